Source: an optimization exercise on an open RTL-to-GDS flow (aim: small area, a short achievable clock period and few clock cycles per item). Production flows keep margins and buffers that such runs may drop. The RTL was checked by simulation tests, not by an equivalence proof against the original design. Runs are listed by start time; runs that overlapped did not see each other's results, and the first one shown may already differ from the original design. The series may have gaps, and a smaller design here may also do less where the tests do not look.

==> design/flow/design.v <==
module ALU (input logic [31:0] A, B,
				input logic	[1:0] ALUK,
			   output logic [31:0] out);
always_comb begin
	case (ALUK)
		2'b00: out = A+B;
		2'b01: out = A & B;
		2'b10: out = ~A;
		2'b11: out = A-B;
	endcase
end
endmodule
module int_mult( input clk,
			 input reset,
			 input execute,
			 input [15:0] val1,
			 input [15:0] val2,
			 output logic [31:0] out,
			 output logic ready); 
logic sign, active, add;
logic [15:0] A, B, S;
logic [4:0] cycle;
assign ready = active;
always_ff @ (posedge clk) begin
	if (reset) begin
		sign <= 0;
		active <= 0;
		add <= 0;
		cycle <= 0;
		out <= 32'b0;
		S <= 16'b0;
	end
	else begin
		if (execute) begin
			cycle <= 5'b0;
			sign <= val1[15] ^ val2[15];
			A <= 16'b0;
			if (val1[15] == 1'b0) B[15:0] <= val1;
			else B[15:0] <= ~val1+16'b1;
			if (val2[15] == 1'b0) S <= val2;
			else S <= ~val2+1'b1;
			active <= 1'b1;
			add <= 1'b0;
		end	
		else if (active) begin
			if (add == 1'b0) begin
				if (B[0] == 1'b1) A <= A+S;
				add <= 1'b1;
			end
			else begin
				B <= {A[0], B[15:1]};
				A <= {1'b0, A[15:1]};
				if (cycle == 5'b11111) active <= 0;
				add <= 1'b0;
			end
			cycle <= cycle+5'b00001;
		end
		else begin
			if (sign == 1'b0) out <= {A, B};
			else out <= ~{A, B}+32'b1;
		end
	end	
end
endmodule
module int_div (
    input clk,
    input reset,
    input execute,
    input [31:0] dividend,
    input [31:0] divisor,
    output logic [31:0] quotient,
    output logic [31:0] remainder,
    output logic ready
    );
    logic sign, sign_rem, active, rem_add;
    logic [4:0] cycle;
    logic [31:0] divisor_temp;
    logic [63:0] result;
    logic setup;
    logic status;  
    assign ready = active;
    always_ff @ (posedge clk) begin
        if (reset) begin
            active <= 1'b0;
            sign <= 1'b0;
            cycle <= 5'b0;
            divisor_temp <= 32'b0;
            result <= 64'b0;
            status <= 1'b0;
            setup <= 1'b0;
        end
        else begin
            if (execute) begin
                sign <= dividend[31] ^ divisor[31];
					 sign_rem <= dividend[31];
                if (dividend[31] == 1'b0) 
                    result <= {32'b0, dividend[30:0]};
                else
                    result <= {32'b0, ~dividend[30:0]} + 64'b1;
                if (divisor[31] == 1'b0) divisor_temp <= divisor;
                else divisor_temp <= ~divisor + 32'b1;
                setup <= 1'b1;
            end
            else if (setup) begin
                result <= {result[62:0], 1'b0};
                cycle <= 5'b11111;
                setup <= 1'b0;
                status <= 1'b0;
                rem_add <= 1'b0;
					 active <= 1'b1;
            end
            else if (active) begin
                if (status == 1'b0) begin
                    if (rem_add == 1'b0) begin
                        result[63:32] <= result[63:32] - divisor_temp;
							end
                    else begin
                        result[63:32] <= result[63:32] + divisor_temp;
							end
                    status <= 1'b1;
                end
                else if (status == 1'b1) begin
                    if (result[63] == 1'b1) begin
                        result <= {result[62:0], 1'b0};
                        rem_add <= 1'b1;
                    end
                    else begin
                        result <= {result[62:0], 1'b1};
                        rem_add <= 1'b0;
                    end
                    if (cycle == 5'b0) active <= 1'b0;
                    status <= 1'b0;
                    cycle <= cycle - 1'b1;
                end               
            end
            else begin
                if (sign) quotient <= ~result[31:0] + 32'b1;
                else quotient <= result[31:0];
                if (sign_rem) begin
					     if (result[63] == 1'b0) begin
							   if (result[63:33] == 31'b0) remainder <= 32'b0;
								else remainder <= {1'b0, result[63:33]} - divisor_temp;
						  end
					     else remainder <= {1'b1, result[63:33]};
					 end
                else begin
					     if (result[63] == 1'b1) remainder <= {1'b1, result[63:33]} + divisor_temp;
                    else remainder <= {1'b0, result[63:33]};
				    end
            end
        end         
    end
endmodule
module denormalize_24 (input [24:0] A,  input [7:0] shift, output logic [24:0] out); 
  assign out = A >> shift;
endmodule
module float_add_sub( input clk,
			 input reset,
			 input select,
			 input execute,
			 input [31:0] A,
			 input [31:0] B,
			 output logic [31:0] out,
			 output logic ready); 
	 logic [24:0] shift_out_A, shift_out_B;
	 logic A_sign, B_sign, out_sign, greater, active;  
	 logic [24:0] A_frac, B_frac, result;  
	 logic [22:0] frac_diff;
	 logic [7:0] A_exp, B_exp, exp_diff, out_exp;
	 logic [3:0] status;
	 logic debug;
    denormalize_24 shift_A (.A(A_frac), .shift(exp_diff), .out(shift_out_A));
    denormalize_24 shift_B (.A(B_frac), .shift(exp_diff), .out(shift_out_B));
	 assign ready = active;
	 always_ff @ (posedge clk) begin
	     if (reset) begin
			   A_sign <= 1'b0;
				B_sign <= 1'b0;
				out_sign <= 1'b0;
				A_frac <= 25'b0;
				B_frac <= 25'b0;
				A_exp <= 8'b0;
				B_exp <= 8'b0;
				greater <= 1'b0;
				exp_diff <= 8'b0;
		      status <= 3'b000;
				result <= 25'b0;
				out_exp <= 8'b0;
				frac_diff <= 23'b0;
				active <= 1'b0;
		  end
		  else begin
			  if (execute) begin
					A_sign <= A[31];
					if (select == 1'b0) B_sign <= B[31];
					else B_sign <= ~B[31];
					A_frac <= {1'b0, 1'b1, A[22:0]};
					B_frac <= {1'b0, 1'b1, B[22:0]};
					A_exp <= A[30:23] - 8'b01111111;
					B_exp <= B[30:23] - 8'b01111111;
					greater <= 1'b0;
					exp_diff <= 8'b0;
					status <= 3'b000;
					result <= 24'b0;
					out_exp <= 8'b0;
					frac_diff <= 23'b0;
					active <= 1'b1;
					debug <= 1'b0;
			  end
			  else if (active) begin
				  if (status == 3'b000) begin
						exp_diff <= A_exp - B_exp;
						status <= 3'b001;
				  end
				  else if (status == 3'b001) begin
						if (exp_diff[7] == 1'b1) begin  
							 exp_diff <= ~exp_diff + 8'b1;
							 greater <= 1'b1;
						end
						else greater <= 1'b0;
						status <= 3'b010;
				  end
				  else if (status == 3'b010) begin  
						if (greater == 1'b0) out_exp <= A_exp;
						else out_exp <= B_exp; 
						status <= 3'b011;
				  end
				  else if (status == 3'b011) begin  
				  		if (greater == 1'b0) begin  
						    frac_diff <= A_frac[22:0] - shift_out_B[22:0];
							 B_frac <= shift_out_B;
						end
						else begin
						    frac_diff <= shift_out_A[22:0] - B_frac[22:0];
							 A_frac <= shift_out_A;
						end
						status <= 3'b100;
				  end
				  else if (status == 3'b100) begin  
						if (A_sign == 1'b0 && B_sign == 1'b0) begin
							 result <= A_frac + B_frac;
							 out_sign <= 1'b0;
						end
						else if (A_sign == 1'b0 && B_sign == 1'b1) begin
							 if (frac_diff[22] == 1'b1) begin
								  result <= B_frac - A_frac;
								  out_sign <= 1'b1;
							 end
							 else begin
								  result <= A_frac - B_frac;
								  out_sign <= 1'b0;
							 end
						end
						else if (A_sign == 1'b1 && B_sign == 1'b0) begin
							 if (frac_diff[22] == 1'b1) begin
								  result <= B_frac - A_frac;
								  out_sign <= 1'b0;
							 end
							 else begin
								  result <= A_frac - B_frac;
								  out_sign <= 1'b1;
							 end
						end
						else begin
							 out_sign <= 1'b1;
							 result <= A_frac + B_frac;
						end
						status <= 3'b101;
				  end
				  else if (status == 3'b101) begin  
				      if (result == 25'b0 && exp_diff == 8'b0) begin  
						    out_sign <= 1'b0;
							 out_exp <= 8'b0;
							 result <= 25'b0;
						end
						else if (result[24] == 1'b1) begin
							 out_exp <= out_exp + 8'b1 + 8'b01111111;
							 result <= {1'b0, result[24:1]};
						end
						else begin
							 result <= result;
							 out_exp <= out_exp + 8'b01111111;
						end
						active <= 1'b0;
				  end
			  end
			  else begin  
				   debug <= 1'b1;
					out <= {out_sign, out_exp, result[22:0]};
			  end
		  end
    end
endmodule
module denormalize_23 (input [22:0] A,  input [7:0] shift, output logic [22:0] out); 
  assign out = A >> shift;
endmodule
module float_cmp( input clk,
			 input reset,
			 input execute,
			 input [31:0] A,
			 input [31:0] B,
			 output logic [1:0] out,
			 output logic ready); 
	 logic [22:0] shift_out_A, shift_out_B;
	 logic A_sign, B_sign, greater, active;  
	 logic [22:0] A_frac, B_frac, frac_diff;
	 logic [7:0] A_exp, B_exp, exp_diff;
	 logic [3:0] status;
    denormalize_23 shift_A (.A(A_frac), .shift(exp_diff), .out(shift_out_A));
    denormalize_23 shift_B (.A(B_frac), .shift(exp_diff), .out(shift_out_B));
	 assign ready = active;
	 always_ff @ (posedge clk) begin
	     if (reset) begin
			   A_sign <= 1'b0;
				B_sign <= 1'b0;
				A_frac <= 23'b0;
				B_frac <= 23'b0;
				A_exp <= 8'b0;
				B_exp <= 8'b0;
				greater <= 1'b0;
				exp_diff <= 8'b0;
		      status <= 3'b000;
				frac_diff <= 23'b0;
				active <= 1'b0;
		  end
		  else begin
			  if (execute) begin
					A_sign <= A[31];
					B_sign <= B[31];
					A_frac <= A[22:0];
					B_frac <= B[22:0];
					A_exp <= A[30:23] - 8'b01111111;
					B_exp <= B[30:23] - 8'b01111111;
					greater <= 1'b0;
					exp_diff <= 8'b0;
					status <= 3'b000;
					frac_diff <= 23'b0;
					active <= 1'b1;
			  end
			  else if (active) begin
			     if (status == 3'b000) begin
						exp_diff <= A_exp - B_exp;
						status <= 3'b001;
				  end
				  else if (status == 3'b001) begin
						if (exp_diff[7] == 1'b1) begin  
							 exp_diff <= ~exp_diff + 8'b1;
							 greater <= 1'b1;
						end
						else greater <= 1'b0;
						status <= 3'b010;
				  end
				  else if (status == 3'b010) begin  
						status <= 3'b011;
				  end
				  else if (status == 3'b011) begin  
				      if (greater == 1'b1)
						    frac_diff <= A_frac - shift_out_B;
						else
						    frac_diff <= shift_out_A - B_frac;
						active <= 1'b0;
				  end
			end
         else begin  
				 if (A_sign == 1'b0 && B_sign == 1'b0) begin  
                 if (frac_diff == 23'b0) out <= 2'b00;
					  else if (frac_diff[22] == 1'b1) out <= 2'b11;
					  else out <= 2'b01;
				 end
				 else if (A_sign == 1'b0 && B_sign == 1'b1) out <= 2'b01;  
				 else if (A_sign == 1'b1 && B_sign == 1'b0) out <= 2'b11;  
				 else begin  
                 if (frac_diff == 23'b0) out <= 2'b00;
					  else if (frac_diff[22] == 1'b1) out <= 2'b01;
					  else out <= 2'b11;
			    end
		   end
      end
    end
endmodule
module left_shift (input [54:0] A,  input [7:0] shift, output logic [54:0] out); 
  assign out = A << shift;
endmodule
module float_round( input clk,
			 input reset,
			 input execute,
			 input [31:0] in,
			 output logic [31:0] out,
			 output logic ready);
    logic [54:0] result, shift_out;
	 logic [7:0] exp_diff;
	 logic sign, active, exception;
	 assign ready = active;
	 left_shift shift_55(.A(result), .shift(exp_diff), .out(shift_out));
    always_ff @ (posedge clk) begin
	     if (reset) begin
			   sign <= 1'b0;
				exp_diff <= 8'b0;
				active <= 1'b0;
				exception <= 1'b0;
				result <= 54'b0;
		  end
		  else begin
		      if (execute) begin
				    sign <= in[31];
					 exp_diff <= in[30:23] - 8'b01111111;
					 result <= {31'b0, 1'b1, in[22:0]};
				    active <= 1'b1;
					 exception <= 1'b0;
				end
				else if (active) begin
					 if (exp_diff[7] == 1'b0 && exp_diff > 8'b00011110) begin  
						  if (sign ==1'b0) out <= 32'b01111111111111111111111111111111;
						  else out <= 32'b10000000000000000000000000000000;
						  exception <= 1'b1;
					 end
					 else if (exp_diff == 8'b11111111) begin  
						  if (sign == 1'b0) out <= 32'b00000000000000000000000000000001;
						  else out <= 32'b11111111111111111111111111111111;
						  exception <= 1'b1;
					 end
					 else if (exp_diff[7] == 1'b1) begin  
						  out <= 32'b00000000000000000000000000000000;
						  exception <= 1'b1;
					 end
					 else begin
					     exception <= 1'b0;
					 end
					 active <= 1'b0;
				end
				else begin
				    if (exception == 1'b1) out <= out;
					 else begin
					     if (result[22] == 1'b0) begin  
						      if (sign == 1'b0) out <= shift_out[54:23];
								else out <= ~shift_out[54:23] + 32'b1;
						  end
						  else begin
						      if (sign == 1'b0) out <= shift_out[54:23] + 32'b1;
								else out <= ~shift_out[54:23];
						  end
					 end
				end
		  end
    end
endmodule
module mips_arith (input  logic        clk,
                   input  logic        reset,
                   input  logic        start,
                   input  logic [3:0]  op,
                   input  logic [31:0] a,
                   input  logic [31:0] b,
                   output logic        ready,
                   output logic        done,
                   output logic [31:0] result,
                   output logic [31:0] result2);
localparam logic [1:0] S_IDLE = 2'd0, S_WAIT = 2'd1, S_FIN = 2'd2;
logic [1:0]  state;
logic [3:0]  op_q;
logic        seen_busy;
logic [31:0] alu_out, alu_q;
logic [31:0] mult_out, quo_out, rem_out, fadd_out, fround_out;
logic [1:0]  fcmp_out;
logic        mult_busy, div_busy, fadd_busy, fcmp_busy, fround_busy;
logic        accept, is_alu, busy;
assign ready  = (state != S_WAIT);
assign done   = (state == S_FIN);
assign accept = start & ready;
assign is_alu = (op < 4'd4) | (op > 4'd9);
ALU ALU(.A(a), .B(b), .ALUK(op[1:0]), .out(alu_out));
int_mult multiply(.clk(clk), .reset(reset), .execute(accept & (op == 4'd4)),
                  .val1(a[15:0]), .val2(b[15:0]), .out(mult_out), .ready(mult_busy));
int_div division(.clk(clk), .reset(reset), .execute(accept & (op == 4'd5)),
                 .dividend(a), .divisor(b), .quotient(quo_out), .remainder(rem_out),
                 .ready(div_busy));
float_add_sub fadd(.clk(clk), .reset(reset), .select(op == 4'd7),
                   .execute(accept & ((op == 4'd6) | (op == 4'd7))),
                   .A(a), .B(b), .out(fadd_out), .ready(fadd_busy));
float_cmp fcmp(.clk(clk), .reset(reset), .execute(accept & (op == 4'd8)),
               .A(a), .B(b), .out(fcmp_out), .ready(fcmp_busy));
float_round fround(.clk(clk), .reset(reset), .execute(accept & (op == 4'd9)),
                   .in(a), .out(fround_out), .ready(fround_busy));
always_comb begin
	case (op_q)
		4'd4:       busy = mult_busy;
		4'd5:       busy = div_busy;
		4'd6, 4'd7: busy = fadd_busy;
		4'd8:       busy = fcmp_busy;
		4'd9:       busy = fround_busy;
		default:    busy = 1'b0;
	endcase
end
always_comb begin
	result2 = 32'b0;
	case (op_q)
		4'd4:       result = mult_out;
		4'd5: begin
			result  = quo_out;
			result2 = rem_out;
		end
		4'd6, 4'd7: result = fadd_out;
		4'd8:       result = {30'b0, fcmp_out};
		4'd9:       result = fround_out;
		default:    result = alu_q;
	endcase
end
always_ff @ (posedge clk) begin
	if (reset) begin
		state     <= S_IDLE;
		op_q      <= 4'd0;
		seen_busy <= 1'b0;
		alu_q     <= 32'b0;
	end
	else begin
		case (state)
			S_WAIT: begin
				if (busy) seen_busy <= 1'b1;
				else if (seen_busy) state <= S_FIN;
			end
			default: begin
				if (start) begin
					op_q      <= op;
					seen_busy <= 1'b0;
					alu_q     <= alu_out;
					state     <= is_alu ? S_FIN : S_WAIT;
				end
				else state <= S_IDLE;
			end
		endcase
	end
end
endmodule
==> design/flow/run.sh <==
#!/bin/bash
# synth_recipe.tcl (not shown) runs the flow's synth.tcl, then flattens the netlist and writes it again
# the make line also repeats each setting of config.mk as NAME=value (left out here)
make -C /OpenROAD-flow-scripts/flow DESIGN_CONFIG=/design/flow/config.mk WORK_HOME=/design/flow/orfs CLKGATE_MAP_FILE= SYNTH_SCRIPT=/design/flow/synth_recipe.tcl finish
==> design/flow/config.mk <==
export PLATFORM = sky130hd
export DESIGN_NAME = mips_arith
export DESIGN_NICKNAME = mips_arith
export VERILOG_FILES = /design/flow/design.v
export SDC_FILE = /design/flow/constraint.sdc
export NUM_CORES = 4
export LEC_CHECK = 0
export CAP_MARGIN = 20
export CORE_MARGIN = 2
export CORE_UTILIZATION = 40
export SLEW_MARGIN = 20
==> design/flow/constraint.sdc <==
create_clock -name core_clock -period 10.0 [get_ports {clk}]
set_input_delay 2.0000 -clock core_clock [delete_from_list [all_inputs] [get_ports {clk}]]
set_output_delay 2.0000 -clock core_clock [all_outputs]
set_load 0.01 [all_outputs]
==> results of run 1 <==
[logic make-up (layout without fill, tap and decap cells)]
| group | count (synthesis) | count (layout) |
|---|---|---|
| xor gates and xnor gates | 431 | 431 |
| AOI/OAI and AO/OA | 2131 | 2131 |
| DFF | 614 | 614 |
| other | 0 | 6 |
| and+or+nand+nor | 2322 | 2322 |
| buffers and inverters | 780 | 668 |
| muxes | 191 | 191 |
| adders and majority gates | 359 | 359 |
[layout make-up]
cell class	instances	area, um^2
Clock buffer	98	2090
Inverter	263	987.2
Sequential cell	614	13940
Antenna cell	6	15.01
Fill cell	13150	72090
Tap cell	1742	2180
Clock inverter	40	446.7
Multi-Input combinational cell	5434	35560
Timing Repair Buffer	267	2341
[worst paths after layout]
| check | startpoint | endpoint | slack (ns) | cells after the start |
|---|---|---|---|---|
| worst max-delay path | b[3] | alu_q[31] | 2.64 | 21 |
| worst min-delay path | fadd.out_sign | fadd.out[31] | 0.45 | 0 |
| worst max register to register | fcmp.exp_diff[0] | fcmp.frac_diff[22] | 3.58 | 21 |
| worst min register to register | fadd.out_sign | fadd.out[31] | 0.45 | 0 |
[flip-flops by register name, summed over array words and instances (netlist names), 25 cells and up]
name                   count
division.quotient         32
alu_q                     32
fadd.B_frac               25
fadd.A_frac               25
division.result           64
fround.out                32
fadd.out                  32
division.divisor_temp     32
division.remainder        32
fadd.result               25
multiply.out              32
[layout by cell type (no fill, tap or decap), drive strengths merged, types with 134 or more instances in the layout]
master and n:
nor2 721, nand3 164, dfxtp 450, xnor2 304, edfxtp 164, clkdlybuf4s50 134
inv 262, o21ai 506, a21oi 492, a211oi 192, nand2 714, nor3 171
ha 347
[metrics by stage]
step | hold WS (ns) | std cells | setup WS [ns] | area (um^2)
finish | 0.4472 | 8464 | 2.642 | 57560
detailed placement | 0.4325 | 8319 | 2.029 | 55010
floorplan | 0.4019 | 6828 | 3.448 | 52380
global placement | 0.4327 | 8319 | 2.051 | 55000
global route | 0.4652 | 8460 | 2.362 | 57550
CTS | 0.4475 | 8457 | 2.752 | 57540
[routing by layer]
metal / vias up / global-route usage / part of all wire
li1: 24490 / - / -
met3: 388 / 0.05772 / 0.086
met2: 2267 / 0.4683 / 0.44
met5: - / 0 / 0.00019
met4: 6 / 0.1390 / 0.050
met1: 24950 / 0.4056 / 0.43
==> results.ini, run 1 <==
[run_status]
status=no timing/DRC/antenna violations

[synth]
netlist_area_um2=52380
synth_cell_types=107
synth_top_family_by_area=compound AO/OA/AOI/OAI gates
synth_top_area_share=0.1720
synth_nets=7258
synth-simple-area-share=0.2057
syn-mean-instance-area_um2=7.671
synthAdderAreaFrac=0.08748
ys_seq_area_frac=0.2660
async_flop_share=0
yosysWarnings=7
post-synth-top-area-cell=dfxtp_1
synth_compound_area_frac=0.2636
synth_area_leaders=dfxtp_1, edfxtp_1, ha_1
synth_xor_xnor_area_share=0.07207
synthTopCellsByCount=nor2_1, nand2_1, a21oi_1, o21ai_0, dfxtp_1
ys_seq_elements=614
yosys.cell_count.top_type=nor2_1
synth-edff-count=164
synth_top_flop_cell=dfxtp_1
synthCells=6828
muxShareOfSynthArea=0.04785

[grt]
grt_pass1_wl_um=312400
grt_usage=0.3024
grt_max_degree=88
grt_pass1_vias=47750
antenna_found_initial=13
grt_overflow=0

[cts]
cts.path.max_buffers=3
cts_setup_buffers=0
cts_tree=built
ctsRootBufferMaster=clkbuf_16
clock_insertion_delay_worst_skew_ns=0.71
htreeDepth=3
cts.repair.resized=0
hold_buffers=0
cts_num_sinks=614
numCtsBuffers=76
clk_pin_slew_ns=0.06

[floorplanning]
rows=132
core_um2=129600
die_x_um=365.9
start_util=0.4040
dieHeight_um=365.9
design.portCount=137
die_area_um2=133900

[placed_design]
place_congestion=0.9674
dp_hpwl_um=156900
portBuffers=136

[sta]
finalClockSkew_ns=0.05578
period_needed_ns=7.358
setup-tns-final_ns=0
hold_viol_final=0
fmax_ghz=0.1359
slew_violations=0
rsz0062_at_grt=false
fin_crit_sh=0.7358
relSlewSlack=0.3027
setup_viol=0
tightestPinTransition_ns=1.042

[setup_path]
critPathArrivalTime_ns=7.97
critPathKind=in -> reg
crit_buf_inv=1
cp-start-kind=primary input
cpMaxStageDelayCell=clkdlybuf4s50_1
worstPathCellList=clkdlybuf4s50_1 -> nor2_1 -> nand2_1 -> or4_1 -> or4_1 -> or3_1 -> or3_1 -> nor2b_1 -> xnor2_1 -> ha_1 -> a21o_1 -> a21o_1 -> a21oi_1 -> o21a_1 -> o21ai_0 -> nand3_1 -> o211ai_1 -> nand3_1 -> o41ai_1 -> xnor2_1 -> a311oi_1
crit_family=simple AND/OR/NAND/NOR gates
worst_setup_path_end_kind=flop
cp_data_required_time_ns=10.61
critPathMaxStageDelay_ns=0.84
cp_max_fo=8

[worst_hold_path]
hold_path.class=reg -> reg

[detailed_routing]
routed_wl_um=211300
avgRoutedWirePerCell_um=24.96
ant_nets=0
drcViolationCount=0
firstDrtPassIters=6
vias_per_cell=6.156
vias=52100
drtIter0Drc=6030

[layout]
area_growth_pct=9.907
fin_util=0.4440
drive_gt1_frac=0.06447
nets=7086

[run]
cap_violations=0

Testbench counts, summed over its fixed seeds: cycles 103,886, ops 8,000.
Power of run 1 is not shown: the default activity estimate is doubtful for this run.
==> run 2: changes to the inputs <==
==> design/flow/design.v (replaced) <==
module int_mult (input  logic [15:0] a,
                 input  logic [15:0] b,
                 output logic [31:0] s,
                 output logic [31:0] c);
wire [16:0] ax = {a[15], a};
wire [16:0] a2 = {a, 1'b0};
wire [16:0] bx = {b, 1'b0};
wire neg0 = bx[2];
wire one0 = bx[1] ^ bx[0];
wire two0 = (bx[2] & ~bx[1] & ~bx[0]) | (~bx[2] & bx[1] & bx[0]);
wire [16:0] w0 = (({17{one0}} & ax) | ({17{two0}} & a2)) ^ {17{neg0}};
wire neg1 = bx[4];
wire one1 = bx[3] ^ bx[2];
wire two1 = (bx[4] & ~bx[3] & ~bx[2]) | (~bx[4] & bx[3] & bx[2]);
wire [16:0] w1 = (({17{one1}} & ax) | ({17{two1}} & a2)) ^ {17{neg1}};
wire neg2 = bx[6];
wire one2 = bx[5] ^ bx[4];
wire two2 = (bx[6] & ~bx[5] & ~bx[4]) | (~bx[6] & bx[5] & bx[4]);
wire [16:0] w2 = (({17{one2}} & ax) | ({17{two2}} & a2)) ^ {17{neg2}};
wire neg3 = bx[8];
wire one3 = bx[7] ^ bx[6];
wire two3 = (bx[8] & ~bx[7] & ~bx[6]) | (~bx[8] & bx[7] & bx[6]);
wire [16:0] w3 = (({17{one3}} & ax) | ({17{two3}} & a2)) ^ {17{neg3}};
wire neg4 = bx[10];
wire one4 = bx[9] ^ bx[8];
wire two4 = (bx[10] & ~bx[9] & ~bx[8]) | (~bx[10] & bx[9] & bx[8]);
wire [16:0] w4 = (({17{one4}} & ax) | ({17{two4}} & a2)) ^ {17{neg4}};
wire neg5 = bx[12];
wire one5 = bx[11] ^ bx[10];
wire two5 = (bx[12] & ~bx[11] & ~bx[10]) | (~bx[12] & bx[11] & bx[10]);
wire [16:0] w5 = (({17{one5}} & ax) | ({17{two5}} & a2)) ^ {17{neg5}};
wire neg6 = bx[14];
wire one6 = bx[13] ^ bx[12];
wire two6 = (bx[14] & ~bx[13] & ~bx[12]) | (~bx[14] & bx[13] & bx[12]);
wire [16:0] w6 = (({17{one6}} & ax) | ({17{two6}} & a2)) ^ {17{neg6}};
wire neg7 = bx[16];
wire one7 = bx[15] ^ bx[14];
wire two7 = (bx[16] & ~bx[15] & ~bx[14]) | (~bx[16] & bx[15] & bx[14]);
wire [16:0] w7 = (({17{one7}} & ax) | ({17{two7}} & a2)) ^ {17{neg7}};
wire s1 = w0[10] ^ w1[8];
wire k2 = w0[10] & w1[8];
wire s3 = w0[11] ^ w1[9];
wire k4 = w0[11] & w1[9];
wire s5 = w0[12] ^ w1[10] ^ w2[8];
wire k6 = (w0[12] & w1[10]) | (w0[12] & w2[8]) | (w1[10] & w2[8]);
wire s7 = w3[6] ^ w4[4];
wire k8 = w3[6] & w4[4];
wire s9 = w0[13] ^ w1[11] ^ w2[9];
wire k10 = (w0[13] & w1[11]) | (w0[13] & w2[9]) | (w1[11] & w2[9]);
wire s11 = w3[7] ^ w4[5];
wire k12 = w3[7] & w4[5];
wire s13 = w0[14] ^ w1[12] ^ w2[10];
wire k14 = (w0[14] & w1[12]) | (w0[14] & w2[10]) | (w1[12] & w2[10]);
wire s15 = w3[8] ^ w4[6] ^ w5[4];
wire k16 = (w3[8] & w4[6]) | (w3[8] & w5[4]) | (w4[6] & w5[4]);
wire s17 = w6[2] ^ w7[0];
wire k18 = w6[2] & w7[0];
wire s19 = w0[15] ^ w1[13] ^ w2[11];
wire k20 = (w0[15] & w1[13]) | (w0[15] & w2[11]) | (w1[13] & w2[11]);
wire s21 = w3[9] ^ w4[7] ^ w5[5];
wire k22 = (w3[9] & w4[7]) | (w3[9] & w5[5]) | (w4[7] & w5[5]);
wire s23 = w6[3] ^ w7[1];
wire k24 = w6[3] & w7[1];
wire s25 = ~w0[16] ^ w1[14] ^ w2[12];
wire k26 = (~w0[16] & w1[14]) | (~w0[16] & w2[12]) | (w1[14] & w2[12]);
wire s27 = w3[10] ^ w4[8] ^ w5[6];
wire k28 = (w3[10] & w4[8]) | (w3[10] & w5[6]) | (w4[8] & w5[6]);
wire s29 = w6[4] ^ w7[2] ^ 1'b1;
wire k30 = (w6[4] & w7[2]) | (w6[4] & 1'b1) | (w7[2] & 1'b1);
wire s31 = w1[15] ^ w2[13] ^ w3[11];
wire k32 = (w1[15] & w2[13]) | (w1[15] & w3[11]) | (w2[13] & w3[11]);
wire s33 = w4[9] ^ w5[7] ^ w6[5];
wire k34 = (w4[9] & w5[7]) | (w4[9] & w6[5]) | (w5[7] & w6[5]);
wire s35 = w7[3] ^ 1'b1;
wire k36 = w7[3] & 1'b1;
wire s37 = ~w1[16] ^ w2[14] ^ w3[12];
wire k38 = (~w1[16] & w2[14]) | (~w1[16] & w3[12]) | (w2[14] & w3[12]);
wire s39 = w4[10] ^ w5[8] ^ w6[6];
wire k40 = (w4[10] & w5[8]) | (w4[10] & w6[6]) | (w5[8] & w6[6]);
wire s41 = w2[15] ^ w3[13] ^ w4[11];
wire k42 = (w2[15] & w3[13]) | (w2[15] & w4[11]) | (w3[13] & w4[11]);
wire s43 = w5[9] ^ w6[7];
wire k44 = w5[9] & w6[7];
wire s45 = ~w2[16] ^ w3[14] ^ w4[12];
wire k46 = (~w2[16] & w3[14]) | (~w2[16] & w4[12]) | (w3[14] & w4[12]);
wire s47 = w3[15] ^ w4[13];
wire k48 = w3[15] & w4[13];
wire s49 = w0[6] ^ w1[4];
wire k50 = w0[6] & w1[4];
wire s51 = w0[7] ^ w1[5];
wire k52 = w0[7] & w1[5];
wire s53 = w0[8] ^ w1[6] ^ w2[4];
wire k54 = (w0[8] & w1[6]) | (w0[8] & w2[4]) | (w1[6] & w2[4]);
wire s55 = w3[2] ^ w4[0];
wire k56 = w3[2] & w4[0];
wire s57 = w0[9] ^ w1[7] ^ w2[5];
wire k58 = (w0[9] & w1[7]) | (w0[9] & w2[5]) | (w1[7] & w2[5]);
wire s59 = w3[3] ^ w4[1];
wire k60 = w3[3] & w4[1];
wire s61 = s1 ^ w2[6] ^ w3[4];
wire k62 = (s1 & w2[6]) | (s1 & w3[4]) | (w2[6] & w3[4]);
wire s63 = w4[2] ^ w5[0] ^ neg5;
wire k64 = (w4[2] & w5[0]) | (w4[2] & neg5) | (w5[0] & neg5);
wire s65 = k2 ^ s3 ^ w2[7];
wire k66 = (k2 & s3) | (k2 & w2[7]) | (s3 & w2[7]);
wire s67 = w3[5] ^ w4[3] ^ w5[1];
wire k68 = (w3[5] & w4[3]) | (w3[5] & w5[1]) | (w4[3] & w5[1]);
wire s69 = k4 ^ s5 ^ s7;
wire k70 = (k4 & s5) | (k4 & s7) | (s5 & s7);
wire s71 = w5[2] ^ w6[0] ^ neg6;
wire k72 = (w5[2] & w6[0]) | (w5[2] & neg6) | (w6[0] & neg6);
wire s73 = k6 ^ k8 ^ s9;
wire k74 = (k6 & k8) | (k6 & s9) | (k8 & s9);
wire s75 = s11 ^ w5[3] ^ w6[1];
wire k76 = (s11 & w5[3]) | (s11 & w6[1]) | (w5[3] & w6[1]);
wire s77 = k10 ^ k12 ^ s13;
wire k78 = (k10 & k12) | (k10 & s13) | (k12 & s13);
wire s79 = s15 ^ s17 ^ neg7;
wire k80 = (s15 & s17) | (s15 & neg7) | (s17 & neg7);
wire s81 = k14 ^ k16 ^ k18;
wire k82 = (k14 & k16) | (k14 & k18) | (k16 & k18);
wire s83 = s19 ^ s21 ^ s23;
wire k84 = (s19 & s21) | (s19 & s23) | (s21 & s23);
wire s85 = k20 ^ k22 ^ k24;
wire k86 = (k20 & k22) | (k20 & k24) | (k22 & k24);
wire s87 = s25 ^ s27 ^ s29;
wire k88 = (s25 & s27) | (s25 & s29) | (s27 & s29);
wire s89 = k26 ^ k28 ^ k30;
wire k90 = (k26 & k28) | (k26 & k30) | (k28 & k30);
wire s91 = s31 ^ s33 ^ s35;
wire k92 = (s31 & s33) | (s31 & s35) | (s33 & s35);
wire s93 = k32 ^ k34 ^ k36;
wire k94 = (k32 & k34) | (k32 & k36) | (k34 & k36);
wire s95 = s37 ^ s39 ^ w7[4];
wire k96 = (s37 & s39) | (s37 & w7[4]) | (s39 & w7[4]);
wire s97 = k38 ^ k40 ^ s41;
wire k98 = (k38 & k40) | (k38 & s41) | (k40 & s41);
wire s99 = s43 ^ w7[5] ^ 1'b1;
wire k100 = (s43 & w7[5]) | (s43 & 1'b1) | (w7[5] & 1'b1);
wire s101 = k42 ^ k44 ^ s45;
wire k102 = (k42 & k44) | (k42 & s45) | (k44 & s45);
wire s103 = w5[10] ^ w6[8] ^ w7[6];
wire k104 = (w5[10] & w6[8]) | (w5[10] & w7[6]) | (w6[8] & w7[6]);
wire s105 = k46 ^ s47 ^ w5[11];
wire k106 = (k46 & s47) | (k46 & w5[11]) | (s47 & w5[11]);
wire s107 = w6[9] ^ w7[7] ^ 1'b1;
wire k108 = (w6[9] & w7[7]) | (w6[9] & 1'b1) | (w7[7] & 1'b1);
wire s109 = k48 ^ ~w3[16] ^ w4[14];
wire k110 = (k48 & ~w3[16]) | (k48 & w4[14]) | (~w3[16] & w4[14]);
wire s111 = w5[12] ^ w6[10] ^ w7[8];
wire k112 = (w5[12] & w6[10]) | (w5[12] & w7[8]) | (w6[10] & w7[8]);
wire s113 = w4[15] ^ w5[13] ^ w6[11];
wire k114 = (w4[15] & w5[13]) | (w4[15] & w6[11]) | (w5[13] & w6[11]);
wire s115 = w7[9] ^ 1'b1;
wire k116 = w7[9] & 1'b1;
wire s117 = ~w4[16] ^ w5[14] ^ w6[12];
wire k118 = (~w4[16] & w5[14]) | (~w4[16] & w6[12]) | (w5[14] & w6[12]);
wire s119 = w5[15] ^ w6[13];
wire k120 = w5[15] & w6[13];
wire s121 = w0[4] ^ w1[2];
wire k122 = w0[4] & w1[2];
wire s123 = w0[5] ^ w1[3];
wire k124 = w0[5] & w1[3];
wire s125 = s49 ^ w2[2] ^ w3[0];
wire k126 = (s49 & w2[2]) | (s49 & w3[0]) | (w2[2] & w3[0]);
wire s127 = k50 ^ s51 ^ w2[3];
wire k128 = (k50 & s51) | (k50 & w2[3]) | (s51 & w2[3]);
wire s129 = k52 ^ s53 ^ s55;
wire k130 = (k52 & s53) | (k52 & s55) | (s53 & s55);
wire s131 = k54 ^ k56 ^ s57;
wire k132 = (k54 & k56) | (k54 & s57) | (k56 & s57);
wire s133 = k58 ^ k60 ^ s61;
wire k134 = (k58 & k60) | (k58 & s61) | (k60 & s61);
wire s135 = k62 ^ k64 ^ s65;
wire k136 = (k62 & k64) | (k62 & s65) | (k64 & s65);
wire s137 = k66 ^ k68 ^ s69;
wire k138 = (k66 & k68) | (k66 & s69) | (k68 & s69);
wire s139 = k70 ^ k72 ^ s73;
wire k140 = (k70 & k72) | (k70 & s73) | (k72 & s73);
wire s141 = k74 ^ k76 ^ s77;
wire k142 = (k74 & k76) | (k74 & s77) | (k76 & s77);
wire s143 = k78 ^ k80 ^ s81;
wire k144 = (k78 & k80) | (k78 & s81) | (k80 & s81);
wire s145 = k82 ^ k84 ^ s85;
wire k146 = (k82 & k84) | (k82 & s85) | (k84 & s85);
wire s147 = k86 ^ k88 ^ s89;
wire k148 = (k86 & k88) | (k86 & s89) | (k88 & s89);
wire s149 = k90 ^ k92 ^ s93;
wire k150 = (k90 & k92) | (k90 & s93) | (k92 & s93);
wire s151 = k94 ^ k96 ^ s97;
wire k152 = (k94 & k96) | (k94 & s97) | (k96 & s97);
wire s153 = k98 ^ k100 ^ s101;
wire k154 = (k98 & k100) | (k98 & s101) | (k100 & s101);
wire s155 = k102 ^ k104 ^ s105;
wire k156 = (k102 & k104) | (k102 & s105) | (k104 & s105);
wire s157 = k106 ^ k108 ^ s109;
wire k158 = (k106 & k108) | (k106 & s109) | (k108 & s109);
wire s159 = k110 ^ k112 ^ s113;
wire k160 = (k110 & k112) | (k110 & s113) | (k112 & s113);
wire s161 = k114 ^ k116 ^ s117;
wire k162 = (k114 & k116) | (k114 & s117) | (k116 & s117);
wire s163 = k118 ^ s119 ^ w7[11];
wire k164 = (k118 & s119) | (k118 & w7[11]) | (s119 & w7[11]);
wire s165 = k120 ^ ~w5[16] ^ w6[14];
wire k166 = (k120 & ~w5[16]) | (k120 & w6[14]) | (~w5[16] & w6[14]);
wire s167 = w6[15] ^ w7[13];
wire k168 = w6[15] & w7[13];
wire s169 = w0[2] ^ w1[0];
wire k170 = w0[2] & w1[0];
wire s171 = w0[3] ^ w1[1];
wire k172 = w0[3] & w1[1];
wire s173 = s121 ^ w2[0] ^ neg2;
wire k174 = (s121 & w2[0]) | (s121 & neg2) | (w2[0] & neg2);
wire s175 = k122 ^ s123 ^ w2[1];
wire k176 = (k122 & s123) | (k122 & w2[1]) | (s123 & w2[1]);
wire s177 = k124 ^ s125 ^ neg3;
wire k178 = (k124 & s125) | (k124 & neg3) | (s125 & neg3);
wire s179 = k126 ^ s127 ^ w3[1];
wire k180 = (k126 & s127) | (k126 & w3[1]) | (s127 & w3[1]);
wire s181 = k128 ^ s129 ^ neg4;
wire k182 = (k128 & s129) | (k128 & neg4) | (s129 & neg4);
wire s183 = k130 ^ s131 ^ s59;
wire k184 = (k130 & s131) | (k130 & s59) | (s131 & s59);
wire s185 = k132 ^ s133 ^ s63;
wire k186 = (k132 & s133) | (k132 & s63) | (s133 & s63);
wire s187 = k134 ^ s135 ^ s67;
wire k188 = (k134 & s135) | (k134 & s67) | (s135 & s67);
wire s189 = k136 ^ s137 ^ s71;
wire k190 = (k136 & s137) | (k136 & s71) | (s137 & s71);
wire s191 = k138 ^ s139 ^ s75;
wire k192 = (k138 & s139) | (k138 & s75) | (s139 & s75);
wire s193 = k140 ^ s141 ^ s79;
wire k194 = (k140 & s141) | (k140 & s79) | (s141 & s79);
wire s195 = k142 ^ s143 ^ s83;
wire k196 = (k142 & s143) | (k142 & s83) | (s143 & s83);
wire s197 = k144 ^ s145 ^ s87;
wire k198 = (k144 & s145) | (k144 & s87) | (s145 & s87);
wire s199 = k146 ^ s147 ^ s91;
wire k200 = (k146 & s147) | (k146 & s91) | (s147 & s91);
wire s201 = k148 ^ s149 ^ s95;
wire k202 = (k148 & s149) | (k148 & s95) | (s149 & s95);
wire s203 = k150 ^ s151 ^ s99;
wire k204 = (k150 & s151) | (k150 & s99) | (s151 & s99);
wire s205 = k152 ^ s153 ^ s103;
wire k206 = (k152 & s153) | (k152 & s103) | (s153 & s103);
wire s207 = k154 ^ s155 ^ s107;
wire k208 = (k154 & s155) | (k154 & s107) | (s155 & s107);
wire s209 = k156 ^ s157 ^ s111;
wire k210 = (k156 & s157) | (k156 & s111) | (s157 & s111);
wire s211 = k158 ^ s159 ^ s115;
wire k212 = (k158 & s159) | (k158 & s115) | (s159 & s115);
wire s213 = k160 ^ s161 ^ w7[10];
wire k214 = (k160 & s161) | (k160 & w7[10]) | (s161 & w7[10]);
wire s215 = k162 ^ s163 ^ 1'b1;
wire k216 = (k162 & s163) | (k162 & 1'b1) | (s163 & 1'b1);
wire s217 = k164 ^ s165 ^ w7[12];
wire k218 = (k164 & s165) | (k164 & w7[12]) | (s165 & w7[12]);
wire s219 = k166 ^ s167 ^ 1'b1;
wire k220 = (k166 & s167) | (k166 & 1'b1) | (s167 & 1'b1);
wire s221 = k168 ^ ~w6[16] ^ w7[14];
wire k222 = (k168 & ~w6[16]) | (k168 & w7[14]) | (~w6[16] & w7[14]);
wire s223 = w7[15] ^ 1'b1;
wire k224 = w7[15] & 1'b1;
assign s = {1'b1, k224, k222, k220, k218, k216, k214, k212, k210, k208, k206, k204, k202, k200, k198, k196, k194, k192, k190, k188, k186, k184, k182, k180, k178, k176, k174, k172, k170, s169, w0[1], w0[0]};
assign c = {1'b0, ~w7[16], s223, s221, s219, s217, s215, s213, s211, s209, s207, s205, s203, s201, s199, s197, s195, s193, s191, s189, s187, s185, s183, s181, s179, s177, s175, s173, s171, neg1, 1'b0, neg0};
endmodule
module mips_arith (input  logic        clk,
                   input  logic        reset,
                   input  logic        start,
                   input  logic [3:0]  op,
                   input  logic [31:0] a,
                   input  logic [31:0] b,
                   output logic        ready,
                   output logic        done,
                   output logic [31:0] result,
                   output logic [31:0] result2);
localparam logic [2:0] K_INC = 3'd0, K_MUL = 3'd1, K_FADD = 3'd2, K_FCMP = 3'd3, K_DIV = 3'd4;
localparam logic [1:0] D_NONE = 2'd0, D_LOAD = 2'd1, D_STEP = 2'd2, D_FIN = 2'd3;
logic        rdy, v1;
logic [3:0]  op1;
logic [31:0] a1, b1;
assign ready = rdy;
logic        v2;
logic [2:0]  k2;
logic [1:0]  dph;
logic [31:0] m_a, m_b;
logic [7:0]  m_c;
logic        f0, f1, f2;
logic        is_div1;
logic [2:0]  k1;
assign is_div1 = (op1 == 4'd5);
always_comb begin
	case (op1)
		4'd4:       k1 = K_MUL;
		4'd5:       k1 = K_DIV;
		4'd6, 4'd7: k1 = K_FADD;
		4'd8:       k1 = K_FCMP;
		default:    k1 = K_INC;    
	endcase
end
logic [31:0] alu;
always_comb begin
	case (op1[1:0])
		2'b00: alu = a1 + b1;
		2'b01: alu = a1 & b1;
		2'b10: alu = ~a1;
		2'b11: alu = a1 - b1;
	endcase
end
logic [7:0]  re;
logic [54:0] rwide;
logic [31:0] rint, rj;
logic        rcin, r_norm, r_sat, r_m1;
assign re     = a1[30:23];
assign rwide  = {31'b0, 1'b1, a1[22:0]} << (re[4:0] + 5'd1);
assign rint   = rwide[54:23];
assign r_norm = (re >= 8'd127) && (re <= 8'd157);
assign r_sat  = (re >= 8'd158) && (re <= 8'd254);
assign r_m1   = (re == 8'd126);
always_comb begin
	if (r_norm)     rj = rint ^ {32{a1[31]}};
	else if (r_sat) rj = a1[31] ? 32'h80000000 : 32'h7fffffff;
	else if (r_m1)  rj = a1[31] ? 32'hffffffff : 32'h00000001;
	else            rj = 32'h0;
end
assign rcin = r_norm & (a1[22] ^ a1[31]);
logic [7:0]  ea, eb, dab, dba, ad;
logic        greater, isadd, sh_a;
logic [23:0] sh_in, sh_out, unsh, fx, fy;
assign ea      = a1[30:23];
assign eb      = b1[30:23];
assign dab     = ea - eb;
assign dba     = eb - ea;
assign greater = dab[7];
assign ad      = greater ? dba : dab;
assign isadd   = (op1[3:1] == 3'b011);
assign sh_a    = isadd ? greater : ~greater;
assign sh_in   = {isadd, sh_a ? a1[22:0] : b1[22:0]};
assign unsh    = {isadd, sh_a ? b1[22:0] : a1[22:0]};
assign sh_out  = sh_in >> ad;
assign fx      = sh_a ? sh_out : unsh;
assign fy      = sh_a ? unsh : sh_out;
logic [31:0] ms, mc;
int_mult multiply(.a(a1[15:0]), .b(b1[15:0]), .s(ms), .c(mc));
logic [31:0] dn, dd;
logic [5:0]  lzn, lzd;
logic [6:0]  sdiff;
logic [4:0]  dsh;
logic        dz;
assign dn = a1[31] ? -a1 : a1;
assign dd = b1[31] ? -b1 : b1;
always_comb begin
	lzn = 6'd32;
	for (int i = 0; i < 32; i++) if (dn[i]) lzn = 6'(31 - i);
	lzd = 6'd32;
	for (int i = 0; i < 32; i++) if (dd[i]) lzd = 6'(31 - i);
end
assign dz    = (dd == 32'b0);
assign sdiff = {1'b0, lzd} - {1'b0, lzn};
assign dsh   = (dz | sdiff[6]) ? 5'd0 : sdiff[4:0];
logic [32:0] dt;
logic        dq, dlast;
assign dt    = {1'b0, m_a} - {1'b0, m_b};
assign dq    = ~dt[32];
assign dlast = (m_c[4:0] == 5'd0);
logic [31:0] qf, quo, ds, dsd, rem;
assign qf  = f2 ? {31'h7fffffff, ~m_a[31]} : result;
assign quo = f0 ? -qf : qf;
assign ds  = {m_a[30], m_a[30:0]};
assign dsd = f1 ? ds - m_b : ds + m_b;
always_comb begin
	if (f1) rem = m_a[30] ? ds : ((m_a[30:0] == 31'b0) ? 32'b0 : dsd);
	else    rem = m_a[30] ? dsd : ds;
end
logic [24:0] fxx, fyy, fsum, fdxy, fdyx, fres;
logic        fd22, feff, fsign, fzero, fxy_eq;
logic [31:0] fadd_out;
logic [1:0]  fcmp_out;
assign fxx    = {1'b0, m_a[23:0]};
assign fyy    = {1'b0, m_b[23:0]};
assign fsum   = fxx + fyy;
assign fdxy   = fxx - fyy;
assign fdyx   = fyy - fxx;
assign fd22   = fdxy[22];
assign fxy_eq = (m_a[23:0] == m_b[23:0]);
assign feff   = f0 ^ f1;
assign fres   = feff ? (fd22 ? fdyx : fdxy) : fsum;
assign fsign  = feff ? (f0 ^ fd22) : f0;
assign fzero  = feff ? fxy_eq : ((m_a[23:0] == 24'b0) && (m_b[23:0] == 24'b0));
always_comb begin
	if (fzero && f2)  fadd_out = 32'b0;
	else if (fres[24]) fadd_out = {fsign, m_c + 8'd1, fres[23:1]};
	else               fadd_out = {fsign, m_c, fres[22:0]};
end
always_comb begin
	case ({f0, f1})
		2'b00:   fcmp_out = fxy_eq ? 2'b00 : (fd22 ? 2'b11 : 2'b01);
		2'b01:   fcmp_out = 2'b01;
		2'b10:   fcmp_out = 2'b11;
		default: fcmp_out = fxy_eq ? 2'b00 : (fd22 ? 2'b01 : 2'b11);
	endcase
end
logic [31:0] res_n;
always_comb begin
	case (k2)
		K_MUL:   res_n = m_a + m_b;
		K_FADD:  res_n = fadd_out;
		K_FCMP:  res_n = {30'b0, fcmp_out};
		K_DIV: begin
			case (dph)
				D_LOAD:  res_n = 32'b0;
				D_STEP:  res_n = {result[30:0], dq};
				default: res_n = quo;
			endcase
		end
		default: res_n = m_a + {31'b0, f0};
	endcase
end
logic mid_free;
assign mid_free = (dph == D_NONE) || (dph == D_FIN);
always_ff @(posedge clk) begin
	op1 <= op;
	a1  <= a;
	b1  <= b;
	result  <= res_n;
	result2 <= rem;
	if (reset) begin
		rdy  <= 1'b1;
		v1   <= 1'b0;
		v2   <= 1'b0;
		dph  <= D_NONE;
		done <= 1'b0;
	end
	else begin
		v1   <= start & rdy;
		done <= v2 & ((k2 != K_DIV) | (dph == D_FIN));
		rdy  <= ~(start & rdy & (op == 4'd5)) & ~(v1 & is_div1) &
		        ~((dph == D_LOAD) & (m_c[4:0] != 5'd0)) &
		        ~((dph == D_STEP) & (m_c[4:0] > 5'd1));
		if (mid_free) begin
			v2  <= v1;
			dph <= (v1 & is_div1) ? D_LOAD : D_NONE;
		end
		else if (dph == D_LOAD) dph <= D_STEP;
		else if (dlast)         dph <= D_FIN;
	end
	if (mid_free) begin
		k2 <= k1;
		case (k1)
			K_MUL: begin
				m_a <= ms;
				m_b <= mc;
			end
			K_FADD, K_FCMP: begin
				m_a <= {8'b0, fx};
				m_b <= {8'b0, fy};
				m_c <= greater ? eb : ea;
				f0  <= a1[31];
				f1  <= b1[31] ^ (isadd & op1[0]);
				f2  <= (ea == eb);
			end
			K_DIV: begin
				m_a <= dn;
				m_b <= dd;
				m_c <= {3'b0, dsh};
				f0  <= a1[31] ^ b1[31];
				f1  <= a1[31];
				f2  <= dz;
			end
			default: begin
				m_a <= (op1 == 4'd9) ? rj : alu;
				f0  <= (op1 == 4'd9) & rcin;
			end
		endcase
	end
	else if (dph == D_LOAD) begin
		m_b <= m_b << m_c[4:0];
	end
	else begin
		if (dq | dlast) m_a <= dt[31:0];
		if (!dlast) m_b <= m_b >> 1;
		m_c <= m_c - 8'd1;
	end
end
endmodule
==> run 2 against run 1 <==
Effect of this change: still clean; wire length down 20%; clock-buffer cell count down 61; non-clock buffer count down 16; global-route usage up 5.9 points; sequential share of layout area down 11 points; worst setup slack better by 1.2 ns; critical endpoint is now m_a[29].
==> results.ini, run 2 <==
[sta]
rsz0062_at_grt=false  ; unchanged
setup_viol=0  ; unchanged
slew_violations=0  ; unchanged
hold_viol_final=0  ; unchanged
tightestPinTransition_ns=1.140  ; was 1.042 ns
period_needed_ns=6.161  ; was 7.358 ns
fin_crit_sh=0.6161  ; was 0.7358
setup-tns-final_ns=0  ; unchanged
fmax_ghz=0.1623  ; was 0.1359 GHz
finalClockSkew_ns=0.02017  ; was 0.05578 ns
relSlewSlack=0.2319  ; was 0.3027

[setup_path]
cpMaxStageDelayCell=o41ai_1  ; was clkdlybuf4s50_1
cp_data_required_time_ns=10.49  ; was 10.61 ns
cp-start-kind=flop  ; was primary input
cp_max_fo=22  ; was 8
critPathKind=reg -> reg  ; was in -> reg
worstPathCellList=buf_4 -> inv_1 -> ha_1 -> and4b_1 -> and3_1 -> and2_0 -> nor2_1 -> xnor2_1 -> ha_1 -> nand2_1 -> nor3b_1 -> o31a_1 -> o31a_1 -> o21ai_0 -> a21oi_1 -> o41ai_1 -> nand3_1 -> a221oi_1 -> o32a_1  ; was clkdlybuf4s50_1 -> nor2_1 -> nand2_1 -> or4_1 -> or4_1 -> or3_1 -> or3_1 -> nor2b_1 -> xnor2_1 -> ha_1 -> a21o_1 -> a21o_1 -> a21oi_1 -> o21a_1 -> o21ai_0 -> nand3_1 -> o211ai_1 -> nand3_1 -> o41ai_1 -> xnor2_1 -> a311oi_1
worst_setup_path_end_kind=flop  ; unchanged
critPathMaxStageDelay_ns=0.87  ; was 0.84 ns
critPathArrivalTime_ns=6.65  ; was 7.97 ns

[detailed_routing]
routed_wl_um=168200  ; was 211,300 um
firstDrtPassIters=7  ; was 6
avgRoutedWirePerCell_um=29.22  ; was 24.96 um
ant_nets=0  ; unchanged
drcViolationCount=0  ; unchanged
vias_per_cell=6.614  ; was 6.156
drtIter0Drc=4933  ; was 6,030
vias=38080  ; was 52.10k

[cts]
clk_pin_slew_ns=0.06  ; about the same
numCtsBuffers=28  ; was 76
cts.repair.resized=0  ; unchanged
cts_setup_buffers=0  ; unchanged
ctsRootBufferMaster=clkbuf_16  ; unchanged
cts_num_sinks=216  ; was 614
cts.path.max_buffers=3  ; unchanged
htreeDepth=1  ; was 3
hold_buffers=0  ; unchanged
clock_insertion_delay_worst_skew_ns=0.63  ; was 0.71 ns
cts_tree=built  ; unchanged

[grt]
grt_pass1_wl_um=246000  ; was 312,400 um
grt_overflow=0  ; unchanged
grt_usage=0.3618  ; was 0.3024
grt_max_degree=67  ; was 88
grt_pass1_vias=36060  ; was 47.75k
antenna_found_initial=6  ; was 13

[placed_design]
dp_hpwl_um=129000  ; was 156,900 um
place_congestion=1.087  ; was 0.9674
portBuffers=136  ; unchanged

[synth]
yosysWarnings=1  ; was 7
ys_seq_area_frac=0.1445  ; was 0.2660
synth_top_area_share=0.09138  ; was 0.1720
synthTopCellsByCount=nand2_1, nor2_1, xnor2_1, a21oi_1, o21ai_0  ; was nor2_1, nand2_1, a21oi_1, o21ai_0, dfxtp_1
post-synth-top-area-cell=ha_1  ; was dfxtp_1
synth-edff-count=78  ; was 164
synthCells=4666  ; was 6,828
yosys.cell_count.top_type=nand2_1  ; was nor2_1
async_flop_share=0  ; unchanged
synth_area_leaders=ha_1, xnor2_1, dfxtp_1  ; was dfxtp_1, edfxtp_1, ha_1
synth_nets=5087  ; was 7,258
netlist_area_um2=35330  ; was 52,380 um^2
synth_cell_types=105  ; was 107
synth_top_flop_cell=dfxtp_1  ; unchanged
ys_seq_elements=216  ; was 614
syn-mean-instance-area_um2=7.571  ; was 7.671 um^2

[run_status]
status=no timing/DRC/antenna violations  ; unchanged

[floorplanning]
design.portCount=137  ; unchanged
die_x_um=301.2  ; was 365.9 um
rows=108  ; was 132
core_um2=87160  ; was 129,600 um^2
dieHeight_um=301.2  ; was 365.9 um
start_util=0.4053  ; was 0.4040
die_area_um2=90710  ; was 133,900 um^2

[worst_hold_path]
hold_path.class=reg -> reg  ; unchanged

[layout]
layout_commonest_cell=nand2_1  ; was nor2_1
drive_gt1_frac=0.06868  ; was 0.06447
nets=5001  ; was 7,086
area_growth_pct=9.304  ; was 9.907%
final_cell_mix=nand2_1, nor2_1, xnor2_1  ; was nor2_1, nand2_1, o21ai_0, a21oi_1, dfxtp_1

[run]
cap_violations=0  ; unchanged

run 2: cell count changes in the layout (fill, tap and decap cells not counted), sizes merged, moves of 134 or more:
| cell | before | now |
|---|---|---|
| a211oi | 192 | 58 |
| a21oi | 492 | 328 |
| dfxtp | 450 | 138 |
| nand2 | 714 | 395 |
| nor2 | 721 | 388 |
| o21ai | 506 | 326 |
run 2: metrics by stage:
stage                       util  setup WS (ns)  instance area [um^2]  std cells  hold slack (ns)
after floorplan                -          4.946                 35330       4666           0.4517
after global placement    0.4320          3.949                 37650       5705           0.4460
after detailed placement  0.4321          3.970                 37660       5705           0.4404
after CTS                 0.4429          3.948                 38600       5756           0.4571
after global routing      0.4430          3.348                 38610       5757           0.5054
final                     0.4430          3.839                 38610       5757           0.4564
run 2: cell families (layout without fill, tap and decap cells):
kind of cell	count (synthesis)	count (layout)	share of synthesized area
other	0	1	0
and+or+nand+nor	1345	1345	0.1800
xor gates and xnor gates	449	449	0.1115
muxes	182	182	0.07020
AOI/OAI and AO/OA	1508	1508	0.2830
adders and majority gates	350	350	0.1435
buffers and inverters	616	551	0.06722
DFF	216	216	0.1445
run 2: path summary, 6_finish.rpt:
kind,startpoint,end,slack [ns],depth (start not counted)
setup / recovery,b1[3],m_a[29],3.84,19
hold / removal,rdy,v1,0.46,2
setup reg to reg,b1[3],m_a[29],3.84,19
hold reg to reg,rdy,v1,0.46,2
run 2: worst max-delay path: cells and delay by family, from the launching register on:
| family | cells | cell delay, ns |
|---|---|---|
| AND/OR/NAND/NOR | 7 | 1.73 |
| buffers and inverters | 2 | 0.77 |
| flip-flops | 1 | 0.30 |
| AO/OA/AOI/OAI | 7 | 2.39 |
| XOR/XNOR | 1 | 0.15 |
| adder cells (fa/ha/maj) | 2 | 0.67 |
run 2: cell type report:
cell class | count | area [um^2]
Tap cell | 1155 | 1445
Multi-Input combinational cell | 3834 | 27960
Clock buffer | 37 | 785.8
Sequential cell | 216 | 5109
Inverter | 249 | 934.6
Clock inverter | 14 | 150.1
Fill cell | 9016 | 48550
Timing Repair Buffer | 251 | 2225
Antenna cell | 1 | 2.502
run 2: per-layer routing:
layer / track usage / part of all wire / up-vias
li1: - / - / 16870
met1: 0.4477 / 0.38 / 18190
met2: 0.5609 / 0.43 / 2402
met3: 0.07197 / 0.097 / 618
met4: 0.2591 / 0.092 / 4
met5: 0.003704 / 0.00038 / -
Testbench counts for the RTL of run 2, summed over its fixed seeds: cycles 13,808, ops 8,000.
Power of run 2 is not shown: the default activity estimate is doubtful for this run.
==> run 3: changes to the inputs <==
--- a/design/flow/design.v
+++ b/design/flow/design.v
@@ -344,23 +344,29 @@
 int_mult multiply(.a(a1[15:0]), .b(b1[15:0]), .s(ms), .c(mc));
 logic [31:0] dn, dd;
-logic [5:0]  lzn, lzd;
-logic [6:0]  sdiff;
-logic [4:0]  dsh;
-logic        dz;
 assign dn = a1[31] ? -a1 : a1;
 assign dd = b1[31] ? -b1 : b1;
+logic [5:0]  lzn, lzd;
+logic [6:0]  sdiff;
+logic        dz, dsingle;
 always_comb begin
 	lzn = 6'd32;
-	for (int i = 0; i < 32; i++) if (dn[i]) lzn = 6'(31 - i);
+	for (int i = 0; i < 32; i++) if (m_a[i]) lzn = 6'(31 - i);
 	lzd = 6'd32;
-	for (int i = 0; i < 32; i++) if (dd[i]) lzd = 6'(31 - i);
+	for (int i = 0; i < 32; i++) if (m_b[i]) lzd = 6'(31 - i);
 end
-assign dz    = (dd == 32'b0);
-assign sdiff = {1'b0, lzd} - {1'b0, lzn};
-assign dsh   = (dz | sdiff[6]) ? 5'd0 : sdiff[4:0];
-logic [32:0] dt;
-logic        dq, dlast;
-assign dt    = {1'b0, m_a} - {1'b0, m_b};
-assign dq    = ~dt[32];
+logic [31:0] dsmear;
+assign dz      = (m_b == 32'b0);
+assign sdiff   = {1'b0, lzd} - {1'b0, lzn};
+assign dsmear  = m_b | (m_b >> 1) | (m_b >> 2) | (m_b >> 3) | (m_b >> 4) | (m_b >> 5) |
+                 (m_b >> 6) | (m_b >> 7) | (m_b >> 8) | (m_b >> 9) | (m_b >> 10) | (m_b >> 11) |
+                 (m_b >> 12) | (m_b >> 13) | (m_b >> 14) | (m_b >> 15) | (m_b >> 16) | (m_b >> 17) |
+                 (m_b >> 18) | (m_b >> 19) | (m_b >> 20) | (m_b >> 21) | (m_b >> 22) | (m_b >> 23) |
+                 (m_b >> 24) | (m_b >> 25) | (m_b >> 26) | (m_b >> 27) | (m_b >> 28) | (m_b >> 29) |
+                 (m_b >> 30) | (m_b >> 31);
+assign dsingle = dz | ((m_a & ~dsmear) == 32'b0);
+logic        dsub, dq, dlast;
+logic [31:0] dsum;
+assign dsub = ~((dph == D_FIN) & ~f1);
+assign {dq, dsum} = {1'b0, m_a} + {1'b0, m_b ^ {32{dsub}}} + {32'b0, dsub};
 assign dlast = (m_c[4:0] == 5'd0);
 logic [31:0] qf, quo, ds, dsd, rem;
@@ -368,5 +374,5 @@
 assign quo = f0 ? -qf : qf;
 assign ds  = {m_a[30], m_a[30:0]};
-assign dsd = f1 ? ds - m_b : ds + m_b;
+assign dsd = {dsum[31] ^ m_a[31] ^ m_a[30], dsum[30:0]};
 always_comb begin
 	if (f1) rem = m_a[30] ? ds : ((m_a[30:0] == 31'b0) ? 32'b0 : dsd);
@@ -379,5 +385,5 @@
 assign fxx    = {1'b0, m_a[23:0]};
 assign fyy    = {1'b0, m_b[23:0]};
-assign fsum   = fxx + fyy;
+assign fsum   = ssum[24:0];
 assign fdxy   = fxx - fyy;
 assign fdyx   = fyy - fxx;
@@ -401,18 +407,20 @@
 	endcase
 end
+logic [31:0] ssum;
+assign ssum = m_a + m_b + {31'b0, (k2 == K_INC) & f0};
 logic [31:0] res_n;
 always_comb begin
 	case (k2)
-		K_MUL:   res_n = m_a + m_b;
+		K_MUL:   res_n = ssum;
 		K_FADD:  res_n = fadd_out;
 		K_FCMP:  res_n = {30'b0, fcmp_out};
 		K_DIV: begin
 			case (dph)
-				D_LOAD:  res_n = 32'b0;
+				D_LOAD:  res_n = {31'b0, dsingle & dq};
 				D_STEP:  res_n = {result[30:0], dq};
 				default: res_n = quo;
 			endcase
 		end
-		default: res_n = m_a + {31'b0, f0};
+		default: res_n = ssum;
 	endcase
 end
@@ -436,5 +444,5 @@
 		done <= v2 & ((k2 != K_DIV) | (dph == D_FIN));
 		rdy  <= ~(start & rdy & (op == 4'd5)) & ~(v1 & is_div1) &
-		        ~((dph == D_LOAD) & (m_c[4:0] != 5'd0)) &
+		        ~((dph == D_LOAD) & ~dsingle) &
 		        ~((dph == D_STEP) & (m_c[4:0] > 5'd1));
 		if (mid_free) begin
@@ -442,5 +450,5 @@
 			dph <= (v1 & is_div1) ? D_LOAD : D_NONE;
 		end
-		else if (dph == D_LOAD) dph <= D_STEP;
+		else if (dph == D_LOAD) dph <= dsingle ? D_FIN : D_STEP;
 		else if (dlast)         dph <= D_FIN;
 	end
@@ -463,11 +471,10 @@
 				m_a <= dn;
 				m_b <= dd;
-				m_c <= {3'b0, dsh};
 				f0  <= a1[31] ^ b1[31];
 				f1  <= a1[31];
-				f2  <= dz;
 			end
 			default: begin
 				m_a <= (op1 == 4'd9) ? rj : alu;
+				m_b <= 32'b0;
 				f0  <= (op1 == 4'd9) & rcin;
 			end
@@ -475,8 +482,13 @@
 	end
 	else if (dph == D_LOAD) begin
-		m_b <= m_b << m_c[4:0];
+		f2 <= dz;
+		if (dsingle) m_a <= dsum;
+		else begin
+			m_b <= m_b << sdiff[4:0];
+			m_c <= {3'b0, sdiff[4:0]};
+		end
 	end
 	else begin
-		if (dq | dlast) m_a <= dt[31:0];
+		if (dq | dlast) m_a <= dsum;
 		if (!dlast) m_b <= m_b >> 1;
 		m_c <= m_c - 8'd1;
--- a/design/flow/config.mk
+++ b/design/flow/config.mk
@@ -8,4 +8,5 @@
 export CAP_MARGIN = 20
 export CORE_MARGIN = 2
-export CORE_UTILIZATION = 40
+export CORE_UTILIZATION = 60
+export SETUP_SLACK_MARGIN = 5
 export SLEW_MARGIN = 20
==> run 3 against run 2 <==
Effect of this change: wire length down 17%; global-route usage grew 11 points; critical path depth grew 1; register-to-register slack better by 1.1 ns; synthesized cell count down 6.3%; clock-buffer cell count is 4 lower; via count fell by 4.4%; hold slack worse by 0.0089 ns; non-clock buffer count up 59; die area shrank 37%; final area down 3.1%; worst setup slack better by 1.1 ns; critical endpoint is now m_b[14].
==> results.ini, run 3 <==
[detailed_routing]
routed_wl_um=140300  ; was 168,200 um
drcViolationCount=0  ; unchanged
ant_nets=0  ; unchanged
vias_per_cell=7.125  ; was 6.614
vias=36420  ; was 38.08k
drtIter0Drc=5373  ; was 4,933
firstDrtPassIters=7  ; unchanged
avgRoutedWirePerCell_um=27.46  ; was 29.22 um

[cts]
numCtsBuffers=27  ; was 28
htreeDepth=1  ; unchanged
clock_insertion_delay_worst_skew_ns=0.62  ; was 0.63 ns
clk_pin_slew_ns=0.06  ; about the same
cts_num_sinks=216  ; unchanged
cts_tree=built  ; unchanged
ctsRootBufferMaster=clkbuf_16  ; unchanged
cts.path.max_buffers=3  ; unchanged

[run_status]
status=no timing/DRC/antenna violations  ; unchanged

[setup_path]
crit_buf_inv=3  ; was 2
cpMaxStageDelayCell=fa_2  ; was o41ai_1
cp-start-kind=flop  ; unchanged
critPathKind=reg -> reg  ; unchanged
cp_data_required_time_ns=10.33  ; was 10.49 ns
r2r-start=m_b[2]  ; was b1[3]
cp_max_fo=6  ; was 22
worstPathCellList=buf_4 -> o311ai_1 -> a211oi_1 -> o311ai_1 -> a311oi_1 -> nor3_1 -> nor3_1 -> nor3_1 -> o31ai_1 -> a21boi_1 -> fa_2 -> buf_12 -> buf_4 -> mux4_2 -> mux2i_1 -> mux2i_1 -> a31oi_2 -> a21oi_1 -> a21oi_1 -> o21ai_0  ; was buf_4 -> inv_1 -> ha_1 -> and4b_1 -> and3_1 -> and2_0 -> nor2_1 -> xnor2_1 -> ha_1 -> nand2_1 -> nor3b_1 -> o31a_1 -> o31a_1 -> o21ai_0 -> a21oi_1 -> o41ai_1 -> nand3_1 -> a221oi_1 -> o32a_1
worst_setup_path_end_kind=flop  ; unchanged
crit_family=compound AO/OA/AOI/OAI gates  ; unchanged
critPathArrivalTime_ns=5.36  ; was 6.65 ns
critPathMaxStageDelay_ns=0.53  ; was 0.87 ns
worstSetupStartpoint=m_b[2]  ; was b1[3]
crit_path_frequent_cell=nor3_1

[worst_hold_path]
hold_path.startpoint=rdy  ; unchanged
hold_path.class=reg -> reg  ; unchanged

[placed_design]
dp.cells=4973  ; was 5,705
portBuffers=136  ; unchanged
place_congestion=1.086  ; was 1.087
dp_hpwl_um=103100  ; was 129,000 um

[sta]
tightestPinTransition_ns=1.290  ; was 1.140 ns
finalClockSkew_ns=0.02962  ; was 0.02017 ns
hold_ws_ns=0.4475  ; was 0.4564 ns
relSlewSlack=0.1312  ; was 0.2319
setup-tns-final_ns=0  ; unchanged
setup_viol=0  ; unchanged
fin_crit_sh=0.5031  ; was 0.6161
period_needed_ns=5.031  ; was 6.161 ns
slew_violations=0  ; unchanged
rsz0062_at_grt=true  ; was false
fmax_ghz=0.1988  ; was 0.1623 GHz
hold_viol_final=0  ; unchanged

[layout]
area_growth_pct=12.13  ; was 9.304%
nets=4727  ; was 5,001
drive_gt1_frac=0.1087  ; was 0.06868
final_cells=5111  ; was 5,757
final_cell_mix=nand2_1, nor2_1, xnor2_1  ; unchanged
layout_commonest_cell=nand2_1  ; unchanged

[floorplanning]
rows=86  ; was 108
core_um2=54990  ; was 87,160 um^2
start_util=0.6068  ; was 0.4053
design.portCount=137  ; unchanged
die_area_um2=57510  ; was 90,710 um^2
die_x_um=239.8  ; was 301.2 um
dieHeight_um=239.8  ; was 301.2 um

[synth]
synth-edff-count=78  ; unchanged
synthTopCellsByCount=nand2_1, nor2_1, xnor2_1, o21ai_0, a21oi_1  ; was nand2_1, nor2_1, xnor2_1, a21oi_1, o21ai_0
synth_top_area_share=0.08872  ; was 0.09138
netlist_area_um2=33370  ; was 35,330 um^2
synth_cell_types=113  ; was 105
synthCells=4371  ; was 4,666
ys_seq_elements=216  ; unchanged
yosys.cell_count.top_type=nand2_1  ; unchanged
post-synth-top-area-cell=xnor2_1  ; was ha_1
synth_area_leaders=xnor2_1, ha_1, dfxtp_1  ; was ha_1, xnor2_1, dfxtp_1
synth_nets=4757  ; was 5,087
ys_seq_area_frac=0.1530  ; was 0.1445
synth_top_flop_cell=dfxtp_1  ; unchanged
async_flop_share=0  ; unchanged
yosysWarnings=1  ; unchanged
syn-mean-instance-area_um2=7.633  ; was 7.571 um^2

[grt]
grt_pass1_wl_um=208600  ; was 246,000 um
grt_pass1_vias=33560  ; was 36.06k
grt_overflow=0  ; unchanged
grt_usage=0.4765  ; was 0.3618
grt_max_degree=62  ; was 67
antenna_found_initial=3  ; was 6

[run]
cap_violations=0  ; unchanged

run 3: routing by layer:
metal	track usage	up-vias	share of wire
met2	0.7426	2877	0.44
met1	0.5554	16900	0.34
met4	0.3714	6	0.10
met5	0.01039	-	0.00063
met3	0.1279	772	0.12
li1	-	15860	-
run 3: cell type report:
type | instances | area [um^2]
clock buffer | 33 | 750.7
sequential | 216 | 5112
timing repair buffer | 310 | 2843
antenna | 1 | 2.502
fill | 4685 | 17570
clock inverter | 17 | 163.9
inverter | 233 | 919.6
multi-input combinational | 3553 | 26680
tap | 748 | 935.9
run 3: what timing repair did:
| item | in CTS | in global routing |
|---|---|---|
| hold buffers | 0 | 0 |
| endpoints found under the setup margin | 130 | 119 |
| buffers inserted | 31 | 51 |
| gates cloned | 1 | 3 |
| pin swaps | 8 | 23 |
| gates resized for setup | 80 | 107 |
| hold endpoints to repair | 0 | 0 |
run 3: cell families after synthesis:
group,share of synthesized area
AO/OA/AOI/OAI,0.2832
AND/OR/NAND/NOR,0.1686
buffers and inverters,0.07065
XOR/XNOR,0.1110
adder cells (fa/ha/maj),0.1388
flip-flops,0.1530
multiplexers,0.07481
run 3: metrics by stage:
| stage | setup WS [ns] | utilization | area (um^2) |
|---|---|---|---|
| floorplan | 5.026 | - | 33370 |
| global placement | 3.643 | 0.6358 | 34960 |
| detailed placement | 3.540 | 0.6359 | 34970 |
| CTS | 4.994 | 0.6629 | 36450 |
| global route | 4.785 | 0.6804 | 37410 |
| finish | 4.969 | 0.6804 | 37410 |
run 3: worst reg2reg max path: cells and delay by family, from the launching register on:
| kind | cells | cell delay (ns) |
|---|---|---|
| AO/OA/AOI/OAI | 10 | 2.00 |
| adder cells (fa/ha/maj) | 1 | 0.53 |
| buffers and inverters | 3 | 0.52 |
| flip-flops | 1 | 0.45 |
| multiplexers | 3 | 0.77 |
| AND/OR/NAND/NOR | 3 | 0.50 |
run 3: worst paths after layout:
path                            endpoint  depth (start not counted)  slack (ns)
worst max register to register   m_b[14]                         20        4.97
worst max-delay path             m_b[14]                         20        4.97
worst min register to register        v1                          2        0.45
worst min-delay path                  v1                          2        0.45
Testbench counts for the RTL of run 3, summed over its fixed seeds: cycles 13,808, ops 8,000.
Power of run 3 is not shown: the default activity estimate is doubtful for this run.
==> run 4: changes to the inputs <==
--- a/design/flow/config.mk
+++ b/design/flow/config.mk
@@ -9,4 +9,3 @@
 export CORE_MARGIN = 2
 export CORE_UTILIZATION = 60
-export SETUP_SLACK_MARGIN = 5
 export SLEW_MARGIN = 20
==> run 4 against run 3 <==
Effect of this change: first-iteration DRC count down 3.5%; via count shrank 2.1%; die area unchanged; register-to-register slack got worse by 1.9 ns; sequential share of layout area up 0.54 points; final area down 3.9%; still clean; clock skew decreased by 0.0028 ns.
==> results.ini, run 4 <==
[detailed_routing]
vias_per_cell=7.098  ; was 7.125
routed_wl_um=137600  ; was 140,300 um
avgRoutedWirePerCell_um=27.40  ; was 27.46 um
drtIter0Drc=5187  ; was 5,373
vias=35660  ; was 36.42k
ant_nets=0  ; unchanged
drcViolationCount=0  ; unchanged
firstDrtPassIters=7  ; unchanged

[setup_path]
cp_max_fo=40  ; was 6
critPathArrivalTime_ns=7.47  ; was 5.36 ns
r2r-start=f0  ; was m_b[2]
worst_setup_path_end_kind=flop  ; unchanged
worstSetupStartpoint=f0  ; was m_b[2]
critPathKind=reg -> reg  ; unchanged
cp-start-kind=flop  ; unchanged
cp_data_required_time_ns=10.50  ; was 10.33 ns

[run_status]
status=no timing/DRC/antenna violations  ; unchanged

[placed_design]
dp_hpwl_um=103100  ; unchanged
dp.cells=4973  ; unchanged
portBuffers=136  ; unchanged
place_congestion=1.086  ; unchanged

[grt]
grt_pass1_vias=33110  ; was 33.56k
grt_pass1_wl_um=206500  ; was 208,600 um
grt_usage=0.4725  ; was 0.4765
antenna_found_initial=2  ; was 3
grt_max_degree=62  ; unchanged
grt_overflow=0  ; unchanged

[synth]
synthCells=4371  ; unchanged
post-synth-top-area-cell=xnor2_1  ; unchanged
yosysWarnings=1  ; unchanged
ys_seq_elements=216  ; unchanged
synth_top_family_by_area=compound AO/OA/AOI/OAI gates  ; unchanged
synth_top_area_share=0.08872  ; unchanged
synthTopCellsByCount=nand2_1, nor2_1, xnor2_1, o21ai_0, a21oi_1  ; unchanged
synthAdderAreaFrac=0.1388  ; unchanged
synth_xor_xnor_area_share=0.1110  ; unchanged
synth-edff-count=78  ; unchanged
async_flop_share=0  ; unchanged
synth_area_leaders=xnor2_1, ha_1, dfxtp_1  ; unchanged
synth_nets=4757  ; unchanged
yosys.cell_count.top_type=nand2_1  ; unchanged
netlist_area_um2=33370  ; unchanged
synth-simple-area-share=0.1686  ; unchanged
muxShareOfSynthArea=0.07481  ; unchanged
synth_top_flop_cell=dfxtp_1  ; unchanged
synth_compound_area_frac=0.2832  ; unchanged
syn-mean-instance-area_um2=7.633  ; unchanged
ys_seq_area_frac=0.1530  ; unchanged
synth_cell_types=113  ; unchanged

[run]
cap_violations=0  ; unchanged

[layout]
n_fill_cell=4919  ; was 4,685
n_antenna_cell=0  ; was 1
drive_gt1_frac=0.06642  ; was 0.1087
final_cells=5024  ; was 5,111
nets=4641  ; was 4,727
layout_commonest_cell=nand2_1  ; unchanged
area_growth_pct=7.740  ; was 12.13%
final_cell_mix=nand2_1, nor2_1, xnor2_1  ; unchanged

[cts]
cts_num_sinks=216  ; unchanged
cts.path.max_buffers=3  ; unchanged
hold_buffers=0  ; unchanged
cts_tree=built  ; unchanged
cts_setup_buffers=0  ; was 31
htreeDepth=1  ; unchanged
cts.repair.resized=0  ; was 80
clk_pin_slew_ns=0.07  ; was 0.06 ns
ctsRootBufferMaster=clkbuf_16  ; unchanged
numCtsBuffers=27  ; unchanged
clock_insertion_delay_worst_skew_ns=0.62  ; about the same

[sta]
relSlewSlack=0.1487  ; was 0.1312
setup_viol=0  ; unchanged
period_needed_ns=6.965  ; was 5.031 ns
fin_crit_sh=0.6965  ; was 0.5031
tightestPinTransition_ns=1.264  ; was 1.290 ns
hold_viol_final=0  ; unchanged
rsz0062_at_grt=false  ; was true
fmax_ghz=0.1436  ; was 0.1988 GHz
slew_violations=0  ; unchanged
setup-tns-final_ns=0  ; unchanged
finalClockSkew_ns=0.02685  ; was 0.02962 ns

[worst_hold_path]
hold_path.startpoint=rdy  ; unchanged
hold_path.class=reg -> reg  ; unchanged

[floorplanning]
core_um2=54990  ; unchanged
rows=86  ; unchanged
start_util=0.6068  ; unchanged
dieHeight_um=239.8  ; unchanged
die_area_um2=57510  ; unchanged
design.portCount=137  ; unchanged
die_x_um=239.8  ; unchanged

-- run 4: cell counts after synthesis --
Identical to the previous run, type by type.
-- run 4: worst paths after layout --
kind	slack, ns	to	depth (start not counted)
max	3.03	result[20]	18
min	0.45	v1	2
max reg2reg	3.03	result[20]	18
min reg2reg	0.45	v1	2
-- run 4: logic make-up (layout without fill, tap and decap cells) --
kind of cell,count (synthesis),in the layout
XOR/XNOR,421,421
flip-flops,216,216
AO/OA/AOI/OAI,1412,1412
buffers and inverters,602,507
multiplexers,191,191
adder cells (fa/ha/maj),315,315
AND/OR/NAND/NOR,1214,1214
-- run 4: metal layers --
layer  share of wire  vias to the layer above  track usage
met5        0.000087                        -            0
li1                -                    15680            -
met3            0.12                      687       0.1237
met1            0.35                    16700       0.5544
met2            0.44                     2602       0.7399
met4           0.098                        2       0.3587
-- run 4: final cells by class --
cell class / instances / area [um^2] / share of cell area
multi-input combinational: 3553 / 26090 / 0.7258
sequential: 216 / 5106 / 0.1420
timing repair buffer: 224 / 2026 / 0.05635
tap: 748 / 935.9 / 0.02603
inverter: 233 / 874.6 / 0.02433
clock buffer: 33 / 750.7 / 0.02088
clock inverter: 17 / 163.9 / 0.004560
-- run 4: through the flow --
step | worst slack, ns | hold slack [ns] | utilization | instance area (um^2)
2_1_floorplan | 5.026 | 0.4517 | - | 33370
3_3_place_gp | 3.643 | 0.4403 | 0.6358 | 34960
3_5_place_dp | 3.540 | 0.4405 | 0.6359 | 34970
4_1_cts | 3.489 | 0.4449 | 0.6526 | 35880
5_1_grt | 2.885 | 0.4627 | 0.6538 | 35950
6_report | 3.035 | 0.4450 | 0.6538 | 35950
-- run 4: worst max-delay path: stages (launching register included) --
cell	delay [ns]
edfxtp_1	0.33
buf_4	0.36
clkinv_1	0.65
nor4_1	1.08
fa_1	0.36
inv_1	0.06
fa_1	0.43
nor2_1	0.16
o311a_1	0.19
o221ai_1	0.29
o41a_1	0.46
o21ai_1	0.48
a21boi_0	0.21
xnor2_1	0.20
o221ai_2	0.51
buf_4	0.35
nand2b_1	0.26
o2111a_1	0.21
a21bo_2	0.21
Power of run 4 is not shown: the default activity estimate is doubtful for this run.
==> run 5: changes to the inputs <==
--- a/design/flow/design.v
+++ b/design/flow/design.v
@@ -286,5 +286,6 @@
 logic [31:0] m_a, m_b;
 logic [7:0]  m_c;
-logic        f0, f1, f2;
+logic        f0, f1, f2, f3, m_ci;
+logic [1:0]  d3h;
 logic        is_div1;
 logic [2:0]  k1;
@@ -299,11 +300,11 @@
 	endcase
 end
-logic [31:0] alu;
+logic [31:0] alu, alu_as;
+assign alu_as = a1 + (b1 ^ {32{op1[1]}}) + {31'b0, op1[1]};
 always_comb begin
 	case (op1[1:0])
-		2'b00: alu = a1 + b1;
-		2'b01: alu = a1 & b1;
-		2'b10: alu = ~a1;
-		2'b11: alu = a1 - b1;
+		2'b01:   alu = a1 & b1;
+		2'b10:   alu = ~a1;
+		default: alu = alu_as;
 	endcase
 end
@@ -341,28 +342,31 @@
 assign fx      = sh_a ? sh_out : unsh;
 assign fy      = sh_a ? unsh : sh_out;
+logic fsub1;
+assign fsub1   = ~isadd | (a1[31] ^ b1[31] ^ op1[0]);
 logic [31:0] ms, mc;
 int_mult multiply(.a(a1[15:0]), .b(b1[15:0]), .s(ms), .c(mc));
-logic [31:0] dn, dd;
-assign dn = a1[31] ? -a1 : a1;
-assign dd = b1[31] ? -b1 : b1;
+logic [31:0] dn, dd, dsmear;
 logic [5:0]  lzn, lzd;
 logic [6:0]  sdiff;
 logic        dz, dsingle;
+assign dn = a1[31] ? -a1 : a1;
+assign dd = b1[31] ? -b1 : b1;
 always_comb begin
 	lzn = 6'd32;
-	for (int i = 0; i < 32; i++) if (m_a[i]) lzn = 6'(31 - i);
+	for (int i = 0; i < 32; i++) if (dn[i]) lzn = 6'(31 - i);
 	lzd = 6'd32;
-	for (int i = 0; i < 32; i++) if (m_b[i]) lzd = 6'(31 - i);
+	for (int i = 0; i < 32; i++) if (dd[i]) lzd = 6'(31 - i);
 end
-logic [31:0] dsmear;
-assign dz      = (m_b == 32'b0);
+assign dz      = (dd == 32'b0);
 assign sdiff   = {1'b0, lzd} - {1'b0, lzn};
-assign dsmear  = m_b | (m_b >> 1) | (m_b >> 2) | (m_b >> 3) | (m_b >> 4) | (m_b >> 5) |
-                 (m_b >> 6) | (m_b >> 7) | (m_b >> 8) | (m_b >> 9) | (m_b >> 10) | (m_b >> 11) |
-                 (m_b >> 12) | (m_b >> 13) | (m_b >> 14) | (m_b >> 15) | (m_b >> 16) | (m_b >> 17) |
-                 (m_b >> 18) | (m_b >> 19) | (m_b >> 20) | (m_b >> 21) | (m_b >> 22) | (m_b >> 23) |
-                 (m_b >> 24) | (m_b >> 25) | (m_b >> 26) | (m_b >> 27) | (m_b >> 28) | (m_b >> 29) |
-                 (m_b >> 30) | (m_b >> 31);
-assign dsingle = dz | ((m_a & ~dsmear) == 32'b0);
+assign dsmear  = dd | (dd >> 1) | (dd >> 2) | (dd >> 3) | (dd >> 4) | (dd >> 5) |
+                 (dd >> 6) | (dd >> 7) | (dd >> 8) | (dd >> 9) | (dd >> 10) | (dd >> 11) |
+                 (dd >> 12) | (dd >> 13) | (dd >> 14) | (dd >> 15) | (dd >> 16) | (dd >> 17) |
+                 (dd >> 18) | (dd >> 19) | (dd >> 20) | (dd >> 21) | (dd >> 22) | (dd >> 23) |
+                 (dd >> 24) | (dd >> 25) | (dd >> 26) | (dd >> 27) | (dd >> 28) | (dd >> 29) |
+                 (dd >> 30) | (dd >> 31);
+assign dsingle = dz | ((dn & ~dsmear) == 32'b0);
+logic [31:0] ssum;
+assign ssum = m_a + m_b + {31'b0, m_ci};
 logic        dsub, dq, dlast;
 logic [31:0] dsum;
@@ -370,4 +374,13 @@
 assign {dq, dsum} = {1'b0, m_a} + {1'b0, m_b ^ {32{dsub}}} + {32'b0, dsub};
 assign dlast = (m_c[4:0] == 5'd0);
+logic [33:0] dtb, dtc, dl3_load;
+logic [31:0] dl_load;
+logic        dq1, dq0;
+assign dtb      = {2'b0, m_a} - {1'b0, m_b, 1'b0};
+assign dtc      = {2'b0, m_a} - {d3h, result2};
+assign dq1      = ~dtb[33];
+assign dq0      = dq1 ? ~dtc[33] : dq;
+assign dl_load  = m_b << {m_c[4:1], 1'b0};
+assign dl3_load = {2'b0, dl_load} + {1'b0, dl_load, 1'b0};
 logic [31:0] qf, quo, ds, dsd, rem;
 assign qf  = f2 ? {31'h7fffffff, ~m_a[31]} : result;
@@ -379,17 +392,13 @@
 	else    rem = m_a[30] ? dsd : ds;
 end
-logic [24:0] fxx, fyy, fsum, fdxy, fdyx, fres;
+logic [24:0] fdyx, fres;
 logic        fd22, feff, fsign, fzero, fxy_eq;
 logic [31:0] fadd_out;
 logic [1:0]  fcmp_out;
-assign fxx    = {1'b0, m_a[23:0]};
-assign fyy    = {1'b0, m_b[23:0]};
-assign fsum   = ssum[24:0];
-assign fdxy   = fxx - fyy;
-assign fdyx   = fyy - fxx;
-assign fd22   = fdxy[22];
-assign fxy_eq = (m_a[23:0] == m_b[23:0]);
+assign fdyx   = ~(m_a[24:0] + m_b[24:0]);
+assign fd22   = ssum[22];
+assign fxy_eq = &(m_a[23:0] ^ m_b[23:0]);
 assign feff   = f0 ^ f1;
-assign fres   = feff ? (fd22 ? fdyx : fdxy) : fsum;
+assign fres   = (feff & fd22) ? fdyx : ssum[24:0];
 assign fsign  = feff ? (f0 ^ fd22) : f0;
 assign fzero  = feff ? fxy_eq : ((m_a[23:0] == 24'b0) && (m_b[23:0] == 24'b0));
@@ -407,6 +416,4 @@
 	endcase
 end
-logic [31:0] ssum;
-assign ssum = m_a + m_b + {31'b0, (k2 == K_INC) & f0};
 logic [31:0] res_n;
 always_comb begin
@@ -417,6 +424,6 @@
 		K_DIV: begin
 			case (dph)
-				D_LOAD:  res_n = {31'b0, dsingle & dq};
-				D_STEP:  res_n = {result[30:0], dq};
+				D_LOAD:  res_n = {31'b0, f3 & dq};
+				D_STEP:  res_n = {result[29:0], dq1, dq0};
 				default: res_n = quo;
 			endcase
@@ -432,5 +439,7 @@
 	b1  <= b;
 	result  <= res_n;
-	result2 <= rem;
+	if ((k2 == K_DIV) & (dph == D_LOAD)) {d3h, result2} <= dl3_load;
+	else if ((k2 == K_DIV) & (dph == D_STEP)) {d3h, result2} <= {2'b0, d3h, result2[31:2]};
+	else result2 <= rem;
 	if (reset) begin
 		rdy  <= 1'b1;
@@ -443,13 +452,13 @@
 		v1   <= start & rdy;
 		done <= v2 & ((k2 != K_DIV) | (dph == D_FIN));
-		rdy  <= ~(start & rdy & (op == 4'd5)) & ~(v1 & is_div1) &
-		        ~((dph == D_LOAD) & ~dsingle) &
-		        ~((dph == D_STEP) & (m_c[4:0] > 5'd1));
+		rdy  <= ~(start & rdy & (op == 4'd5)) & ~(v1 & is_div1 & ~dsingle) &
+		        ~((dph == D_LOAD) & ~f3 & (m_c[4:1] != 4'd0)) &
+		        ~((dph == D_STEP) & (m_c[4:1] != 4'd0));
 		if (mid_free) begin
 			v2  <= v1;
 			dph <= (v1 & is_div1) ? D_LOAD : D_NONE;
 		end
-		else if (dph == D_LOAD) dph <= dsingle ? D_FIN : D_STEP;
-		else if (dlast)         dph <= D_FIN;
+		else if (dph == D_LOAD) dph <= f3 ? D_FIN : D_STEP;
+		else if (dlast) dph <= D_FIN;
 	end
 	if (mid_free) begin
@@ -459,8 +468,10 @@
 				m_a <= ms;
 				m_b <= mc;
+				m_ci <= 1'b0;
 			end
 			K_FADD, K_FCMP: begin
 				m_a <= {8'b0, fx};
-				m_b <= {8'b0, fy};
+				m_b <= {8'b0, fy} ^ {32{fsub1}};
+				m_ci <= fsub1;
 				m_c <= greater ? eb : ea;
 				f0  <= a1[31];
@@ -471,25 +482,29 @@
 				m_a <= dn;
 				m_b <= dd;
+				m_c <= {3'b0, sdiff[4:0]};
 				f0  <= a1[31] ^ b1[31];
 				f1  <= a1[31];
+				f2  <= dz;
+				f3  <= dsingle;
 			end
 			default: begin
 				m_a <= (op1 == 4'd9) ? rj : alu;
 				m_b <= 32'b0;
-				f0  <= (op1 == 4'd9) & rcin;
+				m_ci <= (op1 == 4'd9) & rcin;
 			end
 		endcase
 	end
 	else if (dph == D_LOAD) begin
-		f2 <= dz;
-		if (dsingle) m_a <= dsum;
+		if (f3) m_a <= dsum;
 		else begin
-			m_b <= m_b << sdiff[4:0];
-			m_c <= {3'b0, sdiff[4:0]};
+			m_b <= dl_load;
+			m_c <= {4'b0, m_c[4:1]};
 		end
 	end
+	else if (dlast) m_a <= dq1 ? dtc[31:0] : dsum;
 	else begin
-		if (dq | dlast) m_a <= dsum;
-		if (!dlast) m_b <= m_b >> 1;
+		if (dq1) m_a <= dq0 ? dtc[31:0] : dtb[31:0];
+		else if (dq0) m_a <= dsum;
+		m_b <= m_b >> 2;
 		m_c <= m_c - 8'd1;
 	end
--- a/design/flow/config.mk
+++ b/design/flow/config.mk
@@ -6,6 +6,8 @@
 export NUM_CORES = 4
 export LEC_CHECK = 0
+export ABC_AREA = 1
 export CAP_MARGIN = 20
 export CORE_MARGIN = 2
-export CORE_UTILIZATION = 60
+export CORE_UTILIZATION = 50
+export SETUP_SLACK_MARGIN = 5
 export SLEW_MARGIN = 20
==> run 5 against run 4 <==
Effect of this change: sequential cell count is 4 higher; clock-buffer cell count is 4 higher; wire length is 40% higher; synthesized cell count is 37% higher; sequential share of layout area is 1.7 points lower; area after synthesis is 12% higher; non-clock buffer count is 97 higher; critical endpoint is now m_a[19].
==> results.ini, run 5 <==
[run_status]
status=no timing/DRC/antenna violations  ; unchanged

[layout]
nets=6467  ; was 4,641
fin_util=0.5661  ; was 0.6538
final_cell_mix=nand2_1, inv_1, o21ai_0  ; was nand2_1, nor2_1, xnor2_1
drive_gt1_frac=0.07347  ; was 0.06642
area_growth_pct=12.15  ; was 7.740%
layout_commonest_cell=nand2_1  ; unchanged

[synth]
synth_top_area_share=0.1370  ; was 0.08872
synth_nets=6423  ; was 4,757
ys_seq_elements=220  ; was 216
synth_area_leaders=nand2_1, ha_1, xor2_1  ; was xnor2_1, ha_1, dfxtp_1
synthTopCellsByCount=nand2_1, inv_1, o21ai_0, a21oi_1, nor2_1  ; was nand2_1, nor2_1, xnor2_1, o21ai_0, a21oi_1
ys_seq_area_frac=0.1393  ; was 0.1530
yosys.cell_count.top_type=nand2_1  ; unchanged
async_flop_share=0  ; unchanged
synthCells=5991  ; was 4,371
post-synth-top-area-cell=nand2_1  ; was xnor2_1
synth_top_flop_cell=dfxtp_1  ; unchanged
yosysWarnings=1  ; unchanged
netlist_area_um2=37520  ; was 33,370 um^2
syn-mean-instance-area_um2=6.262  ; was 7.633 um^2
synth_cell_types=76  ; was 113
synth-edff-count=82  ; was 78

[cts]
cts_num_sinks=220  ; was 216
clock_insertion_delay_worst_skew_ns=0.64  ; was 0.62 ns
htreeDepth=1  ; unchanged
ctsRootBufferMaster=clkbuf_16  ; unchanged
cts_tree=built  ; unchanged
clk_pin_slew_ns=0.07  ; about the same
numCtsBuffers=29  ; was 27
cts.path.max_buffers=3  ; unchanged

[floorplanning]
dieHeight_um=277.9  ; was 239.8 um
design.portCount=137  ; unchanged
start_util=0.5048  ; was 0.6068
rows=100  ; was 86
die_x_um=277.9  ; was 239.8 um
die_area_um2=77240  ; was 57,510 um^2
core_um2=74320  ; was 54,990 um^2

[setup_path]
reg2reg_depth=15  ; was 18
worstSetupStartpoint=b1[6]  ; was f0
crit_path_frequent_cell=fa_1
cp_data_required_time_ns=10.35  ; was 10.50 ns
worstReg2RegEnd=m_a[19]  ; was result[20]
cp_max_fo=7  ; was 40
worstPathCellList=inv_1 -> ha_2 -> clkinvlp_4 -> buf_4 -> o22ai_1 -> xor2_1 -> fa_1 -> fa_1 -> inv_1 -> fa_1 -> fa_1 -> nand2_1 -> nand3_1 -> nand2_1 -> o211ai_1  ; was buf_4 -> clkinv_1 -> nor4_1 -> fa_1 -> inv_1 -> fa_1 -> nor2_1 -> o311a_1 -> o221ai_1 -> o41a_1 -> o21ai_1 -> a21boi_0 -> xnor2_1 -> o221ai_2 -> buf_4 -> nand2b_1 -> o2111a_1 -> a21bo_2
critPathArrivalTime_ns=5.38  ; was 7.47 ns
crit_path_end=m_a[19]  ; was result[20]
worst_setup_path_end_kind=flop  ; unchanged
critPathMaxStageDelay_ns=0.56  ; was 1.08 ns
cp-start-kind=flop  ; unchanged
r2r-start=b1[6]  ; was f0
critPathKind=reg -> reg  ; unchanged
reg2reg_slack_ns=4.97  ; was 3.03 ns
cpMaxStageDelayCell=dfxtp_2  ; was nor4_1

[grt]
grt_pass1_vias=41060  ; was 33.11k
grt_pass1_wl_um=274900  ; was 206,500 um
antenna_found_initial=7  ; was 2
grt_usage=0.4753  ; was 0.4725
grt_max_degree=72  ; was 62
grt_overflow=0  ; unchanged

[detailed_routing]
vias_per_cell=6.496  ; was 7.098
firstDrtPassIters=10  ; was 7
vias=45670  ; was 35.66k
drcViolationCount=0  ; unchanged
ant_nets=0  ; unchanged
drtIter0Drc=6798  ; was 5,187
avgRoutedWirePerCell_um=27.35  ; was 27.40 um
routed_wl_um=192300  ; was 137,600 um

[sta]
finalClockSkew_ns=0.03457  ; was 0.02685 ns
hold_ws_ns=0.4803  ; was 0.4450 ns
setup-tns-final_ns=0  ; unchanged
slew_violations=0  ; unchanged
hold_viol_final=0  ; unchanged
relSlewSlack=0.2033  ; was 0.1487
period_needed_ns=5.032  ; was 6.965 ns
fin_crit_sh=0.5032  ; was 0.6965
tightestPinTransition_ns=1.176  ; was 1.264 ns
setup_viol=0  ; unchanged
fmax_ghz=0.1987  ; was 0.1436 GHz
rsz0062_at_grt=true  ; was false

[placed_design]
portBuffers=136  ; unchanged
dp_hpwl_um=147900  ; was 103,100 um
place_congestion=1.138  ; was 1.086

[worst_hold_path]
hold_path.class=reg -> reg  ; unchanged

[run]
cap_violations=0  ; unchanged

run 5: area by class of cell:
| class | instances | area [um^2] |
|---|---|---|
| Fill cell | 7506 | 32250 |
| Multi-Input combinational cell | 4743 | 28860 |
| Sequential cell | 220 | 5248 |
| Timing Repair Buffer | 321 | 2925 |
| Inverter | 718 | 2796 |
| Tap cell | 969 | 1212 |
| Clock buffer | 37 | 804.5 |
| Clock inverter | 16 | 201.4 |
| Timing Repair inverter | 2 | 12.51 |
| Antenna cell | 4 | 10.01 |
run 5: worst max-delay path, delay by kind of cell, from the launching register on:
kind | cells | cell delay (ns)
compound gates | 2 | 0.32
xor+xnor | 1 | 0.12
fa+ha+maj | 5 | 2.37
buf+inv | 4 | 0.72
flops | 1 | 0.56
simple gates | 3 | 0.65
run 5: worst min path at each step:
stage          to  cells past startpoint  start
2_1_floorplan  v2                      2     v1
3_3_place_gp   v2                      2     v1
3_5_place_dp   v2                      2     v1
4_1_cts        v2                      2     v1
5_1_grt        v2                      2     v1
6_report       v2                      2     v1
run 5: per-layer routing:
metal  vias to the layer above  wire [um]  global-route usage
met4                         8      17700              0.3453
met1                     21000      70820              0.6009
li1                      20380          -                   -
met2                      3471      78770              0.7018
met5                         -         38                   0
met3                       816      24960              0.1184
run 5: what timing repair did:
item,CTS,global route
setup buffers,24,56
endpoints found under the setup margin,135,104
pin swaps,0,23
gates cloned,0,4
hold endpoints to repair,0,0
resized for setup,65,131
hold buffers,0,0
run 5: cells by family (layout without fill, tap and decap cells):
| logic type | count (synthesis) | in the layout | share of synthesized area |
|---|---|---|---|
| compound gates | 1567 | 1567 | 0.2427 |
| buf+inv | 1030 | 1094 | 0.1060 |
| fa+ha+maj | 361 | 361 | 0.1392 |
| xor+xnor | 444 | 444 | 0.1049 |
| other cells | 0 | 4 | 0 |
| simple gates | 2347 | 2349 | 0.2620 |
| flops | 220 | 220 | 0.1393 |
| mux | 22 | 22 | 0.005970 |
run 5: metrics by stage:
step,cell area [um^2],worst slack (ns),cells
after detailed placement,39660,3.824,6888
final,42070,4.968,7030
after CTS,41110,4.967,6965
after global routing,42060,4.801,7026
after floorplan,37520,5.271,5991
after global placement,39660,3.819,6888
Testbench counts for the RTL of run 5, summed over its fixed seeds: cycles 11,227, ops 8,000.
Power of run 5 is not shown: the default activity estimate is doubtful for this run.
==> run 6: changes to the inputs <==
==> design/flow/flow/run.sh (new file) <==
#!/bin/bash
set -euo pipefail
bash standard.sh SETUP_SLACK_MARGIN=6 finish > standard.log 2>&1
==> design/flow/standard.sh (new file) <==
#!/bin/bash
# synth_recipe.tcl (not shown) runs the flow's synth.tcl, then flattens the netlist and writes it again
# the make line also repeats each setting of config.mk as NAME=value (left out here)
make -C /OpenROAD-flow-scripts/flow DESIGN_CONFIG=/design/flow/config.mk WORK_HOME=/design/flow/orfs CLKGATE_MAP_FILE= SYNTH_SCRIPT=/design/flow/synth_recipe.tcl "${@:-finish}"
--- a/design/flow/config.mk
+++ b/design/flow/config.mk
@@ -10,4 +10,3 @@
 export CORE_MARGIN = 2
 export CORE_UTILIZATION = 50
-export SETUP_SLACK_MARGIN = 5
 export SLEW_MARGIN = 20
removed: design/flow/run.sh
==> run 6 against run 5 <==
Effect of this change: area after synthesis stayed put; wire length grew 11%; critical path depth grew 3; clock skew is 0.013 ns lower; clock-buffer cell count unchanged; highest routed layer unchanged.
==> results.ini, run 6 <==
[run_status]
status=no timing/DRC/antenna violations  ; unchanged

[setup_path]
critPathMaxStageDelay_ns=0.55  ; was 0.56 ns
worst_setup_path_end_kind=flop  ; unchanged
cp_data_required_time_ns=10.36  ; was 10.35 ns
cpMaxStageDelayCell=fa_2  ; was dfxtp_2
crit_buf_inv=6  ; was 4
critPathArrivalTime_ns=4.99  ; was 5.38 ns
critPathKind=reg -> reg  ; unchanged
crit_family=adder cells  ; unchanged
worstSetupStartpoint=b1[2]  ; was b1[6]
cp_max_fo=5  ; was 7
r2r-start=b1[2]  ; was b1[6]
cp-start-kind=flop  ; unchanged
worstPathCellList=buf_8 -> clkinvlp_4 -> buf_4 -> buf_4 -> o21ai_1 -> nand2_2 -> buf_4 -> o22ai_2 -> xor2_2 -> fa_2 -> fa_1 -> inv_1 -> fa_2 -> fa_2 -> a22oi_1 -> o21ai_2 -> nand2_1 -> o211ai_1  ; was inv_1 -> ha_2 -> clkinvlp_4 -> buf_4 -> o22ai_1 -> xor2_1 -> fa_1 -> fa_1 -> inv_1 -> fa_1 -> fa_1 -> nand2_1 -> nand3_1 -> nand2_1 -> o211ai_1

[synth]
synth-edff-count=82  ; unchanged
synth_top_family_by_area=simple AND/OR/NAND/NOR gates  ; unchanged
ys_seq_area_frac=0.1393  ; unchanged
synth_nets=6423  ; unchanged
synth_compound_area_frac=0.2427  ; unchanged
synth_xor_xnor_area_share=0.1049  ; unchanged
async_flop_share=0  ; unchanged
muxShareOfSynthArea=0.005970  ; unchanged
synthCells=5991  ; unchanged
yosysWarnings=1  ; unchanged
synth_cell_types=76  ; unchanged
yosys.cell_count.top_type=nand2_1  ; unchanged
synth_top_area_share=0.1370  ; unchanged
synth_top_flop_cell=dfxtp_1  ; unchanged
ys_seq_elements=220  ; unchanged
post-synth-top-area-cell=nand2_1  ; unchanged
netlist_area_um2=37520  ; unchanged
synth_area_leaders=nand2_1, ha_1, xor2_1  ; unchanged
synthTopCellsByCount=nand2_1, inv_1, o21ai_0, a21oi_1, nor2_1  ; unchanged
synth-simple-area-share=0.2620  ; unchanged
syn-mean-instance-area_um2=6.262  ; unchanged
synthAdderAreaFrac=0.1392  ; unchanged

[layout]
final_cells=7396  ; was 7,030
n_fill_cell=6555  ; was 7,506
register_area_um2=5331  ; was 5248 um^2
area_growth_pct=29.65  ; was 12.15%
final_cell_mix=nand2_1, inv_1, o21ai_0  ; unchanged
drive_gt1_frac=0.1982  ; was 0.07347
fin_util=0.6544  ; was 0.5661
layout_commonest_cell=nand2_1  ; unchanged
nets=6826  ; was 6,467
multi_input_area_um2=31430  ; was 28,860 um^2

[cts]
cts_tree=built  ; unchanged
numCtsBuffers=30  ; was 29
ctsRootBufferMaster=clkbuf_16  ; unchanged
cts.path.max_buffers=3  ; unchanged
cts_num_sinks=220  ; unchanged
hold_buffers=0  ; unchanged
clk_pin_slew_ns=0.07  ; about the same
htreeDepth=1  ; unchanged
clock_insertion_delay_worst_skew_ns=0.64  ; about the same

[floorplanning]
die_area_um2=77240  ; unchanged
design.portCount=137  ; unchanged
start_util=0.5048  ; unchanged
die_x_um=277.9  ; unchanged
dieHeight_um=277.9  ; unchanged
rows=100  ; unchanged
core_um2=74320  ; unchanged

[grt]
grt_max_degree=66  ; was 72
grt_usage=0.5127  ; was 0.4753
grt_pass1_wl_um=293600  ; was 274,900 um
grt_pass1_vias=43480  ; was 41.06k
grt_overflow=0  ; unchanged
antenna_found_initial=12  ; was 7

[worst_hold_path]
hold_path.class=reg -> reg  ; unchanged
hold_path.startpoint=v1  ; unchanged

[sta]
relSlewSlack=0.2731  ; was 0.2033
fin_crit_sh=0.4622  ; was 0.5032
setup-tns-final_ns=0  ; unchanged
fmax_ghz=0.2164  ; was 0.1987 GHz
slew_violations=0  ; unchanged
rsz0062_at_grt=true  ; unchanged
finalClockSkew_ns=0.02134  ; was 0.03457 ns
tightestPinTransition_ns=1.063  ; was 1.176 ns
setup_viol=0  ; unchanged
period_needed_ns=4.622  ; was 5.032 ns
hold_viol_final=0  ; unchanged

[placed_design]
dp.cells=6880  ; was 6,888
place_congestion=1.134  ; was 1.138
dp_hpwl_um=149600  ; was 147,900 um
portBuffers=136  ; unchanged

[detailed_routing]
routed_wl_um=213900  ; was 192,300 um
drcViolationCount=0  ; unchanged
vias_per_cell=6.644  ; was 6.496
vias=49140  ; was 45.67k
avgRoutedWirePerCell_um=28.92  ; was 27.35 um
firstDrtPassIters=11  ; was 10
ant_nets=0  ; unchanged
drtIter0Drc=8091  ; was 6,798

[run]
cap_violations=0  ; unchanged

## run 6: cell counts after synthesis
Identical to the previous run, type by type.
## run 6: final cells by class
cell class	count	area share
multi-input cells	4755	0.6461
repair buffers	659	0.1327
flip-flops and latches	220	0.1096
inverters	718	0.06279
well taps	969	0.02493
clock buffers	37	0.01749
clock inverters	19	0.004142
repair inverters	10	0.001775
diodes	9	0.0004630
## run 6: worst reg2reg max path: stages (launching register included)
cell        delay, ns
dfxtp_2          0.33
buf_8            0.14
clkinvlp_4       0.14
buf_4            0.15
buf_4            0.13
o21ai_1          0.14
nand2_2          0.16
buf_4            0.18
o22ai_2          0.13
xor2_2           0.23
fa_2             0.50
fa_1             0.51
inv_1            0.06
fa_2             0.55
fa_2             0.47
a22oi_1          0.22
o21ai_2          0.13
nand2_1          0.09
o211ai_1         0.10
## run 6: per-stage QoR
stage               area [um^2]  setup slack (ns)  hold slack [ns]
floorplan                 37880             6.004           0.4303
global placement          39770             4.073           0.4508
detailed placement        39770             3.804           0.4632
CTS                       45570             5.608           0.4660
global route              48620             5.156           0.5091
finish                    48640             5.378           0.4805
## run 6: kinds of logic (layout without fill, tap and decap cells)
logic type,after synthesis,count (layout)
AO/OA/AOI/OAI,1567,1567
XOR/XNOR,444,444
adder cells (fa/ha/maj),361,361
buffers and inverters,1030,1443
flip-flops,220,220
multiplexers,22,22
other,0,9
AND/OR/NAND/NOR,2347,2361
## run 6: timing repair
action	CTS	global route
pin swaps	100	175
endpoints found under the setup margin	173	143
gates cloned	31	13
resized for setup	592	382
buffers inserted	234	172
## run 6: worst paths after layout
path / slack, ns / depth (start not counted) / end
setup reg to reg: 5.38 / 18 / m_b[14]
hold / removal: 0.48 / 2 / v2
hold reg to reg: 0.48 / 2 / v2
setup / recovery: 5.38 / 18 / m_b[14]
## run 6: routing by layer
layer	up-vias	track usage	routed length [um]
li1	21150	-	-
met2	4306	0.7496	84890
met5	-	0.005629	54
met1	22340	0.6191	73520
met4	8	0.4144	24410
met3	1337	0.1587	31030
Power of run 6 is not shown: the default activity estimate is doubtful for this run.
==> run 7: changes to the inputs <==
--- a/design/flow/design.v
+++ b/design/flow/design.v
@@ -1,40 +1,53 @@
+module booth_enc (input  logic [15:0] b,
+                  output logic [7:0]  neg,
+                  output logic [7:0]  one,
+                  output logic [7:0]  two);
+wire [16:0] bx = {b, 1'b0};
+genvar j;
+for (j = 0; j < 8; j++) begin : g
+	assign neg[j] = bx[2*j+2];
+	assign one[j] = bx[2*j+1] ^ bx[2*j];
+	assign two[j] = (bx[2*j+2] & ~bx[2*j+1] & ~bx[2*j]) | (~bx[2*j+2] & bx[2*j+1] & bx[2*j]);
+end
+endmodule
 module int_mult (input  logic [15:0] a,
-                 input  logic [15:0] b,
+                 input  logic [7:0]  neg,
+                 input  logic [7:0]  one,
+                 input  logic [7:0]  two,
                  output logic [31:0] s,
                  output logic [31:0] c);
 wire [16:0] ax = {a[15], a};
 wire [16:0] a2 = {a, 1'b0};
-wire [16:0] bx = {b, 1'b0};
-wire neg0 = bx[2];
-wire one0 = bx[1] ^ bx[0];
-wire two0 = (bx[2] & ~bx[1] & ~bx[0]) | (~bx[2] & bx[1] & bx[0]);
+wire neg0 = neg[0];
+wire one0 = one[0];
+wire two0 = two[0];
 wire [16:0] w0 = (({17{one0}} & ax) | ({17{two0}} & a2)) ^ {17{neg0}};
-wire neg1 = bx[4];
-wire one1 = bx[3] ^ bx[2];
-wire two1 = (bx[4] & ~bx[3] & ~bx[2]) | (~bx[4] & bx[3] & bx[2]);
+wire neg1 = neg[1];
+wire one1 = one[1];
+wire two1 = two[1];
 wire [16:0] w1 = (({17{one1}} & ax) | ({17{two1}} & a2)) ^ {17{neg1}};
-wire neg2 = bx[6];
-wire one2 = bx[5] ^ bx[4];
-wire two2 = (bx[6] & ~bx[5] & ~bx[4]) | (~bx[6] & bx[5] & bx[4]);
+wire neg2 = neg[2];
+wire one2 = one[2];
+wire two2 = two[2];
 wire [16:0] w2 = (({17{one2}} & ax) | ({17{two2}} & a2)) ^ {17{neg2}};
-wire neg3 = bx[8];
-wire one3 = bx[7] ^ bx[6];
-wire two3 = (bx[8] & ~bx[7] & ~bx[6]) | (~bx[8] & bx[7] & bx[6]);
+wire neg3 = neg[3];
+wire one3 = one[3];
+wire two3 = two[3];
 wire [16:0] w3 = (({17{one3}} & ax) | ({17{two3}} & a2)) ^ {17{neg3}};
-wire neg4 = bx[10];
-wire one4 = bx[9] ^ bx[8];
-wire two4 = (bx[10] & ~bx[9] & ~bx[8]) | (~bx[10] & bx[9] & bx[8]);
+wire neg4 = neg[4];
+wire one4 = one[4];
+wire two4 = two[4];
 wire [16:0] w4 = (({17{one4}} & ax) | ({17{two4}} & a2)) ^ {17{neg4}};
-wire neg5 = bx[12];
-wire one5 = bx[11] ^ bx[10];
-wire two5 = (bx[12] & ~bx[11] & ~bx[10]) | (~bx[12] & bx[11] & bx[10]);
+wire neg5 = neg[5];
+wire one5 = one[5];
+wire two5 = two[5];
 wire [16:0] w5 = (({17{one5}} & ax) | ({17{two5}} & a2)) ^ {17{neg5}};
-wire neg6 = bx[14];
-wire one6 = bx[13] ^ bx[12];
-wire two6 = (bx[14] & ~bx[13] & ~bx[12]) | (~bx[14] & bx[13] & bx[12]);
+wire neg6 = neg[6];
+wire one6 = one[6];
+wire two6 = two[6];
 wire [16:0] w6 = (({17{one6}} & ax) | ({17{two6}} & a2)) ^ {17{neg6}};
-wire neg7 = bx[16];
-wire one7 = bx[15] ^ bx[14];
-wire two7 = (bx[16] & ~bx[15] & ~bx[14]) | (~bx[16] & bx[15] & bx[14]);
+wire neg7 = neg[7];
+wire one7 = one[7];
+wire two7 = two[7];
 wire [16:0] w7 = (({17{one7}} & ax) | ({17{two7}} & a2)) ^ {17{neg7}};
 wire s1 = w0[10] ^ w1[8];
@@ -281,4 +294,27 @@
 logic [31:0] a1, b1;
 assign ready = rdy;
+logic [7:0]  bone_n, btwo_n, bone1, btwo1;
+booth_enc benc(.b(b[15:0]), .neg(), .one(bone_n), .two(btwo_n));
+logic [7:0]  dab_n, dba_n, ad_n, ad1;
+logic        gt_n, gt1, eq1;
+assign dab_n = a[30:23] - b[30:23];
+assign dba_n = b[30:23] - a[30:23];
+assign gt_n  = dab_n[7];
+assign ad_n  = gt_n ? dba_n : dab_n;
+logic [31:0] na, nb;
+logic [5:0]  lza, lzb;
+logic [5:0]  lza1, lzb1;
+logic        pa, pb, pa1, pb1, dz_n, dz1;
+assign na = a ^ {32{a[31]}};
+assign nb = b ^ {32{b[31]}};
+always_comb begin
+	lza = 6'd32;
+	for (int i = 0; i < 32; i++) if (na[i]) lza = 6'(31 - i);
+	lzb = 6'd32;
+	for (int i = 0; i < 32; i++) if (nb[i]) lzb = 6'(31 - i);
+end
+assign pa        = a[31] & ((na[31:1] & ~na[30:0]) == 31'b0);
+assign pb        = b[31] & ((nb[31:1] & ~nb[30:0]) == 31'b0);
+assign dz_n      = (b == 32'b0);
 logic        v2;
 logic [2:0]  k2;
@@ -309,11 +345,28 @@
 	endcase
 end
+logic [7:0]  ea, eb, ad, sh_amt;
+logic        greater, isadd, isround, sh_a;
+logic [30:0] sh_in, sh_out;
+logic [23:0] unsh, fx, fy;
+assign ea      = a1[30:23];
+assign eb      = b1[30:23];
+assign greater = gt1;
+assign ad      = ad1;
+assign isadd   = (op1[3:1] == 3'b011);
+assign isround = (op1 == 4'd9);
+assign sh_a    = isadd ? greater : ~greater;
+assign sh_in   = {isadd | isround, (sh_a | isround) ? a1[22:0] : b1[22:0], 7'b0};
+assign sh_amt  = isround ? {3'b0, 5'd29 - a1[27:23]} : ad;
+assign sh_out  = sh_in >> sh_amt;
+assign unsh    = {isadd, sh_a ? b1[22:0] : a1[22:0]};
+assign fx      = sh_a ? sh_out[30:7] : unsh;
+assign fy      = sh_a ? unsh : sh_out[30:7];
+logic fsub1;
+assign fsub1   = ~isadd | (a1[31] ^ b1[31] ^ op1[0]);
 logic [7:0]  re;
-logic [54:0] rwide;
 logic [31:0] rint, rj;
 logic        rcin, r_norm, r_sat, r_m1;
 assign re     = a1[30:23];
-assign rwide  = {31'b0, 1'b1, a1[22:0]} << (re[4:0] + 5'd1);
-assign rint   = rwide[54:23];
+assign rint   = {1'b0, sh_out};
 assign r_norm = (re >= 8'd127) && (re <= 8'd157);
 assign r_sat  = (re >= 8'd158) && (re <= 8'd254);
@@ -326,45 +379,14 @@
 end
 assign rcin = r_norm & (a1[22] ^ a1[31]);
-logic [7:0]  ea, eb, dab, dba, ad;
-logic        greater, isadd, sh_a;
-logic [23:0] sh_in, sh_out, unsh, fx, fy;
-assign ea      = a1[30:23];
-assign eb      = b1[30:23];
-assign dab     = ea - eb;
-assign dba     = eb - ea;
-assign greater = dab[7];
-assign ad      = greater ? dba : dab;
-assign isadd   = (op1[3:1] == 3'b011);
-assign sh_a    = isadd ? greater : ~greater;
-assign sh_in   = {isadd, sh_a ? a1[22:0] : b1[22:0]};
-assign unsh    = {isadd, sh_a ? b1[22:0] : a1[22:0]};
-assign sh_out  = sh_in >> ad;
-assign fx      = sh_a ? sh_out : unsh;
-assign fy      = sh_a ? unsh : sh_out;
-logic fsub1;
-assign fsub1   = ~isadd | (a1[31] ^ b1[31] ^ op1[0]);
 logic [31:0] ms, mc;
-int_mult multiply(.a(a1[15:0]), .b(b1[15:0]), .s(ms), .c(mc));
-logic [31:0] dn, dd, dsmear;
-logic [5:0]  lzn, lzd;
+int_mult multiply(.a(a1[15:0]), .neg({b1[15], b1[13], b1[11], b1[9], b1[7], b1[5], b1[3], b1[1]}),
+                  .one(bone1), .two(btwo1), .s(ms), .c(mc));
+logic [31:0] dn, dd;
 logic [6:0]  sdiff;
-logic        dz, dsingle;
+logic        dsingle;
 assign dn = a1[31] ? -a1 : a1;
 assign dd = b1[31] ? -b1 : b1;
-always_comb begin
-	lzn = 6'd32;
-	for (int i = 0; i < 32; i++) if (dn[i]) lzn = 6'(31 - i);
-	lzd = 6'd32;
-	for (int i = 0; i < 32; i++) if (dd[i]) lzd = 6'(31 - i);
-end
-assign dz      = (dd == 32'b0);
-assign sdiff   = {1'b0, lzd} - {1'b0, lzn};
-assign dsmear  = dd | (dd >> 1) | (dd >> 2) | (dd >> 3) | (dd >> 4) | (dd >> 5) |
-                 (dd >> 6) | (dd >> 7) | (dd >> 8) | (dd >> 9) | (dd >> 10) | (dd >> 11) |
-                 (dd >> 12) | (dd >> 13) | (dd >> 14) | (dd >> 15) | (dd >> 16) | (dd >> 17) |
-                 (dd >> 18) | (dd >> 19) | (dd >> 20) | (dd >> 21) | (dd >> 22) | (dd >> 23) |
-                 (dd >> 24) | (dd >> 25) | (dd >> 26) | (dd >> 27) | (dd >> 28) | (dd >> 29) |
-                 (dd >> 30) | (dd >> 31);
-assign dsingle = dz | ((dn & ~dsmear) == 32'b0);
+assign sdiff   = {1'b0, lzb1} - {6'b0, pb1} - {1'b0, lza1} + {6'b0, pa1};
+assign dsingle = dz1 | sdiff[6] | (sdiff == 7'd0);
 logic [31:0] ssum;
 assign ssum = m_a + m_b + {31'b0, m_ci};
@@ -438,4 +460,14 @@
 	a1  <= a;
 	b1  <= b;
+	bone1    <= bone_n;
+	btwo1    <= btwo_n;
+	ad1      <= ad_n;
+	gt1      <= gt_n;
+	eq1      <= (dab_n == 8'd0);
+	lza1     <= lza;
+	lzb1     <= lzb;
+	pa1      <= pa;
+	pb1      <= pb;
+	dz1      <= dz_n;
 	result  <= res_n;
 	if ((k2 == K_DIV) & (dph == D_LOAD)) {d3h, result2} <= dl3_load;
@@ -477,5 +509,5 @@
 				f0  <= a1[31];
 				f1  <= b1[31] ^ (isadd & op1[0]);
-				f2  <= (ea == eb);
+				f2  <= eq1;
 			end
 			K_DIV: begin
@@ -485,5 +517,5 @@
 				f0  <= a1[31] ^ b1[31];
 				f1  <= a1[31];
-				f2  <= dz;
+				f2  <= dz1;
 				f3  <= dsingle;
 			end
==> design/flow/run.sh (new file) <==
#!/bin/bash
# synth_recipe.tcl (not shown) runs the flow's synth.tcl, then flattens the netlist and writes it again
# the make line also repeats each setting of config.mk as NAME=value (left out here)
make -C /OpenROAD-flow-scripts/flow DESIGN_CONFIG=/design/flow/config.mk WORK_HOME=/design/flow/orfs CLKGATE_MAP_FILE= SYNTH_SCRIPT=/design/flow/synth_recipe.tcl finish
--- a/design/flow/config.mk
+++ b/design/flow/config.mk
@@ -9,4 +9,5 @@
 export CAP_MARGIN = 20
 export CORE_MARGIN = 2
-export CORE_UTILIZATION = 50
+export CORE_UTILIZATION = 40
+export SETUP_SLACK_MARGIN = 5
 export SLEW_MARGIN = 20
removed: design/flow/flow/run.sh
removed: design/flow/standard.sh
==> run 7 against run 6 <==
Effect of this change: still clean on timing, DRC and antenna; sequential share of layout area grew 3.4 points; utilization decreased by 21 points; cell count shrank 2.0%; via count decreased by 11%; sequential cell count rose by 40; hold slack gained 0.023 ns; register-to-register slack worse by 0.34 ns; critical endpoint is now m_a[19]; largest cell class unchanged.
==> results.ini, run 7 <==
[sta]
slew_violations=0  ; unchanged
tightestPinTransition_ns=1.186  ; was 1.063 ns
fmax_ghz=0.2017  ; was 0.2164 GHz
finalWorstSetupSlack_ns=5.041  ; was 5.378 ns
setup_viol=0  ; unchanged
hold_viol_final=0  ; unchanged
relSlewSlack=0.2091  ; was 0.2731
finalClockSkew_ns=0.03629  ; was 0.02134 ns
fin_crit_sh=0.4959  ; was 0.4622
period_needed_ns=4.959  ; was 4.622 ns
setup-tns-final_ns=0  ; unchanged
rsz0062_at_grt=false  ; was true

[grt]
antenna_found_initial=6  ; was 12
grt_pass1_vias=40820  ; was 43.48k
grt_overflow=0  ; unchanged
grt_max_degree=68  ; was 66
grt_pass1_wl_um=279300  ; was 293,600 um
grt_usage=0.3850  ; was 0.5127

[floorplanning]
design.portCount=137  ; unchanged
die_area_um2=97980  ; was 77,240 um^2
rows=113  ; was 100
dieHeight_um=313.0  ; was 277.9 um
core_um2=94870  ; was 74,320 um^2
start_util=0.4026  ; was 0.5048
die_x_um=313.0  ; was 277.9 um

[synth]
ys_seq_area_frac=0.1577  ; was 0.1393
synth_nets=6420  ; was 6,423
synth_cell_types=80  ; was 76
synth-edff-count=82  ; unchanged
async_flop_share=0  ; unchanged
yosysWarnings=1  ; unchanged
ys_seq_elements=260  ; was 220
synth_top_flop_cell=dfxtp_1  ; unchanged
post-synth-top-area-cell=nand2_1  ; unchanged
synthTopCellsByCount=nand2_1, inv_1, o21ai_0, a21oi_1, nor2_1  ; unchanged
syn-mean-instance-area_um2=6.373  ; was 6.262 um^2
synthCells=5994  ; was 5,991
synth_area_leaders=nand2_1, dfxtp_1, ha_1  ; was nand2_1, ha_1, xor2_1
yosys.cell_count.top_type=nand2_1  ; unchanged
synth_top_area_share=0.1292  ; was 0.1370
netlist_area_um2=38200  ; was 37,520 um^2

[placed_design]
dp_hpwl_um=153300  ; was 149,600 um
place_congestion=1.074  ; was 1.134
dp_slack_ns=3.372  ; was 3.804 ns
portBuffers=136  ; unchanged

[layout]
nets=6382  ; was 6,826
final_cell_mix=nand2_1, inv_1, o21ai_0  ; unchanged
drive_gt1_frac=0.05200  ; was 0.1982
layout_commonest_cell=nand2_1  ; unchanged
area_growth_pct=10.13  ; was 29.65%

[cts]
hold_buffers=0  ; unchanged
clock_insertion_delay_worst_skew_ns=0.62  ; was 0.64 ns
htreeDepth=2  ; was 1
clk_pin_slew_ns=0.06  ; was 0.07 ns
ctsRootBufferMaster=clkbuf_16  ; unchanged
numCtsBuffers=36  ; was 30
cts_num_sinks=260  ; was 220
cts_tree=built  ; unchanged
cts.path.max_buffers=3  ; unchanged

[detailed_routing]
drcViolationCount=0  ; unchanged
routed_wl_um=195200  ; was 213,900 um
ant_nets=0  ; unchanged
drtIter0Drc=4777  ; was 8,091
firstDrtPassIters=6  ; was 11
vias=43590  ; was 49.14k
vias_per_cell=6.015  ; was 6.644
avgRoutedWirePerCell_um=26.93  ; was 28.92 um

[setup_path]
worst_setup_path_end_kind=flop  ; unchanged
reg2reg_depth=12  ; was 18
critPathArrivalTime_ns=5.31  ; was 4.99 ns
cp_data_required_time_ns=10.35  ; was 10.36 ns
critPathKind=reg -> reg  ; unchanged
cp-start-kind=flop  ; unchanged
cp_max_fo=11  ; was 5

[worst_hold_path]
hold_path_depth=2  ; unchanged
hold_path.class=reg -> reg  ; unchanged

[run_status]
status=no timing/DRC/antenna violations  ; unchanged

[run]
cap_violations=0  ; unchanged

[run 7: cell types whose count changed in the layout (fill, tap and decap cells not counted), sizes merged, moves of 34 or more]
cell / before / now
xor2: 367 / 317
nand3: 340 / 300
xnor2: 77 / 128
nand4: 95 / 45
nand2: 1395 / 1326
buf: 504 / 85
dfxtp: 138 / 178
nor2: 415 / 466
nor3: 59 / 93
o21ai: 588 / 622
o211ai: 73 / 120
[run 7: repair_timing]
item                       4_1_cts  5_1_grt
gates resized for setup         32       52
buffers inserted                 2       12
setup endpoints to repair       91       88
pin swaps                        1        5
cloned                           2        2
[run 7: per-stage QoR]
| step | hold WS [ns] | cells | area [um^2] | utilization |
|---|---|---|---|---|
| final | 0.5034 | 7247 | 42070 | 0.4434 |
| after detailed placement | 0.4743 | 7165 | 40520 | 0.4271 |
| after floorplan | 0.4469 | 5994 | 38200 | - |
| after global placement | 0.4711 | 7165 | 40520 | 0.4271 |
| after global routing | 0.5154 | 7247 | 42070 | 0.4434 |
| after CTS | 0.5021 | 7232 | 41780 | 0.4404 |
[run 7: area by class of cell]
type	count	area, um^2
fill	10280	52800
multi-input combinational	4745	28640
sequential	260	6028
inverter	691	2648
timing repair buffer	220	2007
tap	1265	1583
clock buffer	53	1049
clock inverter	10	96.34
timing repair inverter	2	12.51
antenna	1	2.502
[run 7: per-layer routing]
layer / track usage / share of wire / vias up
li1: - / - / 20210
met1: 0.4649 / 0.38 / 20530
met2: 0.6180 / 0.45 / 2229
met3: 0.07265 / 0.085 / 617
met4: 0.2697 / 0.082 / 8
met5: 0 / 0.00029 / -
[run 7: path summary, 6_finish.rpt]
| kind | startpoint | to | slack, ns |
|---|---|---|---|
| worst max-delay path | a1[9] | m_a[19] | 5.04 |
| worst min register to register | v1 | v2 | 0.50 |
| worst min-delay path | v1 | v2 | 0.50 |
| worst max register to register | a1[9] | m_a[19] | 5.04 |
[run 7: cells by family after synthesis]
| kind of cell | synth area share |
|---|---|
| adders and majority gates | 0.1351 |
| xor gates and xnor gates | 0.1022 |
| buffers and inverters | 0.1005 |
| DFF | 0.1577 |
| AOI/OAI and AO/OA | 0.2465 |
| muxes | 0.003243 |
| and+or+nand+nor | 0.2546 |
[run 7: worst max-delay path, cell delays in order, from the launching register on]
cell	delay, ns
dfxtp_1	0.72
clkinvlp_4	0.51
o22ai_1	0.30
xor2_1	0.13
fa_1	0.49
fa_1	0.51
inv_1	0.05
fa_1	0.46
fa_1	0.57
a2111oi_2	0.48
nor2_1	0.13
nand2_1	0.23
o21ai_1	0.11
Testbench counts for the RTL of run 7, summed over its fixed seeds: cycles 11,227, ops 8,000.
Power of run 7 is not shown: the default activity estimate is doubtful for this run.
==> run 8: changes to the inputs <==
--- a/design/flow/design.v
+++ b/design/flow/design.v
@@ -1,53 +1,40 @@
-module booth_enc (input  logic [15:0] b,
-                  output logic [7:0]  neg,
-                  output logic [7:0]  one,
-                  output logic [7:0]  two);
-wire [16:0] bx = {b, 1'b0};
-genvar j;
-for (j = 0; j < 8; j++) begin : g
-	assign neg[j] = bx[2*j+2];
-	assign one[j] = bx[2*j+1] ^ bx[2*j];
-	assign two[j] = (bx[2*j+2] & ~bx[2*j+1] & ~bx[2*j]) | (~bx[2*j+2] & bx[2*j+1] & bx[2*j]);
-end
-endmodule
 module int_mult (input  logic [15:0] a,
-                 input  logic [7:0]  neg,
-                 input  logic [7:0]  one,
-                 input  logic [7:0]  two,
+                 input  logic [15:0] b,
                  output logic [31:0] s,
                  output logic [31:0] c);
 wire [16:0] ax = {a[15], a};
 wire [16:0] a2 = {a, 1'b0};
-wire neg0 = neg[0];
-wire one0 = one[0];
-wire two0 = two[0];
+wire [16:0] bx = {b, 1'b0};
+wire neg0 = bx[2];
+wire one0 = bx[1] ^ bx[0];
+wire two0 = (bx[2] & ~bx[1] & ~bx[0]) | (~bx[2] & bx[1] & bx[0]);
 wire [16:0] w0 = (({17{one0}} & ax) | ({17{two0}} & a2)) ^ {17{neg0}};
-wire neg1 = neg[1];
-wire one1 = one[1];
-wire two1 = two[1];
+wire neg1 = bx[4];
+wire one1 = bx[3] ^ bx[2];
+wire two1 = (bx[4] & ~bx[3] & ~bx[2]) | (~bx[4] & bx[3] & bx[2]);
 wire [16:0] w1 = (({17{one1}} & ax) | ({17{two1}} & a2)) ^ {17{neg1}};
-wire neg2 = neg[2];
-wire one2 = one[2];
-wire two2 = two[2];
+wire neg2 = bx[6];
+wire one2 = bx[5] ^ bx[4];
+wire two2 = (bx[6] & ~bx[5] & ~bx[4]) | (~bx[6] & bx[5] & bx[4]);
 wire [16:0] w2 = (({17{one2}} & ax) | ({17{two2}} & a2)) ^ {17{neg2}};
-wire neg3 = neg[3];
-wire one3 = one[3];
-wire two3 = two[3];
+wire neg3 = bx[8];
+wire one3 = bx[7] ^ bx[6];
+wire two3 = (bx[8] & ~bx[7] & ~bx[6]) | (~bx[8] & bx[7] & bx[6]);
 wire [16:0] w3 = (({17{one3}} & ax) | ({17{two3}} & a2)) ^ {17{neg3}};
-wire neg4 = neg[4];
-wire one4 = one[4];
-wire two4 = two[4];
+wire neg4 = bx[10];
+wire one4 = bx[9] ^ bx[8];
+wire two4 = (bx[10] & ~bx[9] & ~bx[8]) | (~bx[10] & bx[9] & bx[8]);
 wire [16:0] w4 = (({17{one4}} & ax) | ({17{two4}} & a2)) ^ {17{neg4}};
-wire neg5 = neg[5];
-wire one5 = one[5];
-wire two5 = two[5];
+wire neg5 = bx[12];
+wire one5 = bx[11] ^ bx[10];
+wire two5 = (bx[12] & ~bx[11] & ~bx[10]) | (~bx[12] & bx[11] & bx[10]);
 wire [16:0] w5 = (({17{one5}} & ax) | ({17{two5}} & a2)) ^ {17{neg5}};
-wire neg6 = neg[6];
-wire one6 = one[6];
-wire two6 = two[6];
+wire neg6 = bx[14];
+wire one6 = bx[13] ^ bx[12];
+wire two6 = (bx[14] & ~bx[13] & ~bx[12]) | (~bx[14] & bx[13] & bx[12]);
 wire [16:0] w6 = (({17{one6}} & ax) | ({17{two6}} & a2)) ^ {17{neg6}};
-wire neg7 = neg[7];
-wire one7 = one[7];
-wire two7 = two[7];
+wire neg7 = bx[16];
+wire one7 = bx[15] ^ bx[14];
+wire two7 = (bx[16] & ~bx[15] & ~bx[14]) | (~bx[16] & bx[15] & bx[14]);
 wire [16:0] w7 = (({17{one7}} & ax) | ({17{two7}} & a2)) ^ {17{neg7}};
 wire s1 = w0[10] ^ w1[8];
@@ -294,27 +281,4 @@
 logic [31:0] a1, b1;
 assign ready = rdy;
-logic [7:0]  bone_n, btwo_n, bone1, btwo1;
-booth_enc benc(.b(b[15:0]), .neg(), .one(bone_n), .two(btwo_n));
-logic [7:0]  dab_n, dba_n, ad_n, ad1;
-logic        gt_n, gt1, eq1;
-assign dab_n = a[30:23] - b[30:23];
-assign dba_n = b[30:23] - a[30:23];
-assign gt_n  = dab_n[7];
-assign ad_n  = gt_n ? dba_n : dab_n;
-logic [31:0] na, nb;
-logic [5:0]  lza, lzb;
-logic [5:0]  lza1, lzb1;
-logic        pa, pb, pa1, pb1, dz_n, dz1;
-assign na = a ^ {32{a[31]}};
-assign nb = b ^ {32{b[31]}};
-always_comb begin
-	lza = 6'd32;
-	for (int i = 0; i < 32; i++) if (na[i]) lza = 6'(31 - i);
-	lzb = 6'd32;
-	for (int i = 0; i < 32; i++) if (nb[i]) lzb = 6'(31 - i);
-end
-assign pa        = a[31] & ((na[31:1] & ~na[30:0]) == 31'b0);
-assign pb        = b[31] & ((nb[31:1] & ~nb[30:0]) == 31'b0);
-assign dz_n      = (b == 32'b0);
 logic        v2;
 logic [2:0]  k2;
@@ -345,5 +309,5 @@
 	endcase
 end
-logic [7:0]  ea, eb, ad, sh_amt;
+logic [7:0]  ea, eb, dab, dba, ad, sh_amt;
 logic        greater, isadd, isround, sh_a;
 logic [30:0] sh_in, sh_out;
@@ -351,6 +315,8 @@
 assign ea      = a1[30:23];
 assign eb      = b1[30:23];
-assign greater = gt1;
-assign ad      = ad1;
+assign dab     = ea - eb;
+assign dba     = eb - ea;
+assign greater = dab[7];
+assign ad      = greater ? dba : dab;
 assign isadd   = (op1[3:1] == 3'b011);
 assign isround = (op1 == 4'd9);
@@ -380,13 +346,26 @@
 assign rcin = r_norm & (a1[22] ^ a1[31]);
 logic [31:0] ms, mc;
-int_mult multiply(.a(a1[15:0]), .neg({b1[15], b1[13], b1[11], b1[9], b1[7], b1[5], b1[3], b1[1]}),
-                  .one(bone1), .two(btwo1), .s(ms), .c(mc));
-logic [31:0] dn, dd;
+int_mult multiply(.a(a1[15:0]), .b(b1[15:0]), .s(ms), .c(mc));
+logic [31:0] dn, dd, dsmear;
+logic [5:0]  lzn, lzd;
 logic [6:0]  sdiff;
-logic        dsingle;
+logic        dz, dsingle;
 assign dn = a1[31] ? -a1 : a1;
 assign dd = b1[31] ? -b1 : b1;
-assign sdiff   = {1'b0, lzb1} - {6'b0, pb1} - {1'b0, lza1} + {6'b0, pa1};
-assign dsingle = dz1 | sdiff[6] | (sdiff == 7'd0);
+always_comb begin
+	lzn = 6'd32;
+	for (int i = 0; i < 32; i++) if (dn[i]) lzn = 6'(31 - i);
+	lzd = 6'd32;
+	for (int i = 0; i < 32; i++) if (dd[i]) lzd = 6'(31 - i);
+end
+assign dz      = (dd == 32'b0);
+assign sdiff   = {1'b0, lzd} - {1'b0, lzn};
+assign dsmear  = dd | (dd >> 1) | (dd >> 2) | (dd >> 3) | (dd >> 4) | (dd >> 5) |
+                 (dd >> 6) | (dd >> 7) | (dd >> 8) | (dd >> 9) | (dd >> 10) | (dd >> 11) |
+                 (dd >> 12) | (dd >> 13) | (dd >> 14) | (dd >> 15) | (dd >> 16) | (dd >> 17) |
+                 (dd >> 18) | (dd >> 19) | (dd >> 20) | (dd >> 21) | (dd >> 22) | (dd >> 23) |
+                 (dd >> 24) | (dd >> 25) | (dd >> 26) | (dd >> 27) | (dd >> 28) | (dd >> 29) |
+                 (dd >> 30) | (dd >> 31);
+assign dsingle = dz | ((dn & ~dsmear) == 32'b0);
 logic [31:0] ssum;
 assign ssum = m_a + m_b + {31'b0, m_ci};
@@ -460,14 +439,4 @@
 	a1  <= a;
 	b1  <= b;
-	bone1    <= bone_n;
-	btwo1    <= btwo_n;
-	ad1      <= ad_n;
-	gt1      <= gt_n;
-	eq1      <= (dab_n == 8'd0);
-	lza1     <= lza;
-	lzb1     <= lzb;
-	pa1      <= pa;
-	pb1      <= pb;
-	dz1      <= dz_n;
 	result  <= res_n;
 	if ((k2 == K_DIV) & (dph == D_LOAD)) {d3h, result2} <= dl3_load;
@@ -509,5 +478,5 @@
 				f0  <= a1[31];
 				f1  <= b1[31] ^ (isadd & op1[0]);
-				f2  <= eq1;
+				f2  <= (ea == eb);
 			end
 			K_DIV: begin
@@ -517,5 +486,5 @@
 				f0  <= a1[31] ^ b1[31];
 				f1  <= a1[31];
-				f2  <= dz1;
+				f2  <= dz;
 				f3  <= dsingle;
 			end
==> run 8 against run 7 <==
Effect of this change: still clean on timing, DRC and antenna; clock skew is 0.010 ns lower; wire length is 1.7% lower; critical path depth grew 4; area after synthesis shrank 4.3%; largest cell class unchanged; highest routed layer unchanged.
==> results.ini, run 8 <==
[run_status]
status=no timing/DRC/antenna violations  ; unchanged

[synth]
synth_area_leaders=nand2_1, ha_1, xor2_1  ; was nand2_1, dfxtp_1, ha_1
synthTopCellsByCount=nand2_1, inv_1, a21oi_1, o21ai_0, nand3_1  ; was nand2_1, inv_1, o21ai_0, a21oi_1, nor2_1
synth_compound_area_frac=0.2383  ; was 0.2465
netlist_area_um2=36570  ; was 38,200 um^2
synth-edff-count=82  ; unchanged
yosys.cell_count.top_type=nand2_1  ; unchanged
async_flop_share=0  ; unchanged
synth-simple-area-share=0.2712  ; was 0.2546
synth_nets=6257  ; was 6,420
yosysWarnings=1  ; unchanged
synth_xor_xnor_area_share=0.1008  ; was 0.1022
synth_cell_types=71  ; was 80
syn-mean-instance-area_um2=6.277  ; was 6.373 um^2
synth_top_flop_cell=dfxtp_1  ; unchanged
synth_top_family_by_area=simple AND/OR/NAND/NOR gates  ; unchanged
ys_seq_area_frac=0.1429  ; was 0.1577
synthCells=5826  ; was 5,994
post-synth-top-area-cell=nand2_1  ; unchanged
muxShareOfSynthArea=0.0008211  ; was 0.003243
synthAdderAreaFrac=0.1425  ; was 0.1351
ys_seq_elements=220  ; was 260
synth_top_area_share=0.1372  ; was 0.1292

[setup_path]
critPathMaxStageDelay_ns=0.51  ; was 0.72 ns
crit_buf_inv=4  ; was 2
critPathKind=reg -> reg  ; unchanged
worst_setup_path_end_kind=flop  ; unchanged
cp.depth=16  ; was 12
crit_family=adder cells  ; unchanged
cp-start-kind=flop  ; unchanged
reg2reg_depth=16  ; was 12
cp_data_required_time_ns=10.39  ; was 10.35 ns
crit_path_frequent_cell=fa_1  ; unchanged
cpMaxStageDelayCell=fa_1  ; was dfxtp_1
worstSetupStartpoint=b1[3]  ; was a1[9]
cp_max_fo=16  ; was 11
critPathArrivalTime_ns=5.35  ; was 5.31 ns
r2r-start=b1[3]  ; was a1[9]
worstPathCellList=buf_12 -> buf_4 -> buf_4 -> o21ai_0 -> nand2_2 -> o22ai_1 -> xor2_1 -> fa_1 -> fa_1 -> inv_1 -> fa_1 -> fa_1 -> nand2_1 -> o21ai_0 -> o21ai_1 -> nand2_1  ; was clkinvlp_4 -> o22ai_1 -> xor2_1 -> fa_1 -> fa_1 -> inv_1 -> fa_1 -> fa_1 -> a2111oi_2 -> nor2_1 -> nand2_1 -> o21ai_1

[sta]
relSlewSlack=0.2684  ; was 0.2091
setup-tns-final_ns=0  ; unchanged
tightestPinTransition_ns=1.080  ; was 1.186 ns
slew_violations=0  ; unchanged
rsz0062_at_grt=true  ; was false
hold_viol_final=0  ; unchanged
hold_ws_ns=0.4790  ; was 0.5034 ns
finalClockSkew_ns=0.02584  ; was 0.03629 ns
fin_crit_sh=0.4962  ; was 0.4959
period_needed_ns=4.962  ; was 4.959 ns
fmax_ghz=0.2015  ; was 0.2017 GHz
setup_viol=0  ; unchanged
finalWorstSetupSlack_ns=5.038  ; was 5.041 ns

[placed_design]
dp_hpwl_um=148000  ; was 153,300 um
dp.cells=6920  ; was 7,165
place_congestion=1.085  ; was 1.074
dp_slack_ns=4.150  ; was 3.372 ns
portBuffers=136  ; unchanged

[cts]
cts.path.max_buffers=3  ; unchanged
clk_pin_slew_ns=0.07  ; was 0.06 ns
clock_insertion_delay_worst_skew_ns=0.66  ; was 0.62 ns
cts_num_sinks=220  ; was 260
numCtsBuffers=31  ; was 36
ctsRootBufferMaster=clkbuf_16  ; unchanged
cts_tree=built  ; unchanged
hold_buffers=0  ; unchanged
htreeDepth=1  ; was 2

[worst_hold_path]
hold_path_depth=2  ; unchanged
hold_path.class=reg -> reg  ; unchanged
hold_path.startpoint=v1  ; unchanged

[layout]
drive_gt1_frac=0.08509  ; was 0.05200
final_cells=7101  ; was 7,247
layout_commonest_cell=nand2_1  ; unchanged
nets=6330  ; was 6,382
area_growth_pct=13.73  ; was 10.13%
final_cell_mix=nand2_1, inv_1, a21oi_1  ; was nand2_1, inv_1, o21ai_0

[floorplanning]
dieHeight_um=306.4  ; was 313.0 um
rows=110  ; was 113
start_util=0.4051  ; was 0.4026
design.portCount=137  ; unchanged
die_area_um2=93860  ; was 97,980 um^2
die_x_um=306.4  ; was 313.0 um
core_um2=90290  ; was 94,870 um^2

[grt]
grt_usage=0.3911  ; was 0.3850
grt_max_degree=65  ; was 68
grt_pass1_wl_um=273100  ; was 279,300 um
antenna_found_initial=3  ; was 6
grt_pass1_vias=40190  ; was 40.82k
grt_overflow=0  ; unchanged

[detailed_routing]
routed_wl_um=191900  ; was 195,200 um
firstDrtPassIters=8  ; was 6
vias=43430  ; was 43.59k
avgRoutedWirePerCell_um=27.02  ; was 26.93 um
ant_nets=0  ; unchanged
vias_per_cell=6.117  ; was 6.015
drtIter0Drc=6173  ; was 4,777
drcViolationCount=0  ; unchanged

[run]
cap_violations=0  ; unchanged

==> run 8: cell families after synthesis <==
kind of cell,after synthesis
buf+inv,975
flops,220
simple gates,2347
xor+xnor,419
mux,3
compound gates,1502
fa+ha+maj,360
==> run 8: timing repair <==
action,in CTS,in global routing
setup endpoints to repair,121,126
pin swaps,4,23
setup buffers,27,80
resized for setup,87,160
cloned,7,8
==> run 8: worst reg2reg max path, stage by stage, from the launching register on <==
cell and delay [ns]:
dfxtp_1 0.33, buf_12 0.14, buf_4 0.19, buf_4 0.20, o21ai_0 0.22, nand2_2 0.28
o22ai_1 0.25, xor2_1 0.22, fa_1 0.47, fa_1 0.51, inv_1 0.05, fa_1 0.48
fa_1 0.47, nand2_1 0.12, o21ai_0 0.37, o21ai_1 0.35, nand2_1 0.07
==> run 8: metrics by stage <==
| step | util | cell area (um^2) |
|---|---|---|
| 2_1_floorplan | - | 36570 |
| 3_3_place_gp | 0.4299 | 38810 |
| 3_5_place_dp | 0.4299 | 38810 |
| 4_1_cts | 0.4471 | 40370 |
| 5_1_grt | 0.4606 | 41590 |
| 6_report | 0.4607 | 41590 |
==> run 8: worst paths after layout <==
check | end | slack, ns
worst max-delay path | m_b[12] | 5.04
worst max register to register | m_b[12] | 5.04
worst min-delay path | v2 | 0.48
worst min register to register | v2 | 0.48
==> run 8: per-layer routing <==
layer / up-vias / global-route usage / wire, um
met3: 535 / 0.06539 / 19720
met2: 2598 / 0.6060 / 82040
met4: 6 / 0.2356 / 14600
met1: 20410 / 0.5090 / 75470
met5: - / 0 / 51
li1: 19890 / - / -
==> run 8: layout make-up <==
cell class,count,area [um^2]
clock inverters,21,182.7
clock buffers,36,825.8
inverters,681,2694
repair inverters,9,56.30
flip-flops and latches,220,5276
diodes,2,5.005
multi-input cells,4634,28070
fillers,9688,48690
well taps,1176,1471
repair buffers,322,3009
Testbench counts for the RTL of run 8, summed over its fixed seeds: cycles 11,227, ops 8,000.
Power of run 8 is not shown: the default activity estimate is doubtful for this run.
==> run 9: changes to the inputs <==
--- a/design/flow/design.v
+++ b/design/flow/design.v
@@ -1,40 +1,53 @@
+module booth_enc (input  logic [15:0] b,
+                  output logic [7:0]  neg,
+                  output logic [7:0]  one,
+                  output logic [7:0]  two);
+wire [16:0] bx = {b, 1'b0};
+genvar j;
+for (j = 0; j < 8; j++) begin : g
+	assign neg[j] = bx[2*j+2];
+	assign one[j] = bx[2*j+1] ^ bx[2*j];
+	assign two[j] = (bx[2*j+2] & ~bx[2*j+1] & ~bx[2*j]) | (~bx[2*j+2] & bx[2*j+1] & bx[2*j]);
+end
+endmodule
 module int_mult (input  logic [15:0] a,
-                 input  logic [15:0] b,
+                 input  logic [7:0]  neg,
+                 input  logic [7:0]  one,
+                 input  logic [7:0]  two,
                  output logic [31:0] s,
                  output logic [31:0] c);
 wire [16:0] ax = {a[15], a};
 wire [16:0] a2 = {a, 1'b0};
-wire [16:0] bx = {b, 1'b0};
-wire neg0 = bx[2];
-wire one0 = bx[1] ^ bx[0];
-wire two0 = (bx[2] & ~bx[1] & ~bx[0]) | (~bx[2] & bx[1] & bx[0]);
+wire neg0 = neg[0];
+wire one0 = one[0];
+wire two0 = two[0];
 wire [16:0] w0 = (({17{one0}} & ax) | ({17{two0}} & a2)) ^ {17{neg0}};
-wire neg1 = bx[4];
-wire one1 = bx[3] ^ bx[2];
-wire two1 = (bx[4] & ~bx[3] & ~bx[2]) | (~bx[4] & bx[3] & bx[2]);
+wire neg1 = neg[1];
+wire one1 = one[1];
+wire two1 = two[1];
 wire [16:0] w1 = (({17{one1}} & ax) | ({17{two1}} & a2)) ^ {17{neg1}};
-wire neg2 = bx[6];
-wire one2 = bx[5] ^ bx[4];
-wire two2 = (bx[6] & ~bx[5] & ~bx[4]) | (~bx[6] & bx[5] & bx[4]);
+wire neg2 = neg[2];
+wire one2 = one[2];
+wire two2 = two[2];
 wire [16:0] w2 = (({17{one2}} & ax) | ({17{two2}} & a2)) ^ {17{neg2}};
-wire neg3 = bx[8];
-wire one3 = bx[7] ^ bx[6];
-wire two3 = (bx[8] & ~bx[7] & ~bx[6]) | (~bx[8] & bx[7] & bx[6]);
+wire neg3 = neg[3];
+wire one3 = one[3];
+wire two3 = two[3];
 wire [16:0] w3 = (({17{one3}} & ax) | ({17{two3}} & a2)) ^ {17{neg3}};
-wire neg4 = bx[10];
-wire one4 = bx[9] ^ bx[8];
-wire two4 = (bx[10] & ~bx[9] & ~bx[8]) | (~bx[10] & bx[9] & bx[8]);
+wire neg4 = neg[4];
+wire one4 = one[4];
+wire two4 = two[4];
 wire [16:0] w4 = (({17{one4}} & ax) | ({17{two4}} & a2)) ^ {17{neg4}};
-wire neg5 = bx[12];
-wire one5 = bx[11] ^ bx[10];
-wire two5 = (bx[12] & ~bx[11] & ~bx[10]) | (~bx[12] & bx[11] & bx[10]);
+wire neg5 = neg[5];
+wire one5 = one[5];
+wire two5 = two[5];
 wire [16:0] w5 = (({17{one5}} & ax) | ({17{two5}} & a2)) ^ {17{neg5}};
-wire neg6 = bx[14];
-wire one6 = bx[13] ^ bx[12];
-wire two6 = (bx[14] & ~bx[13] & ~bx[12]) | (~bx[14] & bx[13] & bx[12]);
+wire neg6 = neg[6];
+wire one6 = one[6];
+wire two6 = two[6];
 wire [16:0] w6 = (({17{one6}} & ax) | ({17{two6}} & a2)) ^ {17{neg6}};
-wire neg7 = bx[16];
-wire one7 = bx[15] ^ bx[14];
-wire two7 = (bx[16] & ~bx[15] & ~bx[14]) | (~bx[16] & bx[15] & bx[14]);
+wire neg7 = neg[7];
+wire one7 = one[7];
+wire two7 = two[7];
 wire [16:0] w7 = (({17{one7}} & ax) | ({17{two7}} & a2)) ^ {17{neg7}};
 wire s1 = w0[10] ^ w1[8];
@@ -281,4 +294,27 @@
 logic [31:0] a1, b1;
 assign ready = rdy;
+logic [7:0]  bone_n, btwo_n, bone1, btwo1;
+booth_enc benc(.b(b[15:0]), .neg(), .one(bone_n), .two(btwo_n));
+logic [7:0]  dab_n, dba_n, ad_n, ad1;
+logic        gt_n, gt1, eq1;
+assign dab_n = a[30:23] - b[30:23];
+assign dba_n = b[30:23] - a[30:23];
+assign gt_n  = dab_n[7];
+assign ad_n  = gt_n ? dba_n : dab_n;
+logic [31:0] na, nb;
+logic [5:0]  lza, lzb;
+logic [5:0]  lza1, lzb1;
+logic        pa, pb, pa1, pb1, dz_n, dz1;
+assign na = a ^ {32{a[31]}};
+assign nb = b ^ {32{b[31]}};
+always_comb begin
+	lza = 6'd32;
+	for (int i = 0; i < 32; i++) if (na[i]) lza = 6'(31 - i);
+	lzb = 6'd32;
+	for (int i = 0; i < 32; i++) if (nb[i]) lzb = 6'(31 - i);
+end
+assign pa        = a[31] & ((na[31:1] & ~na[30:0]) == 31'b0);
+assign pb        = b[31] & ((nb[31:1] & ~nb[30:0]) == 31'b0);
+assign dz_n      = (b == 32'b0);
 logic        v2;
 logic [2:0]  k2;
@@ -286,6 +322,6 @@
 logic [31:0] m_a, m_b;
 logic [7:0]  m_c;
-logic        f0, f1, f2, f3, m_ci;
-logic [1:0]  d3h;
+logic        f0, f1, f2, f3, m_ci;    
+logic [33:0] m_d;
 logic        is_div1;
 logic [2:0]  k1;
@@ -309,5 +345,5 @@
 	endcase
 end
-logic [7:0]  ea, eb, dab, dba, ad, sh_amt;
+logic [7:0]  ea, eb, ad, sh_amt;
 logic        greater, isadd, isround, sh_a;
 logic [30:0] sh_in, sh_out;
@@ -315,8 +351,6 @@
 assign ea      = a1[30:23];
 assign eb      = b1[30:23];
-assign dab     = ea - eb;
-assign dba     = eb - ea;
-assign greater = dab[7];
-assign ad      = greater ? dba : dab;
+assign greater = gt1;
+assign ad      = ad1;
 assign isadd   = (op1[3:1] == 3'b011);
 assign isround = (op1 == 4'd9);
@@ -346,26 +380,16 @@
 assign rcin = r_norm & (a1[22] ^ a1[31]);
 logic [31:0] ms, mc;
-int_mult multiply(.a(a1[15:0]), .b(b1[15:0]), .s(ms), .c(mc));
-logic [31:0] dn, dd, dsmear;
-logic [5:0]  lzn, lzd;
+int_mult multiply(.a(a1[15:0]), .neg({b1[15], b1[13], b1[11], b1[9], b1[7], b1[5], b1[3], b1[1]}),
+                  .one(bone1), .two(btwo1), .s(ms), .c(mc));
+logic [31:0] dn, dd, dl_s1;
+logic [33:0] dl3_s1;
 logic [6:0]  sdiff;
-logic        dz, dsingle;
+logic        dsingle;
 assign dn = a1[31] ? -a1 : a1;
 assign dd = b1[31] ? -b1 : b1;
-always_comb begin
-	lzn = 6'd32;
-	for (int i = 0; i < 32; i++) if (dn[i]) lzn = 6'(31 - i);
-	lzd = 6'd32;
-	for (int i = 0; i < 32; i++) if (dd[i]) lzd = 6'(31 - i);
-end
-assign dz      = (dd == 32'b0);
-assign sdiff   = {1'b0, lzd} - {1'b0, lzn};
-assign dsmear  = dd | (dd >> 1) | (dd >> 2) | (dd >> 3) | (dd >> 4) | (dd >> 5) |
-                 (dd >> 6) | (dd >> 7) | (dd >> 8) | (dd >> 9) | (dd >> 10) | (dd >> 11) |
-                 (dd >> 12) | (dd >> 13) | (dd >> 14) | (dd >> 15) | (dd >> 16) | (dd >> 17) |
-                 (dd >> 18) | (dd >> 19) | (dd >> 20) | (dd >> 21) | (dd >> 22) | (dd >> 23) |
-                 (dd >> 24) | (dd >> 25) | (dd >> 26) | (dd >> 27) | (dd >> 28) | (dd >> 29) |
-                 (dd >> 30) | (dd >> 31);
-assign dsingle = dz | ((dn & ~dsmear) == 32'b0);
+assign sdiff   = {1'b0, lzb1} - {6'b0, pb1} - {1'b0, lza1} + {6'b0, pa1};
+assign dsingle = dz1 | sdiff[6] | (sdiff == 7'd0);
+assign dl_s1   = dsingle ? dd : dd << {sdiff[4:1], 1'b0};
+assign dl3_s1  = {2'b0, dl_s1} + {1'b0, dl_s1, 1'b0};
 logic [31:0] ssum;
 assign ssum = m_a + m_b + {31'b0, m_ci};
@@ -375,13 +399,10 @@
 assign {dq, dsum} = {1'b0, m_a} + {1'b0, m_b ^ {32{dsub}}} + {32'b0, dsub};
 assign dlast = (m_c[4:0] == 5'd0);
-logic [33:0] dtb, dtc, dl3_load;
-logic [31:0] dl_load;
+logic [33:0] dtb, dtc;
 logic        dq1, dq0;
 assign dtb      = {2'b0, m_a} - {1'b0, m_b, 1'b0};
-assign dtc      = {2'b0, m_a} - {d3h, result2};
+assign dtc      = {2'b0, m_a} - m_d;
 assign dq1      = ~dtb[33];
 assign dq0      = dq1 ? ~dtc[33] : dq;
-assign dl_load  = m_b << {m_c[4:1], 1'b0};
-assign dl3_load = {2'b0, dl_load} + {1'b0, dl_load, 1'b0};
 logic [31:0] qf, quo, ds, dsd, rem;
 assign qf  = f2 ? {31'h7fffffff, ~m_a[31]} : result;
@@ -425,6 +446,5 @@
 		K_DIV: begin
 			case (dph)
-				D_LOAD:  res_n = {31'b0, f3 & dq};
-				D_STEP:  res_n = {result[29:0], dq1, dq0};
+				D_STEP:  res_n = f3 ? {30'b0, dq1, dq0} : {result[29:0], dq1, dq0};
 				default: res_n = quo;
 			endcase
@@ -439,8 +459,16 @@
 	a1  <= a;
 	b1  <= b;
+	bone1    <= bone_n;
+	btwo1    <= btwo_n;
+	ad1      <= ad_n;
+	gt1      <= gt_n;
+	eq1      <= (dab_n == 8'd0);
+	lza1     <= lza;
+	lzb1     <= lzb;
+	pa1      <= pa;
+	pb1      <= pb;
+	dz1      <= dz_n;
 	result  <= res_n;
-	if ((k2 == K_DIV) & (dph == D_LOAD)) {d3h, result2} <= dl3_load;
-	else if ((k2 == K_DIV) & (dph == D_STEP)) {d3h, result2} <= {2'b0, d3h, result2[31:2]};
-	else result2 <= rem;
+	result2 <= rem;
 	if (reset) begin
 		rdy  <= 1'b1;
@@ -453,14 +481,14 @@
 		v1   <= start & rdy;
 		done <= v2 & ((k2 != K_DIV) | (dph == D_FIN));
-		rdy  <= ~(start & rdy & (op == 4'd5)) & ~(v1 & is_div1 & ~dsingle) &
-		        ~((dph == D_LOAD) & ~f3 & (m_c[4:1] != 4'd0)) &
+		rdy  <= ~(start & rdy & (op == 4'd5)) &
+		        ~(v1 & is_div1 & ~dsingle & (sdiff[4:1] != 4'd0)) &
 		        ~((dph == D_STEP) & (m_c[4:1] != 4'd0));
 		if (mid_free) begin
 			v2  <= v1;
-			dph <= (v1 & is_div1) ? D_LOAD : D_NONE;
+			dph <= (v1 & is_div1) ? D_STEP : D_NONE;
 		end
-		else if (dph == D_LOAD) dph <= f3 ? D_FIN : D_STEP;
 		else if (dlast) dph <= D_FIN;
 	end
+	m_d <= mid_free ? dl3_s1 : m_d >> 2;
 	if (mid_free) begin
 		k2 <= k1;
@@ -478,14 +506,14 @@
 				f0  <= a1[31];
 				f1  <= b1[31] ^ (isadd & op1[0]);
-				f2  <= (ea == eb);
+				f2  <= eq1;
 			end
 			K_DIV: begin
 				m_a <= dn;
-				m_b <= dd;
-				m_c <= {3'b0, sdiff[4:0]};
+				m_b <= dl_s1;
+				m_c <= dsingle ? 8'd0 : {4'b0, sdiff[4:1]};
 				f0  <= a1[31] ^ b1[31];
 				f1  <= a1[31];
-				f2  <= dz;
-				f3  <= dsingle;
+				f2  <= dz1;
+				f3  <= 1'b1;
 			end
 			default: begin
@@ -496,18 +524,14 @@
 		endcase
 	end
-	else if (dph == D_LOAD) begin
-		if (f3) m_a <= dsum;
+	else begin
+		f3 <= 1'b0;
+		if (dlast) m_a <= dq1 ? dtc[31:0] : dsum;
 		else begin
-			m_b <= dl_load;
-			m_c <= {4'b0, m_c[4:1]};
+			if (dq1) m_a <= dq0 ? dtc[31:0] : dtb[31:0];
+			else if (dq0) m_a <= dsum;
+			m_b <= m_b >> 2;
+			m_c <= m_c - 8'd1;
 		end
 	end
-	else if (dlast) m_a <= dq1 ? dtc[31:0] : dsum;
-	else begin
-		if (dq1) m_a <= dq0 ? dtc[31:0] : dtb[31:0];
-		else if (dq0) m_a <= dsum;
-		m_b <= m_b >> 2;
-		m_c <= m_c - 8'd1;
-	end
 end
 endmodule
==> run 9 against run 8 <==
Effect of this change: critical endpoint is now m_d[30]; non-clock buffer count is 46 lower; area after synthesis is 6.4% higher; final area is 6.0% higher; clock skew is 0.016 ns higher; fmax is 11% lower; hold slack worse by 0.026 ns.
==> results.ini, run 9 <==
[synth]
yosysWarnings=1  ; unchanged
syn-mean-instance-area_um2=6.503  ; was 6.277 um^2
synth_top_area_share=0.1270  ; was 0.1372
synth_area_leaders=nand2_1, dfxtp_1, ha_1  ; was nand2_1, ha_1, xor2_1
synth_nets=6411  ; was 6,257
synthCells=5986  ; was 5,826
async_flop_share=0  ; unchanged
synth_top_flop_cell=dfxtp_1  ; unchanged
yosys.cell_count.top_type=nand2_1  ; unchanged
ys_seq_elements=292  ; was 220
synth_cell_types=91  ; was 71
ys_seq_area_frac=0.1705  ; was 0.1429
synthTopCellsByCount=nand2_1, inv_1, a21oi_1, o21ai_0, nor2_1  ; was nand2_1, inv_1, a21oi_1, o21ai_0, nand3_1
synth-edff-count=79  ; was 82
netlist_area_um2=38930  ; was 36,570 um^2
post-synth-top-area-cell=nand2_1  ; unchanged

[sta]
period_needed_ns=5.600  ; was 4.962 ns
setup_viol=0  ; unchanged
finalClockSkew_ns=0.04137  ; was 0.02584 ns
rsz0062_at_grt=true  ; unchanged
tightestPinTransition_ns=1.215  ; was 1.080 ns
hold_viol_final=0  ; unchanged
fmax_ghz=0.1786  ; was 0.2015 GHz
setup-tns-final_ns=0  ; unchanged
slew_violations=0  ; unchanged
relSlewSlack=0.1817  ; was 0.2684
fin_crit_sh=0.5600  ; was 0.4962

[worst_hold_path]
hold_path.class=reg -> reg  ; unchanged
hold_path.startpoint=rdy  ; was v1
hold_path_depth=2  ; unchanged
whs_endpoint=v1  ; was v2

[layout]
largest_reg_flops=34
n_fill_cell=10250  ; was 9,688
nets=6430  ; was 6,330
regMostFlops=m_d
area_growth_pct=13.24  ; was 13.73%
layout_commonest_cell=nand2_1  ; unchanged
fin_area_um2=44080  ; was 41,590 um^2
drive_gt1_frac=0.08553  ; was 0.08509
final_cell_mix=nand2_1, inv_1, a21oi_1  ; unchanged
final_cells=7310  ; was 7,101

[setup_path]
critPathArrivalTime_ns=6.07  ; was 5.35 ns
crit_path_frequent_cell=nand2_2  ; was fa_1
cp-start-kind=flop  ; unchanged
cp_max_fo=7  ; was 16
worst_setup_path_end_kind=flop  ; unchanged
reg2reg_depth=37  ; was 16
reg2reg_slack_ns=4.40  ; was 5.04 ns
r2r-start=lza1[0]  ; was b1[3]
critPathMaxStageDelay_ns=0.64  ; was 0.51 ns
critPathKind=reg -> reg  ; unchanged
worstReg2RegEnd=m_d[30]  ; was m_b[12]
cp_data_required_time_ns=10.47  ; was 10.39 ns
cpMaxStageDelayCell=fa_2  ; was fa_1

[floorplanning]
rows=114  ; was 110
die_x_um=316.0  ; was 306.4 um
die_area_um2=99830  ; was 93,860 um^2
core_um2=96570  ; was 90,290 um^2
start_util=0.4031  ; was 0.4051
dieHeight_um=316.0  ; was 306.4 um
design.portCount=137  ; unchanged

[cts]
cts_num_sinks=292  ; was 220
htreeDepth=2  ; was 1
ctsRootBufferMaster=clkbuf_16  ; unchanged
clock_insertion_delay_worst_skew_ns=0.61  ; was 0.66 ns
cts.path.max_buffers=3  ; unchanged
clk_pin_slew_ns=0.06  ; was 0.07 ns
hold_buffers=0  ; unchanged
cts_tree=built  ; unchanged
numCtsBuffers=36  ; was 31

[detailed_routing]
routed_wl_um=188200  ; was 191,900 um
drcViolationCount=0  ; unchanged
firstDrtPassIters=6  ; was 8
vias=42970  ; was 43.43k
avgRoutedWirePerCell_um=25.74  ; was 27.02 um
vias_per_cell=5.878  ; was 6.117
drtIter0Drc=4613  ; was 6,173
ant_nets=0  ; unchanged

[grt]
grt_pass1_wl_um=267000  ; was 273,100 um
grt_max_degree=70  ; was 65
grt_usage=0.3634  ; was 0.3911
antenna_found_initial=8  ; was 3
grt_pass1_vias=39560  ; was 40.19k
grt_overflow=0  ; unchanged

[placed_design]
dp_hpwl_um=149900  ; was 148,000 um
place_area_um2=41320  ; was 38,810 um^2
portBuffers=136  ; unchanged
place_congestion=1.087  ; was 1.085
dp.cells=7165  ; was 6,920

[run_status]
status=no timing/DRC/antenna violations  ; unchanged

[run]
cap_violations=0  ; unchanged

run 9: cell count changes in the layout (fill, tap and decap cells not counted), moves of 25 or more:
cell and change:
o21ai_0 -28, o21ai_2 +33, xnor2_1 +57, o21ai_1 +84, a22oi_1 -36, clkinvlp_4 -26, buf_4 -36, nor3_1 +31
nor2_1 +56, nand3_1 -126, dfxtp_1 +96, o221ai_1 -25
run 9: logic make-up (layout without fill, tap and decap cells):
| logic type | Yosys count | after routing | share of synthesized area |
|---|---|---|---|
| AO/OA/AOI/OAI | 1570 | 1571 | 0.2328 |
| XOR/XNOR | 492 | 492 | 0.1112 |
| adder cells (fa/ha/maj) | 354 | 354 | 0.1323 |
| buffers and inverters | 971 | 1016 | 0.09884 |
| flip-flops | 292 | 292 | 0.1705 |
| multiplexers | 7 | 7 | 0.001929 |
| other | 0 | 1 | 0 |
| AND/OR/NAND/NOR | 2300 | 2301 | 0.2525 |
run 9: routing by layer:
layer | vias to the layer above | wire length [um] | GRT usage
met2 | 2037 | 84380 | 0.5864
met5 | - | 60 | 0
met3 | 492 | 14230 | 0.04801
met1 | 20220 | 74670 | 0.4561
met4 | 8 | 14830 | 0.2351
li1 | 20210 | - | -
run 9: cell type report:
class	instances	area, um^2	share of cell area
Antenna cell	1	2.502	0.00005677
Timing Repair Buffer	276	2574	0.05839
Tap cell	1276	1597	0.03622
Inverter	668	2601	0.05901
Clock buffer	47	1035	0.02347
Multi-Input combinational cell	4725	29310	0.6649
Sequential cell	292	6639	0.1506
Timing Repair inverter	6	45.04	0.001022
Clock inverter	19	277.8	0.006301
run 9: worst max path at each step:
| stage | to | startpoint | cells after the start | slack (ns) |
|---|---|---|---|---|
| after detailed placement | m_d[29] | lza1[0] | 31 | 2.48 |
| after global placement | m_d[31] | lza1[0] | 32 | 2.62 |
| after floorplan | m_d[31] | lza1[0] | 29 | 4.85 |
| final | m_d[30] | lza1[0] | 37 | 4.40 |
| after CTS | m_d[31] | lza1[0] | 32 | 4.49 |
| after global routing | m_d[30] | lza1[0] | 37 | 4.19 |
run 9: worst max-delay path: cells and delay by family, from the launching register on:
family                     cells  cell delay (ns)
AOI/OAI and AO/OA              6             0.82
adders and majority gates      5             2.00
buffers and inverters          6             0.56
DFF                            1             0.32
and+or+nand+nor               20             1.75
run 9: repair_timing:
item,4_1_cts,5_1_grt
gates cloned,6,4
setup endpoints to repair,137,114
setup buffers,48,20
pin swaps,34,20
resized for setup,112,75
run 9: through the flow:
step,utilization,worst slack (ns),hold WS (ns)
4_1_cts,0.4512,4.492,0.4604
3_3_place_gp,0.4276,2.624,0.4488
6_report,0.4565,4.400,0.4535
3_5_place_dp,0.4279,2.485,0.4520
2_1_floorplan,-,4.852,0.4283
5_1_grt,0.4565,4.185,0.4875
Testbench counts for the RTL of run 9, summed over its fixed seeds: cycles 10,794, ops 8,000.
Power of run 9 is not shown: the default activity estimate is doubtful for this run.
==> run 10: changes to the inputs <==
--- a/design/flow/design.v
+++ b/design/flow/design.v
@@ -1,2 +1,36 @@
+module bk_add #(parameter int W = 32)
+               (input  logic [W-1:0] x,
+                input  logic [W-1:0] y,
+                input  logic         ci,
+                output logic [W-1:0] s,
+                output logic         co);
+localparam int L = (W <= 2) ? 1 : (W <= 4) ? 2 : (W <= 8) ? 3 : (W <= 16) ? 4 : (W <= 32) ? 5 : 6;
+logic [W-1:0] p, g, pp, gg;
+always_comb begin
+	p  = x ^ y;
+	g  = x & y;
+	pp = p;
+	gg = g;
+	gg[0] = g[0] | (p[0] & ci);
+	for (int lv = 0; lv < L; lv++) begin
+		for (int i = 0; i < W; i++) begin
+			if ((i % (2 << lv)) == (2 << lv) - 1) begin
+				gg[i] = gg[i] | (pp[i] & gg[i - (1 << lv)]);
+				pp[i] = pp[i] & pp[i - (1 << lv)];
+			end
+		end
+	end
+	for (int lv = L - 2; lv >= 0; lv--) begin
+		for (int i = 0; i < W; i++) begin
+			if ((i >= 3 * (1 << lv) - 1) && (((i - (3 * (1 << lv) - 1)) % (2 << lv)) == 0)) begin
+				gg[i] = gg[i] | (pp[i] & gg[i - (1 << lv)]);
+				pp[i] = pp[i] & pp[i - (1 << lv)];
+			end
+		end
+	end
+	s  = p ^ {gg[W-2:0], ci};
+	co = gg[W-1];
+end
+endmodule
 module booth_enc (input  logic [15:0] b,
                   output logic [7:0]  neg,
@@ -322,6 +356,6 @@
 logic [31:0] m_a, m_b;
 logic [7:0]  m_c;
-logic        f0, f1, f2, f3, m_ci;    
-logic [33:0] m_d;
+logic        f0, f1, f2, f3, m_ci;
+logic [1:0]  d3h;
 logic        is_div1;
 logic [2:0]  k1;
@@ -337,5 +371,5 @@
 end
 logic [31:0] alu, alu_as;
-assign alu_as = a1 + (b1 ^ {32{op1[1]}}) + {31'b0, op1[1]};
+bk_add #(32) alu_add(.x(a1), .y(b1 ^ {32{op1[1]}}), .ci(op1[1]), .s(alu_as), .co());
 always_comb begin
 	case (op1[1:0])
@@ -382,16 +416,13 @@
 int_mult multiply(.a(a1[15:0]), .neg({b1[15], b1[13], b1[11], b1[9], b1[7], b1[5], b1[3], b1[1]}),
                   .one(bone1), .two(btwo1), .s(ms), .c(mc));
-logic [31:0] dn, dd, dl_s1;
-logic [33:0] dl3_s1;
+logic [31:0] dn, dd;
 logic [6:0]  sdiff;
 logic        dsingle;
-assign dn = a1[31] ? -a1 : a1;
-assign dd = b1[31] ? -b1 : b1;
+bk_add #(32) dn_add(.x(a1 ^ {32{a1[31]}}), .y(32'b0), .ci(a1[31]), .s(dn), .co());
+bk_add #(32) dd_add(.x(b1 ^ {32{b1[31]}}), .y(32'b0), .ci(b1[31]), .s(dd), .co());
 assign sdiff   = {1'b0, lzb1} - {6'b0, pb1} - {1'b0, lza1} + {6'b0, pa1};
 assign dsingle = dz1 | sdiff[6] | (sdiff == 7'd0);
-assign dl_s1   = dsingle ? dd : dd << {sdiff[4:1], 1'b0};
-assign dl3_s1  = {2'b0, dl_s1} + {1'b0, dl_s1, 1'b0};
 logic [31:0] ssum;
-assign ssum = m_a + m_b + {31'b0, m_ci};
+bk_add #(32) s_add(.x(m_a), .y(m_b), .ci(m_ci), .s(ssum), .co());
 logic        dsub, dq, dlast;
 logic [31:0] dsum;
@@ -399,13 +430,16 @@
 assign {dq, dsum} = {1'b0, m_a} + {1'b0, m_b ^ {32{dsub}}} + {32'b0, dsub};
 assign dlast = (m_c[4:0] == 5'd0);
-logic [33:0] dtb, dtc;
+logic [33:0] dtb, dtc, dl3_load;
+logic [31:0] dl_load;
 logic        dq1, dq0;
 assign dtb      = {2'b0, m_a} - {1'b0, m_b, 1'b0};
-assign dtc      = {2'b0, m_a} - m_d;
+assign dtc      = {2'b0, m_a} - {d3h, result2};
 assign dq1      = ~dtb[33];
 assign dq0      = dq1 ? ~dtc[33] : dq;
+assign dl_load  = m_b << {m_c[4:1], 1'b0};
+bk_add #(34) d3_add(.x({2'b0, dl_load}), .y({1'b0, dl_load, 1'b0}), .ci(1'b0), .s(dl3_load), .co());
 logic [31:0] qf, quo, ds, dsd, rem;
 assign qf  = f2 ? {31'h7fffffff, ~m_a[31]} : result;
-assign quo = f0 ? -qf : qf;
+bk_add #(32) q_add(.x(qf ^ {32{f0}}), .y(32'b0), .ci(f0), .s(quo), .co());
 assign ds  = {m_a[30], m_a[30:0]};
 assign dsd = {dsum[31] ^ m_a[31] ^ m_a[30], dsum[30:0]};
@@ -418,5 +452,7 @@
 logic [31:0] fadd_out;
 logic [1:0]  fcmp_out;
-assign fdyx   = ~(m_a[24:0] + m_b[24:0]);
+logic [24:0] fxy;
+bk_add #(25) f_add(.x(m_a[24:0]), .y(m_b[24:0]), .ci(1'b0), .s(fxy), .co());
+assign fdyx   = ~fxy;
 assign fd22   = ssum[22];
 assign fxy_eq = &(m_a[23:0] ^ m_b[23:0]);
@@ -446,5 +482,6 @@
 		K_DIV: begin
 			case (dph)
-				D_STEP:  res_n = f3 ? {30'b0, dq1, dq0} : {result[29:0], dq1, dq0};
+				D_LOAD:  res_n = {31'b0, f3 & dq};
+				D_STEP:  res_n = {result[29:0], dq1, dq0};
 				default: res_n = quo;
 			endcase
@@ -470,5 +507,7 @@
 	dz1      <= dz_n;
 	result  <= res_n;
-	result2 <= rem;
+	if ((k2 == K_DIV) & (dph == D_LOAD)) {d3h, result2} <= dl3_load;
+	else if ((k2 == K_DIV) & (dph == D_STEP)) {d3h, result2} <= {2'b0, d3h, result2[31:2]};
+	else result2 <= rem;
 	if (reset) begin
 		rdy  <= 1'b1;
@@ -481,14 +520,14 @@
 		v1   <= start & rdy;
 		done <= v2 & ((k2 != K_DIV) | (dph == D_FIN));
-		rdy  <= ~(start & rdy & (op == 4'd5)) &
-		        ~(v1 & is_div1 & ~dsingle & (sdiff[4:1] != 4'd0)) &
+		rdy  <= ~(start & rdy & (op == 4'd5)) & ~(v1 & is_div1 & ~dsingle) &
+		        ~((dph == D_LOAD) & ~f3 & (m_c[4:1] != 4'd0)) &
 		        ~((dph == D_STEP) & (m_c[4:1] != 4'd0));
 		if (mid_free) begin
 			v2  <= v1;
-			dph <= (v1 & is_div1) ? D_STEP : D_NONE;
+			dph <= (v1 & is_div1) ? D_LOAD : D_NONE;
 		end
+		else if (dph == D_LOAD) dph <= f3 ? D_FIN : D_STEP;
 		else if (dlast) dph <= D_FIN;
 	end
-	m_d <= mid_free ? dl3_s1 : m_d >> 2;
 	if (mid_free) begin
 		k2 <= k1;
@@ -510,10 +549,10 @@
 			K_DIV: begin
 				m_a <= dn;
-				m_b <= dl_s1;
-				m_c <= dsingle ? 8'd0 : {4'b0, sdiff[4:1]};
+				m_b <= dd;
+				m_c <= {3'b0, sdiff[4:0]};
 				f0  <= a1[31] ^ b1[31];
 				f1  <= a1[31];
 				f2  <= dz1;
-				f3  <= 1'b1;
+				f3  <= dsingle;
 			end
 			default: begin
@@ -524,14 +563,18 @@
 		endcase
 	end
-	else begin
-		f3 <= 1'b0;
-		if (dlast) m_a <= dq1 ? dtc[31:0] : dsum;
+	else if (dph == D_LOAD) begin
+		if (f3) m_a <= dsum;
 		else begin
-			if (dq1) m_a <= dq0 ? dtc[31:0] : dtb[31:0];
-			else if (dq0) m_a <= dsum;
-			m_b <= m_b >> 2;
-			m_c <= m_c - 8'd1;
+			m_b <= dl_load;
+			m_c <= {4'b0, m_c[4:1]};
 		end
 	end
+	else if (dlast) m_a <= dq1 ? dtc[31:0] : dsum;
+	else begin
+		if (dq1) m_a <= dq0 ? dtc[31:0] : dtb[31:0];
+		else if (dq0) m_a <= dsum;
+		m_b <= m_b >> 2;
+		m_c <= m_c - 8'd1;
+	end
 end
 endmodule
==> run 10 against run 9 <==
Effect of this change: still clean on timing, DRC and antenna; register-to-register slack improved by 0.68 ns; clock skew decreased by 0.015 ns; wire length decreased by 5.7%; final area decreased by 5.4%; first-iteration DRC count decreased by 10%; cell count decreased by 7.5%; critical endpoint is now m_b[17]; largest cell class unchanged.
==> results.ini, run 10 <==
[run_status]
status=no timing/DRC/antenna violations  ; unchanged

[synth]
ys_seq_area_frac=0.1621  ; was 0.1705
synth_top_flop_cell=dfxtp_1  ; unchanged
synth_cell_types=71  ; was 91
ys_seq_elements=260  ; was 292
synth_compound_area_frac=0.2125  ; was 0.2328
yosys.cell_count.top_type=nand2_1  ; unchanged
synthCells=5449  ; was 5,986
netlist_area_um2=37180  ; was 38,930 um^2
synth-edff-count=82  ; was 79
synth_top_family_by_area=simple AND/OR/NAND/NOR gates  ; unchanged
syn-mean-instance-area_um2=6.824  ; was 6.503 um^2
yosysWarnings=4  ; was 1
synth_top_area_share=0.1201  ; was 0.1270
muxShareOfSynthArea=0.003533  ; was 0.001929
async_flop_share=0  ; unchanged
synthAdderAreaFrac=0.1826  ; was 0.1323
synth_xor_xnor_area_share=0.1260  ; was 0.1112
synth_area_leaders=nand2_1, ha_1, dfxtp_1  ; was nand2_1, dfxtp_1, ha_1
synth-simple-area-share=0.2185  ; was 0.2525
synth_nets=5972  ; was 6,411
post-synth-top-area-cell=nand2_1  ; unchanged
synthTopCellsByCount=nand2_1, inv_1, o21ai_0, xor2_1, nor2_1  ; was nand2_1, inv_1, a21oi_1, o21ai_0, nor2_1

[cts]
numCtsBuffers=38  ; was 36
clock_insertion_delay_worst_skew_ns=0.60  ; was 0.61 ns
cts_num_sinks=260  ; was 292
clk_pin_slew_ns=0.06  ; about the same
ctsRootBufferMaster=clkbuf_16  ; unchanged
cts.path.max_buffers=3  ; unchanged
htreeDepth=2  ; unchanged
cts_tree=built  ; unchanged

[detailed_routing]
firstDrtPassIters=6  ; unchanged
vias=40080  ; was 42.97k
ant_nets=0  ; unchanged
avgRoutedWirePerCell_um=26.26  ; was 25.74 um
vias_per_cell=5.930  ; was 5.878
routed_wl_um=177500  ; was 188,200 um
drcViolationCount=0  ; unchanged
drtIter0Drc=4152  ; was 4,613

[floorplanning]
die_area_um2=95410  ; was 99,830 um^2
die_x_um=308.9  ; was 316.0 um
dieHeight_um=308.9  ; was 316.0 um
rows=111  ; was 114
start_util=0.4044  ; was 0.4031
core_um2=91940  ; was 96,570 um^2
design.portCount=137  ; unchanged

[sta]
finalWorstSetupSlack_ns=5.081  ; was 4.400 ns
setup_viol=0  ; unchanged
slew_violations=0  ; unchanged
hold_viol_final=0  ; unchanged
setup-tns-final_ns=0  ; unchanged
fin_crit_sh=0.4919  ; was 0.5600
finalClockSkew_ns=0.02674  ; was 0.04137 ns
period_needed_ns=4.919  ; was 5.600 ns
fmax_ghz=0.2033  ; was 0.1786 GHz
relSlewSlack=0.1787  ; was 0.1817
rsz0062_at_grt=true  ; unchanged
tightestPinTransition_ns=1.232  ; was 1.215 ns

[setup_path]
critPathKind=reg -> reg  ; unchanged
worst_setup_path_end_kind=flop  ; unchanged
reg2reg_depth=12  ; was 37
critPathArrivalTime_ns=5.23  ; was 6.07 ns
cp_max_fo=18  ; was 7
cp-start-kind=flop  ; unchanged
cp_data_required_time_ns=10.31  ; was 10.47 ns

[placed_design]
place_congestion=1.021  ; was 1.087
dp_slack_ns=3.620  ; was 2.485 ns
portBuffers=136  ; unchanged
dp_hpwl_um=139800  ; was 149,900 um

[layout]
drive_gt1_frac=0.06258  ; was 0.08553
nets=6008  ; was 6,430
area_growth_pct=12.18  ; was 13.24%
final_cell_mix=nand2_1, inv_1, o21ai_0  ; was nand2_1, inv_1, a21oi_1
layout_commonest_cell=nand2_1  ; unchanged

[worst_hold_path]
hold_path_depth=2  ; unchanged
hold_path.class=reg -> reg  ; unchanged

[grt]
grt_overflow=0  ; unchanged
grt_pass1_wl_um=255100  ; was 267,000 um
grt_usage=0.3623  ; was 0.3634
antenna_found_initial=6  ; was 8
grt_pass1_vias=38250  ; was 39.56k
grt_max_degree=68  ; was 70

[run]
cap_violations=0  ; unchanged

==> run 10: changes by cell type after synthesis, moves of 55 or more <==
cell     delta
a21oi_1   -182
o21ai_1   -107
nand3_1    -84
nor2_1     -85
xnor2_1    +57
fa_1       +55
nand2_1   -127
==> run 10: worst max-delay path, cell delays in order (launching register included) <==
cell,delay [ns]
dfxtp_1,0.68
clkinvlp_4,0.59
o22ai_1,0.31
xor2_1,0.13
fa_1,0.46
fa_1,0.51
inv_1,0.05
fa_1,0.53
inv_1,0.06
fa_1,0.55
nor2_1,0.14
o31ai_1,0.50
nand3_1,0.14
==> run 10: through the flow <==
| step | cell area [um^2] | utilization | hold slack [ns] | cells |
|---|---|---|---|---|
| final | 41710 | 0.4537 | 0.4807 | 6759 |
| after CTS | 41160 | 0.4477 | 0.4744 | 6719 |
| after detailed placement | 39630 | 0.4310 | 0.4496 | 6632 |
| after global placement | 39600 | 0.4307 | 0.4509 | 6631 |
| after global routing | 41700 | 0.4536 | 0.5091 | 6756 |
| after floorplan | 37180 | - | 0.4451 | 5449 |
==> run 10: kinds of logic after synthesis <==
group / after synthesis
flops: 260
mux: 13
xor+xnor: 535
simple gates: 1942
compound gates: 1335
buf+inv: 912
fa+ha+maj: 452
==> run 10: cell type report <==
type / count / area, um^2
Fill cell: 9761 / 50230
Multi-Input combinational cell: 4278 / 27930
Sequential cell: 260 / 6030
Inverter: 644 / 2502
Timing Repair Buffer: 258 / 2401
Tap cell: 1243 / 1555
Clock buffer: 42 / 1028
Clock inverter: 26 / 229.0
Timing Repair inverter: 5 / 32.53
Antenna cell: 3 / 7.507
==> run 10: final timing paths <==
kind	start	endpoint	slack [ns]
worst min register to register	rdy	v1	0.48
worst min-delay path	rdy	v1	0.48
worst max register to register	a1[7]	m_b[17]	5.08
worst max-delay path	a1[7]	m_b[17]	5.08
==> run 10: what timing repair did <==
action                     in CTS  in global routing
gates resized for setup        48                 64
pin swaps                       0                  6
gates cloned                    3                  5
buffers inserted               16                 32
setup endpoints to repair     128                 90
hold buffers                    0                  0
==> run 10: metal layers <==
layer | GRT usage | wire (um)
met2 | 0.5922 | 80710
met5 | 0 | 39
met4 | 0.2242 | 13200
met1 | 0.4424 | 68140
met3 | 0.06474 | 15430
Testbench counts for the RTL of run 10, summed over its fixed seeds: cycles 11,227, ops 8,000.
Power of run 10 is not shown: the default activity estimate is doubtful for this run.
==> run 11: changes to the inputs <==
--- a/design/flow/design.v
+++ b/design/flow/design.v
@@ -339,5 +339,5 @@
 logic [5:0]  lza, lzb;
 logic [5:0]  lza1, lzb1;
-logic        pa, pb, pa1, pb1, dz_n, dz1;
+logic        pa, pb, dz_n, dz1;
 assign na = a ^ {32{a[31]}};
 assign nb = b ^ {32{b[31]}};
@@ -356,6 +356,6 @@
 logic [31:0] m_a, m_b;
 logic [7:0]  m_c;
-logic        f0, f1, f2, f3, m_ci;
-logic [1:0]  d3h;
+logic        f0, f1, f2, f3, m_ci;    
+logic [33:0] m_d;
 logic        is_div1;
 logic [2:0]  k1;
@@ -416,11 +416,14 @@
 int_mult multiply(.a(a1[15:0]), .neg({b1[15], b1[13], b1[11], b1[9], b1[7], b1[5], b1[3], b1[1]}),
                   .one(bone1), .two(btwo1), .s(ms), .c(mc));
-logic [31:0] dn, dd;
+logic [31:0] dn, dd, dl_s1;
+logic [33:0] dl3_s1;
 logic [6:0]  sdiff;
 logic        dsingle;
-bk_add #(32) dn_add(.x(a1 ^ {32{a1[31]}}), .y(32'b0), .ci(a1[31]), .s(dn), .co());
-bk_add #(32) dd_add(.x(b1 ^ {32{b1[31]}}), .y(32'b0), .ci(b1[31]), .s(dd), .co());
-assign sdiff   = {1'b0, lzb1} - {6'b0, pb1} - {1'b0, lza1} + {6'b0, pa1};
+assign dn = a1[31] ? -a1 : a1;
+assign dd = b1[31] ? -b1 : b1;
+assign sdiff   = {1'b0, lzb1} - {1'b0, lza1};
 assign dsingle = dz1 | sdiff[6] | (sdiff == 7'd0);
+assign dl_s1   = dsingle ? dd : dd << {sdiff[4:1], 1'b0};
+assign dl3_s1  = {2'b0, dl_s1} + {1'b0, dl_s1, 1'b0};
 logic [31:0] ssum;
 bk_add #(32) s_add(.x(m_a), .y(m_b), .ci(m_ci), .s(ssum), .co());
@@ -430,13 +433,10 @@
 assign {dq, dsum} = {1'b0, m_a} + {1'b0, m_b ^ {32{dsub}}} + {32'b0, dsub};
 assign dlast = (m_c[4:0] == 5'd0);
-logic [33:0] dtb, dtc, dl3_load;
-logic [31:0] dl_load;
+logic [33:0] dtb, dtc;
 logic        dq1, dq0;
 assign dtb      = {2'b0, m_a} - {1'b0, m_b, 1'b0};
-assign dtc      = {2'b0, m_a} - {d3h, result2};
+assign dtc      = {2'b0, m_a} - m_d;
 assign dq1      = ~dtb[33];
 assign dq0      = dq1 ? ~dtc[33] : dq;
-assign dl_load  = m_b << {m_c[4:1], 1'b0};
-bk_add #(34) d3_add(.x({2'b0, dl_load}), .y({1'b0, dl_load, 1'b0}), .ci(1'b0), .s(dl3_load), .co());
 logic [31:0] qf, quo, ds, dsd, rem;
 assign qf  = f2 ? {31'h7fffffff, ~m_a[31]} : result;
@@ -482,6 +482,5 @@
 		K_DIV: begin
 			case (dph)
-				D_LOAD:  res_n = {31'b0, f3 & dq};
-				D_STEP:  res_n = {result[29:0], dq1, dq0};
+				D_STEP:  res_n = f3 ? {30'b0, dq1, dq0} : {result[29:0], dq1, dq0};
 				default: res_n = quo;
 			endcase
@@ -501,13 +500,9 @@
 	gt1      <= gt_n;
 	eq1      <= (dab_n == 8'd0);
-	lza1     <= lza;
-	lzb1     <= lzb;
-	pa1      <= pa;
-	pb1      <= pb;
+	lza1     <= lza - {5'b0, pa};
+	lzb1     <= lzb - {5'b0, pb};
 	dz1      <= dz_n;
 	result  <= res_n;
-	if ((k2 == K_DIV) & (dph == D_LOAD)) {d3h, result2} <= dl3_load;
-	else if ((k2 == K_DIV) & (dph == D_STEP)) {d3h, result2} <= {2'b0, d3h, result2[31:2]};
-	else result2 <= rem;
+	result2 <= rem;
 	if (reset) begin
 		rdy  <= 1'b1;
@@ -520,14 +515,14 @@
 		v1   <= start & rdy;
 		done <= v2 & ((k2 != K_DIV) | (dph == D_FIN));
-		rdy  <= ~(start & rdy & (op == 4'd5)) & ~(v1 & is_div1 & ~dsingle) &
-		        ~((dph == D_LOAD) & ~f3 & (m_c[4:1] != 4'd0)) &
+		rdy  <= ~(start & rdy & (op == 4'd5)) &
+		        ~(v1 & is_div1 & ~dsingle & (sdiff[4:1] != 4'd0)) &
 		        ~((dph == D_STEP) & (m_c[4:1] != 4'd0));
 		if (mid_free) begin
 			v2  <= v1;
-			dph <= (v1 & is_div1) ? D_LOAD : D_NONE;
+			dph <= (v1 & is_div1) ? D_STEP : D_NONE;
 		end
-		else if (dph == D_LOAD) dph <= f3 ? D_FIN : D_STEP;
 		else if (dlast) dph <= D_FIN;
 	end
+	m_d <= mid_free ? dl3_s1 : m_d >> 2;
 	if (mid_free) begin
 		k2 <= k1;
@@ -549,10 +544,10 @@
 			K_DIV: begin
 				m_a <= dn;
-				m_b <= dd;
-				m_c <= {3'b0, sdiff[4:0]};
+				m_b <= dl_s1;
+				m_c <= dsingle ? 8'd0 : {4'b0, sdiff[4:1]};
 				f0  <= a1[31] ^ b1[31];
 				f1  <= a1[31];
 				f2  <= dz1;
-				f3  <= dsingle;
+				f3  <= 1'b1;
 			end
 			default: begin
@@ -563,18 +558,14 @@
 		endcase
 	end
-	else if (dph == D_LOAD) begin
-		if (f3) m_a <= dsum;
+	else begin
+		f3 <= 1'b0;
+		if (dlast) m_a <= dq1 ? dtc[31:0] : dsum;
 		else begin
-			m_b <= dl_load;
-			m_c <= {4'b0, m_c[4:1]};
+			if (dq1) m_a <= dq0 ? dtc[31:0] : dtb[31:0];
+			else if (dq0) m_a <= dsum;
+			m_b <= m_b >> 2;
+			m_c <= m_c - 8'd1;
 		end
 	end
-	else if (dlast) m_a <= dq1 ? dtc[31:0] : dsum;
-	else begin
-		if (dq1) m_a <= dq0 ? dtc[31:0] : dtb[31:0];
-		else if (dq0) m_a <= dsum;
-		m_b <= m_b >> 2;
-		m_c <= m_c - 8'd1;
-	end
 end
 endmodule
==> run 11 against run 10 <==
Effect of this change: still clean on timing, DRC and antenna; register-to-register slack lost 0.20 ns; die area is 1.2% higher; critical path depth grew 14; hold slack lost 0.029 ns; sequential cell count rose by 30; fmax decreased by 3.9%; wire length shrank 1.9%; worst setup slack lost 0.20 ns; first-iteration DRC count rose by 9.0%; area after synthesis is 1.3% higher; non-clock buffer count rose by 48; global-route usage fell by 1.7 points; critical path type unchanged; largest cell class unchanged.
==> results.ini, run 11 <==
[run_status]
status=no timing/DRC/antenna violations  ; unchanged

[cts]
cts_tree=built  ; unchanged
clock_insertion_delay_worst_skew_ns=0.61  ; was 0.60 ns
cts.path.max_buffers=3  ; unchanged
cts_num_sinks=290  ; was 260
numCtsBuffers=37  ; was 38
ctsRootBufferMaster=clkbuf_16  ; unchanged
htreeDepth=2  ; unchanged
clk_pin_slew_ns=0.06  ; about the same

[setup_path]
cp_data_required_time_ns=10.46  ; was 10.31 ns
reg2reg_slack_ns=4.88  ; was 5.08 ns
worstSetupStartpoint=b1[11]  ; was a1[7]
critPathArrivalTime_ns=5.58  ; was 5.23 ns
crit_path_end=m_d[17]  ; was m_b[17]
critPathKind=reg -> reg  ; unchanged
worst_setup_path_end_kind=flop  ; unchanged
worstReg2RegEnd=m_d[17]  ; was m_b[17]
cp-start-kind=flop  ; unchanged
reg2reg_depth=26  ; was 12
r2r-start=b1[11]  ; was a1[7]
cp_max_fo=15  ; was 18

[synth]
synth_cell_types=74  ; was 71
synth_top_flop_cell=dfxtp_1  ; unchanged
synth_nets=6057  ; was 5,972
ys_seq_elements=290  ; was 260
synth_area_leaders=nand2_1, dfxtp_1, ha_1  ; was nand2_1, ha_1, dfxtp_1
synth_top_area_share=0.1183  ; was 0.1201
syn-mean-instance-area_um2=6.744  ; was 6.824 um^2
netlist_area_um2=37650  ; was 37,180 um^2
synthTopCellsByCount=nand2_1, inv_1, o21ai_0, a21oi_1, xor2_1  ; was nand2_1, inv_1, o21ai_0, xor2_1, nor2_1
async_flop_share=0  ; unchanged
ys_seq_area_frac=0.1752  ; was 0.1621
yosysWarnings=3  ; was 4
synth-edff-count=79  ; was 82
post-synth-top-area-cell=nand2_1  ; unchanged
yosys.cell_count.top_type=nand2_1  ; unchanged
synthCells=5583  ; was 5,449

[sta]
rsz0062_at_grt=true  ; unchanged
tightestPinTransition_ns=1.203  ; was 1.232 ns
period_needed_ns=5.118  ; was 4.919 ns
fin_crit_sh=0.5118  ; was 0.4919
finalClockSkew_ns=0.02052  ; was 0.02674 ns
fmax_ghz=0.1954  ; was 0.2033 GHz
setup_viol=0  ; unchanged
hold_viol_final=0  ; unchanged
setup-tns-final_ns=0  ; unchanged
relSlewSlack=0.1896  ; was 0.1787
slew_violations=0  ; unchanged

[layout]
nets=6122  ; was 6,008
layout_commonest_cell=nand2_1  ; unchanged
regMostFlops=m_d
final_cell_mix=nand2_1, inv_1, o21ai_0  ; unchanged
largest_reg_flops=34
final_cells=6931  ; was 6,759
area_growth_pct=14.77  ; was 12.18%
fin_area_um2=43210  ; was 41,710 um^2
n_fill_cell=9870  ; was 9,761
drive_gt1_frac=0.09408  ; was 0.06258

[grt]
grt_pass1_vias=37720  ; was 38.25k
grt_usage=0.3450  ; was 0.3623
antenna_found_initial=4  ; was 6
grt_pass1_wl_um=250400  ; was 255,100 um
grt_max_degree=67  ; was 68
grt_overflow=0  ; unchanged

[floorplanning]
die_x_um=310.8  ; was 308.9 um
dieHeight_um=310.8  ; was 308.9 um
design.portCount=137  ; unchanged
core_um2=93330  ; was 91,940 um^2
die_area_um2=96590  ; was 95,410 um^2
rows=112  ; was 111
start_util=0.4034  ; was 0.4044

[detailed_routing]
ant_nets=0  ; unchanged
vias_per_cell=5.804  ; was 5.930
avgRoutedWirePerCell_um=25.13  ; was 26.26 um
firstDrtPassIters=8  ; was 6
routed_wl_um=174200  ; was 177,500 um
vias=40230  ; was 40.08k
drcViolationCount=0  ; unchanged
drtIter0Drc=4524  ; was 4,152

[worst_hold_path]
hold_path.startpoint=rdy  ; unchanged
hold_path.class=reg -> reg  ; unchanged

[placed_design]
portBuffers=136  ; unchanged
place_area_um2=40020  ; was 39,630 um^2
place_congestion=1.042  ; was 1.021
dp_hpwl_um=135400  ; was 139,800 um
dp.cells=6768  ; was 6,632

[run]
cap_violations=0  ; unchanged

## run 11: worst min-delay path by stage
stage	slack, ns	end	cells after the start
final	0.45	v1	2
after global routing	0.48	v1	2
after CTS	0.46	m_d[18]	2
after detailed placement	0.45	m_d[18]	2
after global placement	0.44	done	2
after floorplan	0.43	m_d[10]	2
## run 11: what timing repair did
item	CTS	global route
setup endpoints to repair	126	124
resized for setup	117	179
buffers inserted	35	51
cloned	5	3
pin swaps	25	47
hold buffers	0	0
## run 11: kinds of logic (layout without fill, tap and decap cells)
kind of cell	Yosys count	in the layout	share of synthesized area
simple gates	1950	1952	0.2174
fa+ha+maj	403	403	0.1608
mux	12	12	0.003190
flops	290	290	0.1752
xor+xnor	514	514	0.1196
compound gates	1463	1464	0.2253
buf+inv	951	1041	0.09843
other cells	0	1	0
## run 11: routing by layer
layer	vias to the layer above	track usage	part of all wire
met1	18770	0.4364	0.39
met2	2125	0.5387	0.44
met3	488	0.05625	0.091
met4	8	0.2363	0.083
met5	-	0	0.00030
li1	18840	-	-
## run 11: critical path: stages, from the launching register on
cell,delay [ns]
dfxtp_1,0.31
buf_4,0.27
clkinv_2,0.48
nand2_1,0.32
nor2_1,0.09
inv_1,0.11
o21ai_1,0.09
xor2_1,0.17
inv_1,0.12
nand2_1,0.07
o21ai_1,0.09
o21ai_0,0.31
mux2i_1,0.18
o22ai_1,0.50
ha_2,0.45
a21oi_2,0.18
nor2_1,0.07
nor2_2,0.13
o31ai_4,0.09
buf_4,0.13
buf_4,0.12
buf_4,0.12
buf_4,0.12
buf_4,0.12
buf_4,0.12
xnor2_1,0.13
o21ai_1,0.06
## run 11: cell type report
class	instances	area, um^2	share of cell area
timing repair inverter	1	5.005	0.0001158
clock inverter	20	267.8	0.006197
sequential	290	6606	0.1529
multi-input combinational	4345	28280	0.6545
timing repair buffer	306	2904	0.06721
tap	1254	1569	0.03631
clock buffer	47	1005	0.02325
antenna	1	2.502	0.00005791
inverter	667	2571	0.05950
## run 11: stage by stage
| step | hold WS, ns | util | setup slack (ns) |
|---|---|---|---|
| after global routing | 0.4769 | 0.4630 | 4.661 |
| final | 0.4513 | 0.4630 | 4.882 |
| after floorplan | 0.4283 | - | 5.153 |
| after global placement | 0.4441 | 0.4288 | 3.225 |
| after detailed placement | 0.4471 | 0.4288 | 3.200 |
| after CTS | 0.4589 | 0.4506 | 4.987 |
Testbench counts for the RTL of run 11, summed over its fixed seeds: cycles 10,794, ops 8,000.
Power of run 11 is not shown: the default activity estimate is doubtful for this run.
==> run 12: changes to the inputs <==
==> design/flow/design.v: back to that of run 10 <==
==> design/flow/flow/run.sh (new file) <==
#!/bin/bash
set -euo pipefail
bash standard.sh SETUP_SLACK_MARGIN=5.5 finish > standard.log 2>&1
==> design/flow/standard.sh (new file) <==
#!/bin/bash
# synth_recipe.tcl (not shown) runs the flow's synth.tcl, then flattens the netlist and writes it again
# the make line also repeats each setting of config.mk as NAME=value (left out here)
make -C /OpenROAD-flow-scripts/flow DESIGN_CONFIG=/design/flow/config.mk WORK_HOME=/design/flow/orfs CLKGATE_MAP_FILE= SYNTH_SCRIPT=/design/flow/synth_recipe.tcl "${@:-finish}"
--- a/design/flow/config.mk
+++ b/design/flow/config.mk
@@ -10,4 +10,3 @@
 export CORE_MARGIN = 2
 export CORE_UTILIZATION = 40
-export SETUP_SLACK_MARGIN = 5
 export SLEW_MARGIN = 20
removed: design/flow/run.sh
==> run 12 against run 11 <==
Effect of this change: wire length increased by 2.6%; still clean; area after synthesis decreased by 1.2%; global-route usage increased by 1.5 points; highest routed layer unchanged; sequential share of layout area decreased by 1.3 points; sequential cell count is 30 lower; clock-buffer cell count up 3; non-clock buffer count grew 42; worst setup slack gained 0.65 ns.
==> results.ini, run 12 <==
[detailed_routing]
routed_wl_um=178800  ; was 174,200 um
ant_nets=0  ; unchanged
avgRoutedWirePerCell_um=26.08  ; was 25.13 um
drcViolationCount=0  ; unchanged
vias=40860  ; was 40.23k
firstDrtPassIters=7  ; was 8
vias_per_cell=5.961  ; was 5.804
drtIter0Drc=4631  ; was 4,524

[layout]
drive_gt1_frac=0.09613  ; was 0.09408
final_cells=6854  ; was 6,931
final_cell_mix=nand2_1, inv_1, o21ai_0  ; unchanged
layout_commonest_cell=nand2_1  ; unchanged
nets=6102  ; was 6,122
area_growth_pct=16.39  ; was 14.77%
fin_area_um2=43280  ; was 43,210 um^2

[setup_path]
crit_path_end=m_b[15]  ; was m_d[17]
cp_max_fo=28  ; was 15
critPathArrivalTime_ns=4.87  ; was 5.58 ns
cp_data_required_time_ns=10.40  ; was 10.46 ns
critPathKind=reg -> reg  ; unchanged
worstReg2RegEnd=m_b[15]  ; was m_d[17]
cp-start-kind=flop  ; unchanged
worstSetupStartpoint=op1[1]  ; was b1[11]
worst_setup_path_end_kind=flop  ; unchanged
reg2reg_slack_ns=5.53  ; was 4.88 ns
reg2reg_depth=21  ; was 26
r2r-start=op1[1]  ; was b1[11]

[grt]
grt_pass1_wl_um=254300  ; was 250,400 um
grt_pass1_vias=38580  ; was 37.72k
grt_max_degree=71  ; was 67
grt_usage=0.3598  ; was 0.3450
antenna_found_initial=6  ; was 4
grt_overflow=0  ; unchanged

[sta]
fmax_ghz=0.2239  ; was 0.1954 GHz
fin_crit_sh=0.4465  ; was 0.5118
tightestPinTransition_ns=1.015  ; was 1.203 ns
hold_viol_final=0  ; unchanged
setup_viol=0  ; unchanged
finalClockSkew_ns=0.03862  ; was 0.02052 ns
slew_violations=0  ; unchanged
relSlewSlack=0.3224  ; was 0.1896
rsz0062_at_grt=true  ; unchanged
setup-tns-final_ns=0  ; unchanged
period_needed_ns=4.465  ; was 5.118 ns

[synth]
synthCells=5449  ; was 5,583
synth_cell_types=71  ; was 74
synthTopCellsByCount=nand2_1, inv_1, o21ai_0, xor2_1, nor2_1  ; was nand2_1, inv_1, o21ai_0, a21oi_1, xor2_1
synth_top_flop_cell=dfxtp_1  ; unchanged
synth_nets=5972  ; was 6,057
ys_seq_area_frac=0.1621  ; was 0.1752
yosysWarnings=4  ; was 3
async_flop_share=0  ; unchanged
netlist_area_um2=37180  ; was 37,650 um^2
synth_top_area_share=0.1201  ; was 0.1183
yosys.cell_count.top_type=nand2_1  ; unchanged
post-synth-top-area-cell=nand2_1  ; unchanged
synth_area_leaders=nand2_1, ha_1, dfxtp_1  ; was nand2_1, dfxtp_1, ha_1
syn-mean-instance-area_um2=6.824  ; was 6.744 um^2
synth-edff-count=82  ; was 79
ys_seq_elements=260  ; was 290

[placed_design]
dp.cells=6626  ; was 6,768
dp_hpwl_um=136100  ; was 135,400 um
place_congestion=1.106  ; was 1.042
portBuffers=136  ; unchanged
place_area_um2=39580  ; was 40,020 um^2

[run]
cap_violations=0  ; unchanged

[floorplanning]
rows=111  ; was 112
dieHeight_um=308.9  ; was 310.8 um
design.portCount=137  ; unchanged
core_um2=91940  ; was 93,330 um^2
start_util=0.4044  ; was 0.4034
die_area_um2=95410  ; was 96,590 um^2
die_x_um=308.9  ; was 310.8 um

[cts]
numCtsBuffers=36  ; was 37
clk_pin_slew_ns=0.07  ; was 0.06 ns
cts_tree=built  ; unchanged
htreeDepth=2  ; unchanged
ctsRootBufferMaster=clkbuf_16  ; unchanged
clock_insertion_delay_worst_skew_ns=0.61  ; about the same
cts.path.max_buffers=3  ; unchanged
cts_num_sinks=260  ; was 290

[run_status]
status=no timing/DRC/antenna violations  ; unchanged

[worst_hold_path]
hold_path.class=reg -> reg  ; unchanged

[run 12: per-stage QoR]
stage                     hold slack [ns]    util  worst slack (ns)
after CTS                          0.4654  0.4563             5.500
after global routing               0.4814  0.4706             5.327
after detailed placement           0.4572  0.4305             3.848
after floorplan                    0.4451       -             5.505
final                              0.4583  0.4707             5.535
after global placement             0.4486  0.4302             3.992
[run 12: per-layer routing]
metal  track usage  wire [um]
met2        0.5787      79270
met1        0.4398      67740
met4        0.2375      14900
met5             0         41
met3       0.06687      16810
[run 12: final cells by class]
cell class	count	area, um^2
antenna	4	10.01
clock inverter	16	191.4
clock buffer	50	1077
inverter	644	2567
tap	1243	1555
timing repair buffer	348	3357
multi-input combinational	4282	28420
fill	9623	48660
sequential	260	6051
timing repair inverter	7	50.05
[run 12: cell families (layout without fill, tap and decap cells)]
| kind of cell | after synthesis | in the layout | share of synthesized area |
|---|---|---|---|
| flip-flops | 260 | 260 | 0.1621 |
| adder cells (fa/ha/maj) | 452 | 452 | 0.1826 |
| XOR/XNOR | 535 | 535 | 0.1260 |
| buffers and inverters | 912 | 1065 | 0.09482 |
| AND/OR/NAND/NOR | 1942 | 1944 | 0.2185 |
| other | 0 | 4 | 0 |
| AO/OA/AOI/OAI | 1335 | 1338 | 0.2125 |
| multiplexers | 13 | 13 | 0.003533 |
[run 12: how the worst min path moves through the flow]
stage	startpoint	endpoint	slack (ns)	depth (start not counted)
final	rdy	v1	0.46	2
after global routing	rdy	v1	0.48	2
after CTS	rdy	v1	0.47	2
after detailed placement	rdy	v1	0.46	2
after global placement	rdy	v1	0.45	2
after floorplan	v1	v2	0.45	2
[run 12: critical path: stages, from the launching register on]
cell and delay [ns]:
dfxtp_4 0.37, buf_4 0.14, inv_4 0.12, ha_1 0.16, buf_4 0.38, nand3_4 0.12, buf_12 0.19, nand2_2 0.16
o21ai_4 0.11, inv_2 0.28, o21ai_0 0.23, nand2_1 0.10, o21ai_1 0.07, o21ai_0 0.32, nand2_1 0.12, o211ai_1 0.32
nand2_1 0.22, o21ai_1 0.16, nor2_1 0.06, o21bai_1 0.29, nand2_1 0.20, o211ai_1 0.15
[run 12: what timing repair did]
action	in CTS	in global routing
resized for setup	155	153
pin swaps	18	43
setup endpoints to repair	143	102
hold buffers	0	0
gates cloned	10	10
setup buffers	57	80
Testbench counts for the RTL of run 12, summed over its fixed seeds: cycles 11,227, ops 8,000.
Power of run 12 is not shown: the default activity estimate is doubtful for this run.
==> run 13: changes to the inputs <==
==> design/flow/flow/run.sh (replaced) <==
#!/bin/bash
set -euo pipefail
bash standard.sh SETUP_SLACK_MARGIN=5.7 finish > standard.log 2>&1
==> run 13 against run 12 <==
Effect of this change: fmax up 2.9%; clock skew increased by 0.0038 ns; still clean on timing, DRC and antenna; sequential share of layout area fell by 0.34 points; global-route usage fell by 0.32 points; cell count is 1.3% higher; critical path depth fell by 8; die area did not move; synthesized cell count is the same; via count increased by 1.8%; wire length fell by 0.37%.
==> results.ini, run 13 <==
[floorplanning]
die_x_um=308.9  ; unchanged
design.portCount=137  ; unchanged
core_um2=91940  ; unchanged
start_util=0.4044  ; unchanged
die_area_um2=95410  ; unchanged
rows=111  ; unchanged
dieHeight_um=308.9  ; unchanged

[detailed_routing]
drcViolationCount=0  ; unchanged
vias_per_cell=5.989  ; was 5.961
dr_wl_met3_um=17500  ; was 16,810 um
firstDrtPassIters=6  ; was 7
dr.max_layer_used=met5  ; unchanged
avgRoutedWirePerCell_um=25.64  ; was 26.08 um
routed_wl_um=178100  ; was 178,800 um
drtIter0Drc=4783  ; was 4,631
vias=41600  ; was 40.86k
ant_nets=0  ; unchanged
routedLengthMet1_um=67530  ; was 67,740 um
met2_length_um=79000  ; was 79,270 um

[layout]
drive_gt1_frac=0.1210  ; was 0.09613
final_cell_mix=nand2_1, inv_1, o21ai_0  ; unchanged
layout_commonest_cell=nand2_1  ; unchanged
area_growth_pct=19.53  ; was 16.39%
fin_area_um2=44450  ; was 43,280 um^2
n_fill_cell=9395  ; was 9,623
nets=6200  ; was 6,102

[sta]
setup-tns-final_ns=0  ; unchanged
relSlewSlack=0.2247  ; was 0.3224
setup_viol=0  ; unchanged
fmax_ghz=0.2305  ; was 0.2239 GHz
hold_ws_ns=0.4507  ; was 0.4583 ns
slew_violations=0  ; unchanged
tightestPinTransition_ns=1.163  ; was 1.015 ns
rsz0062_at_grt=true  ; unchanged
fin_crit_sh=0.4339  ; was 0.4465
period_needed_ns=4.339  ; was 4.465 ns
hold_viol_final=0  ; unchanged
finalClockSkew_ns=0.04243  ; was 0.03862 ns

[setup_path]
worstPathCellList=clkinv_4 -> o22ai_1 -> xor2_1 -> fa_1 -> fa_1 -> inv_1 -> fa_1 -> inv_1 -> fa_1 -> o21ai_0 -> o21bai_1 -> nand2_1 -> o211ai_1  ; was buf_4 -> inv_4 -> ha_1 -> buf_4 -> nand3_4 -> buf_12 -> nand2_2 -> o21ai_4 -> inv_2 -> o21ai_0 -> nand2_1 -> o21ai_1 -> o21ai_0 -> nand2_1 -> o211ai_1 -> nand2_1 -> o21ai_1 -> nor2_1 -> o21bai_1 -> nand2_1 -> o211ai_1
crit_path_frequent_cell=fa_1  ; was nand2_1
critPathArrivalTime_ns=4.77  ; was 4.87 ns
reg2reg_slack_ns=5.66  ; was 5.53 ns
reg2reg_depth=13  ; was 21
worst_setup_path_end_kind=flop  ; unchanged
critPathKind=reg -> reg  ; unchanged
cp_data_required_time_ns=10.43  ; was 10.40 ns
r2r-start=a1[3]  ; was op1[1]
cpMaxStageDelayCell=dfxtp_1  ; was buf_4
worstReg2RegEnd=m_b[15]  ; unchanged
cp-start-kind=flop  ; unchanged
critPathMaxStageDelay_ns=0.62  ; was 0.38 ns
cp_max_fo=18  ; was 28
worstSetupStartpoint=a1[3]  ; was op1[1]

[grt]
antenna_found_initial=8  ; was 6
grt_usage=0.3566  ; was 0.3598
grt_pass1_wl_um=253100  ; was 254,300 um
grt_max_degree=71  ; unchanged
grt_pass1_vias=38920  ; was 38.58k
grt_overflow=0  ; unchanged

[synth]
synth_top_flop_cell=dfxtp_1  ; unchanged
yosysWarnings=4  ; unchanged
synth-edff-count=82  ; unchanged
syn-mean-instance-area_um2=6.824  ; unchanged
synth_top_area_share=0.1201  ; unchanged
async_flop_share=0  ; unchanged
synth_nets=5972  ; unchanged
ys_seq_area_frac=0.1621  ; unchanged
post-synth-top-area-cell=nand2_1  ; unchanged
yosys.cell_count.top_type=nand2_1  ; unchanged
synth_area_leaders=nand2_1, ha_1, dfxtp_1  ; unchanged
ys_seq_elements=260  ; unchanged
synthTopCellsByCount=nand2_1, inv_1, o21ai_0, xor2_1, nor2_1  ; unchanged
netlist_area_um2=37180  ; unchanged
synthCells=5449  ; unchanged
synth_cell_types=71  ; unchanged

[placed_design]
place_area_um2=39610  ; was 39,580 um^2
dp_hpwl_um=133500  ; was 136,100 um
place_congestion=1.068  ; was 1.106
portBuffers=136  ; unchanged

[cts]
clock_insertion_delay_worst_skew_ns=0.60  ; was 0.61 ns
htreeDepth=2  ; unchanged
cts_tree=built  ; unchanged
numCtsBuffers=36  ; unchanged
clk_pin_slew_ns=0.06  ; was 0.07 ns
cts_num_sinks=260  ; unchanged
cts.path.max_buffers=3  ; unchanged
ctsRootBufferMaster=clkbuf_16  ; unchanged

[worst_hold_path]
hold_path_depth=2  ; unchanged
hold_path.startpoint=rdy  ; unchanged
hold_path.class=reg -> reg  ; unchanged
whs_endpoint=v1  ; unchanged

[run]
cap_violations=0  ; unchanged

[run_status]
status=no timing/DRC/antenna violations  ; unchanged

-- run 13: cell counts after synthesis --
Identical to the previous run, type by type.
-- run 13: layout make-up --
type,count,area [um^2],area share
diodes,1,2.502,0.00005630
repair buffers,443,4233,0.09524
inverters,644,2633,0.05923
clock buffers,44,1005,0.02261
well taps,1243,1555,0.03499
flip-flops and latches,260,6062,0.1364
clock inverters,19,135.1,0.003040
repair inverters,9,63.81,0.001436
multi-input cells,4283,28760,0.6470
-- run 13: cell families (layout without fill, tap and decap cells) --
logic type,Yosys count,in the layout,share of synthesized area
AOI/OAI and AO/OA,1335,1338,0.2125
muxes,13,13,0.003533
buffers and inverters,912,1159,0.09482
DFF,260,260,0.1621
adders and majority gates,452,452,0.1826
and+or+nand+nor,1942,1945,0.2185
xor gates and xnor gates,535,535,0.1260
other,0,1,0
-- run 13: metal layers --
metal,up-vias,GRT usage
met4,14,0.2304
met1,19680,0.4372
met3,645,0.07529
li1,18840,-
met5,-,0
met2,2421,0.5674
-- run 13: how the worst max path moves through the flow --
| stage | slack [ns] | to | depth (start not counted) |
|---|---|---|---|
| 3_3_place_gp | 3.90 | m_a[1] | 15 |
| 6_report | 5.66 | m_b[15] | 13 |
| 4_1_cts | 5.69 | result2[30] | 29 |
| 3_5_place_dp | 3.86 | m_a[24] | 22 |
| 2_1_floorplan | 5.73 | m_a[31] | 25 |
| 5_1_grt | 5.60 | result2[29] | 20 |
-- run 13: through the flow --
stage,setup WS [ns],std cells,util
final,5.661,6946,0.4834
after global routing,5.604,6945,0.4834
after CTS,5.690,6801,0.4625
after detailed placement,3.862,6629,0.4308
after global placement,3.898,6627,0.4304
after floorplan,5.734,5449,-
-- run 13: timing repair --
item                                    4_1_cts  5_1_grt
gates cloned                                 15       10
pin swaps                                    47       80
buffers inserted                             94      134
resized for setup                           236      201
endpoints found under the hold margin         0        0
hold buffers                                  0        0
endpoints found under the setup margin      173      138
-- run 13: worst max-delay path, delay by kind of cell, from the launching register on --
kind	cells	cell delay [ns]
adder cells (fa/ha/maj)	4	1.98
flip-flops	1	0.62
buffers and inverters	3	0.39
AND/OR/NAND/NOR	1	0.14
AO/OA/AOI/OAI	4	0.91
XOR/XNOR	1	0.12
Power of run 13 is not shown: the default activity estimate is doubtful for this run.
==> run 14: changes to the inputs <==
==> design/flow/flow/run.sh (replaced) <==
#!/bin/bash
set -euo pipefail
bash standard.sh SETUP_SLACK_MARGIN=5.5 finish > standard.log 2>&1
--- a/design/flow/config.mk
+++ b/design/flow/config.mk
@@ -9,4 +9,4 @@
 export CAP_MARGIN = 20
 export CORE_MARGIN = 2
-export CORE_UTILIZATION = 40
+export CORE_UTILIZATION = 55
 export SLEW_MARGIN = 20
==> run 14 against run 13 <==
Effect of this change: synthesized cell count unchanged; sequential share of layout area increased by 0.30 points; area after synthesis unchanged; first-iteration DRC count increased by 37%; critical endpoint is now result2[30].
==> results.ini, run 14 <==
[layout]
nets=6155  ; was 6,200
final_cell_mix=nand2_1, inv_1, o21ai_0  ; unchanged
register_area_um2=6066  ; was 6062 um^2
multi_input_area_um2=28580  ; was 28,760 um^2
drive_gt1_frac=0.1101  ; was 0.1210
area_growth_pct=16.99  ; was 19.53%
n_fill_cell=6017  ; was 9,395
fin_area_um2=43500  ; was 44,450 um^2
layout_commonest_cell=nand2_1  ; unchanged

[synth]
netlist_area_um2=37180  ; unchanged
synthTopCellsByCount=nand2_1, inv_1, o21ai_0, xor2_1, nor2_1  ; unchanged
ys_seq_area_frac=0.1621  ; unchanged
ys_seq_elements=260  ; unchanged
synthCells=5449  ; unchanged
synth_area_leaders=nand2_1, ha_1, dfxtp_1  ; unchanged
async_flop_share=0  ; unchanged
synth_top_flop_cell=dfxtp_1  ; unchanged
syn-mean-instance-area_um2=6.824  ; unchanged
synth-edff-count=82  ; unchanged
synth_cell_types=71  ; unchanged
post-synth-top-area-cell=nand2_1  ; unchanged
synth_top_area_share=0.1201  ; unchanged
yosysWarnings=4  ; unchanged
synth_nets=5972  ; unchanged
yosys.cell_count.top_type=nand2_1  ; unchanged

[floorplanning]
rows=95  ; was 111
dieHeight_um=264.0  ; was 308.9 um
start_util=0.5546  ; was 0.4044
die_x_um=264.0  ; was 308.9 um
core_um2=67040  ; was 91,940 um^2
design.portCount=137  ; unchanged
die_area_um2=69700  ; was 95,410 um^2

[grt]
grt_max_degree=71  ; unchanged
grt_pass1_wl_um=257900  ; was 253,100 um
grt_overflow=0  ; unchanged
grt_usage=0.4974  ; was 0.3566
antenna_found_initial=12  ; was 8
grt_pass1_vias=39540  ; was 38.92k

[run]
cap_violations=0  ; unchanged

[setup_path]
cp_data_required_time_ns=10.44  ; was 10.43 ns
crit_path_end=result2[30]  ; was m_b[15]
worstReg2RegEnd=result2[30]  ; was m_b[15]
worstSetupStartpoint=m_c[1]  ; was a1[3]
critPathMaxStageDelay_ns=0.45  ; was 0.62 ns
worst_setup_path_end_kind=flop  ; unchanged
critPathArrivalTime_ns=5.06  ; was 4.77 ns
r2r-start=m_c[1]  ; was a1[3]
worstPathCellList=buf_12 -> buf_12 -> clkbuf_16 -> nand2_1 -> o21ai_2 -> or2_2 -> o21ai_4 -> inv_1 -> o21ai_2 -> nor2_2 -> ha_1 -> nand3_1 -> nand2_2 -> nand4_1 -> o21ai_2 -> nand3_2 -> nor2_2 -> nor2_4 -> o21ai_2 -> fa_2 -> nand2_1 -> o21ai_0  ; was clkinv_4 -> o22ai_1 -> xor2_1 -> fa_1 -> fa_1 -> inv_1 -> fa_1 -> inv_1 -> fa_1 -> o21ai_0 -> o21bai_1 -> nand2_1 -> o211ai_1
reg2reg_depth=22  ; was 13
cp-start-kind=flop  ; unchanged
critPathKind=reg -> reg  ; unchanged
cp_max_fo=16  ; was 18
cpMaxStageDelayCell=o21ai_2  ; was dfxtp_1
crit_path_frequent_cell=o21ai_2  ; was fa_1
reg2reg_slack_ns=5.38  ; was 5.66 ns

[detailed_routing]
drcViolationCount=0  ; unchanged
routed_wl_um=182900  ; was 178,100 um
vias_per_cell=6.637  ; was 5.989
drtIter0Drc=6572  ; was 4,783
vias=43410  ; was 41.60k
avgRoutedWirePerCell_um=27.96  ; was 25.64 um
ant_nets=0  ; unchanged
firstDrtPassIters=9  ; was 6

[sta]
relSlewSlack=0.2187  ; was 0.2247
fmax_ghz=0.2165  ; was 0.2305 GHz
setup-tns-final_ns=0  ; unchanged
slew_violations=0  ; unchanged
hold_viol_final=0  ; unchanged
period_needed_ns=4.620  ; was 4.339 ns
setup_viol=0  ; unchanged
finalWorstSetupSlack_ns=5.381  ; was 5.661 ns
fin_crit_sh=0.4620  ; was 0.4339
tightestPinTransition_ns=1.168  ; was 1.163 ns
finalClockSkew_ns=0.04621  ; was 0.04243 ns
rsz0062_at_grt=true  ; unchanged

[placed_design]
dp_slack_ns=3.795  ; was 3.862 ns
place_area_um2=39190  ; was 39,610 um^2
portBuffers=136  ; unchanged
dp_hpwl_um=134200  ; was 133,500 um
place_congestion=1.129  ; was 1.068

[cts]
clk_pin_slew_ns=0.06  ; about the same
clock_insertion_delay_worst_skew_ns=0.61  ; was 0.60 ns
cts_num_sinks=260  ; unchanged
ctsRootBufferMaster=clkbuf_16  ; unchanged
cts.path.max_buffers=3  ; unchanged
cts_tree=built  ; unchanged
hold_buffers=0  ; unchanged
numCtsBuffers=35  ; was 36
htreeDepth=2  ; unchanged

[worst_hold_path]
hold_path.class=reg -> reg  ; unchanged

[run_status]
status=no timing/DRC/antenna violations  ; unchanged

[run 14: how the worst min path moves through the flow]
stage / from / end / slack (ns) / depth (start not counted)
final: rdy / v1 / 0.47 / 2
after global routing: rdy / v1 / 0.49 / 2
after CTS: rdy / v1 / 0.46 / 2
after detailed placement: rdy / v1 / 0.45 / 2
after global placement: rdy / v1 / 0.45 / 2
after floorplan: v1 / v2 / 0.45 / 2
[run 14: metrics by stage]
stage                 util  cells  hold WS (ns)
global route        0.6485   6532        0.4897
floorplan                -   5449        0.4451
global placement    0.5840   6263        0.4462
detailed placement  0.5845   6264        0.4523
CTS                 0.6258   6421        0.4610
finish              0.6489   6541        0.4728
[run 14: cells by family after synthesis]
group | share of synthesized area
buffers and inverters | 0.09482
DFF | 0.1621
adders and majority gates | 0.1826
xor gates and xnor gates | 0.1260
and+or+nand+nor | 0.2185
muxes | 0.003533
AOI/OAI and AO/OA | 0.2125
[run 14: per-layer routing]
metal | global-route usage | share of wire | wire (um)
met3 | 0.1467 | 0.13 | 23920
met2 | 0.7525 | 0.42 | 76450
met4 | 0.4185 | 0.11 | 19960
met1 | 0.5799 | 0.34 | 62450
met5 | 0 | 0.00044 | 81
[run 14: layout make-up]
cell class	count	area share
Inverter	644	0.05980
Antenna cell	10	0.0005753
Multi-Input combinational cell	4282	0.6569
Clock inverter	19	0.004314
Tap cell	873	0.02511
Timing Repair Buffer	404	0.08951
Timing Repair inverter	5	0.0007478
Clock buffer	44	0.02356
Sequential cell	260	0.1394
[run 14: critical path, delay by kind of cell (launching register included)]
family          cells  cell delay (ns)
flops               1             0.42
compound gates      6             1.22
simple gates       10             1.37
buf+inv             4             0.62
fa+ha+maj           2             0.82
[run 14: repair_timing]
action / CTS / global route
buffers inserted: 84 / 100
setup endpoints to repair: 166 / 126
gates resized for setup: 207 / 164
pin swaps: 22 / 57
gates cloned: 10 / 10
Power of run 14 is not shown: the default activity estimate is doubtful for this run.
==> run 15: changes to the inputs <==
==> design/flow/flow/run.sh (replaced) <==
#!/bin/bash
set -euo pipefail
bash standard.sh SETUP_SLACK_MARGIN=5.85 finish > standard.log 2>&1
--- a/design/flow/config.mk
+++ b/design/flow/config.mk
@@ -9,4 +9,4 @@
 export CAP_MARGIN = 20
 export CORE_MARGIN = 2
-export CORE_UTILIZATION = 55
+export CORE_UTILIZATION = 40
 export SLEW_MARGIN = 20
==> run 15 against run 14 <==
Effect of this change: largest cell class unchanged; clock-buffer cell count increased by 12; via count decreased by 3.3%; still clean on timing, DRC and antenna; register-to-register slack improved by 0.27 ns; critical path type unchanged.
==> results.ini, run 15 <==
[run_status]
status=no timing/DRC/antenna violations  ; unchanged

[worst_hold_path]
hold_path.class=reg -> reg  ; unchanged

[floorplanning]
core_um2=91940  ; was 67,040 um^2
die_area_um2=95410  ; was 69,700 um^2
rows=111  ; was 95
dieHeight_um=308.9  ; was 264.0 um
die_x_um=308.9  ; was 264.0 um
start_util=0.4044  ; was 0.5546
design.portCount=137  ; unchanged

[synth]
ys_seq_area_frac=0.1621  ; unchanged
yosysWarnings=4  ; unchanged
ys_seq_elements=260  ; unchanged
synth-edff-count=82  ; unchanged
synthTopCellsByCount=nand2_1, inv_1, o21ai_0, xor2_1, nor2_1  ; unchanged
synth_cell_types=71  ; unchanged
synthCells=5449  ; unchanged
netlist_area_um2=37180  ; unchanged
post-synth-top-area-cell=nand2_1  ; unchanged
yosys.cell_count.top_type=nand2_1  ; unchanged
async_flop_share=0  ; unchanged
synth_area_leaders=nand2_1, ha_1, dfxtp_1  ; unchanged
syn-mean-instance-area_um2=6.824  ; unchanged
synth_top_area_share=0.1201  ; unchanged
synth_nets=5972  ; unchanged
synth_top_flop_cell=dfxtp_1  ; unchanged

[detailed_routing]
drtIter0Drc=4571  ; was 6,572
avgRoutedWirePerCell_um=26.12  ; was 27.96 um
vias_per_cell=5.937  ; was 6.637
firstDrtPassIters=7  ; was 9
ant_nets=0  ; unchanged
vias=41970  ; was 43.41k
routed_wl_um=184600  ; was 182,900 um
drcViolationCount=0  ; unchanged

[sta]
finalClockSkew_ns=0.05051  ; was 0.04621 ns
setup_viol=0  ; unchanged
rsz0062_at_grt=true  ; unchanged
period_needed_ns=4.349  ; was 4.620 ns
hold_viol_final=0  ; unchanged
fmax_ghz=0.2300  ; was 0.2165 GHz
slew_violations=0  ; unchanged
fin_crit_sh=0.4349  ; was 0.4620
relSlewSlack=0.3229  ; was 0.2187
setup-tns-final_ns=0  ; unchanged
tightestPinTransition_ns=1.014  ; was 1.168 ns

[grt]
grt_overflow=0  ; unchanged
antenna_found_initial=6  ; was 12
grt_pass1_vias=38910  ; was 39.54k
grt_max_degree=71  ; unchanged
grt_usage=0.3682  ; was 0.4974
grt_pass1_wl_um=260000  ; was 257,900 um

[placed_design]
portBuffers=136  ; unchanged
place_congestion=1.084  ; was 1.129
dp_hpwl_um=135700  ; was 134,200 um

[run]
cap_violations=0  ; unchanged

[cts]
cts_tree=built  ; unchanged
clock_insertion_delay_worst_skew_ns=0.61  ; about the same
cts_num_sinks=260  ; unchanged
ctsRootBufferMaster=clkbuf_16  ; unchanged
htreeDepth=2  ; unchanged
clk_pin_slew_ns=0.06  ; about the same
cts.path.max_buffers=3  ; unchanged
hold_buffers=0  ; unchanged
numCtsBuffers=38  ; was 35

[layout]
final_cell_mix=nand2_1, inv_1, o21ai_0  ; unchanged
fin_util=0.5070  ; was 0.6489
layout_commonest_cell=nand2_1  ; unchanged
nets=6317  ; was 6,155
drive_gt1_frac=0.1606  ; was 0.1101
area_growth_pct=25.36  ; was 16.99%

[setup_path]
critPathArrivalTime_ns=4.89  ; was 5.06 ns
critPathKind=reg -> reg  ; unchanged
worst_setup_path_end_kind=flop  ; unchanged
cp_data_required_time_ns=10.54  ; was 10.44 ns
cp_max_fo=8  ; was 16
cp-start-kind=flop  ; unchanged

==> run 15: cell types whose count changed in the layout (fill, tap and decap cells not counted), sizes merged <==
cell / delta
diode: -7
clkinv: -1
clkbuf: +15
bufinv: +2
buf: +150
nand2: +3
clkdlybuf4s50: -11
bufbuf: +1
dlymetal6s2s: +10
inv: -16
clkinvlp: +12
==> run 15: critical path, cell delays in order (launching register included) <==
cell and delay, ns:
edfxtp_1 0.45, buf_6 0.19, buf_12 0.14, clkbuf_16 0.17, o21ai_4 0.19, mux2i_1 0.12, buf_4 0.14, buf_4 0.13
o311ai_4 0.39, ha_1 0.30, nand2_1 0.08, nor2_1 0.05, a211oi_2 0.26, o21ai_1 0.13, a311oi_2 0.30, o21ai_2 0.12
nand3_2 0.12, nor2_4 0.04, nor2_4 0.20, inv_2 0.06, fa_2 0.55, nand2_1 0.05, o21ai_0 0.08
==> run 15: final cells by class <==
cell class | instances | area [um^2]
timing repair buffer | 557 | 5381
clock buffer | 56 | 1164
clock inverter | 13 | 166.4
tap | 1243 | 1555
sequential | 260 | 6097
antenna | 3 | 7.507
inverter | 644 | 2775
multi-input combinational | 4285 | 29410
timing repair inverter | 8 | 58.81
fill | 9324 | 45330
==> run 15: stage by stage <==
stage               hold slack (ns)  instances  setup slack, ns  instance area (um^2)
CTS                          0.4681       6891            5.561                 43870
finish                       0.4634       7069            5.651                 46610
global route                 0.4914       7066            5.508                 46600
detailed placement           0.4621       6624            3.536                 39590
floorplan                    0.4451       5449            5.862                 37240
global placement             0.4555       6623            3.667                 39560
==> run 15: cell families (layout without fill, tap and decap cells) <==
family	count (synthesis)	after routing	synth area share
simple gates	1942	1947	0.2185
compound gates	1335	1338	0.2125
buf+inv	912	1278	0.09482
xor+xnor	535	535	0.1260
fa+ha+maj	452	452	0.1826
flops	260	260	0.1621
mux	13	13	0.003533
other cells	0	3	0
==> run 15: repair_timing <==
item | in CTS | in global routing
pin swaps | 70 | 130
cloned | 20 | 11
setup buffers | 178 | 164
resized for setup | 336 | 316
endpoints found under the setup margin | 177 | 150
==> run 15: path summary, 6_finish.rpt <==
path / start / end / slack (ns) / depth (start not counted)
worst max-delay path: m_c[1] / result2[28] / 5.65 / 22
worst min-delay path: rdy / v1 / 0.46 / 2
worst max register to register: m_c[1] / result2[28] / 5.65 / 22
worst min register to register: rdy / v1 / 0.46 / 2
==> run 15: per-layer routing <==
metal  GRT usage  up-vias  part of all wire
met5           0        -           0.00029
met4      0.2489        8             0.087
met3     0.06618      620             0.093
met2      0.5902     2387              0.44
met1      0.4508    19870              0.38
li1            -    19090                 -
Power of run 15 is not shown: the default activity estimate is doubtful for this run.

==> static timing again, ports no longer ideal <==
Ports are ideal in the flow. The routed layouts listed here were re-timed in OpenROAD. Step 1 sets driving cells, clkbuf_16 on the clock port and buf_2 on the other inputs (assumed; they add their load-dependent delay and slew). Step 2 also shifts input and output timing later by t, the mid clock arrival at the registers, as if the neighbouring blocks saw the same clock. a / b / c = ideal / step 1 / step 2; a / b = the first two.
run	shift t [ns]	setup WS [ns]	hold slack, ns
run 1	0.756	2.642 / 2.692 / 1.936	0.447 / 0.447 / 0.447
run 2	0.700	3.839 / 3.839 / 3.839	0.456 / 0.456 / 0.456
run 3	0.664	4.969 / 4.969 / 4.969	0.447 / 0.447 / 0.447
run 4	0.673	3.035 / 3.035 / 3.035	0.445 / 0.445 / 0.445
run 5	0.701	4.968 / 4.968 / 4.968	0.480 / 0.480 / 0.480
run 6	0.700	5.378 / 5.378 / 5.378	0.480 / 0.480 / 0.480
run 7	0.680	5.041 / 5.041 / 5.041	0.503 / 0.503 / 0.503
run 8	0.718	5.038 / 5.038 / 5.038	0.479 / 0.479 / 0.479
run 9	0.660	4.400 / 4.400 / 4.400	0.453 / 0.453 / 0.453
run 10	0.665	5.081 / 5.081 / 5.021	0.481 / 0.481 / 0.481
run 11	0.666	4.882 / 4.882 / 4.650	0.451 / 0.451 / 0.451
run 12	0.665	5.535 / 5.535 / 5.212	0.458 / 0.458 / 0.458
run 13	0.648	5.661 / 5.661 / 5.377	0.451 / 0.451 / 0.451
run 14	0.657	5.380 / 5.380 / 5.197	0.473 / 0.473 / 0.473
run 15	0.659	5.651 / 5.651 / 5.484	0.463 / 0.463 / 0.463
After both steps setup and hold are still met in every run listed. For run 1, which loses most, drivers alone change the setup slack by +0.050 ns; drivers and shift together by -0.706 ns.
